What follows belongs to an exercise in optimizing a design on an open flow for small area; a production flow would make more cautious choices.
Where RTL was checked, it was by simulation tests only, not by an equivalence proof against the original.
Order is by start time. A run may have started before the one above it ended, and the first run may already hold edits.
Some runs may be left out. An edit can pass the tests and still lose a function that they never use.
For run 15, only the layout was checked, not whether the RTL still works.

==> flow/config.mk <==
export PLATFORM = sky130hd
export DESIGN_NAME = ime_sad_8x8
export DESIGN_NICKNAME = ime_sad_8x8
export VERILOG_FILES = /design/flow/design.v
export SDC_FILE = /design/flow/constraint.sdc
export NUM_CORES = 4
export LEC_CHECK = 0
export CAP_MARGIN = 20
export CORE_MARGIN = 2
export CORE_UTILIZATION = 40
export SLEW_MARGIN = 20
==> flow/constraint.sdc <==
create_clock -name core_clock -period 14.0 [get_ports {clk}]
set_input_delay 2.8000 -clock core_clock [delete_from_list [all_inputs] [get_ports {clk}]]
set_output_delay 2.8000 -clock core_clock [all_outputs]
set_load 0.01 [all_outputs]
==> flow/run.sh <==
#!/bin/bash
# synth_recipe.tcl (not shown) runs the flow's synth.tcl, then flattens the netlist and writes it again
# the make line also repeats each setting of config.mk as NAME=value (left out here)
make -C /OpenROAD-flow-scripts/flow DESIGN_CONFIG=/design/flow/config.mk WORK_HOME=/design/flow/orfs CLKGATE_MAP_FILE= SYNTH_SCRIPT=/design/flow/synth_recipe.tcl finish
==> flow/design.v <==
`timescale 1ns/100ps
module ime_sad_8x8 (
  clk         , rstn        ,
  enable_i    ,
  ori_i       ,
  ref_i       ,
  sad_o
  );
  input                                 clk         ;
  input                                 rstn        ;
  input                                 enable_i    ;
  input      [8*64-1 : 0]    ori_i       ;
  input      [8*64-1 : 0]    ref_i       ;
  output reg [8+6-1  : 0]    sad_o       ;
  wire        [8-1 : 0]    ori_00_w    , ori_10_w    , ori_20_w    , ori_30_w    ;
  wire        [8-1 : 0]    ori_01_w    , ori_11_w    , ori_21_w    , ori_31_w    ;
  wire        [8-1 : 0]    ori_02_w    , ori_12_w    , ori_22_w    , ori_32_w    ;
  wire        [8-1 : 0]    ori_03_w    , ori_13_w    , ori_23_w    , ori_33_w    ;
  wire        [8-1 : 0]    ori_04_w    , ori_14_w    , ori_24_w    , ori_34_w    ;
  wire        [8-1 : 0]    ori_05_w    , ori_15_w    , ori_25_w    , ori_35_w    ;
  wire        [8-1 : 0]    ori_06_w    , ori_16_w    , ori_26_w    , ori_36_w    ;
  wire        [8-1 : 0]    ori_07_w    , ori_17_w    , ori_27_w    , ori_37_w    ;
  wire        [8-1 : 0]    ori_40_w    , ori_50_w    , ori_60_w    , ori_70_w    ;
  wire        [8-1 : 0]    ori_41_w    , ori_51_w    , ori_61_w    , ori_71_w    ;
  wire        [8-1 : 0]    ori_42_w    , ori_52_w    , ori_62_w    , ori_72_w    ;
  wire        [8-1 : 0]    ori_43_w    , ori_53_w    , ori_63_w    , ori_73_w    ;
  wire        [8-1 : 0]    ori_44_w    , ori_54_w    , ori_64_w    , ori_74_w    ;
  wire        [8-1 : 0]    ori_45_w    , ori_55_w    , ori_65_w    , ori_75_w    ;
  wire        [8-1 : 0]    ori_46_w    , ori_56_w    , ori_66_w    , ori_76_w    ;
  wire        [8-1 : 0]    ori_47_w    , ori_57_w    , ori_67_w    , ori_77_w    ;
  wire        [8-1 : 0]    ref_00_w    , ref_10_w    , ref_20_w    , ref_30_w    ;
  wire        [8-1 : 0]    ref_01_w    , ref_11_w    , ref_21_w    , ref_31_w    ;
  wire        [8-1 : 0]    ref_02_w    , ref_12_w    , ref_22_w    , ref_32_w    ;
  wire        [8-1 : 0]    ref_03_w    , ref_13_w    , ref_23_w    , ref_33_w    ;
  wire        [8-1 : 0]    ref_04_w    , ref_14_w    , ref_24_w    , ref_34_w    ;
  wire        [8-1 : 0]    ref_05_w    , ref_15_w    , ref_25_w    , ref_35_w    ;
  wire        [8-1 : 0]    ref_06_w    , ref_16_w    , ref_26_w    , ref_36_w    ;
  wire        [8-1 : 0]    ref_07_w    , ref_17_w    , ref_27_w    , ref_37_w    ;
  wire        [8-1 : 0]    ref_40_w    , ref_50_w    , ref_60_w    , ref_70_w    ;
  wire        [8-1 : 0]    ref_41_w    , ref_51_w    , ref_61_w    , ref_71_w    ;
  wire        [8-1 : 0]    ref_42_w    , ref_52_w    , ref_62_w    , ref_72_w    ;
  wire        [8-1 : 0]    ref_43_w    , ref_53_w    , ref_63_w    , ref_73_w    ;
  wire        [8-1 : 0]    ref_44_w    , ref_54_w    , ref_64_w    , ref_74_w    ;
  wire        [8-1 : 0]    ref_45_w    , ref_55_w    , ref_65_w    , ref_75_w    ;
  wire        [8-1 : 0]    ref_46_w    , ref_56_w    , ref_66_w    , ref_76_w    ;
  wire        [8-1 : 0]    ref_47_w    , ref_57_w    , ref_67_w    , ref_77_w    ;
  wire signed [8   : 0]    p_d_00_w    , p_d_10_w    , p_d_20_w    , p_d_30_w    ;
  wire signed [8   : 0]    p_d_01_w    , p_d_11_w    , p_d_21_w    , p_d_31_w    ;
  wire signed [8   : 0]    p_d_02_w    , p_d_12_w    , p_d_22_w    , p_d_32_w    ;
  wire signed [8   : 0]    p_d_03_w    , p_d_13_w    , p_d_23_w    , p_d_33_w    ;
  wire signed [8   : 0]    p_d_04_w    , p_d_14_w    , p_d_24_w    , p_d_34_w    ;
  wire signed [8   : 0]    p_d_05_w    , p_d_15_w    , p_d_25_w    , p_d_35_w    ;
  wire signed [8   : 0]    p_d_06_w    , p_d_16_w    , p_d_26_w    , p_d_36_w    ;
  wire signed [8   : 0]    p_d_07_w    , p_d_17_w    , p_d_27_w    , p_d_37_w    ;
  wire signed [8   : 0]    p_d_40_w    , p_d_50_w    , p_d_60_w    , p_d_70_w    ;
  wire signed [8   : 0]    p_d_41_w    , p_d_51_w    , p_d_61_w    , p_d_71_w    ;
  wire signed [8   : 0]    p_d_42_w    , p_d_52_w    , p_d_62_w    , p_d_72_w    ;
  wire signed [8   : 0]    p_d_43_w    , p_d_53_w    , p_d_63_w    , p_d_73_w    ;
  wire signed [8   : 0]    p_d_44_w    , p_d_54_w    , p_d_64_w    , p_d_74_w    ;
  wire signed [8   : 0]    p_d_45_w    , p_d_55_w    , p_d_65_w    , p_d_75_w    ;
  wire signed [8   : 0]    p_d_46_w    , p_d_56_w    , p_d_66_w    , p_d_76_w    ;
  wire signed [8   : 0]    p_d_47_w    , p_d_57_w    , p_d_67_w    , p_d_77_w    ;
  wire        [8-1 : 0]    p_ad_00_w   , p_ad_10_w   , p_ad_20_w   , p_ad_30_w   ;
  wire        [8-1 : 0]    p_ad_01_w   , p_ad_11_w   , p_ad_21_w   , p_ad_31_w   ;
  wire        [8-1 : 0]    p_ad_02_w   , p_ad_12_w   , p_ad_22_w   , p_ad_32_w   ;
  wire        [8-1 : 0]    p_ad_03_w   , p_ad_13_w   , p_ad_23_w   , p_ad_33_w   ;
  wire        [8-1 : 0]    p_ad_04_w   , p_ad_14_w   , p_ad_24_w   , p_ad_34_w   ;
  wire        [8-1 : 0]    p_ad_05_w   , p_ad_15_w   , p_ad_25_w   , p_ad_35_w   ;
  wire        [8-1 : 0]    p_ad_06_w   , p_ad_16_w   , p_ad_26_w   , p_ad_36_w   ;
  wire        [8-1 : 0]    p_ad_07_w   , p_ad_17_w   , p_ad_27_w   , p_ad_37_w   ;
  wire        [8-1 : 0]    p_ad_40_w   , p_ad_50_w   , p_ad_60_w   , p_ad_70_w   ;
  wire        [8-1 : 0]    p_ad_41_w   , p_ad_51_w   , p_ad_61_w   , p_ad_71_w   ;
  wire        [8-1 : 0]    p_ad_42_w   , p_ad_52_w   , p_ad_62_w   , p_ad_72_w   ;
  wire        [8-1 : 0]    p_ad_43_w   , p_ad_53_w   , p_ad_63_w   , p_ad_73_w   ;
  wire        [8-1 : 0]    p_ad_44_w   , p_ad_54_w   , p_ad_64_w   , p_ad_74_w   ;
  wire        [8-1 : 0]    p_ad_45_w   , p_ad_55_w   , p_ad_65_w   , p_ad_75_w   ;
  wire        [8-1 : 0]    p_ad_46_w   , p_ad_56_w   , p_ad_66_w   , p_ad_76_w   ;
  wire        [8-1 : 0]    p_ad_47_w   , p_ad_57_w   , p_ad_67_w   , p_ad_77_w   ;
  wire        [8   : 0]    l_2_00_w    , l_2_20_w    , l_2_40_w    , l_2_60_w   ;
  wire        [8   : 0]    l_2_01_w    , l_2_21_w    , l_2_41_w    , l_2_61_w   ;
  wire        [8   : 0]    l_2_02_w    , l_2_22_w    , l_2_42_w    , l_2_62_w   ;
  wire        [8   : 0]    l_2_03_w    , l_2_23_w    , l_2_43_w    , l_2_63_w   ;
  wire        [8   : 0]    l_2_04_w    , l_2_24_w    , l_2_44_w    , l_2_64_w   ;
  wire        [8   : 0]    l_2_05_w    , l_2_25_w    , l_2_45_w    , l_2_65_w   ;
  wire        [8   : 0]    l_2_06_w    , l_2_26_w    , l_2_46_w    , l_2_66_w   ;
  wire        [8   : 0]    l_2_07_w    , l_2_27_w    , l_2_47_w    , l_2_67_w   ;
  wire        [8+1 : 0]    l_3_00_w    , l_3_40_w    ;
  wire        [8+1 : 0]    l_3_01_w    , l_3_41_w    ;
  wire        [8+1 : 0]    l_3_02_w    , l_3_42_w    ;
  wire        [8+1 : 0]    l_3_03_w    , l_3_43_w    ;
  wire        [8+1 : 0]    l_3_04_w    , l_3_44_w    ;
  wire        [8+1 : 0]    l_3_05_w    , l_3_45_w    ;
  wire        [8+1 : 0]    l_3_06_w    , l_3_46_w    ;
  wire        [8+1 : 0]    l_3_07_w    , l_3_47_w    ;
  wire        [8+2 : 0]    l_4_00_w    ;
  wire        [8+2 : 0]    l_4_01_w    ;
  wire        [8+2 : 0]    l_4_02_w    ;
  wire        [8+2 : 0]    l_4_03_w    ;
  wire        [8+2 : 0]    l_4_04_w    ;
  wire        [8+2 : 0]    l_4_05_w    ;
  wire        [8+2 : 0]    l_4_06_w    ;
  wire        [8+2 : 0]    l_4_07_w    ;
  wire        [8+3 : 0]    l_5_00_w    ;
  wire        [8+3 : 0]    l_5_02_w    ;
  wire        [8+3 : 0]    l_5_04_w    ;
  wire        [8+3 : 0]    l_5_06_w    ;
  wire        [8+4 : 0]    l_6_00_w    ;
  wire        [8+4 : 0]    l_6_04_w    ;
  wire        [8+5 : 0]    l_7_00_w    ;
  assign { ori_00_w ,ori_10_w ,ori_20_w ,ori_30_w ,ori_40_w ,ori_50_w ,ori_60_w ,ori_70_w ,
           ori_01_w ,ori_11_w ,ori_21_w ,ori_31_w ,ori_41_w ,ori_51_w ,ori_61_w ,ori_71_w ,
           ori_02_w ,ori_12_w ,ori_22_w ,ori_32_w ,ori_42_w ,ori_52_w ,ori_62_w ,ori_72_w ,
           ori_03_w ,ori_13_w ,ori_23_w ,ori_33_w ,ori_43_w ,ori_53_w ,ori_63_w ,ori_73_w ,
           ori_04_w ,ori_14_w ,ori_24_w ,ori_34_w ,ori_44_w ,ori_54_w ,ori_64_w ,ori_74_w ,
           ori_05_w ,ori_15_w ,ori_25_w ,ori_35_w ,ori_45_w ,ori_55_w ,ori_65_w ,ori_75_w ,
           ori_06_w ,ori_16_w ,ori_26_w ,ori_36_w ,ori_46_w ,ori_56_w ,ori_66_w ,ori_76_w ,
           ori_07_w ,ori_17_w ,ori_27_w ,ori_37_w ,ori_47_w ,ori_57_w ,ori_67_w ,ori_77_w } = ori_i ;
  assign { ref_00_w ,ref_10_w ,ref_20_w ,ref_30_w ,ref_40_w ,ref_50_w ,ref_60_w ,ref_70_w ,
           ref_01_w ,ref_11_w ,ref_21_w ,ref_31_w ,ref_41_w ,ref_51_w ,ref_61_w ,ref_71_w ,
           ref_02_w ,ref_12_w ,ref_22_w ,ref_32_w ,ref_42_w ,ref_52_w ,ref_62_w ,ref_72_w ,
           ref_03_w ,ref_13_w ,ref_23_w ,ref_33_w ,ref_43_w ,ref_53_w ,ref_63_w ,ref_73_w ,
           ref_04_w ,ref_14_w ,ref_24_w ,ref_34_w ,ref_44_w ,ref_54_w ,ref_64_w ,ref_74_w ,
           ref_05_w ,ref_15_w ,ref_25_w ,ref_35_w ,ref_45_w ,ref_55_w ,ref_65_w ,ref_75_w ,
           ref_06_w ,ref_16_w ,ref_26_w ,ref_36_w ,ref_46_w ,ref_56_w ,ref_66_w ,ref_76_w ,
           ref_07_w ,ref_17_w ,ref_27_w ,ref_37_w ,ref_47_w ,ref_57_w ,ref_67_w ,ref_77_w } = ref_i ;
  assign p_d_00_w = ref_00_w - ori_00_w ;    assign p_d_10_w = ref_10_w - ori_10_w ;    assign p_d_20_w = ref_20_w - ori_20_w ;
  assign p_d_01_w = ref_01_w - ori_01_w ;    assign p_d_11_w = ref_11_w - ori_11_w ;    assign p_d_21_w = ref_21_w - ori_21_w ;
  assign p_d_02_w = ref_02_w - ori_02_w ;    assign p_d_12_w = ref_12_w - ori_12_w ;    assign p_d_22_w = ref_22_w - ori_22_w ;
  assign p_d_03_w = ref_03_w - ori_03_w ;    assign p_d_13_w = ref_13_w - ori_13_w ;    assign p_d_23_w = ref_23_w - ori_23_w ;
  assign p_d_04_w = ref_04_w - ori_04_w ;    assign p_d_14_w = ref_14_w - ori_14_w ;    assign p_d_24_w = ref_24_w - ori_24_w ;
  assign p_d_05_w = ref_05_w - ori_05_w ;    assign p_d_15_w = ref_15_w - ori_15_w ;    assign p_d_25_w = ref_25_w - ori_25_w ;
  assign p_d_06_w = ref_06_w - ori_06_w ;    assign p_d_16_w = ref_16_w - ori_16_w ;    assign p_d_26_w = ref_26_w - ori_26_w ;
  assign p_d_07_w = ref_07_w - ori_07_w ;    assign p_d_17_w = ref_17_w - ori_17_w ;    assign p_d_27_w = ref_27_w - ori_27_w ;
  assign p_d_30_w = ref_30_w - ori_30_w ;    assign p_d_40_w = ref_40_w - ori_40_w ;    assign p_d_50_w = ref_50_w - ori_50_w ;
  assign p_d_31_w = ref_31_w - ori_31_w ;    assign p_d_41_w = ref_41_w - ori_41_w ;    assign p_d_51_w = ref_51_w - ori_51_w ;
  assign p_d_32_w = ref_32_w - ori_32_w ;    assign p_d_42_w = ref_42_w - ori_42_w ;    assign p_d_52_w = ref_52_w - ori_52_w ;
  assign p_d_33_w = ref_33_w - ori_33_w ;    assign p_d_43_w = ref_43_w - ori_43_w ;    assign p_d_53_w = ref_53_w - ori_53_w ;
  assign p_d_34_w = ref_34_w - ori_34_w ;    assign p_d_44_w = ref_44_w - ori_44_w ;    assign p_d_54_w = ref_54_w - ori_54_w ;
  assign p_d_35_w = ref_35_w - ori_35_w ;    assign p_d_45_w = ref_45_w - ori_45_w ;    assign p_d_55_w = ref_55_w - ori_55_w ;
  assign p_d_36_w = ref_36_w - ori_36_w ;    assign p_d_46_w = ref_46_w - ori_46_w ;    assign p_d_56_w = ref_56_w - ori_56_w ;
  assign p_d_37_w = ref_37_w - ori_37_w ;    assign p_d_47_w = ref_47_w - ori_47_w ;    assign p_d_57_w = ref_57_w - ori_57_w ;
  assign p_d_60_w = ref_60_w - ori_60_w ;    assign p_d_70_w = ref_70_w - ori_70_w ;
  assign p_d_61_w = ref_61_w - ori_61_w ;    assign p_d_71_w = ref_71_w - ori_71_w ;
  assign p_d_62_w = ref_62_w - ori_62_w ;    assign p_d_72_w = ref_72_w - ori_72_w ;
  assign p_d_63_w = ref_63_w - ori_63_w ;    assign p_d_73_w = ref_73_w - ori_73_w ;
  assign p_d_64_w = ref_64_w - ori_64_w ;    assign p_d_74_w = ref_74_w - ori_74_w ;
  assign p_d_65_w = ref_65_w - ori_65_w ;    assign p_d_75_w = ref_75_w - ori_75_w ;
  assign p_d_66_w = ref_66_w - ori_66_w ;    assign p_d_76_w = ref_76_w - ori_76_w ;
  assign p_d_67_w = ref_67_w - ori_67_w ;    assign p_d_77_w = ref_77_w - ori_77_w ;
  abs #( .INPUT_BITS ( 8+1 ) ) abs00 ( .a_i ( p_d_00_w ), .b_o ( p_ad_00_w ) );
  abs #( .INPUT_BITS ( 8+1 ) ) abs01 ( .a_i ( p_d_01_w ), .b_o ( p_ad_01_w ) );
  abs #( .INPUT_BITS ( 8+1 ) ) abs02 ( .a_i ( p_d_02_w ), .b_o ( p_ad_02_w ) );
  abs #( .INPUT_BITS ( 8+1 ) ) abs03 ( .a_i ( p_d_03_w ), .b_o ( p_ad_03_w ) );
  abs #( .INPUT_BITS ( 8+1 ) ) abs04 ( .a_i ( p_d_04_w ), .b_o ( p_ad_04_w ) );
  abs #( .INPUT_BITS ( 8+1 ) ) abs05 ( .a_i ( p_d_05_w ), .b_o ( p_ad_05_w ) );
  abs #( .INPUT_BITS ( 8+1 ) ) abs06 ( .a_i ( p_d_06_w ), .b_o ( p_ad_06_w ) );
  abs #( .INPUT_BITS ( 8+1 ) ) abs07 ( .a_i ( p_d_07_w ), .b_o ( p_ad_07_w ) );
  abs #( .INPUT_BITS ( 8+1 ) ) abs10 ( .a_i ( p_d_10_w ), .b_o ( p_ad_10_w ) );
  abs #( .INPUT_BITS ( 8+1 ) ) abs11 ( .a_i ( p_d_11_w ), .b_o ( p_ad_11_w ) );
  abs #( .INPUT_BITS ( 8+1 ) ) abs12 ( .a_i ( p_d_12_w ), .b_o ( p_ad_12_w ) );
  abs #( .INPUT_BITS ( 8+1 ) ) abs13 ( .a_i ( p_d_13_w ), .b_o ( p_ad_13_w ) );
  abs #( .INPUT_BITS ( 8+1 ) ) abs14 ( .a_i ( p_d_14_w ), .b_o ( p_ad_14_w ) );
  abs #( .INPUT_BITS ( 8+1 ) ) abs15 ( .a_i ( p_d_15_w ), .b_o ( p_ad_15_w ) );
  abs #( .INPUT_BITS ( 8+1 ) ) abs16 ( .a_i ( p_d_16_w ), .b_o ( p_ad_16_w ) );
  abs #( .INPUT_BITS ( 8+1 ) ) abs17 ( .a_i ( p_d_17_w ), .b_o ( p_ad_17_w ) );
  abs #( .INPUT_BITS ( 8+1 ) ) abs20 ( .a_i ( p_d_20_w ), .b_o ( p_ad_20_w ) );
  abs #( .INPUT_BITS ( 8+1 ) ) abs21 ( .a_i ( p_d_21_w ), .b_o ( p_ad_21_w ) );
  abs #( .INPUT_BITS ( 8+1 ) ) abs22 ( .a_i ( p_d_22_w ), .b_o ( p_ad_22_w ) );
  abs #( .INPUT_BITS ( 8+1 ) ) abs23 ( .a_i ( p_d_23_w ), .b_o ( p_ad_23_w ) );
  abs #( .INPUT_BITS ( 8+1 ) ) abs24 ( .a_i ( p_d_24_w ), .b_o ( p_ad_24_w ) );
  abs #( .INPUT_BITS ( 8+1 ) ) abs25 ( .a_i ( p_d_25_w ), .b_o ( p_ad_25_w ) );
  abs #( .INPUT_BITS ( 8+1 ) ) abs26 ( .a_i ( p_d_26_w ), .b_o ( p_ad_26_w ) );
  abs #( .INPUT_BITS ( 8+1 ) ) abs27 ( .a_i ( p_d_27_w ), .b_o ( p_ad_27_w ) );
  abs #( .INPUT_BITS ( 8+1 ) ) abs30 ( .a_i ( p_d_30_w ), .b_o ( p_ad_30_w ) );
  abs #( .INPUT_BITS ( 8+1 ) ) abs31 ( .a_i ( p_d_31_w ), .b_o ( p_ad_31_w ) );
  abs #( .INPUT_BITS ( 8+1 ) ) abs32 ( .a_i ( p_d_32_w ), .b_o ( p_ad_32_w ) );
  abs #( .INPUT_BITS ( 8+1 ) ) abs33 ( .a_i ( p_d_33_w ), .b_o ( p_ad_33_w ) );
  abs #( .INPUT_BITS ( 8+1 ) ) abs34 ( .a_i ( p_d_34_w ), .b_o ( p_ad_34_w ) );
  abs #( .INPUT_BITS ( 8+1 ) ) abs35 ( .a_i ( p_d_35_w ), .b_o ( p_ad_35_w ) );
  abs #( .INPUT_BITS ( 8+1 ) ) abs36 ( .a_i ( p_d_36_w ), .b_o ( p_ad_36_w ) );
  abs #( .INPUT_BITS ( 8+1 ) ) abs37 ( .a_i ( p_d_37_w ), .b_o ( p_ad_37_w ) );
  abs #( .INPUT_BITS ( 8+1 ) ) abs40 ( .a_i ( p_d_40_w ), .b_o ( p_ad_40_w ) );
  abs #( .INPUT_BITS ( 8+1 ) ) abs41 ( .a_i ( p_d_41_w ), .b_o ( p_ad_41_w ) );
  abs #( .INPUT_BITS ( 8+1 ) ) abs42 ( .a_i ( p_d_42_w ), .b_o ( p_ad_42_w ) );
  abs #( .INPUT_BITS ( 8+1 ) ) abs43 ( .a_i ( p_d_43_w ), .b_o ( p_ad_43_w ) );
  abs #( .INPUT_BITS ( 8+1 ) ) abs44 ( .a_i ( p_d_44_w ), .b_o ( p_ad_44_w ) );
  abs #( .INPUT_BITS ( 8+1 ) ) abs45 ( .a_i ( p_d_45_w ), .b_o ( p_ad_45_w ) );
  abs #( .INPUT_BITS ( 8+1 ) ) abs46 ( .a_i ( p_d_46_w ), .b_o ( p_ad_46_w ) );
  abs #( .INPUT_BITS ( 8+1 ) ) abs47 ( .a_i ( p_d_47_w ), .b_o ( p_ad_47_w ) );
  abs #( .INPUT_BITS ( 8+1 ) ) abs50 ( .a_i ( p_d_50_w ), .b_o ( p_ad_50_w ) );
  abs #( .INPUT_BITS ( 8+1 ) ) abs51 ( .a_i ( p_d_51_w ), .b_o ( p_ad_51_w ) );
  abs #( .INPUT_BITS ( 8+1 ) ) abs52 ( .a_i ( p_d_52_w ), .b_o ( p_ad_52_w ) );
  abs #( .INPUT_BITS ( 8+1 ) ) abs53 ( .a_i ( p_d_53_w ), .b_o ( p_ad_53_w ) );
  abs #( .INPUT_BITS ( 8+1 ) ) abs54 ( .a_i ( p_d_54_w ), .b_o ( p_ad_54_w ) );
  abs #( .INPUT_BITS ( 8+1 ) ) abs55 ( .a_i ( p_d_55_w ), .b_o ( p_ad_55_w ) );
  abs #( .INPUT_BITS ( 8+1 ) ) abs56 ( .a_i ( p_d_56_w ), .b_o ( p_ad_56_w ) );
  abs #( .INPUT_BITS ( 8+1 ) ) abs57 ( .a_i ( p_d_57_w ), .b_o ( p_ad_57_w ) );
  abs #( .INPUT_BITS ( 8+1 ) ) abs60 ( .a_i ( p_d_60_w ), .b_o ( p_ad_60_w ) );
  abs #( .INPUT_BITS ( 8+1 ) ) abs61 ( .a_i ( p_d_61_w ), .b_o ( p_ad_61_w ) );
  abs #( .INPUT_BITS ( 8+1 ) ) abs62 ( .a_i ( p_d_62_w ), .b_o ( p_ad_62_w ) );
  abs #( .INPUT_BITS ( 8+1 ) ) abs63 ( .a_i ( p_d_63_w ), .b_o ( p_ad_63_w ) );
  abs #( .INPUT_BITS ( 8+1 ) ) abs64 ( .a_i ( p_d_64_w ), .b_o ( p_ad_64_w ) );
  abs #( .INPUT_BITS ( 8+1 ) ) abs65 ( .a_i ( p_d_65_w ), .b_o ( p_ad_65_w ) );
  abs #( .INPUT_BITS ( 8+1 ) ) abs66 ( .a_i ( p_d_66_w ), .b_o ( p_ad_66_w ) );
  abs #( .INPUT_BITS ( 8+1 ) ) abs67 ( .a_i ( p_d_67_w ), .b_o ( p_ad_67_w ) );
  abs #( .INPUT_BITS ( 8+1 ) ) abs70 ( .a_i ( p_d_70_w ), .b_o ( p_ad_70_w ) );
  abs #( .INPUT_BITS ( 8+1 ) ) abs71 ( .a_i ( p_d_71_w ), .b_o ( p_ad_71_w ) );
  abs #( .INPUT_BITS ( 8+1 ) ) abs72 ( .a_i ( p_d_72_w ), .b_o ( p_ad_72_w ) );
  abs #( .INPUT_BITS ( 8+1 ) ) abs73 ( .a_i ( p_d_73_w ), .b_o ( p_ad_73_w ) );
  abs #( .INPUT_BITS ( 8+1 ) ) abs74 ( .a_i ( p_d_74_w ), .b_o ( p_ad_74_w ) );
  abs #( .INPUT_BITS ( 8+1 ) ) abs75 ( .a_i ( p_d_75_w ), .b_o ( p_ad_75_w ) );
  abs #( .INPUT_BITS ( 8+1 ) ) abs76 ( .a_i ( p_d_76_w ), .b_o ( p_ad_76_w ) );
  abs #( .INPUT_BITS ( 8+1 ) ) abs77 ( .a_i ( p_d_77_w ), .b_o ( p_ad_77_w ) );
  assign l_2_00_w = p_ad_00_w + p_ad_10_w ;    assign l_2_20_w = p_ad_20_w + p_ad_30_w ;
  assign l_2_01_w = p_ad_01_w + p_ad_11_w ;    assign l_2_21_w = p_ad_21_w + p_ad_31_w ;
  assign l_2_02_w = p_ad_02_w + p_ad_12_w ;    assign l_2_22_w = p_ad_22_w + p_ad_32_w ;
  assign l_2_03_w = p_ad_03_w + p_ad_13_w ;    assign l_2_23_w = p_ad_23_w + p_ad_33_w ;
  assign l_2_04_w = p_ad_04_w + p_ad_14_w ;    assign l_2_24_w = p_ad_24_w + p_ad_34_w ;
  assign l_2_05_w = p_ad_05_w + p_ad_15_w ;    assign l_2_25_w = p_ad_25_w + p_ad_35_w ;
  assign l_2_06_w = p_ad_06_w + p_ad_16_w ;    assign l_2_26_w = p_ad_26_w + p_ad_36_w ;
  assign l_2_07_w = p_ad_07_w + p_ad_17_w ;    assign l_2_27_w = p_ad_27_w + p_ad_37_w ;
  assign l_2_40_w = p_ad_40_w + p_ad_50_w ;    assign l_2_60_w = p_ad_60_w + p_ad_70_w ;
  assign l_2_41_w = p_ad_41_w + p_ad_51_w ;    assign l_2_61_w = p_ad_61_w + p_ad_71_w ;
  assign l_2_42_w = p_ad_42_w + p_ad_52_w ;    assign l_2_62_w = p_ad_62_w + p_ad_72_w ;
  assign l_2_43_w = p_ad_43_w + p_ad_53_w ;    assign l_2_63_w = p_ad_63_w + p_ad_73_w ;
  assign l_2_44_w = p_ad_44_w + p_ad_54_w ;    assign l_2_64_w = p_ad_64_w + p_ad_74_w ;
  assign l_2_45_w = p_ad_45_w + p_ad_55_w ;    assign l_2_65_w = p_ad_65_w + p_ad_75_w ;
  assign l_2_46_w = p_ad_46_w + p_ad_56_w ;    assign l_2_66_w = p_ad_66_w + p_ad_76_w ;
  assign l_2_47_w = p_ad_47_w + p_ad_57_w ;    assign l_2_67_w = p_ad_67_w + p_ad_77_w ;
  assign l_3_00_w = l_2_00_w + l_2_20_w ;    assign l_3_40_w = l_2_40_w + l_2_60_w ;
  assign l_3_01_w = l_2_01_w + l_2_21_w ;    assign l_3_41_w = l_2_41_w + l_2_61_w ;
  assign l_3_02_w = l_2_02_w + l_2_22_w ;    assign l_3_42_w = l_2_42_w + l_2_62_w ;
  assign l_3_03_w = l_2_03_w + l_2_23_w ;    assign l_3_43_w = l_2_43_w + l_2_63_w ;
  assign l_3_04_w = l_2_04_w + l_2_24_w ;    assign l_3_44_w = l_2_44_w + l_2_64_w ;
  assign l_3_05_w = l_2_05_w + l_2_25_w ;    assign l_3_45_w = l_2_45_w + l_2_65_w ;
  assign l_3_06_w = l_2_06_w + l_2_26_w ;    assign l_3_46_w = l_2_46_w + l_2_66_w ;
  assign l_3_07_w = l_2_07_w + l_2_27_w ;    assign l_3_47_w = l_2_47_w + l_2_67_w ;
  assign l_4_00_w = l_3_00_w + l_3_40_w ;
  assign l_4_01_w = l_3_01_w + l_3_41_w ;
  assign l_4_02_w = l_3_02_w + l_3_42_w ;
  assign l_4_03_w = l_3_03_w + l_3_43_w ;
  assign l_4_04_w = l_3_04_w + l_3_44_w ;
  assign l_4_05_w = l_3_05_w + l_3_45_w ;
  assign l_4_06_w = l_3_06_w + l_3_46_w ;
  assign l_4_07_w = l_3_07_w + l_3_47_w ;
  assign l_5_00_w = l_4_00_w + l_4_01_w ;
  assign l_5_02_w = l_4_02_w + l_4_03_w ;
  assign l_5_04_w = l_4_04_w + l_4_05_w ;
  assign l_5_06_w = l_4_06_w + l_4_07_w ;
  assign l_6_00_w = l_5_00_w + l_5_02_w ;
  assign l_6_04_w = l_5_04_w + l_5_06_w ;
  assign l_7_00_w = l_6_00_w + l_6_04_w ;
  always @(posedge clk or negedge rstn ) begin
    if( !rstn )
      sad_o <= 'd0 ;
    else if( enable_i ) begin
      sad_o <= l_7_00_w ;
    end
  end
endmodule
module abs (                                       
  a_i   ,
  b_o
  );
  parameter INPUT_BITS = 8 ;
  input  [INPUT_BITS-1 : 0] a_i   ;
  output [INPUT_BITS-2 : 0] b_o   ;
  wire   [INPUT_BITS-1 : 0] b_o_w ;
  assign b_o_w = ({(INPUT_BITS-1){a_i[INPUT_BITS-1]}} ^ {a_i[INPUT_BITS-2:0]}) + {{(INPUT_BITS-1){1'b0}},a_i[INPUT_BITS-1]};
  assign b_o   = b_o_w[INPUT_BITS-2:0];
endmodule
==> impl_metrics.toml, run 1 <==
[status]
status = "no timing/DRC/antenna violations"

[floorplan]
die-area_sq_um = 125000
start_util = 0.402
io_pins = 1041
die_h_microns = 353
core_area_sq_um = 121000
die_x_microns = 353
num_rows = 128

[finish]
nNetsFinal = 9576
largest_register_ffs = 14
largestRegisters = "sad_o x14"
fillers = 12000
drive_gt1_frac = 0.0177
seq_area_sq_um = 350
multiInputGateArea_sq_um = 43500
regMostFlops = "sad_o"
areaGrowthSynthToFinish_pct = 26.0

[detailed_routing]
post_drt_wl_per_cell_microns = 19.5
drt_wl_total_mm = 176
firstDrtPassIters = 6
num_vias = 46500
drc = 0
postRouteAntennaNets = 0
first_iter_violations = 2465
viasPerCell = 5.16

[cts]
cts_sinks = 14
cts_made_buffers = 3
clk_path_buf_depth = 2
postCtsSetupBuffers = 0
clkLatencyLatePin_ps = 240
clk_pin_slew_worst_paths_ps = 50
htree_levels = 1
root_buffer = "clkbuf_16"
cts_tree = "yes"
ctsResizeCount = 0
cts_hold_buf = 0

[yosys]
async_reset_ff_frac = 1.00
synthTopCellsByArea = "fa_1 (23%), ha_1 (17%), inv_1 (9.6%), xnor2_1 (9.0%), xor2_1 (5.6%)"
yosysMostFrequentCell = "inv_1"
ys_warn_count = 1
ys.flop_type = "dfrtp_1"
netlist.area_leader.share = 0.226
yosysTopAreaCell = "fa_1"
syn-num-nets = 8542
synth.top_cells.by_count = "inv_1 (1,249), ha_1 (646), fa_1 (550)"
synth_cell_types = 89
avgSynthCellArea_sq_um = 7.72
syn-cell-area_sq_um = 48800
synth_cells = 6319
ys_seq_area_frac = 0.00719
synth-seq-cells = 14
synth_edf_count = 0

[grt]
antenna_found_initial = 43
grt_max_degree = 18
grt_use_total = 0.274
grt_pass1_wl_mm = 268
overflow = 0
grt_pass1_vias = 46600

[worst_setup_path]
r2r-end = "sad_o[0]"
r2r.worst_path.cells = 1
endpoint_kind = "flop"
critPathMostFrequentCell = "fa_1"
crit_fanout = 5
r2r_start = "sad_o[0]"
rrSetupSlack_ps = 13050
required_ps = 14130
cpPeakStageDelay_ps = 630
crit_type = "input port to flop"
cp-start-kind = "input port"
critPathCapture = "sad_o[12]"
cpMaxStageDelayCell = "a2111oi_0"
crit_start = "ori_i[368]"
worstPathArrival_ps = 13630

[timing]
fin_crit_ps = 13500
setup_viol = 0
hold_viol = 0
max_freq_mhz = 74.1
skew_ps = 0
slew_headroom = 0.269
period_share = 0.964
rsz0062_at_grt = "false"
slew_violations = 0
tightest_slew_ps = 1080
tns_ps = 0

[place]
dp_hpwl_mm = 162
numPortBuffers = 1040
place.gp.congestion = 0.999

[min_path]
hold_class = "flop to flop"

[run]
cap_violations = 0
==> worst min path at each step <==
| stage | from | end | slack, ps | depth (start not counted) |
|---|---|---|---|---|
| final | sad_o[5] | sad_o[5] | 500 | 1 |
| after detailed placement | sad_o[5] | sad_o[5] | 490 | 1 |
| after global placement | sad_o[9] | sad_o[9] | 490 | 1 |
| after floorplan | sad_o[0] | sad_o[0] | 550 | 1 |
| after global routing | sad_o[5] | sad_o[5] | 520 | 1 |
| after CTS | sad_o[5] | sad_o[5] | 500 | 1 |
==> cell families (layout without fill, tap and decap cells) <==
| family | count (synthesis) | count (layout) | synth area share |
|---|---|---|---|
| AO/OA/AOI/OAI | 1250 | 1250 | 0.165 |
| multiplexers | 84 | 84 | 0.0178 |
| adder cells (fa/ha/maj) | 1196 | 1196 | 0.392 |
| buffers and inverters | 1298 | 2331 | 0.100 |
| other | 0 | 29 | 0 |
| flip-flops | 14 | 14 | 0.00719 |
| AND/OR/NAND/NOR | 1659 | 1659 | 0.171 |
| XOR/XNOR | 818 | 818 | 0.147 |
==> stage by stage <==
step	cells	hold slack (ps)	util	area, sq um	setup slack, ps
detailed placement	8973	494	0.505	61300	323
finish	9006	503	0.506	61400	500
floorplan	6319	551	-	48800	1400
CTS	8977	504	0.506	61400	515
global route	9003	518	0.506	61400	42.6
global placement	8973	494	0.505	61300	427
==> final cells by class <==
class                           count  area share
Multi-Input combinational cell   5007       0.708
Antenna cell                       29     0.00118
Clock buffer                        4     0.00145
Tap cell                         1625      0.0331
Inverter                         1249      0.0763
Timing Repair Buffer             1078       0.174
Sequential cell                    14     0.00570
==> placed cells by master, fill, tap and decap left out, types with 130 or more instances in the layout <==
cell	n
clkdlybuf4s50_1	1040
a21oi_1	384
xor2_1	314
inv_1	1249
ha_1	646
xnor2_1	502
nand2_1	257
a21o_1	130
nor3_1	189
o21ai_0	286
fa_1	550
nor2_1	517
==> worst max-delay path, delay by kind of cell <==
kind                       cells  cell delay, ps
buffers and inverters          8             880
muxes                          1             260
and+or+nand+nor                1             190
adders and majority gates     14            6220
AOI/OAI and AO/OA             11            2860
xor gates and xnor gates       3             420
==> per-layer routing <==
layer,share of wire,vias up,global-route usage
met5,0.00061,-,0
met4,0.025,16,0.0707
met3,0.044,182,0.0347
met2,0.52,1156,0.511
met1,0.41,22100,0.329
li1,-,23000,-
Power of run 1 is not shown: default switching activity piles up to over one toggle a cycle in this logic, so the estimate is an artifact.
==> run 2: too many edits to list; what changed since run 1 <==
flow/design.v: 271 -> 1713 lines; modules unchanged: 0
  ime_sad_8x8: edited, 259 -> 1686 lines, shown in part
  sad_fa: new, 10 lines
  sad_xor: new, 7 lines
  sad_ha: new, 9 lines
  removed: abs
==> module ime_sad_8x8, changes in run 2, first 34 of 1940 lines <==
@@ -1,258 +1,1685 @@
 module ime_sad_8x8 (
-  clk         , rstn        ,
-  enable_i    ,
-  ori_i       ,
-  ref_i       ,
+  clk       ,
+  rstn      ,
+  enable_i  ,
+  ori_i     ,
+  ref_i     ,
   sad_o
   );
-  input                                 clk         ;
-  input                                 rstn        ;
-  input                                 enable_i    ;
-  input      [8*64-1 : 0]    ori_i       ;
-  input      [8*64-1 : 0]    ref_i       ;
-  output reg [8+6-1  : 0]    sad_o       ;
-  wire        [8-1 : 0]    ori_00_w    , ori_10_w    , ori_20_w    , ori_30_w    ;
-  wire        [8-1 : 0]    ori_01_w    , ori_11_w    , ori_21_w    , ori_31_w    ;
-  wire        [8-1 : 0]    ori_02_w    , ori_12_w    , ori_22_w    , ori_32_w    ;
-  wire        [8-1 : 0]    ori_03_w    , ori_13_w    , ori_23_w    , ori_33_w    ;
-  wire        [8-1 : 0]    ori_04_w    , ori_14_w    , ori_24_w    , ori_34_w    ;
-  wire        [8-1 : 0]    ori_05_w    , ori_15_w    , ori_25_w    , ori_35_w    ;
-  wire        [8-1 : 0]    ori_06_w    , ori_16_w    , ori_26_w    , ori_36_w    ;
-  wire        [8-1 : 0]    ori_07_w    , ori_17_w    , ori_27_w    , ori_37_w    ;
-  wire        [8-1 : 0]    ori_40_w    , ori_50_w    , ori_60_w    , ori_70_w    ;
-  wire        [8-1 : 0]    ori_41_w    , ori_51_w    , ori_61_w    , ori_71_w    ;
-  wire        [8-1 : 0]    ori_42_w    , ori_52_w    , ori_62_w    , ori_72_w    ;
-  wire        [8-1 : 0]    ori_43_w    , ori_53_w    , ori_63_w    , ori_73_w    ;
-  wire        [8-1 : 0]    ori_44_w    , ori_54_w    , ori_64_w    , ori_74_w    ;
-  wire        [8-1 : 0]    ori_45_w    , ori_55_w    , ori_65_w    , ori_75_w    ;
-  wire        [8-1 : 0]    ori_46_w    , ori_56_w    , ori_66_w    , ori_76_w    ;
==> module sad_fa as of run 2 <==
module sad_fa (
  input  a  ,
  input  b  ,
  input  ci ,
  output s  ,
  output co
  );
  assign s  = a ^ b ^ ci;
  assign co = (a & b) | (a & ci) | (b & ci);
endmodule
==> module sad_xor as of run 2 <==
module sad_xor (
  input  a  ,
  input  b  ,
  output s
  );
  assign s  = a ^ b;
endmodule
==> module sad_ha as of run 2 <==
module sad_ha (
  input  a  ,
  input  b  ,
  output s  ,
  output co
  );
  assign s  = a ^ b;
  assign co = a & b;
endmodule
--- a/flow/config.mk
+++ b/flow/config.mk
@@ -11 +11,3 @@
 export SLEW_MARGIN = 20
+export SYNTH_HIERARCHICAL = 1
+export SYNTH_MINIMUM_KEEP_SIZE = 0
==> run 2 against run 1 <==
  * The run now fails in I/O pin placement
  * Area after synthesis is 43% lower
  * Synthesized cell count shrank 65%
==> impl_metrics.toml, run 2 <==
[yosys]
netlist.area_leader.share = 0.721
yosysMostFrequentCell = "fa_1"
async_reset_ff_frac = 1.00
synth_cells = 2203
yosysTopAreaCell = "fa_1"
synthTopCellsByArea = "fa_1 (72%), xnor2_1 (14%), inv_1 (6.0%), xor2_1 (2.0%), nand2b_1 (1.4%)"
syn-num-nets = 4252
synth-seq-cells = 14
synth_edf_count = 0
syn-cell-area_sq_um = 28000
avgSynthCellArea_sq_um = 12.7
synth_cell_types = 11
ys_warn_count = 7
synth.top_cells.by_count = "fa_1 (1,009), inv_1 (448), xnor2_1 (448)"
ys.flop_type = "dfrtp_1"
ys_seq_area_frac = 0.0125

[floorplan]
start_util = 0.402
die_h_microns = 269
num_rows = 97
die_x_microns = 269

[status]
flow.stopped_at = "I/O pin placement"
status = "stopped before the end"
error = "[ERROR PPL-0024] Number of IO pins (1041) exceeds maximum number of available positions (968). Increase the die perimeter from 1074.46um to 1415.76um."
## run 2: changes by cell type after synthesis, moves of 110 or more
cell	before	now
a21o_1	130	0
a21oi_1	384	0
fa_1	550	1009
ha_1	646	13
inv_1	1249	448
nand2_1	257	0
nor2_1	517	64
nor2b_1	110	0
nor3_1	189	0
o21ai_0	286	0
xor2_1	314	64
## run 2: cells by family after synthesis
| family | share of synthesized area |
|---|---|
| mux | 0.00563 |
| buf+inv | 0.0719 |
| xor+xnor | 0.160 |
| flops | 0.0125 |
| simple gates | 0.0229 |
| fa+ha+maj | 0.727 |
## run 2: per-module statistics from Yosys, one instance, submodules excluded
| module | flip-flops and latches | area (sq um) | cells inside |
|---|---|---|---|
| sad_fa | 0 | 20.0 | 1 |
| sad_ha | 0 | 12.5 | 1 |
| ime_sad_8x8 | 14 | 7090 | 1117 |
| sad_xor | 0 | 8.76 | 1 |
==> run 3, diff against run 2 <==
--- a/flow/config.mk
+++ b/flow/config.mk
@@ -8,4 +8,4 @@
 export CAP_MARGIN = 20
-export CORE_MARGIN = 2
-export CORE_UTILIZATION = 40
+export CORE_AREA = 5 5 355 355
+export DIE_AREA = 0 0 360 360
 export SLEW_MARGIN = 20
==> run 3 against run 2 <==
  * The run now finishes clean
  * Area after synthesis is the same
  * Synthesized cell count is the same
==> impl_metrics.toml, run 3 <==
[finish]
largestRegisters = "sad_o x14"
drive_gt1_frac = 0.173
mostFrequentLayoutCell = "clkdlybuf4s50_1"
stdcell_count = 5132
largest_register_ffs = 14
areaGrowthSynthToFinish_pct = 56.0
regMostFlops = "sad_o"
final_cell_mix = "clkdlybuf4s50_1 (1,035), fa_1 (796), inv_1 (448)"
nNetsFinal = 5550

[yosys]
syn-num-nets = 4252
yosysTopAreaCell = "fa_1"
synth.top_cells.by_count = "fa_1 (1,009), inv_1 (448), xnor2_1 (448)"
synth_cells = 2203
synth_top_family_by_area = "adder cells"
synth_xor_area_frac = 0.160
synthTopCellsByArea = "fa_1 (72%), xnor2_1 (14%), inv_1 (6.0%), xor2_1 (2.0%), nand2b_1 (1.4%)"
synth_cell_types = 11
avgSynthCellArea_sq_um = 12.7
synthSimpleGateAreaFrac = 0.0229
synth_compound_area_frac = 0
synth_mux_area_frac = 0.00563
synth_fa_ha_area_frac = 0.727
ys.flop_type = "dfrtp_1"
synth-seq-cells = 14
syn-cell-area_sq_um = 28000
synth_edf_count = 0
ys_warn_count = 7
async_reset_ff_frac = 1.00
netlist.area_leader.share = 0.721
ys_seq_area_frac = 0.0125
yosysMostFrequentCell = "fa_1"

[floorplan]
die_h_microns = 360
core_area_sq_um = 122000
start_util = 0.230
die_x_microns = 360
num_rows = 128
io_pins = 1041
die-area_sq_um = 130000

[status]
status = "no timing/DRC/antenna violations"

[detailed_routing]
first_iter_violations = 922
viasPerCell = 3.98
postRouteAntennaNets = 0
drc = 0
post_drt_wl_per_cell_microns = 29.4
firstDrtPassIters = 4
drt_wl_total_mm = 151
num_vias = 20400

[timing]
setup_viol = 0
tightest_slew_ps = 761
period_share = 0.985
slew_headroom = 0.491
tns_ps = 0
worst_slack_ps = 212
rsz0062_at_grt = "true"
slew_violations = 0
fin_crit_ps = 13790
hold_viol = 0
skew_ps = 0
max_freq_mhz = 72.5

[cts]
clk_path_buf_depth = 2
root_buffer = "clkbuf_16"
clk_pin_slew_worst_paths_ps = 50
htree_levels = 1
cts_made_buffers = 3
clkLatencyLatePin_ps = 250
cts_sinks = 14
cts_tree = "yes"

[worst_setup_path]
required_ps = 14140
cp-start-kind = "input port"
endpoint_kind = "flop"
cpMaxStageDelayCell = "clkdlybuf4s50_1"
cpPeakStageDelay_ps = 550
crit_type = "input port to flop"
critPathMostFrequentCell = "fa_1"
worstPathArrival_ps = 13920
crit_fanout = 6

[grt]
grt_max_degree = 15
antenna_found_initial = 20
grt_pass1_wl_mm = 204
grt_use_total = 0.231
overflow = 0
grt_pass1_vias = 25200

[run]
cap_violations = 0

[place]
post-place-ws_ps = -924
numPortBuffers = 1040
dp_hpwl_mm = 147
place_inst = 5108
place.gp.congestion = 0.977

[min_path]
hold_class = "flop to flop"
==> run 3: logic make-up (layout without fill, tap and decap cells) <==
| logic type | after synthesis | count (layout) |
|---|---|---|
| muxes | 14 | 14 |
| adders and majority gates | 1022 | 1022 |
| xor gates and xnor gates | 512 | 512 |
| and+or+nand+nor | 128 | 128 |
| DFF | 14 | 14 |
| buffers and inverters | 513 | 1809 |
| other | 0 | 8 |
==> run 3: routing by layer <==
metal,up-vias,global-route usage,share of wire
met4,12,0.0155,0.0072
met3,57,0.0328,0.046
met5,-,0,0.00048
li1,8742,-,-
met2,692,0.423,0.53
met1,10900,0.304,0.42
==> run 3: worst paths after layout <==
| kind | cells after the start | start | slack (ps) | end |
|---|---|---|---|---|
| setup / recovery | 30 | ref_i[89] | 210 | sad_o[13] |
| hold / removal | 1 | sad_o[11] | 510 | sad_o[11] |
| setup reg to reg | 1 | sad_o[5] | 13230 | sad_o[5] |
| hold reg to reg | 1 | sad_o[11] | 510 | sad_o[11] |
| max in group asynchronous | 1 | rstn | 10540 | sad_o[13] |
| min in group asynchronous | 1 | rstn | 3000 | sad_o[3] |
==> run 3: cell type report <==
cell class                 count  area [sq um]
fill                       12000         78000
multi-input combinational   1676         26600
timing repair buffer        1358         12900
tap                         1625          2030
inverter                     448          1680
sequential                    14           350
clock buffer                   3          75.1
antenna                        8          20.0
==> run 3: worst max-delay path: cells and delay by family <==
kind / cells / cell delay, ps
xor+xnor: 1 / 150
fa+ha+maj: 25 / 9870
mux: 1 / 260
buf+inv: 3 / 820
==> run 3: stage by stage <==
stage	hold slack (ps)	util	area (sq um)
after floorplan	551	-	28000
after global placement	493	0.349	42500
after detailed placement	499	0.349	42500
after CTS	510	0.355	43200
after global routing	524	0.359	43700
final	506	0.359	43700
==> run 3: Yosys stat by module (local to each module, per instance) <==
module | cells | copies in the design | area, sq um
ime_sad_8x8 | 1117 | 1 | 7090
sad_fa | 1 | 1009 | 20.0
sad_ha | 1 | 13 | 12.5
sad_xor | 1 | 64 | 8.76
==> run 3: what timing repair did <==
item | in CTS | in global routing
setup endpoints to repair | 3 | 2
pin swaps | 40 | 44
resized for setup | 173 | 110
hold buffers | 0 | 0
buffers inserted | 5 | 8
Power of run 3 is left out for the same reason.
==> run 4, diff against run 3 <==
==> flow/flow/run.sh (new file) <==
#!/bin/bash
# The standard layout, except that the input and output ports are buffered
# with the smallest buffer (buf_1) instead of the one buffer_ports picks.
set -euo pipefail
export BUFFER_PORTS_ARGS="-buffer_cell sky130_fd_sc_hd__buf_1"
bash standard.sh > standard.log 2>&1
==> flow/standard.sh (new file) <==
#!/bin/bash
# synth_recipe.tcl (not shown) runs the flow's synth.tcl, then flattens the netlist and writes it again
# the make line also repeats each setting of config.mk as NAME=value (left out here)
make -C /OpenROAD-flow-scripts/flow DESIGN_CONFIG=/design/flow/config.mk WORK_HOME=/design/flow/orfs CLKGATE_MAP_FILE= SYNTH_SCRIPT=/design/flow/synth_recipe.tcl "${@:-finish}"
--- a/flow/config.mk
+++ b/flow/config.mk
@@ -10,2 +10,3 @@
 export DIE_AREA = 0 0 360 360
+export GPL_TIMING_DRIVEN = 0
 export SLEW_MARGIN = 20
removed: flow/run.sh
==> run 4 against run 3 <==
  * Still clean
  * Clock skew unchanged
  * Register-to-register slack barely moved
  * Wire length decreased by 5.9%
  * Maximum frequency grew 0.15%
  * Setup slack improved by 21 ps
  * Count of clock-buffer cells in the layout unchanged
  * Synthesized cell count did not move
  * Critical path depth down 1
  * Flip-flop and latch count unchanged
  * Via count is 4.1% lower
  * Critical endpoint unchanged
==> impl_metrics.toml, run 4 <==
[timing]
skew_ps = 0
max_freq_mhz = 72.6
slew_headroom = 0.410
setup_viol = 0
slew_violations = 0
tns_ps = 0
period_share = 0.983
fin_crit_ps = 13770
hold_viol = 0
tightest_slew_ps = 884
rsz0062_at_grt = "false"

[worst_setup_path]
critPathMostFrequentCell = "fa_1"
r2r_start = "sad_o[6]"
crit_type = "input port to flop"
required_ps = 14130
crit_fanout = 8
endpoint_kind = "flop"
cpMaxStageDelayCell = "fa_1"
worstPathArrival_ps = 13900
cp-start-kind = "input port"
r2r-end = "sad_o[6]"
cpPeakStageDelay_ps = 750
r2r.worst_path.cells = 1
rrSetupSlack_ps = 13240

[finish]
drive_gt1_frac = 0.0788
utilization = 0.286
stdcell_count = 4885
mostFrequentLayoutCell = "buf_1"
largestRegisters = "sad_o x14"
seq_area_sq_um = 350
finish.instance_area_sq_um = 34800
multiInputGateArea_sq_um = 26300
largest_register_ffs = 14
final_cell_mix = "buf_1 (1,028), fa_1 (893), inv_1 (448)"
nNetsFinal = 5300
regMostFlops = "sad_o"
areaGrowthSynthToFinish_pct = 24.3
fillers = 12900

[detailed_routing]
firstDrtPassIters = 5
viasPerCell = 4.01
postRouteAntennaNets = 0
num_vias = 19600
drt_wl_total_mm = 142
first_iter_violations = 1036
drc = 0
post_drt_wl_per_cell_microns = 29.0

[yosys]
ys_seq_area_frac = 0.0125
ys.flop_type = "dfrtp_1"
synth_edf_count = 0
synth_top_family_by_area = "adder cells"
synth.top_cells.by_count = "fa_1 (1,009), inv_1 (448), xnor2_1 (448)"
synth_fa_ha_area_frac = 0.727
syn-num-nets = 4252
netlist.area_leader.share = 0.721
ys_warn_count = 7
synth_mux_area_frac = 0.00563
synth_cells = 2203
synthSimpleGateAreaFrac = 0.0229
async_reset_ff_frac = 1.00
synthTopCellsByArea = "fa_1 (72%), xnor2_1 (14%), inv_1 (6.0%), xor2_1 (2.0%), nand2b_1 (1.4%)"
synth_xor_area_frac = 0.160
syn-cell-area_sq_um = 28000
yosysTopAreaCell = "fa_1"
yosysMostFrequentCell = "fa_1"
synth_cell_types = 11
synth-seq-cells = 14
synth_compound_area_frac = 0
avgSynthCellArea_sq_um = 12.7

[status]
status = "no timing/DRC/antenna violations"

[place]
place.gp.congestion = 0.961
dp_hpwl_mm = 139
numPortBuffers = 1040
place_area_sq_um = 33900
place_inst = 4868

[grt]
grt_max_degree = 15
grt_use_total = 0.216
grt_pass1_wl_mm = 190
grt_pass1_vias = 23800
antenna_found_initial = 43
overflow = 0

[min_path]
min_to = "sad_o[2]"
min_from = "sad_o[2]"
hold_class = "flop to flop"
worstHoldPathCells = 1

[floorplan]
start_util = 0.230
die_x_microns = 360
die_h_microns = 360
die-area_sq_um = 130000
io_pins = 1041
num_rows = 128
core_area_sq_um = 122000

[cts]
cts_sinks = 14
clk_pin_slew_worst_paths_ps = 50
clkLatencyLatePin_ps = 240
cts_tree = "yes"
cts_hold_buf = 0
clk_path_buf_depth = 2
htree_levels = 1
root_buffer = "clkbuf_16"
cts_made_buffers = 3

[run]
cap_violations = 0
## run 4: logic make-up (layout without fill, tap and decap cells)
| group | after synthesis | in the layout |
|---|---|---|
| adders and majority gates | 1022 | 1022 |
| other | 0 | 11 |
| and+or+nand+nor | 128 | 128 |
| xor gates and xnor gates | 512 | 512 |
| muxes | 14 | 14 |
| DFF | 14 | 14 |
| buffers and inverters | 513 | 1559 |
## run 4: worst max-delay path: cells and delay by family
kind	cells	cell delay, ps
muxes	1	260
adders and majority gates	24	10160
and+or+nand+nor	1	180
buffers and inverters	2	310
xor gates and xnor gates	1	180
## run 4: final cells by class
| type | instances | area share |
|---|---|---|
| diodes | 11 | 0.000790 |
| inverters | 448 | 0.0483 |
| plain buffers | 65 | 0.0118 |
| clock buffers | 3 | 0.00216 |
| well taps | 1625 | 0.0584 |
| repair buffers | 1043 | 0.114 |
| multi-input cells | 1676 | 0.755 |
| flip-flops and latches | 14 | 0.0101 |
## run 4: modules after synthesis (local to each module, per instance)
module	times used	cells
sad_fa	1009	1
ime_sad_8x8	1	1117
sad_xor	64	1
sad_ha	13	1
## run 4: per-layer routing
metal,GRT usage,vias up,wire length [microns]
met5,0,-,184
met1,0.283,10500,58400
met4,0.0173,32,1400
li1,-,8220,-
met2,0.391,725,73900
met3,0.0363,86,7990
## run 4: how the worst max path moves through the flow
stage	slack, ps	start	cells past startpoint	to
floorplan	500	ori_i[392]	29	sad_o[13]
global placement	-790	ori_i[400]	30	sad_o[13]
detailed placement	-900	ori_i[400]	30	sad_o[13]
CTS	2	ori_i[256]	30	sad_o[13]
global route	3	ori_i[208]	29	sad_o[13]
finish	230	ori_i[264]	29	sad_o[13]
## run 4: repair_timing
item                       CTS  global route
gates cloned                 0             0
gates resized for setup     39           186
pin swaps                    8            38
setup buffers                1             2
setup endpoints to repair    3             2
## run 4: through the flow
stage	setup slack (ps)	hold slack (ps)
finish	233	502
global route	2.99	518
CTS	1.80	505
detailed placement	-905	495
global placement	-791	491
floorplan	495	551
Power of run 4 is left out for the same reason.
==> run 5, diff against run 4 <==
--- a/flow/config.mk
+++ b/flow/config.mk
@@ -10,3 +10,2 @@
 export DIE_AREA = 0 0 360 360
-export GPL_TIMING_DRIVEN = 0
 export SLEW_MARGIN = 20
==> run 5 against run 4 <==
  * Flip-flop and latch count unchanged
  * Synthesized cell count unchanged
  * Core utilization up 1.1 points
  * Area after synthesis unchanged
  * Setup slack worse by 47 ps
  * Worst hold slack better by 1.0 ps
  * Maximum frequency down 0.34%
  * Largest cell class unchanged
  * Wire length up 3.9%
  * First-iteration DRC count up 24%
  * Sequential share of layout area about the same
  * Global-route usage up 0.85 points
  * Register-to-register slack about the same
==> impl_metrics.toml, run 5 <==
[status]
status = "no timing/DRC/antenna violations"

[min_path]
hold_class = "flop to flop"
worstHoldPathCells = 1

[finish]
largest_register_ffs = 14
final_cell_mix = "buf_1 (1,040), fa_1 (945), inv_1 (448)"
finish.instance_area_sq_um = 36100
nNetsFinal = 5503
largestRegisters = "sad_o x14"
drive_gt1_frac = 0.107
mostFrequentLayoutCell = "buf_1"
areaGrowthSynthToFinish_pct = 29.0
fillers = 12800
regMostFlops = "sad_o"
utilization = 0.297

[yosys]
syn-cell-area_sq_um = 28000
synth.top_cells.by_count = "fa_1 (1,009), inv_1 (448), xnor2_1 (448)"
yosysTopAreaCell = "fa_1"
yosysMostFrequentCell = "fa_1"
async_reset_ff_frac = 1.00
synth_cells = 2203
syn-num-nets = 4252
synth_edf_count = 0
ys.flop_type = "dfrtp_1"
synth_cell_types = 11
synth-seq-cells = 14
netlist.area_leader.share = 0.721
avgSynthCellArea_sq_um = 12.7
ys_seq_area_frac = 0.0125
ys_warn_count = 7
synthTopCellsByArea = "fa_1 (72%), xnor2_1 (14%), inv_1 (6.0%), xor2_1 (2.0%), nand2b_1 (1.4%)"

[detailed_routing]
firstDrtPassIters = 4
viasPerCell = 4.02
postRouteAntennaNets = 0
post_drt_wl_per_cell_microns = 29.0
first_iter_violations = 1282
num_vias = 20400
drt_wl_total_mm = 148
drc = 0

[timing]
period_share = 0.987
worst_slack_ps = 186
fin_crit_ps = 13810
slew_violations = 0
tightest_slew_ps = 888
hold_viol = 0
slew_headroom = 0.408
setup_viol = 0
max_freq_mhz = 72.4
skew_ps = 0

[cts]
root_buffer = "clkbuf_16"
clk_path_buf_depth = 2
cts_sinks = 14
clkLatencyLatePin_ps = 240
htree_levels = 1
cts_tree = "yes"
clk_pin_slew_worst_paths_ps = 50
cts_made_buffers = 3

[grt]
grt_use_total = 0.224
use_met1 = 0.293
met2_usage = 0.406
grt_pass1_wl_mm = 198
grt_pass1_vias = 24900
antenna_found_initial = 35
grt_max_degree = 15
met3_usage = 0.0394
grt-busiest-layer = "met2"
overflow = 0

[place]
place_area_sq_um = 35700
dp_hpwl_mm = 145
numPortBuffers = 1040
post-place-ws_ps = -479
place.gp.congestion = 0.966

[worst_setup_path]
r2r.worst_path.cells = 1
worstPathArrival_ps = 13950
endpoint_kind = "flop"
critPathMostFrequentCell = "fa_1"
cp-start-kind = "input port"
required_ps = 14130
crit_buf_inv = 2
crit_family = "adder cells"
cpPeakStageDelay_ps = 610
crit_fanout = 7
crit_type = "input port to flop"
cpMaxStageDelayCell = "fa_2"
critical_path_depth = 29

[floorplan]
start_util = 0.230
num_rows = 128
die_h_microns = 360
core_area_sq_um = 122000
io_pins = 1041
die-area_sq_um = 130000
die_x_microns = 360

[run]
cap_violations = 0
-- run 5: cell counts after synthesis --
Identical to the previous run, type by type.
-- run 5: path summary, 6_finish.rpt --
kind / startpoint / endpoint / slack [ps]
setup / recovery: ori_i[504] / sad_o[13] / 190
hold / removal: sad_o[5] / sad_o[5] / 500
setup reg to reg: sad_o[13] / sad_o[13] / 13240
hold reg to reg: sad_o[5] / sad_o[5] / 500
max in group asynchronous: rstn / sad_o[8] / 10800
min in group asynchronous: rstn / sad_o[3] / 2650
-- run 5: final cells by class --
| type | count | area (sq um) | area share |
|---|---|---|---|
| multi-input combinational | 1676 | 25900 | 0.718 |
| timing repair buffer | 1311 | 6040 | 0.167 |
| tap | 1625 | 2030 | 0.0563 |
| inverter | 448 | 1680 | 0.0465 |
| sequential | 14 | 350 | 0.00970 |
| clock buffer | 3 | 75.1 | 0.00208 |
| antenna | 9 | 22.5 | 0.000623 |
-- run 5: what timing repair did --
item | in CTS | in global routing
hold buffers | 0 | 0
setup endpoints to repair | 2 | 2
pin swaps | 1 | 13
resized for setup | 17 | 66
setup buffers | 0 | 0
-- run 5: through the flow --
| step | std cells | TNS (ps) | hold WS [ps] |
|---|---|---|---|
| 2_1_floorplan | 2203 | 0 | 551 |
| 6_report | 5086 | 0 | 503 |
| 4_1_cts | 5077 | 0 | 505 |
| 3_3_place_gp | 5074 | -678 | 492 |
| 3_5_place_dp | 5074 | -790 | 495 |
| 5_1_grt | 5080 | -0.0409 | 521 |
-- run 5: layer usage --
layer,wire length (microns),vias up
met5,156,-
met4,1480,24
met3,7990,88
met2,76900,789
met1,61000,10900
li1,-,8638
-- run 5: per-module statistics from Yosys (local to each module, per instance) --
module,flops+latches,cells inside,cell area (sq um)
sad_ha,0,1,12.5
sad_xor,0,1,8.76
ime_sad_8x8,14,1117,7090
sad_fa,0,1,20.0
-- run 5: cell families (layout without fill, tap and decap cells) --
kind of cell  count (synthesis)  count (layout)  synth area share
mux                          14              14           0.00563
xor+xnor                    512             512             0.160
fa+ha+maj                  1022            1022             0.727
other cells                   0               9                 0
buf+inv                     513            1762            0.0719
simple gates                128             128            0.0229
flops                        14              14            0.0125
Power of run 5 is left out for the same reason.
==> run 6, diff against run 5 <==
==> flow/flow/run.sh (replaced) <==
#!/bin/bash
# The standard layout, except that:
# - the input and output ports are buffered with the smallest buffer (buf_1)
#   instead of the one buffer_ports picks;
# - each pixel's input pins are placed together (flow/io.tcl).
set -euo pipefail
export BUFFER_PORTS_ARGS="-buffer_cell sky130_fd_sc_hd__buf_1"
export IO_CONSTRAINTS="$PWD/flow/io.tcl"
bash standard.sh > standard.log 2>&1
==> flow/flow/io.tcl (new file) <==
# Keep each pixel's 16 input pins together, bit by bit, so that its
# subtractor chain sits in one place by the die's edge.
set_io_pin_constraint -group -order -pin_names {ori_i[0] ref_i[0] ori_i[1] ref_i[1] ori_i[2] ref_i[2] ori_i[3] ref_i[3] ori_i[4] ref_i[4] ori_i[5] ref_i[5] ori_i[6] ref_i[6] ori_i[7] ref_i[7]}
set_io_pin_constraint -group -order -pin_names {ori_i[8] ref_i[8] ori_i[9] ref_i[9] ori_i[10] ref_i[10] ori_i[11] ref_i[11] ori_i[12] ref_i[12] ori_i[13] ref_i[13] ori_i[14] ref_i[14] ori_i[15] ref_i[15]}
set_io_pin_constraint -group -order -pin_names {ori_i[16] ref_i[16] ori_i[17] ref_i[17] ori_i[18] ref_i[18] ori_i[19] ref_i[19] ori_i[20] ref_i[20] ori_i[21] ref_i[21] ori_i[22] ref_i[22] ori_i[23] ref_i[23]}
set_io_pin_constraint -group -order -pin_names {ori_i[24] ref_i[24] ori_i[25] ref_i[25] ori_i[26] ref_i[26] ori_i[27] ref_i[27] ori_i[28] ref_i[28] ori_i[29] ref_i[29] ori_i[30] ref_i[30] ori_i[31] ref_i[31]}
set_io_pin_constraint -group -order -pin_names {ori_i[32] ref_i[32] ori_i[33] ref_i[33] ori_i[34] ref_i[34] ori_i[35] ref_i[35] ori_i[36] ref_i[36] ori_i[37] ref_i[37] ori_i[38] ref_i[38] ori_i[39] ref_i[39]}
set_io_pin_constraint -group -order -pin_names {ori_i[40] ref_i[40] ori_i[41] ref_i[41] ori_i[42] ref_i[42] ori_i[43] ref_i[43] ori_i[44] ref_i[44] ori_i[45] ref_i[45] ori_i[46] ref_i[46] ori_i[47] ref_i[47]}
set_io_pin_constraint -group -order -pin_names {ori_i[48] ref_i[48] ori_i[49] ref_i[49] ori_i[50] ref_i[50] ori_i[51] ref_i[51] ori_i[52] ref_i[52] ori_i[53] ref_i[53] ori_i[54] ref_i[54] ori_i[55] ref_i[55]}
set_io_pin_constraint -group -order -pin_names {ori_i[56] ref_i[56] ori_i[57] ref_i[57] ori_i[58] ref_i[58] ori_i[59] ref_i[59] ori_i[60] ref_i[60] ori_i[61] ref_i[61] ori_i[62] ref_i[62] ori_i[63] ref_i[63]}
set_io_pin_constraint -group -order -pin_names {ori_i[64] ref_i[64] ori_i[65] ref_i[65] ori_i[66] ref_i[66] ori_i[67] ref_i[67] ori_i[68] ref_i[68] ori_i[69] ref_i[69] ori_i[70] ref_i[70] ori_i[71] ref_i[71]}
set_io_pin_constraint -group -order -pin_names {ori_i[72] ref_i[72] ori_i[73] ref_i[73] ori_i[74] ref_i[74] ori_i[75] ref_i[75] ori_i[76] ref_i[76] ori_i[77] ref_i[77] ori_i[78] ref_i[78] ori_i[79] ref_i[79]}
set_io_pin_constraint -group -order -pin_names {ori_i[80] ref_i[80] ori_i[81] ref_i[81] ori_i[82] ref_i[82] ori_i[83] ref_i[83] ori_i[84] ref_i[84] ori_i[85] ref_i[85] ori_i[86] ref_i[86] ori_i[87] ref_i[87]}
set_io_pin_constraint -group -order -pin_names {ori_i[88] ref_i[88] ori_i[89] ref_i[89] ori_i[90] ref_i[90] ori_i[91] ref_i[91] ori_i[92] ref_i[92] ori_i[93] ref_i[93] ori_i[94] ref_i[94] ori_i[95] ref_i[95]}
set_io_pin_constraint -group -order -pin_names {ori_i[96] ref_i[96] ori_i[97] ref_i[97] ori_i[98] ref_i[98] ori_i[99] ref_i[99] ori_i[100] ref_i[100] ori_i[101] ref_i[101] ori_i[102] ref_i[102] ori_i[103] ref_i[103]}
set_io_pin_constraint -group -order -pin_names {ori_i[104] ref_i[104] ori_i[105] ref_i[105] ori_i[106] ref_i[106] ori_i[107] ref_i[107] ori_i[108] ref_i[108] ori_i[109] ref_i[109] ori_i[110] ref_i[110] ori_i[111] ref_i[111]}
set_io_pin_constraint -group -order -pin_names {ori_i[112] ref_i[112] ori_i[113] ref_i[113] ori_i[114] ref_i[114] ori_i[115] ref_i[115] ori_i[116] ref_i[116] ori_i[117] ref_i[117] ori_i[118] ref_i[118] ori_i[119] ref_i[119]}
set_io_pin_constraint -group -order -pin_names {ori_i[120] ref_i[120] ori_i[121] ref_i[121] ori_i[122] ref_i[122] ori_i[123] ref_i[123] ori_i[124] ref_i[124] ori_i[125] ref_i[125] ori_i[126] ref_i[126] ori_i[127] ref_i[127]}
set_io_pin_constraint -group -order -pin_names {ori_i[128] ref_i[128] ori_i[129] ref_i[129] ori_i[130] ref_i[130] ori_i[131] ref_i[131] ori_i[132] ref_i[132] ori_i[133] ref_i[133] ori_i[134] ref_i[134] ori_i[135] ref_i[135]}
set_io_pin_constraint -group -order -pin_names {ori_i[136] ref_i[136] ori_i[137] ref_i[137] ori_i[138] ref_i[138] ori_i[139] ref_i[139] ori_i[140] ref_i[140] ori_i[141] ref_i[141] ori_i[142] ref_i[142] ori_i[143] ref_i[143]}
set_io_pin_constraint -group -order -pin_names {ori_i[144] ref_i[144] ori_i[145] ref_i[145] ori_i[146] ref_i[146] ori_i[147] ref_i[147] ori_i[148] ref_i[148] ori_i[149] ref_i[149] ori_i[150] ref_i[150] ori_i[151] ref_i[151]}
set_io_pin_constraint -group -order -pin_names {ori_i[152] ref_i[152] ori_i[153] ref_i[153] ori_i[154] ref_i[154] ori_i[155] ref_i[155] ori_i[156] ref_i[156] ori_i[157] ref_i[157] ori_i[158] ref_i[158] ori_i[159] ref_i[159]}
set_io_pin_constraint -group -order -pin_names {ori_i[160] ref_i[160] ori_i[161] ref_i[161] ori_i[162] ref_i[162] ori_i[163] ref_i[163] ori_i[164] ref_i[164] ori_i[165] ref_i[165] ori_i[166] ref_i[166] ori_i[167] ref_i[167]}
set_io_pin_constraint -group -order -pin_names {ori_i[168] ref_i[168] ori_i[169] ref_i[169] ori_i[170] ref_i[170] ori_i[171] ref_i[171] ori_i[172] ref_i[172] ori_i[173] ref_i[173] ori_i[174] ref_i[174] ori_i[175] ref_i[175]}
set_io_pin_constraint -group -order -pin_names {ori_i[176] ref_i[176] ori_i[177] ref_i[177] ori_i[178] ref_i[178] ori_i[179] ref_i[179] ori_i[180] ref_i[180] ori_i[181] ref_i[181] ori_i[182] ref_i[182] ori_i[183] ref_i[183]}
set_io_pin_constraint -group -order -pin_names {ori_i[184] ref_i[184] ori_i[185] ref_i[185] ori_i[186] ref_i[186] ori_i[187] ref_i[187] ori_i[188] ref_i[188] ori_i[189] ref_i[189] ori_i[190] ref_i[190] ori_i[191] ref_i[191]}
set_io_pin_constraint -group -order -pin_names {ori_i[192] ref_i[192] ori_i[193] ref_i[193] ori_i[194] ref_i[194] ori_i[195] ref_i[195] ori_i[196] ref_i[196] ori_i[197] ref_i[197] ori_i[198] ref_i[198] ori_i[199] ref_i[199]}
set_io_pin_constraint -group -order -pin_names {ori_i[200] ref_i[200] ori_i[201] ref_i[201] ori_i[202] ref_i[202] ori_i[203] ref_i[203] ori_i[204] ref_i[204] ori_i[205] ref_i[205] ori_i[206] ref_i[206] ori_i[207] ref_i[207]}
set_io_pin_constraint -group -order -pin_names {ori_i[208] ref_i[208] ori_i[209] ref_i[209] ori_i[210] ref_i[210] ori_i[211] ref_i[211] ori_i[212] ref_i[212] ori_i[213] ref_i[213] ori_i[214] ref_i[214] ori_i[215] ref_i[215]}
set_io_pin_constraint -group -order -pin_names {ori_i[216] ref_i[216] ori_i[217] ref_i[217] ori_i[218] ref_i[218] ori_i[219] ref_i[219] ori_i[220] ref_i[220] ori_i[221] ref_i[221] ori_i[222] ref_i[222] ori_i[223] ref_i[223]}
set_io_pin_constraint -group -order -pin_names {ori_i[224] ref_i[224] ori_i[225] ref_i[225] ori_i[226] ref_i[226] ori_i[227] ref_i[227] ori_i[228] ref_i[228] ori_i[229] ref_i[229] ori_i[230] ref_i[230] ori_i[231] ref_i[231]}
set_io_pin_constraint -group -order -pin_names {ori_i[232] ref_i[232] ori_i[233] ref_i[233] ori_i[234] ref_i[234] ori_i[235] ref_i[235] ori_i[236] ref_i[236] ori_i[237] ref_i[237] ori_i[238] ref_i[238] ori_i[239] ref_i[239]}
set_io_pin_constraint -group -order -pin_names {ori_i[240] ref_i[240] ori_i[241] ref_i[241] ori_i[242] ref_i[242] ori_i[243] ref_i[243] ori_i[244] ref_i[244] ori_i[245] ref_i[245] ori_i[246] ref_i[246] ori_i[247] ref_i[247]}
set_io_pin_constraint -group -order -pin_names {ori_i[248] ref_i[248] ori_i[249] ref_i[249] ori_i[250] ref_i[250] ori_i[251] ref_i[251] ori_i[252] ref_i[252] ori_i[253] ref_i[253] ori_i[254] ref_i[254] ori_i[255] ref_i[255]}
set_io_pin_constraint -group -order -pin_names {ori_i[256] ref_i[256] ori_i[257] ref_i[257] ori_i[258] ref_i[258] ori_i[259] ref_i[259] ori_i[260] ref_i[260] ori_i[261] ref_i[261] ori_i[262] ref_i[262] ori_i[263] ref_i[263]}
set_io_pin_constraint -group -order -pin_names {ori_i[264] ref_i[264] ori_i[265] ref_i[265] ori_i[266] ref_i[266] ori_i[267] ref_i[267] ori_i[268] ref_i[268] ori_i[269] ref_i[269] ori_i[270] ref_i[270] ori_i[271] ref_i[271]}
set_io_pin_constraint -group -order -pin_names {ori_i[272] ref_i[272] ori_i[273] ref_i[273] ori_i[274] ref_i[274] ori_i[275] ref_i[275] ori_i[276] ref_i[276] ori_i[277] ref_i[277] ori_i[278] ref_i[278] ori_i[279] ref_i[279]}
set_io_pin_constraint -group -order -pin_names {ori_i[280] ref_i[280] ori_i[281] ref_i[281] ori_i[282] ref_i[282] ori_i[283] ref_i[283] ori_i[284] ref_i[284] ori_i[285] ref_i[285] ori_i[286] ref_i[286] ori_i[287] ref_i[287]}
set_io_pin_constraint -group -order -pin_names {ori_i[288] ref_i[288] ori_i[289] ref_i[289] ori_i[290] ref_i[290] ori_i[291] ref_i[291] ori_i[292] ref_i[292] ori_i[293] ref_i[293] ori_i[294] ref_i[294] ori_i[295] ref_i[295]}
set_io_pin_constraint -group -order -pin_names {ori_i[296] ref_i[296] ori_i[297] ref_i[297] ori_i[298] ref_i[298] ori_i[299] ref_i[299] ori_i[300] ref_i[300] ori_i[301] ref_i[301] ori_i[302] ref_i[302] ori_i[303] ref_i[303]}
set_io_pin_constraint -group -order -pin_names {ori_i[304] ref_i[304] ori_i[305] ref_i[305] ori_i[306] ref_i[306] ori_i[307] ref_i[307] ori_i[308] ref_i[308] ori_i[309] ref_i[309] ori_i[310] ref_i[310] ori_i[311] ref_i[311]}
set_io_pin_constraint -group -order -pin_names {ori_i[312] ref_i[312] ori_i[313] ref_i[313] ori_i[314] ref_i[314] ori_i[315] ref_i[315] ori_i[316] ref_i[316] ori_i[317] ref_i[317] ori_i[318] ref_i[318] ori_i[319] ref_i[319]}
set_io_pin_constraint -group -order -pin_names {ori_i[320] ref_i[320] ori_i[321] ref_i[321] ori_i[322] ref_i[322] ori_i[323] ref_i[323] ori_i[324] ref_i[324] ori_i[325] ref_i[325] ori_i[326] ref_i[326] ori_i[327] ref_i[327]}
set_io_pin_constraint -group -order -pin_names {ori_i[328] ref_i[328] ori_i[329] ref_i[329] ori_i[330] ref_i[330] ori_i[331] ref_i[331] ori_i[332] ref_i[332] ori_i[333] ref_i[333] ori_i[334] ref_i[334] ori_i[335] ref_i[335]}
set_io_pin_constraint -group -order -pin_names {ori_i[336] ref_i[336] ori_i[337] ref_i[337] ori_i[338] ref_i[338] ori_i[339] ref_i[339] ori_i[340] ref_i[340] ori_i[341] ref_i[341] ori_i[342] ref_i[342] ori_i[343] ref_i[343]}
set_io_pin_constraint -group -order -pin_names {ori_i[344] ref_i[344] ori_i[345] ref_i[345] ori_i[346] ref_i[346] ori_i[347] ref_i[347] ori_i[348] ref_i[348] ori_i[349] ref_i[349] ori_i[350] ref_i[350] ori_i[351] ref_i[351]}
set_io_pin_constraint -group -order -pin_names {ori_i[352] ref_i[352] ori_i[353] ref_i[353] ori_i[354] ref_i[354] ori_i[355] ref_i[355] ori_i[356] ref_i[356] ori_i[357] ref_i[357] ori_i[358] ref_i[358] ori_i[359] ref_i[359]}
set_io_pin_constraint -group -order -pin_names {ori_i[360] ref_i[360] ori_i[361] ref_i[361] ori_i[362] ref_i[362] ori_i[363] ref_i[363] ori_i[364] ref_i[364] ori_i[365] ref_i[365] ori_i[366] ref_i[366] ori_i[367] ref_i[367]}
set_io_pin_constraint -group -order -pin_names {ori_i[368] ref_i[368] ori_i[369] ref_i[369] ori_i[370] ref_i[370] ori_i[371] ref_i[371] ori_i[372] ref_i[372] ori_i[373] ref_i[373] ori_i[374] ref_i[374] ori_i[375] ref_i[375]}
set_io_pin_constraint -group -order -pin_names {ori_i[376] ref_i[376] ori_i[377] ref_i[377] ori_i[378] ref_i[378] ori_i[379] ref_i[379] ori_i[380] ref_i[380] ori_i[381] ref_i[381] ori_i[382] ref_i[382] ori_i[383] ref_i[383]}
set_io_pin_constraint -group -order -pin_names {ori_i[384] ref_i[384] ori_i[385] ref_i[385] ori_i[386] ref_i[386] ori_i[387] ref_i[387] ori_i[388] ref_i[388] ori_i[389] ref_i[389] ori_i[390] ref_i[390] ori_i[391] ref_i[391]}
set_io_pin_constraint -group -order -pin_names {ori_i[392] ref_i[392] ori_i[393] ref_i[393] ori_i[394] ref_i[394] ori_i[395] ref_i[395] ori_i[396] ref_i[396] ori_i[397] ref_i[397] ori_i[398] ref_i[398] ori_i[399] ref_i[399]}
set_io_pin_constraint -group -order -pin_names {ori_i[400] ref_i[400] ori_i[401] ref_i[401] ori_i[402] ref_i[402] ori_i[403] ref_i[403] ori_i[404] ref_i[404] ori_i[405] ref_i[405] ori_i[406] ref_i[406] ori_i[407] ref_i[407]}
set_io_pin_constraint -group -order -pin_names {ori_i[408] ref_i[408] ori_i[409] ref_i[409] ori_i[410] ref_i[410] ori_i[411] ref_i[411] ori_i[412] ref_i[412] ori_i[413] ref_i[413] ori_i[414] ref_i[414] ori_i[415] ref_i[415]}
set_io_pin_constraint -group -order -pin_names {ori_i[416] ref_i[416] ori_i[417] ref_i[417] ori_i[418] ref_i[418] ori_i[419] ref_i[419] ori_i[420] ref_i[420] ori_i[421] ref_i[421] ori_i[422] ref_i[422] ori_i[423] ref_i[423]}
set_io_pin_constraint -group -order -pin_names {ori_i[424] ref_i[424] ori_i[425] ref_i[425] ori_i[426] ref_i[426] ori_i[427] ref_i[427] ori_i[428] ref_i[428] ori_i[429] ref_i[429] ori_i[430] ref_i[430] ori_i[431] ref_i[431]}
set_io_pin_constraint -group -order -pin_names {ori_i[432] ref_i[432] ori_i[433] ref_i[433] ori_i[434] ref_i[434] ori_i[435] ref_i[435] ori_i[436] ref_i[436] ori_i[437] ref_i[437] ori_i[438] ref_i[438] ori_i[439] ref_i[439]}
set_io_pin_constraint -group -order -pin_names {ori_i[440] ref_i[440] ori_i[441] ref_i[441] ori_i[442] ref_i[442] ori_i[443] ref_i[443] ori_i[444] ref_i[444] ori_i[445] ref_i[445] ori_i[446] ref_i[446] ori_i[447] ref_i[447]}
set_io_pin_constraint -group -order -pin_names {ori_i[448] ref_i[448] ori_i[449] ref_i[449] ori_i[450] ref_i[450] ori_i[451] ref_i[451] ori_i[452] ref_i[452] ori_i[453] ref_i[453] ori_i[454] ref_i[454] ori_i[455] ref_i[455]}
set_io_pin_constraint -group -order -pin_names {ori_i[456] ref_i[456] ori_i[457] ref_i[457] ori_i[458] ref_i[458] ori_i[459] ref_i[459] ori_i[460] ref_i[460] ori_i[461] ref_i[461] ori_i[462] ref_i[462] ori_i[463] ref_i[463]}
set_io_pin_constraint -group -order -pin_names {ori_i[464] ref_i[464] ori_i[465] ref_i[465] ori_i[466] ref_i[466] ori_i[467] ref_i[467] ori_i[468] ref_i[468] ori_i[469] ref_i[469] ori_i[470] ref_i[470] ori_i[471] ref_i[471]}
set_io_pin_constraint -group -order -pin_names {ori_i[472] ref_i[472] ori_i[473] ref_i[473] ori_i[474] ref_i[474] ori_i[475] ref_i[475] ori_i[476] ref_i[476] ori_i[477] ref_i[477] ori_i[478] ref_i[478] ori_i[479] ref_i[479]}
set_io_pin_constraint -group -order -pin_names {ori_i[480] ref_i[480] ori_i[481] ref_i[481] ori_i[482] ref_i[482] ori_i[483] ref_i[483] ori_i[484] ref_i[484] ori_i[485] ref_i[485] ori_i[486] ref_i[486] ori_i[487] ref_i[487]}
set_io_pin_constraint -group -order -pin_names {ori_i[488] ref_i[488] ori_i[489] ref_i[489] ori_i[490] ref_i[490] ori_i[491] ref_i[491] ori_i[492] ref_i[492] ori_i[493] ref_i[493] ori_i[494] ref_i[494] ori_i[495] ref_i[495]}
set_io_pin_constraint -group -order -pin_names {ori_i[496] ref_i[496] ori_i[497] ref_i[497] ori_i[498] ref_i[498] ori_i[499] ref_i[499] ori_i[500] ref_i[500] ori_i[501] ref_i[501] ori_i[502] ref_i[502] ori_i[503] ref_i[503]}
set_io_pin_constraint -group -order -pin_names {ori_i[504] ref_i[504] ori_i[505] ref_i[505] ori_i[506] ref_i[506] ori_i[507] ref_i[507] ori_i[508] ref_i[508] ori_i[509] ref_i[509] ori_i[510] ref_i[510] ori_i[511] ref_i[511]}
--- a/flow/config.mk
+++ b/flow/config.mk
@@ -10,2 +10,3 @@
 export DIE_AREA = 0 0 360 360
+export GPL_TIMING_DRIVEN = 0
 export SLEW_MARGIN = 20
==> run 6 against run 5 <==
  * Count of clock-buffer cells in the layout stayed put
  * Core utilization is 0.84 points lower
  * Register-to-register slack worse by 30 ps
  * First-iteration DRC count is 35% lower
  * Highest routed layer unchanged
==> impl_metrics.toml, run 6 <==
[timing]
skew_ps = 0
setup_viol = 0
tightest_slew_ps = 581
max_freq_mhz = 72.3
holdWs_ps = 510
period_share = 0.987
worst_slack_ps = 177
tns_ps = 0
slew_violations = 0
fin_crit_ps = 13820
slew_headroom = 0.610
hold_viol = 0

[yosys]
syn-num-nets = 4252
avgSynthCellArea_sq_um = 12.7
synthTopCellsByArea = "fa_1 (72%), xnor2_1 (14%), inv_1 (6.0%), xor2_1 (2.0%), nand2b_1 (1.4%)"
ys_warn_count = 7
synth_cell_types = 11
netlist.area_leader.share = 0.721
synth.top_cells.by_count = "fa_1 (1,009), inv_1 (448), xnor2_1 (448)"
synthSimpleGateAreaFrac = 0.0229
ys.flop_type = "dfrtp_1"
synth_compound_area_frac = 0
synth-seq-cells = 14
synth_cells = 2203
syn-cell-area_sq_um = 28000
synth_xor_area_frac = 0.160
ys_seq_area_frac = 0.0125
synth_mux_area_frac = 0.00563
async_reset_ff_frac = 1.00
yosysTopAreaCell = "fa_1"
synth_edf_count = 0
synth_fa_ha_area_frac = 0.727
synth_top_family_by_area = "adder cells"
yosysMostFrequentCell = "fa_1"

[detailed_routing]
post_drt_wl_per_cell_microns = 25.3
drt_wl_total_mm = 123
drc = 0
viasPerCell = 3.86
postRouteAntennaNets = 0
num_vias = 18800
first_iter_violations = 828
firstDrtPassIters = 7

[worst_setup_path]
crit_type = "input port to flop"
cp-start-kind = "input port"
required_ps = 14140
endpoint_kind = "flop"
crit_start = "ori_i[88]"
cpMaxStageDelayCell = "fa_1"
critPathMostFrequentCell = "fa_1"
worstPathArrival_ps = 13970
rrSetupSlack_ps = 13210
r2r_start = "sad_o[9]"
crit_fanout = 8
cpPeakStageDelay_ps = 580

[finish]
diodes = 0
largestRegisters = "sad_o x14"
areaGrowthSynthToFinish_pct = 25.4
seq_area_sq_um = 350
nNetsFinal = 5302
regMostFlops = "sad_o"
fillers = 12800
finish.instance_area_sq_um = 35100
drive_gt1_frac = 0.0840
largest_register_ffs = 14
multiInputGateArea_sq_um = 26600
final_cell_mix = "buf_1 (1,035), fa_1 (912), inv_1 (448)"
mostFrequentLayoutCell = "buf_1"

[place]
numPortBuffers = 1040
place.gp.congestion = 0.936
place_area_sq_um = 33900
post-place-ws_ps = -711
dp_hpwl_mm = 120

[floorplan]
core_area_sq_um = 122000
die-area_sq_um = 130000
num_rows = 128
die_x_microns = 360
die_h_microns = 360
io_pins = 1041
start_util = 0.230

[min_path]
hold_class = "flop to flop"
min_from = "sad_o[3]"

[cts]
htree_levels = 1
clk_path_buf_depth = 2
cts_sinks = 14
cts_made_buffers = 3
clkLatencyLatePin_ps = 260
root_buffer = "clkbuf_16"
cts_hold_buf = 0
clk_pin_slew_worst_paths_ps = 60
cts_tree = "yes"

[run]
cap_violations = 0

[grt]
antenna_found_initial = 2
overflow = 0
grt_pass1_wl_mm = 166
grt_max_degree = 15
grt_use_total = 0.187
grt_pass1_vias = 22600

[status]
status = "no timing/DRC/antenna violations"
-- run 6: what timing repair did --
action	CTS	global route
resized for setup	50	174
pin swaps	6	33
setup buffers	1	4
endpoints found under the setup margin	2	2
-- run 6: logic make-up after synthesis --
group | after synthesis
adder cells (fa/ha/maj) | 1022
AND/OR/NAND/NOR | 128
buffers and inverters | 513
flip-flops | 14
multiplexers | 14
XOR/XNOR | 512
-- run 6: layout make-up --
class                   instances  area share
well taps                    1625      0.0579
inverters                     448      0.0479
plain buffers                  65      0.0109
repair buffers               1045       0.113
flip-flops and latches         14     0.00998
multi-input cells            1676       0.758
clock buffers                   3     0.00214
-- run 6: worst paths after layout --
check,cells past startpoint,to
worst max-delay path,29,sad_o[13]
worst min-delay path,1,sad_o[3]
worst max register to register,1,sad_o[9]
worst min register to register,1,sad_o[3]
max in group asynchronous,1,sad_o[3]
min in group asynchronous,1,sad_o[12]
-- run 6: per-stage QoR --
| stage | cells | utilization |
|---|---|---|
| 2_1_floorplan | 2203 | - |
| 3_3_place_gp | 4868 | 0.279 |
| 3_5_place_dp | 4868 | 0.279 |
| 4_1_cts | 4872 | 0.282 |
| 5_1_grt | 4876 | 0.288 |
| 6_report | 4876 | 0.288 |
-- run 6: worst max-delay path, delay by kind of cell --
kind,cells,cell delay [ps]
xor+xnor,1,470
fa+ha+maj,24,9970
buf+inv,2,290
mux,1,260
simple gates,1,160
-- run 6: metal layers --
layer  vias to the layer above  GRT usage  wire [microns]
met4                         2     0.0230            1930
met5                         -          0              20
met1                      9867      0.234           48100
met2                       668      0.353           67400
li1                       8214          -               -
met3                        54     0.0223            5850
-- run 6: modules after synthesis (local to each module, per instance) --
module | flip-flops and latches | times used
sad_ha | 0 | 13
sad_fa | 0 | 1009
ime_sad_8x8 | 14 | 1
sad_xor | 0 | 64
Power of run 6 is left out for the same reason.
==> run 7, diff against run 6 <==
==> flow/flow/run.sh (replaced) <==
#!/bin/bash
# The standard layout, except that:
# - the input and output ports are buffered with the smallest buffer (buf_1)
#   instead of the one buffer_ports picks;
# - pins may sit one routing track apart, so that a smaller die holds them;
# - each pixel's input pins are placed together (flow/io.tcl);
# - synthesis's buffers are removed before global placement (flow/pre_gpl.tcl).
set -euo pipefail
export BUFFER_PORTS_ARGS="-buffer_cell sky130_fd_sc_hd__buf_1"
export PLACE_PINS_ARGS="-min_distance 1 -min_distance_in_tracks"
export IO_CONSTRAINTS="$PWD/flow/io.tcl"
export PRE_GLOBAL_PLACE_TCL="$PWD/flow/pre_gpl.tcl"
bash standard.sh > standard.log 2>&1
==> flow/flow/pre_gpl.tcl (new file) <==
# Take out the buffers that synthesis (abc) put in, before the ports are
# buffered and the design is placed; repair_design puts back those it needs.
remove_buffers
--- a/flow/config.mk
+++ b/flow/config.mk
@@ -8,4 +8,5 @@
 export CAP_MARGIN = 20
-export CORE_AREA = 5 5 355 355
-export DIE_AREA = 0 0 360 360
+export CORE_AREA = 5 5 255 255
+export CTS_BUF_LIST = sky130_fd_sc_hd__clkbuf_4
+export DIE_AREA = 0 0 260 260
 export GPL_TIMING_DRIVEN = 0
==> run 7 against run 6 <==
  * Maximum frequency about the same
  * Highest routed layer unchanged
  * Synthesized cell count stayed put
  * Critical endpoint unchanged
  * Cell area fell by 4.2%
  * Area after synthesis is the same
  * Sequential share of layout area about the same
  * Flip-flop and latch count unchanged
  * First-iteration DRC count is 48% higher
==> impl_metrics.toml, run 7 <==
[status]
status = "no timing/DRC/antenna violations"

[cts]
clkLatencyLatePin_ps = 280
clk_pin_slew_worst_paths_ps = 80
cts_sinks = 14
clk_path_buf_depth = 2
cts_made_buffers = 3
cts_tree = "yes"
root_buffer = "clkbuf_4"
htree_levels = 1
cts_hold_buf = 0

[timing]
fin_crit_ps = 13820
setup_viol = 0
skew_ps = 0
hold_viol = 0
slew_violations = 0
period_share = 0.987
slew_headroom = 0.471
max_freq_mhz = 72.4
tightest_slew_ps = 793

[yosys]
synth-seq-cells = 14
syn-cell-area_sq_um = 28000
ys_seq_area_frac = 0.0125
netlist.area_leader.share = 0.721
syn-num-nets = 4252
synth_edf_count = 0
synthTopCellsByArea = "fa_1 (72%), xnor2_1 (14%), inv_1 (6.0%), xor2_1 (2.0%), nand2b_1 (1.4%)"
synth.top_cells.by_count = "fa_1 (1,009), inv_1 (448), xnor2_1 (448)"
yosysMostFrequentCell = "fa_1"
avgSynthCellArea_sq_um = 12.7
synth_cells = 2203
async_reset_ff_frac = 1.00
ys.flop_type = "dfrtp_1"
synth_cell_types = 11
yosysTopAreaCell = "fa_1"
ys_warn_count = 7

[detailed_routing]
highest_layer = "met5"
viasPerCell = 4.84
num_vias = 19800
postRouteAntennaNets = 0
firstDrtPassIters = 16
drt_wl_total_mm = 103
post_drt_wl_per_cell_microns = 25.1
met3WireLength_mm = 9.59
first_iter_violations = 1222
wl_met2_mm = 47.3
met1_length_mm = 42.9
drc = 0

[worst_setup_path]
crit_family = "adder cells"
critical_path_depth = 29
cp-start-kind = "input port"
crit_type = "input port to flop"
critPathMostFrequentCell = "fa_1"
crit_buf_inv = 1
crit_fanout = 6
required_ps = 14160
cpPeakStageDelay_ps = 630
cpMaxStageDelayCell = "fa_2"
worstPathArrival_ps = 13980
r2r.worst_path.cells = 1
endpoint_kind = "flop"

[floorplan]
io_pins = 1041
die_h_microns = 260
num_rows = 91
start_util = 0.453
die_x_microns = 260
core_area_sq_um = 61800
die-area_sq_um = 67600

[grt]
overflow = 0
grt_use_total = 0.301
grt_pass1_wl_mm = 148
grt_pass1_vias = 23700
grt_max_degree = 15
antenna_found_initial = 7

[run]
cap_violations = 0

[min_path]
worstHoldPathCells = 1
hold_class = "flop to flop"

[finish]
drive_gt1_frac = 0.0639
seq_area_sq_um = 350
mostFrequentLayoutCell = "buf_1"
fillers = 5565
finish.instance_area_sq_um = 33600
multiInputGateArea_sq_um = 26000
areaGrowthSynthToFinish_pct = 20.0
largestRegisters = "sad_o x14"
utilization = 0.544
nNetsFinal = 5306
largest_register_ffs = 14
final_cell_mix = "buf_1 (1,037), fa_1 (915), inv_1 (448)"
regMostFlops = "sad_o"

[place]
numPortBuffers = 1040
place_area_sq_um = 32600
dp_hpwl_mm = 98.9
place.gp.congestion = 1.00
run 7: layer usage:
metal | global-route usage | vias to the layer above
li1 | - | 8232
met1 | 0.427 | 10200
met2 | 0.482 | 1200
met3 | 0.0693 | 204
met4 | 0.0640 | 8
met5 | 0 | -
run 7: worst paths after layout:
check	to	startpoint	slack (ps)
min in group asynchronous	sad_o[6]	rstn	2570
worst min-delay path	sad_o[1]	sad_o[1]	520
max in group asynchronous	sad_o[12]	rstn	10930
worst max register to register	sad_o[6]	sad_o[6]	13230
worst max-delay path	sad_o[13]	ori_i[384]	180
worst min register to register	sad_o[1]	sad_o[1]	520
run 7: what timing repair did:
| item | CTS | global route |
|---|---|---|
| buffers inserted | 1 | 73 |
| resized for setup | 19 | 100 |
| endpoints found under the setup margin | 1 | 2 |
| pin swaps | 1 | 34 |
| cloned | 0 | 0 |
run 7: layout make-up:
| class | count | area share |
|---|---|---|
| antenna | 4 | 0.000298 |
| clock buffer | 3 | 0.000670 |
| inverter | 448 | 0.0500 |
| multi-input combinational | 1676 | 0.775 |
| sequential | 14 | 0.0104 |
| tap | 837 | 0.0311 |
| timing repair buffer | 1114 | 0.133 |
run 7: kinds of logic after synthesis:
family | synth area share
multiplexers | 0.00563
buffers and inverters | 0.0719
adder cells (fa/ha/maj) | 0.727
AND/OR/NAND/NOR | 0.0229
flip-flops | 0.0125
XOR/XNOR | 0.160
run 7: metrics by stage:
stage	TNS [ps]	cells	hold slack [ps]	setup slack, ps
global route	-39.2	4095	535	-39.2
global placement	-445	4015	496	-312
CTS	0	4019	517	0.966
floorplan	0	2203	551	495
detailed placement	-699	4015	498	-445
finish	0	4096	518	182
run 7: modules after synthesis, one instance, submodules excluded:
module       copies in the design  cells  cell area, sq um  flops+latches
sad_xor                        64      1              8.76              0
ime_sad_8x8                     1   1117              7090             14
sad_ha                         13      1              12.5              0
sad_fa                       1009      1              20.0              0
Power of run 7 is left out for the same reason.
==> run 8, diff against run 7 <==
--- a/flow/flow/run.sh
+++ b/flow/flow/run.sh
@@ -5,4 +5,3 @@
 # - pins may sit one routing track apart, so that a smaller die holds them;
-# - each pixel's input pins are placed together (flow/io.tcl);
-# - synthesis's buffers are removed before global placement (flow/pre_gpl.tcl).
+# - each pixel's input pins are placed together (flow/io.tcl).
 set -euo pipefail
@@ -11,3 +10,2 @@
 export IO_CONSTRAINTS="$PWD/flow/io.tcl"
-export PRE_GLOBAL_PLACE_TCL="$PWD/flow/pre_gpl.tcl"
 bash standard.sh > standard.log 2>&1
--- a/flow/config.mk
+++ b/flow/config.mk
@@ -9,3 +9,2 @@
 export CORE_AREA = 5 5 255 255
-export CTS_BUF_LIST = sky130_fd_sc_hd__clkbuf_4
 export DIE_AREA = 0 0 260 260
removed: flow/flow/pre_gpl.tcl
==> run 8 against run 7 <==
  * Setup slack improved by 60 ps
  * Maximum frequency rose by 0.43%
  * Cell area fell by 0.83%
  * Critical endpoint unchanged
  * Largest cell class unchanged
==> impl_metrics.toml, run 8 <==
[status]
status = "no timing/DRC/antenna violations"

[grt]
overflow = 0
grt_max_degree = 15
grt_pass1_vias = 23800
grt_pass1_wl_mm = 149
grt_use_total = 0.302
antenna_found_initial = 2

[place]
place.gp.congestion = 0.987
post-place-ws_ps = -352
place_area_sq_um = 33000
numPortBuffers = 1040
dp_hpwl_mm = 98.7

[finish]
diodes = 0
finish.instance_area_sq_um = 33300
largest_register_ffs = 14
fillers = 5600
regMostFlops = "sad_o"
seq_area_sq_um = 350
multiInputGateArea_sq_um = 25900
largestRegisters = "sad_o x14"
areaGrowthSynthToFinish_pct = 19.0
final_cell_mix = "buf_1 (1,037), fa_1 (972), inv_1 (448)"
drive_gt1_frac = 0.0450
mostFrequentLayoutCell = "buf_1"
nNetsFinal = 5299

[worst_setup_path]
crit_type = "input port to flop"
crit_fanout = 8
required_ps = 14130
critPathMostFrequentCell = "fa_1"
worstPathArrival_ps = 13890
cpPeakStageDelay_ps = 550
cp-start-kind = "input port"
endpoint_kind = "flop"
cpMaxStageDelayCell = "fa_1"

[yosys]
yosysMostFrequentCell = "fa_1"
synth_edf_count = 0
avgSynthCellArea_sq_um = 12.7
async_reset_ff_frac = 1.00
ys_seq_area_frac = 0.0125
syn-cell-area_sq_um = 28000
netlist.area_leader.share = 0.721
ys_warn_count = 7
synthTopCellsByArea = "fa_1 (72%), xnor2_1 (14%), inv_1 (6.0%), xor2_1 (2.0%), nand2b_1 (1.4%)"
synth-seq-cells = 14
synth_cell_types = 11
synth_cells = 2203
syn-num-nets = 4252
ys.flop_type = "dfrtp_1"
yosysTopAreaCell = "fa_1"
synth.top_cells.by_count = "fa_1 (1,009), inv_1 (448), xnor2_1 (448)"

[detailed_routing]
firstDrtPassIters = 25
drc = 0
post_drt_wl_per_cell_microns = 24.9
first_iter_violations = 1284
num_vias = 19700
viasPerCell = 4.82
postRouteAntennaNets = 0
drt_wl_total_mm = 102

[cts]
clk_path_buf_depth = 2
clk_pin_slew_worst_paths_ps = 50
clkLatencyLatePin_ps = 240
cts_tree = "yes"
cts_hold_buf = 0
root_buffer = "clkbuf_16"
cts_sinks = 14
cts_made_buffers = 3
htree_levels = 1

[min_path]
hold_class = "flop to flop"

[timing]
tns_ps = 0
worst_slack_ps = 242
period_share = 0.983
setup_viol = 0
slew_violations = 0
slew_headroom = 0.463
skew_ps = 0
hold_viol = 0
tightest_slew_ps = 806
fin_crit_ps = 13760
max_freq_mhz = 72.7
rsz0062_at_grt = "false"
holdWs_ps = 504

[floorplan]
die_h_microns = 260
core_area_sq_um = 61800
io_pins = 1041
num_rows = 91
die_x_microns = 260
die-area_sq_um = 67600
start_util = 0.453

[run]
cap_violations = 0
-- run 8: changes by cell type in the layout (fill, tap and decap cells not counted), sizes merged --
cell / before / now
buf: 1111 / 1099
clkbuf: 6 / 11
diode: 4 / 0
-- run 8: routing by layer --
| layer | share of wire | vias up | track usage |
|---|---|---|---|
| met5 | 0.00027 | - | 0 |
| met4 | 0.031 | 4 | 0.0653 |
| met3 | 0.10 | 200 | 0.0709 |
| met2 | 0.45 | 1268 | 0.481 |
| met1 | 0.41 | 10000 | 0.429 |
| li1 | - | 8211 | - |
-- run 8: layout make-up --
class / instances / area share
Multi-Input combinational cell: 1676 / 0.777
Timing Repair Buffer: 1042 / 0.118
Inverter: 448 / 0.0504
Tap cell: 837 / 0.0314
Buffer: 65 / 0.0105
Sequential cell: 14 / 0.0105
Clock buffer: 3 / 0.00225
-- run 8: logic make-up (layout without fill, tap and decap cells) --
family / after synthesis / count (layout) / synth area share
and+or+nand+nor: 128 / 128 / 0.0229
xor gates and xnor gates: 512 / 512 / 0.160
buffers and inverters: 513 / 1558 / 0.0719
DFF: 14 / 14 / 0.0125
muxes: 14 / 14 / 0.00563
adders and majority gates: 1022 / 1022 / 0.727
-- run 8: timing repair --
action | in CTS | in global routing
buffers inserted | 0 | 2
endpoints found under the setup margin | 1 | 2
resized for setup | 9 | 65
pin swaps | 4 | 13
-- run 8: through the flow --
stage | utilization | std cells
2_1_floorplan | - | 2203
3_3_place_gp | 0.533 | 4080
3_5_place_dp | 0.533 | 4080
4_1_cts | 0.535 | 4083
5_1_grt | 0.539 | 4085
6_report | 0.539 | 4085
-- run 8: worst max-delay path: cells and delay by family --
| family | cells | cell delay, ps |
|---|---|---|
| fa+ha+maj | 24 | 9980 |
| xor+xnor | 1 | 340 |
| buf+inv | 2 | 330 |
| mux | 1 | 260 |
| simple gates | 1 | 170 |
-- run 8: path summary, 6_finish.rpt --
| kind | from | depth (start not counted) | slack, ps | end |
|---|---|---|---|---|
| min in group asynchronous | rstn | 1 | 2630 | sad_o[0] |
| max in group asynchronous | rstn | 1 | 10880 | sad_o[3] |
| max | ori_i[408] | 29 | 240 | sad_o[13] |
| min reg2reg | sad_o[13] | 1 | 500 | sad_o[13] |
| min | sad_o[13] | 1 | 500 | sad_o[13] |
| max reg2reg | sad_o[1] | 1 | 13230 | sad_o[1] |
-- run 8: Yosys stat by module (local to each module, per instance) --
module	flops+latches	times used
sad_xor	0	64
sad_fa	0	1009
sad_ha	0	13
ime_sad_8x8	14	1
Power of run 8 is left out for the same reason.
==> run 9, diff against run 8 <==
--- a/flow/config.mk
+++ b/flow/config.mk
@@ -9,2 +9,3 @@
 export CORE_AREA = 5 5 255 255
+export CTS_BUF_LIST = sky130_fd_sc_hd__clkbuf_4
 export DIE_AREA = 0 0 260 260
==> run 9 against run 8 <==
  * Still clean on timing, DRC and antenna
  * Die area unchanged
  * Worst hold slack better by 7.0 ps
  * First-iteration DRC count fell by 0.16%
  * Non-clock buffer count did not move
  * Clock skew unchanged
  * Critical path depth grew 1
  * Global-route usage hardly changed
  * Count of clock-buffer cells in the layout unchanged
  * Via count up 0.13%
  * Register-to-register slack about the same
  * Wire length barely moved
  * Maximum frequency rose by 0.14%
  * Largest cell class unchanged
==> impl_metrics.toml, run 9 <==
[status]
status = "no timing/DRC/antenna violations"

[worst_setup_path]
worstPathArrival_ps = 13910
cp-start-kind = "input port"
cpMaxStageDelayCell = "fa_1"
endpoint_kind = "flop"
critPathMostFrequentCell = "fa_1"
required_ps = 14170
crit_type = "input port to flop"
crit_fanout = 8
cpPeakStageDelay_ps = 550

[yosys]
netlist.area_leader.share = 0.721
synth-seq-cells = 14
ys_seq_area_frac = 0.0125
syn-num-nets = 4252
synth_edf_count = 0
async_reset_ff_frac = 1.00
synth.top_cells.by_count = "fa_1 (1,009), inv_1 (448), xnor2_1 (448)"
synthTopCellsByArea = "fa_1 (72%), xnor2_1 (14%), inv_1 (6.0%), xor2_1 (2.0%), nand2b_1 (1.4%)"
avgSynthCellArea_sq_um = 12.7
ys_warn_count = 7
yosysMostFrequentCell = "fa_1"
syn-cell-area_sq_um = 28000
synth_cells = 2203
ys.flop_type = "dfrtp_1"
synth_cell_types = 11
yosysTopAreaCell = "fa_1"

[place]
dp_hpwl_mm = 98.7
numPortBuffers = 1040
place.gp.congestion = 0.987
place_area_sq_um = 33000

[grt]
grt_pass1_wl_mm = 149
grt_use_total = 0.301
grt_pass1_vias = 23800
grt_max_degree = 15
antenna_found_initial = 3
overflow = 0

[floorplan]
die-area_sq_um = 67600
num_rows = 91
io_pins = 1041
start_util = 0.453
die_h_microns = 260
core_area_sq_um = 61800
die_x_microns = 260

[cts]
cts_hold_buf = 0
cts_made_buffers = 3
clk_path_buf_depth = 2
cts_sinks = 14
cts_tree = "yes"
htree_levels = 1
root_buffer = "clkbuf_4"
clk_pin_slew_worst_paths_ps = 80
clkLatencyLatePin_ps = 280

[run]
cap_violations = 0

[detailed_routing]
first_iter_violations = 1282
post_drt_wl_per_cell_microns = 24.9
drc = 0
firstDrtPassIters = 27
postRouteAntennaNets = 0
drt_wl_total_mm = 102
num_vias = 19700
viasPerCell = 4.82

[finish]
largestRegisters = "sad_o x14"
largest_register_ffs = 14
utilization = 0.539
areaGrowthSynthToFinish_pct = 19.0
multiInputGateArea_sq_um = 25900
seq_area_sq_um = 350
nNetsFinal = 5299
finish.instance_area_sq_um = 33300
regMostFlops = "sad_o"
fillers = 5599
drive_gt1_frac = 0.0483
mostFrequentLayoutCell = "buf_1"
final_cell_mix = "buf_1 (1,036), fa_1 (964), inv_1 (448)"

[timing]
tightest_slew_ps = 791
max_freq_mhz = 72.8
slew_violations = 0
slew_headroom = 0.473
hold_viol = 0
setup_viol = 0
skew_ps = 0
period_share = 0.981
tns_ps = 0
fin_crit_ps = 13740

[min_path]
hold_class = "flop to flop"
==> run 9: cell counts after synthesis <==
No cell type changed its count.
==> run 9: routing by layer <==
metal  wire length (microns)  track usage  vias to the layer above
li1                        -            -                     8208
met4                    2900       0.0633                        4
met3                   10300       0.0689                      192
met1                   42000        0.430                    10100
met2                   46600        0.481                     1244
met5                      27            0                        -
==> run 9: metrics by stage <==
stage | hold WS (ps) | cells | setup slack (ps)
after global placement | 497 | 4080 | -278
after detailed placement | 495 | 4080 | -352
final | 511 | 4086 | 261
after global routing | 530 | 4086 | -8.41
after CTS | 514 | 4083 | 1.52
after floorplan | 551 | 2203 | 495
==> run 9: cell type report <==
cell class              instances  share of cell area
diodes                          1           0.0000751
flip-flops and latches         14              0.0105
repair buffers               1042               0.118
plain buffers                  65              0.0106
well taps                     837              0.0314
inverters                     448              0.0505
clock buffers                   3            0.000676
multi-input cells            1676               0.779
==> run 9: per-module statistics from Yosys (local to each module, per instance) <==
module       cells inside  area [sq um]
sad_xor                 1          8.76
sad_fa                  1          20.0
sad_ha                  1          12.5
ime_sad_8x8          1117          7090
==> run 9: worst max-delay path, delay by kind of cell <==
family	cells	cell delay [ps]
AND/OR/NAND/NOR	1	150
buffers and inverters	2	290
XOR/XNOR	1	170
adder cells (fa/ha/maj)	25	10230
multiplexers	1	260
==> run 9: final timing paths <==
kind	from	end	slack [ps]	depth (start not counted)
worst max register to register	sad_o[1]	sad_o[1]	13230	1
min in group asynchronous	rstn	sad_o[5]	2580	1
max in group asynchronous	rstn	sad_o[2]	10940	1
worst min register to register	sad_o[13]	sad_o[13]	510	1
worst max-delay path	ori_i[128]	sad_o[13]	260	30
worst min-delay path	sad_o[13]	sad_o[13]	510	1
==> run 9: repair_timing <==
| item | in CTS | in global routing |
|---|---|---|
| pin swaps | 1 | 22 |
| endpoints found under the hold margin | 0 | 0 |
| resized for setup | 4 | 85 |
| buffers inserted | 0 | 2 |
| setup endpoints to repair | 1 | 2 |
==> run 9: cells by family (layout without fill, tap and decap cells) <==
family                   after synthesis  in the layout  share of synthesized area
buffers and inverters                513           1558                     0.0719
flip-flops                            14             14                     0.0125
adder cells (fa/ha/maj)             1022           1022                      0.727
multiplexers                          14             14                    0.00563
AND/OR/NAND/NOR                      128            128                     0.0229
other                                  0              1                          0
XOR/XNOR                             512            512                      0.160
Power of run 9 is left out for the same reason.
==> run 10, diff against run 9 <==
--- a/flow/flow/run.sh
+++ b/flow/flow/run.sh
@@ -5,2 +5,4 @@
 # - pins may sit one routing track apart, so that a smaller die holds them;
+# - gates off the critical paths are downsized after global routing
+#   (RECOVER_POWER);
 # - each pixel's input pins are placed together (flow/io.tcl).
@@ -9,2 +11,3 @@
 export PLACE_PINS_ARGS="-min_distance 1 -min_distance_in_tracks"
+export RECOVER_POWER=100
 export IO_CONSTRAINTS="$PWD/flow/io.tcl"
--- a/flow/config.mk
+++ b/flow/config.mk
@@ -8,5 +8,5 @@
 export CAP_MARGIN = 20
-export CORE_AREA = 5 5 255 255
+export CORE_AREA = 5 5 225 225
 export CTS_BUF_LIST = sky130_fd_sc_hd__clkbuf_4
-export DIE_AREA = 0 0 260 260
+export DIE_AREA = 0 0 230 230
 export GPL_TIMING_DRIVEN = 0
==> run 10 against run 9 <==
  * Cell area fell by 1.1%
  * Still clean
  * Maximum frequency decreased by 0.30%
  * Critical path depth fell by 3
  * Non-clock buffer count fell by 1
  * Area after synthesis unchanged
  * Final cell count is 5.4% lower
  * Critical endpoint unchanged
  * Register-to-register slack about the same
  * Die area shrank 22%
  * Count of clock-buffer cells in the layout is the same
  * Flip-flop and latch count stayed put
==> impl_metrics.toml, run 10 <==
[worst_setup_path]
r2r-end = "sad_o[7]"
rrSetupSlack_ps = 13220
r2r_start = "sad_o[7]"
crit_buf_inv = 1
cpPeakStageDelay_ps = 640
r2r.worst_path.cells = 1
crit_fanout = 2
cp-start-kind = "input port"
required_ps = 14170
critPathMostFrequentCell = "fa_1"
cpMaxStageDelayCell = "fa_2"
endpoint_kind = "flop"
worstPathArrival_ps = 13950
crit_family = "adder cells"
crit_type = "input port to flop"

[place]
numPortBuffers = 1040
place.gp.congestion = 0.964
place_area_sq_um = 32700
place_inst = 3858
dp_hpwl_mm = 90.5

[timing]
tightest_slew_ps = 772
max_freq_mhz = 72.6
hold_viol = 0
skew_ps = 0
fin_crit_ps = 13780
setup_viol = 0
slew_violations = 0
period_share = 0.984
slew_headroom = 0.485

[min_path]
min_to = "sad_o[12]"
min_from = "sad_o[12]"
worstHoldPathCells = 1
hold_class = "flop to flop"

[floorplan]
die_x_microns = 230
start_util = 0.585
die-area_sq_um = 52900
die_h_microns = 230
io_pins = 1041
num_rows = 80
core_area_sq_um = 47800

[yosys]
synthTopCellsByArea = "fa_1 (72%), xnor2_1 (14%), inv_1 (6.0%), xor2_1 (2.0%), nand2b_1 (1.4%)"
ys_warn_count = 7
syn-cell-area_sq_um = 28000
avgSynthCellArea_sq_um = 12.7
synth_cells = 2203
yosysTopAreaCell = "fa_1"
ys.flop_type = "dfrtp_1"
netlist.area_leader.share = 0.721
ys_seq_area_frac = 0.0125
async_reset_ff_frac = 1.00
synth.top_cells.by_count = "fa_1 (1,009), inv_1 (448), xnor2_1 (448)"
synth_edf_count = 0
synth-seq-cells = 14
synth_cell_types = 11
yosysMostFrequentCell = "fa_1"
syn-num-nets = 4252

[grt]
overflow = 0
antenna_found_initial = 4
grt_pass1_vias = 24500
grt_use_total = 0.358
grt_pass1_wl_mm = 141
grt_max_degree = 15

[finish]
mostFrequentLayoutCell = "buf_1"
largestRegisters = "sad_o x14"
finish.instance_area_sq_um = 33000
final_cell_mix = "buf_1 (1,032), fa_1 (961), inv_1 (448)"
fillers = 3711
utilization = 0.689
drive_gt1_frac = 0.0447
largest_register_ffs = 14
areaGrowthSynthToFinish_pct = 17.7
nNetsFinal = 5298
regMostFlops = "sad_o"
stdcell_count = 3865

[cts]
cts_sinks = 14
clk_path_buf_depth = 2
root_buffer = "clkbuf_4"
cts_tree = "yes"
cts_made_buffers = 3
cts_hold_buf = 0
clk_pin_slew_worst_paths_ps = 80
htree_levels = 1
clkLatencyLatePin_ps = 270

[detailed_routing]
drc = 0
wl_met2_mm = 45.7
viasPerCell = 5.20
firstDrtPassIters = 21
postRouteAntennaNets = 0
first_iter_violations = 1048
met3WireLength_mm = 8.92
num_vias = 20100
post_drt_wl_per_cell_microns = 24.2
highest_layer = "met5"
drt_wl_total_mm = 93.5
met1_length_mm = 34.6

[status]
status = "no timing/DRC/antenna violations"

[run]
cap_violations = 0
## run 10: cell counts after synthesis
No cell type changed its count.
## run 10: how the worst max path moves through the flow
stage               cells after the start   endpoint  startpoint  slack, ps
CTS                                    27  sad_o[13]  ref_i[400]          8
floorplan                              29  sad_o[13]  ori_i[392]        500
global route                           30  sad_o[13]   ori_i[80]         -2
finish                                 27  sad_o[13]  ref_i[384]        220
detailed placement                     27  sad_o[13]  ori_i[392]       -410
global placement                       27  sad_o[13]  ref_i[392]       -230
## run 10: routing by layer
metal / global-route usage / up-vias
met5: 0 / -
met4: 0.123 / 2
met3: 0.0898 / 278
met2: 0.599 / 1260
met1: 0.465 / 10300
li1: - / 8210
## run 10: stage by stage
stage | worst slack (ps) | hold slack, ps | TNS [ps]
after floorplan | 495 | 551 | 0
after global placement | -225 | 494 | -278
after detailed placement | -405 | 497 | -628
after CTS | 8.40 | 515 | 0
after global routing | -2.17 | 528 | -2.17
final | 220 | 516 | 0
## run 10: final cells by class
cell class	count	area (sq um)	area share
repair buffers	1041	3910	0.119
plain buffers	65	372	0.0113
diodes	3	7.51	0.000228
clock buffers	3	22.5	0.000683
multi-input cells	1676	25900	0.784
flip-flops and latches	14	350	0.0106
inverters	448	1680	0.0510
well taps	615	769	0.0233
## run 10: modules after synthesis (local to each module, per instance)
module / cells / cell area, sq um / copies in the design / flops+latches
ime_sad_8x8: 1117 / 7090 / 1 / 14
sad_fa: 1 / 20.0 / 1009 / 0
sad_ha: 1 / 12.5 / 13 / 0
sad_xor: 1 / 8.76 / 64 / 0
## run 10: timing repair
action | 4_1_cts | 5_1_grt
endpoints found under the setup margin | 1 | 2
buffers inserted | 0 | 1
pin swaps | 0 | 15
gates resized for setup | 4 | 81
## run 10: cells by family (layout without fill, tap and decap cells)
family | count (synthesis) | in the layout | share of synthesized area
muxes | 14 | 14 | 0.00563
adders and majority gates | 1022 | 1022 | 0.727
and+or+nand+nor | 128 | 128 | 0.0229
DFF | 14 | 14 | 0.0125
xor gates and xnor gates | 512 | 512 | 0.160
buffers and inverters | 513 | 1557 | 0.0719
other | 0 | 3 | 0
Power of run 10 is left out for the same reason.
==> run 11, diff against run 10 <==
--- a/flow/config.mk
+++ b/flow/config.mk
@@ -8,5 +8,5 @@
 export CAP_MARGIN = 20
-export CORE_AREA = 5 5 225 225
+export CORE_AREA = 5 5 255 255
 export CTS_BUF_LIST = sky130_fd_sc_hd__clkbuf_4
-export DIE_AREA = 0 0 230 230
+export DIE_AREA = 0 0 260 260
 export GPL_TIMING_DRIVEN = 0
==> run 11 against run 10 <==
  * Still clean on timing, DRC and antenna
  * Setup slack gained 46 ps
  * Maximum frequency grew 0.33%
  * Core utilization shrank 15 points
  * Flip-flop and latch count is the same
  * First-iteration DRC count grew 25%
  * Worst hold slack lost 4.3 ps
  * Die area grew 28%
  * Register-to-register slack is essentially flat
  * Global-route usage shrank 5.7 points
  * Largest cell class unchanged
  * Highest routed layer unchanged
==> impl_metrics.toml, run 11 <==
[place]
numPortBuffers = 1040
place.gp.congestion = 0.987
dp_hpwl_mm = 98.7

[cts]
cts_hold_buf = 0
clk_path_buf_depth = 2
htree_levels = 1
cts_tree = "yes"
clkLatencyLatePin_ps = 270
root_buffer = "clkbuf_4"
clk_pin_slew_worst_paths_ps = 80
cts_made_buffers = 3
cts_sinks = 14

[floorplan]
die-area_sq_um = 67600
io_pins = 1041
core_area_sq_um = 61800
num_rows = 91
start_util = 0.453
die_x_microns = 260
die_h_microns = 260

[min_path]
hold_class = "flop to flop"

[finish]
mostFrequentLayoutCell = "buf_1"
largest_register_ffs = 14
drive_gt1_frac = 0.0483
seq_area_sq_um = 350
multiInputGateArea_sq_um = 25900
regMostFlops = "sad_o"
areaGrowthSynthToFinish_pct = 19.0
fillers = 5599
final_cell_mix = "buf_1 (1,031), fa_1 (964), inv_1 (448)"
nNetsFinal = 5299
largestRegisters = "sad_o x14"

[yosys]
async_reset_ff_frac = 1.00
synth_fa_ha_area_frac = 0.727
ys_warn_count = 7
yosysTopAreaCell = "fa_1"
ys.flop_type = "dfrtp_1"
synth-seq-cells = 14
synth_edf_count = 0
synth_cells = 2203
syn-num-nets = 4252
synthSimpleGateAreaFrac = 0.0229
synth_mux_area_frac = 0.00563
synth_top_family_by_area = "adder cells"
synthTopCellsByArea = "fa_1 (72%), xnor2_1 (14%), inv_1 (6.0%), xor2_1 (2.0%), nand2b_1 (1.4%)"
avgSynthCellArea_sq_um = 12.7
synth_compound_area_frac = 0
yosysMostFrequentCell = "fa_1"
synth_cell_types = 11
ys_seq_area_frac = 0.0125
syn-cell-area_sq_um = 28000
synth.top_cells.by_count = "fa_1 (1,009), inv_1 (448), xnor2_1 (448)"
netlist.area_leader.share = 0.721
synth_xor_area_frac = 0.160

[detailed_routing]
first_iter_violations = 1309
viasPerCell = 4.83
postRouteAntennaNets = 0
num_vias = 19700
post_drt_wl_per_cell_microns = 24.9
drc = 0
drt_wl_total_mm = 102
firstDrtPassIters = 26

[grt]
grt_max_degree = 15
grt_use_total = 0.301
grt-busiest-layer = "met2"
overflow = 0
antenna_found_initial = 3
met3_usage = 0.0689
grt_pass1_wl_mm = 149
met2_usage = 0.481
use_met1 = 0.430
grt_pass1_vias = 23800

[worst_setup_path]
rrSetupSlack_ps = 13230
crit_fanout = 8
critPathMostFrequentCell = "fa_1"
cp-start-kind = "input port"
crit_type = "input port to flop"
cpMaxStageDelayCell = "fa_1"
cpPeakStageDelay_ps = 550
required_ps = 14170
worstPathArrival_ps = 13900
endpoint_kind = "flop"

[run]
cap_violations = 0

[timing]
slew_headroom = 0.476
setup_viol = 0
skew_ps = 0
period_share = 0.981
holdWs_ps = 511
slew_violations = 0
tightest_slew_ps = 786
hold_viol = 0
fin_crit_ps = 13730
max_freq_mhz = 72.8

[status]
status = "no timing/DRC/antenna violations"
==> run 11: cell count changes in the layout (fill, tap and decap cells not counted), moves of 2 or more <==
cell      delta
fa_1         +3
fa_2         -3
clkbuf_4     -6
buf_2        +7
xnor2_1      -7
clkbuf_2     +3
clkbuf_1     -2
xor2_1       -4
xnor2_2      +7
diode_2      -2
xor2_2       +3
==> run 11: final cells by class <==
| type | count | area share |
|---|---|---|
| multi-input cells | 1676 | 0.779 |
| repair buffers | 1042 | 0.118 |
| inverters | 448 | 0.0505 |
| well taps | 837 | 0.0314 |
| plain buffers | 65 | 0.0106 |
| flip-flops and latches | 14 | 0.0105 |
| clock buffers | 3 | 0.000676 |
| diodes | 1 | 0.0000751 |
==> run 11: metrics by stage <==
| stage | setup slack [ps] | area [sq um] | instances | TNS, ps | util |
|---|---|---|---|---|---|
| 5_1_grt | -8.41 | 33300 | 4086 | -8.41 | 0.539 |
| 3_5_place_dp | -352 | 33000 | 4080 | -517 | 0.533 |
| 3_3_place_gp | -278 | 33000 | 4080 | -380 | 0.533 |
| 4_1_cts | 1.52 | 33000 | 4083 | 0 | 0.534 |
| 2_1_floorplan | 495 | 28000 | 2203 | 0 | - |
| 6_report | 265 | 33300 | 4086 | 0 | 0.539 |
==> run 11: critical path, delay by kind of cell <==
kind,cells,cell delay [ps]
xor+xnor,1,170
fa+ha+maj,25,10230
buf+inv,2,290
mux,1,260
simple gates,1,150
==> run 11: path summary, 6_finish.rpt <==
| path | from | to | cells past startpoint |
|---|---|---|---|
| worst max-delay path | ori_i[128] | sad_o[13] | 30 |
| max in group asynchronous | rstn | sad_o[2] | 1 |
| min in group asynchronous | rstn | sad_o[9] | 1 |
| worst min register to register | sad_o[13] | sad_o[13] | 1 |
| worst min-delay path | sad_o[13] | sad_o[13] | 1 |
| worst max register to register | sad_o[1] | sad_o[1] | 1 |
==> run 11: logic make-up after synthesis <==
family | count (synthesis)
adder cells (fa/ha/maj) | 1022
buffers and inverters | 513
XOR/XNOR | 512
AND/OR/NAND/NOR | 128
multiplexers | 14
flip-flops | 14
==> run 11: timing repair <==
item,4_1_cts,5_1_grt
pin swaps,1,22
setup endpoints to repair,1,2
setup buffers,0,2
resized for setup,4,85
==> run 11: routing by layer <==
layer	share of wire	vias to the layer above	wire length, microns
li1	-	8210	-
met1	0.41	10100	42000
met2	0.46	1251	46500
met3	0.10	200	10300
met4	0.029	4	2960
met5	0.00027	-	27
==> run 11: Yosys stat by module (local to each module, per instance) <==
| module | cells | copies in the design |
|---|---|---|
| ime_sad_8x8 | 1117 | 1 |
| sad_fa | 1 | 1009 |
| sad_ha | 1 | 13 |
| sad_xor | 1 | 64 |
Power of run 11 is left out for the same reason.
==> run 12, diff against run 11 <==
--- a/flow/flow/run.sh
+++ b/flow/flow/run.sh
@@ -5,4 +5,2 @@
 # - pins may sit one routing track apart, so that a smaller die holds them;
-# - gates off the critical paths are downsized after global routing
-#   (RECOVER_POWER);
 # - each pixel's input pins are placed together (flow/io.tcl).
@@ -11,3 +9,2 @@
 export PLACE_PINS_ARGS="-min_distance 1 -min_distance_in_tracks"
-export RECOVER_POWER=100
 export IO_CONSTRAINTS="$PWD/flow/io.tcl"
--- a/flow/config.mk
+++ b/flow/config.mk
@@ -8,5 +8,5 @@
 export CAP_MARGIN = 20
-export CORE_AREA = 5 5 255 255
+export CORE_AREA = 5 5 225 225
 export CTS_BUF_LIST = sky130_fd_sc_hd__clkbuf_4
-export DIE_AREA = 0 0 260 260
+export DIE_AREA = 0 0 230 230
 export GPL_TIMING_DRIVEN = 0
==> run 12 against run 11 <==
  * Die area is 22% lower
  * Cell area fell by 1.1%
  * Largest cell class unchanged
  * Still clean on timing, DRC and antenna
  * Register-to-register slack about the same
  * Final cell count fell by 5.4%
  * Critical endpoint unchanged
==> impl_metrics.toml, run 12 <==
[status]
status = "no timing/DRC/antenna violations"

[detailed_routing]
drc = 0
post_drt_wl_per_cell_microns = 24.2
wl_met2_mm = 45.6
highest_layer = "met5"
first_iter_violations = 1169
drt_wl_total_mm = 93.6
met3WireLength_mm = 9.06
firstDrtPassIters = 20
viasPerCell = 5.20
postRouteAntennaNets = 0
met1_length_mm = 34.6
num_vias = 20100

[worst_setup_path]
crit_start = "ref_i[384]"
crit_type = "input port to flop"
r2r_start = "sad_o[7]"
cp-start-kind = "input port"
cpPeakStageDelay_ps = 650
critPathCapture = "sad_o[13]"
endpoint_kind = "flop"
cpMaxStageDelayCell = "fa_2"
critical_path_depth = 27
required_ps = 14170
crit_family = "adder cells"
critPathMostFrequentCell = "fa_1"
r2r.worst_path.cells = 1
rrSetupSlack_ps = 13230
crit_fanout = 2
r2r-end = "sad_o[7]"
crit_buf_inv = 1
worstPathArrival_ps = 13950

[cts]
cts_tree = "yes"
clkLatencyLatePin_ps = 270
htree_levels = 1
clk_path_buf_depth = 2
root_buffer = "clkbuf_4"
cts_sinks = 14
cts_made_buffers = 3
clk_pin_slew_worst_paths_ps = 80

[run]
cap_violations = 0

[min_path]
hold_class = "flop to flop"
min_from = "sad_o[9]"

[yosys]
syn-num-nets = 4252
synth_cell_types = 11
syn-cell-area_sq_um = 28000
netlist.area_leader.share = 0.721
synthTopCellsByArea = "fa_1 (72%), xnor2_1 (14%), inv_1 (6.0%), xor2_1 (2.0%), nand2b_1 (1.4%)"
ys_warn_count = 7
yosysTopAreaCell = "fa_1"
yosysMostFrequentCell = "fa_1"
synth_cells = 2203
ys_seq_area_frac = 0.0125
synth-seq-cells = 14
avgSynthCellArea_sq_um = 12.7
synth_edf_count = 0
async_reset_ff_frac = 1.00
synth.top_cells.by_count = "fa_1 (1,009), inv_1 (448), xnor2_1 (448)"
ys.flop_type = "dfrtp_1"

[timing]
fin_crit_ps = 13780
slew_violations = 0
tightest_slew_ps = 770
setup_viol = 0
worst_slack_ps = 217
skew_ps = 0
hold_viol = 0
holdWs_ps = 516
period_share = 0.985
slew_headroom = 0.486
max_freq_mhz = 72.6

[place]
post-place-ws_ps = -405
numPortBuffers = 1040
place.gp.congestion = 0.964
place_area_sq_um = 32700
place_inst = 3858
dp_hpwl_mm = 90.5

[finish]
finish.instance_area_sq_um = 33000
mostFrequentLayoutCell = "buf_1"
areaGrowthSynthToFinish_pct = 17.7
regMostFlops = "sad_o"
stdcell_count = 3865
drive_gt1_frac = 0.0447
largestRegisters = "sad_o x14"
largest_register_ffs = 14
final_cell_mix = "buf_1 (1,039), fa_1 (961), inv_1 (448)"
nNetsFinal = 5298

[floorplan]
die-area_sq_um = 52900
die_h_microns = 230
die_x_microns = 230
core_area_sq_um = 47800
start_util = 0.585
num_rows = 80
io_pins = 1041

[grt]
grt_pass1_wl_mm = 141
overflow = 0
grt_pass1_vias = 24500
grt_use_total = 0.358
antenna_found_initial = 4
grt_max_degree = 15
## run 12: cell count changes in the layout (fill, tap and decap cells not counted), sizes merged
cell,previous run,this run
clkbuf,15,13
diode,1,3
buf,1095,1096
## run 12: repair_timing
action,CTS,global route
gates resized for setup,4,81
setup buffers,0,1
hold buffers,0,0
pin swaps,0,15
setup endpoints to repair,1,2
## run 12: layout make-up
| cell class | instances | area (sq um) |
|---|---|---|
| Multi-Input combinational cell | 1676 | 25900 |
| Fill cell | 3711 | 14900 |
| Timing Repair Buffer | 1041 | 3910 |
| Inverter | 448 | 1680 |
| Tap cell | 615 | 769 |
| Buffer | 65 | 372 |
| Sequential cell | 14 | 350 |
| Clock buffer | 3 | 22.5 |
| Antenna cell | 3 | 7.51 |
## run 12: per-module statistics from Yosys, one instance, submodules excluded
module       flip-flops and latches  cell area (sq um)
sad_xor                           0               8.76
sad_ha                            0               12.5
sad_fa                            0               20.0
ime_sad_8x8                      14               7090
## run 12: worst min-delay path by stage
stage / depth (start not counted) / to
after floorplan: 1 / sad_o[0]
after global placement: 1 / sad_o[7]
after detailed placement: 1 / sad_o[9]
after CTS: 1 / sad_o[9]
after global routing: 1 / sad_o[12]
final: 1 / sad_o[9]
## run 12: metal layers
layer  track usage  vias to the layer above
li1              -                     8211
met1         0.465                    10300
met2         0.599                     1258
met3        0.0898                      286
met4         0.123                        2
met5             0                        -
## run 12: stage by stage
| step | setup TNS (ps) | util |
|---|---|---|
| floorplan | 0 | - |
| global placement | -278 | 0.683 |
| detailed placement | -628 | 0.683 |
| CTS | 0 | 0.684 |
| global route | -2.17 | 0.689 |
| finish | 0 | 0.689 |
## run 12: kinds of logic (layout without fill, tap and decap cells)
family / count (synthesis) / in the layout / share of synthesized area
muxes: 14 / 14 / 0.00563
adders and majority gates: 1022 / 1022 / 0.727
xor gates and xnor gates: 512 / 512 / 0.160
and+or+nand+nor: 128 / 128 / 0.0229
other: 0 / 3 / 0
DFF: 14 / 14 / 0.0125
buffers and inverters: 513 / 1557 / 0.0719
Power of run 12 is left out for the same reason.
==> run 13, diff against run 12 <==
--- a/flow/flow/run.sh
+++ b/flow/flow/run.sh
@@ -5,2 +5,4 @@
 # - pins may sit one routing track apart, so that a smaller die holds them;
+# - timing repair only removes buffers, sizes up and swaps pins
+#   (SETUP_MOVE_SEQUENCE);
 # - each pixel's input pins are placed together (flow/io.tcl).
@@ -9,2 +11,3 @@
 export PLACE_PINS_ARGS="-min_distance 1 -min_distance_in_tracks"
+export SETUP_MOVE_SEQUENCE="unbuffer,sizeup,swap"
 export IO_CONSTRAINTS="$PWD/flow/io.tcl"
==> run 13 against run 12 <==
  * Still clean
  * Sequential share of layout area about the same
  * Core utilization hardly changed
  * Synthesized cell count unchanged
  * First-iteration DRC count shrank 3.4%
  * Global-route usage is the same
  * Maximum frequency hardly changed
  * Clock skew did not move
==> impl_metrics.toml, run 13 <==
[detailed_routing]
first_iter_violations = 1129
post_drt_wl_per_cell_microns = 24.3
drc = 0
num_vias = 20100
drt_wl_total_mm = 93.7
postRouteAntennaNets = 0
firstDrtPassIters = 21
viasPerCell = 5.19

[worst_setup_path]
worstPathArrival_ps = 13950
r2r.worst_path.cells = 1
required_ps = 14170
cp-start-kind = "input port"
crit_type = "input port to flop"
endpoint_kind = "flop"
crit_fanout = 2

[yosys]
syn-cell-area_sq_um = 28000
synth-seq-cells = 14
yosysTopAreaCell = "fa_1"
ys_seq_area_frac = 0.0125
synthTopCellsByArea = "fa_1 (72%), xnor2_1 (14%), inv_1 (6.0%), xor2_1 (2.0%), nand2b_1 (1.4%)"
async_reset_ff_frac = 1.00
synth_cells = 2203
netlist.area_leader.share = 0.721
synth.top_cells.by_count = "fa_1 (1,009), inv_1 (448), xnor2_1 (448)"
yosysMostFrequentCell = "fa_1"
ys.flop_type = "dfrtp_1"
synth_cell_types = 11
ys_warn_count = 7
synth_edf_count = 0
syn-num-nets = 4252
avgSynthCellArea_sq_um = 12.7

[cts]
clkLatencyLatePin_ps = 270
clk_path_buf_depth = 2
cts_made_buffers = 3
htree_levels = 1
cts_sinks = 14
root_buffer = "clkbuf_4"
postCtsSetupBuffers = 0
cts_tree = "yes"
clk_pin_slew_worst_paths_ps = 80
cts_hold_buf = 0

[timing]
holdWs_ps = 515
period_share = 0.985
tns_ps = 0
hold_viol = 0
skew_ps = 0
slew_violations = 0
tightest_slew_ps = 767
max_freq_mhz = 72.5
fin_crit_ps = 13790
slew_headroom = 0.488
setup_viol = 0

[min_path]
worstHoldPathCells = 1
hold_class = "flop to flop"

[grt]
grt_pass1_wl_mm = 141
grt_pass1_vias = 24500
grt_use_total = 0.358
grt_max_degree = 15
antenna_found_initial = 4
overflow = 0

[floorplan]
core_area_sq_um = 47800
die_x_microns = 230
die-area_sq_um = 52900
io_pins = 1041
start_util = 0.585
die_h_microns = 230
num_rows = 80

[status]
status = "no timing/DRC/antenna violations"

[place]
dp_hpwl_mm = 90.5
place_area_sq_um = 32700
numPortBuffers = 1040
place.gp.congestion = 0.964
place_inst = 3858

[run]
cap_violations = 0

[finish]
stdcell_count = 3864
largest_register_ffs = 14
regMostFlops = "sad_o"
largestRegisters = "sad_o x14"
areaGrowthSynthToFinish_pct = 17.7
multiInputGateArea_sq_um = 25900
drive_gt1_frac = 0.0444
seq_area_sq_um = 350
final_cell_mix = "buf_1 (1,039), fa_1 (961), inv_1 (448)"
mostFrequentLayoutCell = "buf_1"
fillers = 3711
finish.instance_area_sq_um = 33000
nNetsFinal = 5297
-- run 13: cell counts after synthesis --
No cell type changed its count.
-- run 13: logic make-up after synthesis --
family / Yosys count / synth area share
flops: 14 / 0.0125
xor+xnor: 512 / 0.160
fa+ha+maj: 1022 / 0.727
simple gates: 128 / 0.0229
mux: 14 / 0.00563
buf+inv: 513 / 0.0719
-- run 13: area by class of cell --
class,count,area share
timing repair buffer,1040,0.118
buffer,65,0.0113
inverter,448,0.0510
tap,615,0.0233
antenna,3,0.000228
multi-input combinational,1676,0.784
sequential,14,0.0106
clock buffer,3,0.000683
-- run 13: Yosys stat by module, one instance, submodules excluded --
module       flops+latches  area [sq um]  cells
sad_fa                   0          20.0      1
sad_xor                  0          8.76      1
sad_ha                   0          12.5      1
ime_sad_8x8             14          7090   1117
-- run 13: repair_timing --
| action | CTS | global route |
|---|---|---|
| pin swaps | 0 | 16 |
| setup endpoints to repair | 1 | 2 |
| resized for setup | 4 | 81 |
-- run 13: final timing paths --
| check | slack (ps) | to | from |
|---|---|---|---|
| worst max-delay path | 210 | sad_o[13] | ref_i[384] |
| worst min-delay path | 510 | sad_o[12] | sad_o[12] |
| worst max register to register | 13230 | sad_o[7] | sad_o[7] |
| worst min register to register | 510 | sad_o[12] | sad_o[12] |
| max in group asynchronous | 10950 | sad_o[0] | rstn |
| min in group asynchronous | 2570 | sad_o[7] | rstn |
-- run 13: per-layer routing --
layer	global-route usage	part of all wire
met3	0.0898	0.096
met1	0.465	0.37
met4	0.123	0.045
met5	0	0.00014
met2	0.599	0.49
-- run 13: metrics by stage --
| step | worst slack, ps | util |
|---|---|---|
| global route | -2.17 | 0.689 |
| finish | 214 | 0.689 |
| detailed placement | -405 | 0.683 |
| CTS | 8.40 | 0.684 |
| floorplan | 495 | - |
| global placement | -225 | 0.683 |
-- run 13: critical path, cell delays in order --
cell and delay [ps]:
buf_1 170, xor2_2 260, fa_1 510, fa_2 640
fa_1 440, fa_1 400, fa_1 410, fa_1 490
fa_1 410, fa_1 480, fa_1 430, fa_1 520
fa_1 420, fa_1 610, fa_2 490, fa_1 450
fa_1 460, fa_1 390, fa_1 400, fa_1 390
fa_1 390, fa_1 400, fa_1 390, fa_1 460
ha_1 200, ha_1 280, mux2_2 260
Power of run 13 is left out for the same reason.
==> run 14, diff against run 13 <==
--- a/flow/flow/run.sh
+++ b/flow/flow/run.sh
@@ -5,4 +5,4 @@
 # - pins may sit one routing track apart, so that a smaller die holds them;
-# - timing repair only removes buffers, sizes up and swaps pins
-#   (SETUP_MOVE_SEQUENCE);
+# - synthesis buffers are removed before global placement (flow/pre_gpl.tcl)
+#   and timing repair only sizes up and swaps pins (SETUP_MOVE_SEQUENCE);
 # - each pixel's input pins are placed together (flow/io.tcl).
@@ -11,3 +11,4 @@
 export PLACE_PINS_ARGS="-min_distance 1 -min_distance_in_tracks"
-export SETUP_MOVE_SEQUENCE="unbuffer,sizeup,swap"
+export SETUP_MOVE_SEQUENCE="sizeup,swap"
+export PRE_GLOBAL_PLACE_TCL="$PWD/flow/pre_gpl.tcl"
 export IO_CONSTRAINTS="$PWD/flow/io.tcl"
==> flow/flow/pre_gpl.tcl (new file) <==
# Take out the buffers that synthesis (abc) put in, before the ports are
# buffered and the design is placed; repair_design puts back those it needs.
remove_buffers
==> run 14 against run 13 <==
  * Via count down 0.67%
  * Synthesized cell count stayed put
  * Still clean on timing, DRC and antenna
  * Core utilization shrank 0.60 points
  * Setup slack gained 36 ps
  * Global-route usage is 0.28 points lower
  * Critical path depth stayed put
  * Sequential share of layout area about the same
  * Maximum frequency is 0.26% higher
  * Cell area decreased by 0.87%
  * Flip-flop and latch count did not move
  * Worst hold slack worse by 4.9 ps
==> impl_metrics.toml, run 14 <==
[yosys]
synth-seq-cells = 14
ys_seq_area_frac = 0.0125
synth_edf_count = 0
ys_warn_count = 7
async_reset_ff_frac = 1.00
avgSynthCellArea_sq_um = 12.7
syn-cell-area_sq_um = 28000
synth.top_cells.by_count = "fa_1 (1,009), inv_1 (448), xnor2_1 (448)"
synth_cells = 2203
synth_cell_types = 11
synthTopCellsByArea = "fa_1 (72%), xnor2_1 (14%), inv_1 (6.0%), xor2_1 (2.0%), nand2b_1 (1.4%)"
netlist.area_leader.share = 0.721
syn-num-nets = 4252
yosysMostFrequentCell = "fa_1"
ys.flop_type = "dfrtp_1"
yosysTopAreaCell = "fa_1"

[worst_setup_path]
crit_type = "input port to flop"
r2r.worst_path.cells = 1
rrSetupSlack_ps = 13230
required_ps = 14170
cp-start-kind = "input port"
worstPathArrival_ps = 13920
endpoint_kind = "flop"
r2r_start = "sad_o[13]"
crit_fanout = 2
r2r-end = "sad_o[13]"

[finish]
largest_register_ffs = 14
regMostFlops = "sad_o"
final_cell_mix = "buf_1 (1,040), fa_1 (931), inv_1 (448)"
finish.instance_area_sq_um = 32700
drive_gt1_frac = 0.0346
largestRegisters = "sad_o x14"
mostFrequentLayoutCell = "buf_1"
nNetsFinal = 5232
areaGrowthSynthToFinish_pct = 16.7

[timing]
rsz0062_at_grt = "false"
holdWs_ps = 510
fin_crit_ps = 13750
worst_slack_ps = 251
period_share = 0.982
tns_ps = 0
tightest_slew_ps = 801
setup_viol = 0
slew_headroom = 0.466
max_freq_mhz = 72.7
slew_violations = 0
hold_viol = 0
skew_ps = 0

[detailed_routing]
post_drt_wl_per_cell_microns = 24.6
num_vias = 19900
postRouteAntennaNets = 0
firstDrtPassIters = 23
first_iter_violations = 1117
viasPerCell = 5.25
drt_wl_total_mm = 93.3
drc = 0

[cts]
postCtsSetupBuffers = 0
cts_tree = "yes"
cts_made_buffers = 3
clk_path_buf_depth = 2
htree_levels = 1
clkLatencyLatePin_ps = 280
root_buffer = "clkbuf_4"
clk_pin_slew_worst_paths_ps = 80
cts_sinks = 14
cts_hold_buf = 0

[grt]
grt_max_degree = 15
antenna_found_initial = 1
grt_pass1_vias = 24000
grt_use_total = 0.356
overflow = 0
grt_pass1_wl_mm = 139

[place]
post-place-ws_ps = -348
place.gp.congestion = 0.983
dp_hpwl_mm = 89.9
numPortBuffers = 1040
place_area_sq_um = 32300

[floorplan]
io_pins = 1041
die_h_microns = 230
die_x_microns = 230
core_area_sq_um = 47800
num_rows = 80
die-area_sq_um = 52900
start_util = 0.585

[min_path]
min_to = "sad_o[7]"
worstHoldPathCells = 1
min_from = "sad_o[7]"
hold_class = "flop to flop"

[run]
cap_violations = 0

[status]
status = "no timing/DRC/antenna violations"
==> run 14: cell counts after synthesis <==
No cell type changed its count.
==> run 14: metal layers <==
| metal | up-vias | global-route usage | share of wire |
|---|---|---|---|
| met5 | - | 0 | 0 |
| met3 | 247 | 0.0780 | 0.092 |
| met1 | 10400 | 0.470 | 0.37 |
| li1 | 8075 | - | - |
| met2 | 1207 | 0.598 | 0.49 |
| met4 | 0 | 0.112 | 0.040 |
==> run 14: cells by family after synthesis <==
family / synth area share
fa+ha+maj: 0.727
buf+inv: 0.0719
xor+xnor: 0.160
simple gates: 0.0229
mux: 0.00563
flops: 0.0125
==> run 14: how the worst max path moves through the flow <==
stage / to / depth (start not counted) / slack, ps / from
floorplan: sad_o[13] / 29 / 500 / ori_i[392]
global placement: sad_o[13] / 29 / -210 / ori_i[392]
detailed placement: sad_o[13] / 29 / -350 / ori_i[392]
CTS: sad_o[13] / 27 / 2 / ref_i[392]
global route: sad_o[13] / 29 / 2 / ori_i[192]
finish: sad_o[13] / 27 / 250 / ref_i[376]
==> run 14: repair_timing <==
action	CTS	global route
endpoints found under the hold margin	0	0
pin swaps	0	17
resized for setup	1	92
endpoints found under the setup margin	1	2
==> run 14: critical path: stages <==
cell	delay, ps
buf_1	150
xor2_2	290
fa_1	510
fa_2	640
fa_1	450
fa_1	400
fa_1	390
fa_1	460
fa_1	390
fa_1	400
fa_1	600
fa_2	470
fa_1	430
fa_1	450
fa_2	590
fa_2	460
fa_1	490
fa_1	400
fa_1	390
fa_1	390
fa_1	390
fa_1	390
fa_1	400
fa_1	450
ha_1	200
ha_1	280
mux2_2	270
==> run 14: through the flow <==
step | utilization | std cells
floorplan | - | 2203
global placement | 0.676 | 3793
detailed placement | 0.676 | 3793
CTS | 0.677 | 3796
global route | 0.683 | 3797
finish | 0.683 | 3797
==> run 14: cell type report <==
| type | count | area [sq um] |
|---|---|---|
| sequential | 14 | 350 |
| antenna | 1 | 2.50 |
| clock buffer | 3 | 22.5 |
| inverter | 448 | 1680 |
| tap | 615 | 769 |
| fill | 3731 | 15200 |
| multi-input combinational | 1676 | 26000 |
| timing repair buffer | 1040 | 3900 |
==> run 14: Yosys stat by module, one instance, submodules excluded <==
module       cells inside  flip-flops and latches
ime_sad_8x8          1117                      14
sad_fa                  1                       0
sad_ha                  1                       0
sad_xor                 1                       0
Power of run 14 is left out for the same reason.
==> run 15, diff against run 14 <==
--- a/flow/design.v
+++ b/flow/design.v
@@ -1148,6 +1148,6 @@
   sad_fa u_n1621 (.a(n1605), .b(n1607), .ci(n1609), .s(n1621), .co(n1622));
-  sad_fa u_n1623 (.a(n1611), .b(n1613), .ci(n1615), .s(n1623), .co(n1624));
-  sad_fa u_n1625 (.a(n1617), .b(n1619), .ci(n1621), .s(n1625), .co(n1626));
-  sad_fa u_n1627 (.a(n1594), .b(n1596), .ci(n1598), .s(n1627), .co(n1628));
-  sad_fa u_n1629 (.a(n1623), .b(n1625), .ci(n1600), .s(n1629), .co(n1630));
+  sad_fa u_n1623 (.a(n1611), .b(n1613), .ci(n1594), .s(n1623), .co(n1624));
+  sad_fa u_n1625 (.a(n1596), .b(n1615), .ci(n1617), .s(n1625), .co(n1626));
+  sad_fa u_n1627 (.a(n1619), .b(n1621), .ci(n1623), .s(n1627), .co(n1628));
+  sad_fa u_n1629 (.a(n1598), .b(n1625), .ci(n1600), .s(n1629), .co(n1630));
   sad_fa u_n1631 (.a(n1627), .b(n1629), .ci(n1001), .s(n1631), .co(n1632));
@@ -1221,4 +1221,4 @@
   sad_fa u_n1767 (.a(n1620), .b(n1622), .ci(n1761), .s(n1767), .co(n1768));
-  sad_fa u_n1769 (.a(n1763), .b(n1765), .ci(n1624), .s(n1769), .co(n1770));
-  sad_fa u_n1771 (.a(n1626), .b(n1767), .ci(n1628), .s(n1771), .co(n1772));
+  sad_fa u_n1769 (.a(n1763), .b(n1624), .ci(n1626), .s(n1769), .co(n1770));
+  sad_fa u_n1771 (.a(n1765), .b(n1767), .ci(n1628), .s(n1771), .co(n1772));
   sad_fa u_n1773 (.a(n1769), .b(n1630), .ci(n1771), .s(n1773), .co(n1774));
@@ -1267,21 +1267,21 @@
   sad_fa u_n1859 (.a(n1811), .b(n1813), .ci(n1815), .s(n1859), .co(n1860));
-  sad_fa u_n1861 (.a(n1817), .b(n1819), .ci(n1821), .s(n1861), .co(n1862));
-  sad_fa u_n1863 (.a(n1823), .b(n1825), .ci(n1827), .s(n1863), .co(n1864));
-  sad_fa u_n1865 (.a(n1829), .b(n1831), .ci(n1833), .s(n1865), .co(n1866));
-  sad_fa u_n1867 (.a(n1835), .b(n1837), .ci(n1839), .s(n1867), .co(n1868));
-  sad_fa u_n1869 (.a(n1841), .b(n1843), .ci(n1845), .s(n1869), .co(n1870));
-  sad_fa u_n1871 (.a(n1718), .b(n1720), .ci(n1722), .s(n1871), .co(n1872));
-  sad_fa u_n1873 (.a(n1724), .b(n1726), .ci(n1728), .s(n1873), .co(n1874));
-  sad_fa u_n1875 (.a(n1730), .b(n1732), .ci(n1734), .s(n1875), .co(n1876));
-  sad_fa u_n1877 (.a(n1736), .b(n1738), .ci(n1740), .s(n1877), .co(n1878));
-  sad_fa u_n1879 (.a(n1742), .b(n1744), .ci(n1847), .s(n1879), .co(n1880));
+  sad_fa u_n1861 (.a(n1817), .b(n1718), .ci(n1720), .s(n1861), .co(n1862));
+  sad_fa u_n1863 (.a(n1722), .b(n1724), .ci(n1726), .s(n1863), .co(n1864));
+  sad_fa u_n1865 (.a(n1728), .b(n1730), .ci(n1732), .s(n1865), .co(n1866));
+  sad_fa u_n1867 (.a(n1734), .b(n1736), .ci(n1738), .s(n1867), .co(n1868));
+  sad_fa u_n1869 (.a(n1740), .b(n1742), .ci(n1744), .s(n1869), .co(n1870));
+  sad_fa u_n1871 (.a(n1819), .b(n1821), .ci(n1823), .s(n1871), .co(n1872));
+  sad_fa u_n1873 (.a(n1825), .b(n1827), .ci(n1829), .s(n1873), .co(n1874));
+  sad_fa u_n1875 (.a(n1831), .b(n1833), .ci(n1835), .s(n1875), .co(n1876));
+  sad_fa u_n1877 (.a(n1837), .b(n1839), .ci(n1841), .s(n1877), .co(n1878));
+  sad_fa u_n1879 (.a(n1843), .b(n1845), .ci(n1847), .s(n1879), .co(n1880));
   sad_fa u_n1881 (.a(n1849), .b(n1851), .ci(n1853), .s(n1881), .co(n1882));
   sad_fa u_n1883 (.a(n1855), .b(n1857), .ci(n1859), .s(n1883), .co(n1884));
-  sad_fa u_n1885 (.a(n1861), .b(n1863), .ci(n1865), .s(n1885), .co(n1886));
-  sad_fa u_n1887 (.a(n1867), .b(n1869), .ci(n1746), .s(n1887), .co(n1888));
-  sad_fa u_n1889 (.a(n1748), .b(n1750), .ci(n1752), .s(n1889), .co(n1890));
-  sad_fa u_n1891 (.a(n1754), .b(n1871), .ci(n1873), .s(n1891), .co(n1892));
+  sad_fa u_n1885 (.a(n1746), .b(n1861), .ci(n1748), .s(n1885), .co(n1886));
+  sad_fa u_n1887 (.a(n1750), .b(n1752), .ci(n1754), .s(n1887), .co(n1888));
+  sad_fa u_n1889 (.a(n1863), .b(n1865), .ci(n1867), .s(n1889), .co(n1890));
+  sad_fa u_n1891 (.a(n1869), .b(n1871), .ci(n1873), .s(n1891), .co(n1892));
   sad_fa u_n1893 (.a(n1875), .b(n1877), .ci(n1879), .s(n1893), .co(n1894));
-  sad_fa u_n1895 (.a(n1881), .b(n1883), .ci(n1885), .s(n1895), .co(n1896));
-  sad_fa u_n1897 (.a(n1756), .b(n1758), .ci(n1887), .s(n1897), .co(n1898));
+  sad_fa u_n1895 (.a(n1881), .b(n1883), .ci(n1756), .s(n1895), .co(n1896));
+  sad_fa u_n1897 (.a(n1885), .b(n1758), .ci(n1887), .s(n1897), .co(n1898));
   sad_fa u_n1899 (.a(n1889), .b(n1891), .ci(n1893), .s(n1899), .co(n1900));
@@ -1290,26 +1290,26 @@
   sad_fa u_n1905 (.a(n1762), .b(n1764), .ci(n1766), .s(n1905), .co(n1906));
-  sad_fa u_n1907 (.a(n1768), .b(n1770), .ci(n1905), .s(n1907), .co(n1908));
-  sad_fa u_n1909 (.a(n1772), .b(n1907), .ci(n1774), .s(n1909), .co(n1910));
-  sad_fa u_n1911 (.a(n1004), .b(n1028), .ci(n1052), .s(n1911), .co(n1912));
-  sad_fa u_n1913 (.a(n1076), .b(n1100), .ci(n1124), .s(n1913), .co(n1914));
-  sad_fa u_n1915 (.a(n1148), .b(n116), .ci(n1172), .s(n1915), .co(n1916));
-  sad_fa u_n1917 (.a(n1196), .b(n1220), .ci(n1244), .s(n1917), .co(n1918));
-  sad_fa u_n1919 (.a(n1268), .b(n1292), .ci(n1316), .s(n1919), .co(n1920));
-  sad_fa u_n1921 (.a(n1340), .b(n1364), .ci(n1388), .s(n1921), .co(n1922));
-  sad_fa u_n1923 (.a(n140), .b(n1412), .ci(n1436), .s(n1923), .co(n1924));
-  sad_fa u_n1925 (.a(n1460), .b(n1484), .ci(n1508), .s(n1925), .co(n1926));
-  sad_fa u_n1927 (.a(n1532), .b(n164), .ci(n188), .s(n1927), .co(n1928));
-  sad_fa u_n1929 (.a(n20), .b(n212), .ci(n236), .s(n1929), .co(n1930));
-  sad_fa u_n1931 (.a(n260), .b(n284), .ci(n308), .s(n1931), .co(n1932));
-  sad_fa u_n1933 (.a(n332), .b(n356), .ci(n380), .s(n1933), .co(n1934));
-  sad_fa u_n1935 (.a(n404), .b(n428), .ci(n44), .s(n1935), .co(n1936));
-  sad_fa u_n1937 (.a(n452), .b(n476), .ci(n500), .s(n1937), .co(n1938));
-  sad_fa u_n1939 (.a(n524), .b(n548), .ci(n572), .s(n1939), .co(n1940));
-  sad_fa u_n1941 (.a(n596), .b(n620), .ci(n644), .s(n1941), .co(n1942));
-  sad_fa u_n1943 (.a(n668), .b(n68), .ci(n692), .s(n1943), .co(n1944));
-  sad_fa u_n1945 (.a(n716), .b(n740), .ci(n764), .s(n1945), .co(n1946));
-  sad_fa u_n1947 (.a(n788), .b(n812), .ci(n836), .s(n1947), .co(n1948));
-  sad_fa u_n1949 (.a(n860), .b(n884), .ci(n908), .s(n1949), .co(n1950));
-  sad_fa u_n1951 (.a(n92), .b(n932), .ci(n956), .s(n1951), .co(n1952));
-  sad_fa u_n1953 (.a(n980), .b(n1776), .ci(n1778), .s(n1953), .co(n1954));
+  sad_fa u_n1907 (.a(n1768), .b(n1905), .ci(n1770), .s(n1907), .co(n1908));
+  sad_fa u_n1909 (.a(n1772), .b(n1907), .ci(n1004), .s(n1909), .co(n1910));
+  sad_fa u_n1911 (.a(n1028), .b(n1052), .ci(n1076), .s(n1911), .co(n1912));
+  sad_fa u_n1913 (.a(n1100), .b(n1124), .ci(n1148), .s(n1913), .co(n1914));
+  sad_fa u_n1915 (.a(n116), .b(n1172), .ci(n1196), .s(n1915), .co(n1916));
+  sad_fa u_n1917 (.a(n1220), .b(n1244), .ci(n1268), .s(n1917), .co(n1918));
+  sad_fa u_n1919 (.a(n1292), .b(n1316), .ci(n1340), .s(n1919), .co(n1920));
+  sad_fa u_n1921 (.a(n1364), .b(n1388), .ci(n140), .s(n1921), .co(n1922));
+  sad_fa u_n1923 (.a(n1412), .b(n1436), .ci(n1460), .s(n1923), .co(n1924));
+  sad_fa u_n1925 (.a(n1484), .b(n1508), .ci(n1532), .s(n1925), .co(n1926));
+  sad_fa u_n1927 (.a(n164), .b(n188), .ci(n20), .s(n1927), .co(n1928));
+  sad_fa u_n1929 (.a(n212), .b(n236), .ci(n260), .s(n1929), .co(n1930));
+  sad_fa u_n1931 (.a(n284), .b(n308), .ci(n332), .s(n1931), .co(n1932));
+  sad_fa u_n1933 (.a(n356), .b(n380), .ci(n404), .s(n1933), .co(n1934));
+  sad_fa u_n1935 (.a(n428), .b(n44), .ci(n452), .s(n1935), .co(n1936));
+  sad_fa u_n1937 (.a(n476), .b(n500), .ci(n524), .s(n1937), .co(n1938));
+  sad_fa u_n1939 (.a(n548), .b(n572), .ci(n596), .s(n1939), .co(n1940));
+  sad_fa u_n1941 (.a(n620), .b(n644), .ci(n668), .s(n1941), .co(n1942));
+  sad_fa u_n1943 (.a(n68), .b(n692), .ci(n716), .s(n1943), .co(n1944));
+  sad_fa u_n1945 (.a(n740), .b(n764), .ci(n788), .s(n1945), .co(n1946));
+  sad_fa u_n1947 (.a(n812), .b(n836), .ci(n860), .s(n1947), .co(n1948));
+  sad_fa u_n1949 (.a(n884), .b(n908), .ci(n92), .s(n1949), .co(n1950));
+  sad_fa u_n1951 (.a(n932), .b(n956), .ci(n980), .s(n1951), .co(n1952));
+  sad_fa u_n1953 (.a(n1774), .b(n1776), .ci(n1778), .s(n1953), .co(n1954));
   sad_fa u_n1955 (.a(n1780), .b(n1782), .ci(n1784), .s(n1955), .co(n1956));
@@ -1332,25 +1332,25 @@
   sad_fa u_n1989 (.a(n1838), .b(n1840), .ci(n1842), .s(n1989), .co(n1990));
-  sad_fa u_n1991 (.a(n1844), .b(n1846), .ci(n1953), .s(n1991), .co(n1992));
-  sad_fa u_n1993 (.a(n1955), .b(n1957), .ci(n1959), .s(n1993), .co(n1994));
-  sad_fa u_n1995 (.a(n1961), .b(n1963), .ci(n1965), .s(n1995), .co(n1996));
-  sad_fa u_n1997 (.a(n1848), .b(n1850), .ci(n1852), .s(n1997), .co(n1998));
-  sad_fa u_n1999 (.a(n1854), .b(n1856), .ci(n1858), .s(n1999), .co(n2000));
-  sad_fa u_n2001 (.a(n1860), .b(n1967), .ci(n1969), .s(n2001), .co(n2002));
+  sad_fa u_n1991 (.a(n1844), .b(n1846), .ci(n1848), .s(n1991), .co(n1992));
+  sad_fa u_n1993 (.a(n1850), .b(n1852), .ci(n1854), .s(n1993), .co(n1994));
+  sad_fa u_n1995 (.a(n1856), .b(n1858), .ci(n1860), .s(n1995), .co(n1996));
+  sad_fa u_n1997 (.a(n1953), .b(n1955), .ci(n1957), .s(n1997), .co(n1998));
+  sad_fa u_n1999 (.a(n1959), .b(n1961), .ci(n1963), .s(n1999), .co(n2000));
+  sad_fa u_n2001 (.a(n1965), .b(n1967), .ci(n1969), .s(n2001), .co(n2002));
   sad_fa u_n2003 (.a(n1971), .b(n1973), .ci(n1975), .s(n2003), .co(n2004));
-  sad_fa u_n2005 (.a(n1977), .b(n1979), .ci(n1862), .s(n2005), .co(n2006));
-  sad_fa u_n2007 (.a(n1864), .b(n1866), .ci(n1868), .s(n2007), .co(n2008));
-  sad_fa u_n2009 (.a(n1870), .b(n1981), .ci(n1983), .s(n2009), .co(n2010));
-  sad_fa u_n2011 (.a(n1985), .b(n1987), .ci(n1989), .s(n2011), .co(n2012));
-  sad_fa u_n2013 (.a(n1872), .b(n1874), .ci(n1876), .s(n2013), .co(n2014));
-  sad_fa u_n2015 (.a(n1878), .b(n1991), .ci(n1993), .s(n2015), .co(n2016));
-  sad_fa u_n2017 (.a(n1995), .b(n1880), .ci(n1882), .s(n2017), .co(n2018));
-  sad_fa u_n2019 (.a(n1884), .b(n1997), .ci(n1999), .s(n2019), .co(n2020));
-  sad_fa u_n2021 (.a(n2001), .b(n2003), .ci(n1886), .s(n2021), .co(n2022));
-  sad_fa u_n2023 (.a(n2005), .b(n2007), .ci(n2009), .s(n2023), .co(n2024));
-  sad_fa u_n2025 (.a(n2011), .b(n1888), .ci(n1890), .s(n2025), .co(n2026));
-  sad_fa u_n2027 (.a(n1892), .b(n2013), .ci(n2015), .s(n2027), .co(n2028));
-  sad_fa u_n2029 (.a(n1894), .b(n2017), .ci(n2019), .s(n2029), .co(n2030));
-  sad_fa u_n2031 (.a(n1896), .b(n2021), .ci(n2023), .s(n2031), .co(n2032));
-  sad_fa u_n2033 (.a(n1898), .b(n2025), .ci(n2027), .s(n2033), .co(n2034));
-  sad_fa u_n2035 (.a(n1900), .b(n2029), .ci(n2031), .s(n2035), .co(n2036));
+  sad_fa u_n2005 (.a(n1977), .b(n1979), .ci(n1981), .s(n2005), .co(n2006));
+  sad_fa u_n2007 (.a(n1862), .b(n1864), .ci(n1866), .s(n2007), .co(n2008));
+  sad_fa u_n2009 (.a(n1868), .b(n1870), .ci(n1872), .s(n2009), .co(n2010));
+  sad_fa u_n2011 (.a(n1874), .b(n1876), .ci(n1878), .s(n2011), .co(n2012));
+  sad_fa u_n2013 (.a(n1983), .b(n1985), .ci(n1987), .s(n2013), .co(n2014));
+  sad_fa u_n2015 (.a(n1989), .b(n1991), .ci(n1880), .s(n2015), .co(n2016));
+  sad_fa u_n2017 (.a(n1882), .b(n1884), .ci(n1993), .s(n2017), .co(n2018));
+  sad_fa u_n2019 (.a(n1995), .b(n1997), .ci(n1999), .s(n2019), .co(n2020));
+  sad_fa u_n2021 (.a(n2001), .b(n2003), .ci(n2005), .s(n2021), .co(n2022));
+  sad_fa u_n2023 (.a(n1886), .b(n1888), .ci(n1890), .s(n2023), .co(n2024));
+  sad_fa u_n2025 (.a(n1892), .b(n1894), .ci(n2007), .s(n2025), .co(n2026));
+  sad_fa u_n2027 (.a(n2009), .b(n2011), .ci(n2013), .s(n2027), .co(n2028));
+  sad_fa u_n2029 (.a(n2015), .b(n2017), .ci(n2019), .s(n2029), .co(n2030));
+  sad_fa u_n2031 (.a(n2021), .b(n1896), .ci(n1898), .s(n2031), .co(n2032));
+  sad_fa u_n2033 (.a(n1900), .b(n2023), .ci(n2025), .s(n2033), .co(n2034));
+  sad_fa u_n2035 (.a(n2027), .b(n2029), .ci(n2031), .s(n2035), .co(n2036));
   sad_fa u_n2037 (.a(n1902), .b(n2033), .ci(n1904), .s(n2037), .co(n2038));
@@ -1396,7 +1396,7 @@
   sad_fa u_n2117 (.a(n1962), .b(n1964), .ci(n1966), .s(n2117), .co(n2118));
-  sad_fa u_n2119 (.a(n2085), .b(n2087), .ci(n2089), .s(n2119), .co(n2120));
-  sad_fa u_n2121 (.a(n2091), .b(n2093), .ci(n2095), .s(n2121), .co(n2122));
-  sad_fa u_n2123 (.a(n2097), .b(n1968), .ci(n1970), .s(n2123), .co(n2124));
-  sad_fa u_n2125 (.a(n1972), .b(n1974), .ci(n1976), .s(n2125), .co(n2126));
-  sad_fa u_n2127 (.a(n1978), .b(n1980), .ci(n2099), .s(n2127), .co(n2128));
+  sad_fa u_n2119 (.a(n1968), .b(n1970), .ci(n1972), .s(n2119), .co(n2120));
+  sad_fa u_n2121 (.a(n1974), .b(n1976), .ci(n1978), .s(n2121), .co(n2122));
+  sad_fa u_n2123 (.a(n1980), .b(n2085), .ci(n2087), .s(n2123), .co(n2124));
+  sad_fa u_n2125 (.a(n2089), .b(n2091), .ci(n2093), .s(n2125), .co(n2126));
+  sad_fa u_n2127 (.a(n2095), .b(n2097), .ci(n2099), .s(n2127), .co(n2128));
   sad_fa u_n2129 (.a(n2101), .b(n2103), .ci(n2105), .s(n2129), .co(n2130));
@@ -1404,19 +1404,19 @@
   sad_fa u_n2133 (.a(n1982), .b(n1984), .ci(n1986), .s(n2133), .co(n2134));
-  sad_fa u_n2135 (.a(n1988), .b(n1990), .ci(n1992), .s(n2135), .co(n2136));
-  sad_fa u_n2137 (.a(n1994), .b(n1996), .ci(n2113), .s(n2137), .co(n2138));
-  sad_fa u_n2139 (.a(n2115), .b(n2117), .ci(n1998), .s(n2139), .co(n2140));
-  sad_fa u_n2141 (.a(n2000), .b(n2119), .ci(n2121), .s(n2141), .co(n2142));
-  sad_fa u_n2143 (.a(n2002), .b(n2004), .ci(n2123), .s(n2143), .co(n2144));
-  sad_fa u_n2145 (.a(n2125), .b(n2127), .ci(n2129), .s(n2145), .co(n2146));
-  sad_fa u_n2147 (.a(n2131), .b(n2006), .ci(n2008), .s(n2147), .co(n2148));
-  sad_fa u_n2149 (.a(n2010), .b(n2012), .ci(n2133), .s(n2149), .co(n2150));
-  sad_fa u_n2151 (.a(n2014), .b(n2016), .ci(n2135), .s(n2151), .co(n2152));
-  sad_fa u_n2153 (.a(n2137), .b(n2018), .ci(n2020), .s(n2153), .co(n2154));
-  sad_fa u_n2155 (.a(n2139), .b(n2141), .ci(n2143), .s(n2155), .co(n2156));
-  sad_fa u_n2157 (.a(n2145), .b(n2022), .ci(n2024), .s(n2157), .co(n2158));
-  sad_fa u_n2159 (.a(n2147), .b(n2149), .ci(n2026), .s(n2159), .co(n2160));
-  sad_fa u_n2161 (.a(n2028), .b(n2151), .ci(n2030), .s(n2161), .co(n2162));
-  sad_fa u_n2163 (.a(n2153), .b(n2155), .ci(n2032), .s(n2163), .co(n2164));
-  sad_fa u_n2165 (.a(n2157), .b(n2159), .ci(n2034), .s(n2165), .co(n2166));
-  sad_fa u_n2167 (.a(n2161), .b(n2036), .ci(n2163), .s(n2167), .co(n2168));
+  sad_fa u_n2135 (.a(n1988), .b(n1990), .ci(n2113), .s(n2135), .co(n2136));
+  sad_fa u_n2137 (.a(n1992), .b(n1994), .ci(n1996), .s(n2137), .co(n2138));
+  sad_fa u_n2139 (.a(n1998), .b(n2000), .ci(n2115), .s(n2139), .co(n2140));
+  sad_fa u_n2141 (.a(n2117), .b(n2002), .ci(n2004), .s(n2141), .co(n2142));
+  sad_fa u_n2143 (.a(n2119), .b(n2121), .ci(n2123), .s(n2143), .co(n2144));
+  sad_fa u_n2145 (.a(n2125), .b(n2127), .ci(n2006), .s(n2145), .co(n2146));
+  sad_fa u_n2147 (.a(n2129), .b(n2131), .ci(n2008), .s(n2147), .co(n2148));
+  sad_fa u_n2149 (.a(n2010), .b(n2012), .ci(n2014), .s(n2149), .co(n2150));
+  sad_fa u_n2151 (.a(n2016), .b(n2133), .ci(n2135), .s(n2151), .co(n2152));
+  sad_fa u_n2153 (.a(n2018), .b(n2020), .ci(n2137), .s(n2153), .co(n2154));
+  sad_fa u_n2155 (.a(n2139), .b(n2141), .ci(n2022), .s(n2155), .co(n2156));
+  sad_fa u_n2157 (.a(n2143), .b(n2145), .ci(n2147), .s(n2157), .co(n2158));
+  sad_fa u_n2159 (.a(n2024), .b(n2026), .ci(n2028), .s(n2159), .co(n2160));
+  sad_fa u_n2161 (.a(n2149), .b(n2151), .ci(n2030), .s(n2161), .co(n2162));
+  sad_fa u_n2163 (.a(n2153), .b(n2155), .ci(n2157), .s(n2163), .co(n2164));
+  sad_fa u_n2165 (.a(n2032), .b(n2034), .ci(n2159), .s(n2165), .co(n2166));
+  sad_fa u_n2167 (.a(n2161), .b(n2163), .ci(n2036), .s(n2167), .co(n2168));
   sad_fa u_n2169 (.a(n2165), .b(n2038), .ci(n2167), .s(n2169), .co(n2170));
@@ -1461,7 +1461,7 @@
   sad_fa u_n2247 (.a(n2094), .b(n2096), .ci(n2098), .s(n2247), .co(n2248));
-  sad_fa u_n2249 (.a(n2215), .b(n2217), .ci(n2219), .s(n2249), .co(n2250));
-  sad_fa u_n2251 (.a(n2221), .b(n2223), .ci(n2225), .s(n2251), .co(n2252));
-  sad_fa u_n2253 (.a(n2227), .b(n2100), .ci(n2102), .s(n2253), .co(n2254));
-  sad_fa u_n2255 (.a(n2104), .b(n2106), .ci(n2108), .s(n2255), .co(n2256));
-  sad_fa u_n2257 (.a(n2110), .b(n2112), .ci(n2229), .s(n2257), .co(n2258));
+  sad_fa u_n2249 (.a(n2100), .b(n2215), .ci(n2102), .s(n2249), .co(n2250));
+  sad_fa u_n2251 (.a(n2104), .b(n2106), .ci(n2108), .s(n2251), .co(n2252));
+  sad_fa u_n2253 (.a(n2110), .b(n2112), .ci(n2217), .s(n2253), .co(n2254));
+  sad_fa u_n2255 (.a(n2219), .b(n2221), .ci(n2223), .s(n2255), .co(n2256));
+  sad_fa u_n2257 (.a(n2225), .b(n2227), .ci(n2229), .s(n2257), .co(n2258));
   sad_fa u_n2259 (.a(n2231), .b(n2233), .ci(n2235), .s(n2259), .co(n2260));
@@ -1469,15 +1469,15 @@
   sad_fa u_n2263 (.a(n2114), .b(n2116), .ci(n2118), .s(n2263), .co(n2264));
-  sad_fa u_n2265 (.a(n2120), .b(n2122), .ci(n2243), .s(n2265), .co(n2266));
-  sad_fa u_n2267 (.a(n2245), .b(n2247), .ci(n2124), .s(n2267), .co(n2268));
-  sad_fa u_n2269 (.a(n2126), .b(n2249), .ci(n2251), .s(n2269), .co(n2270));
-  sad_fa u_n2271 (.a(n2128), .b(n2130), .ci(n2132), .s(n2271), .co(n2272));
+  sad_fa u_n2265 (.a(n2243), .b(n2120), .ci(n2122), .s(n2265), .co(n2266));
+  sad_fa u_n2267 (.a(n2124), .b(n2126), .ci(n2128), .s(n2267), .co(n2268));
+  sad_fa u_n2269 (.a(n2245), .b(n2247), .ci(n2249), .s(n2269), .co(n2270));
+  sad_fa u_n2271 (.a(n2130), .b(n2132), .ci(n2251), .s(n2271), .co(n2272));
   sad_fa u_n2273 (.a(n2253), .b(n2255), .ci(n2257), .s(n2273), .co(n2274));
   sad_fa u_n2275 (.a(n2259), .b(n2261), .ci(n2134), .s(n2275), .co(n2276));
-  sad_fa u_n2277 (.a(n2136), .b(n2138), .ci(n2263), .s(n2277), .co(n2278));
-  sad_fa u_n2279 (.a(n2140), .b(n2142), .ci(n2265), .s(n2279), .co(n2280));
-  sad_fa u_n2281 (.a(n2144), .b(n2267), .ci(n2269), .s(n2281), .co(n2282));
+  sad_fa u_n2277 (.a(n2136), .b(n2138), .ci(n2140), .s(n2277), .co(n2278));
+  sad_fa u_n2279 (.a(n2263), .b(n2142), .ci(n2144), .s(n2279), .co(n2280));
+  sad_fa u_n2281 (.a(n2265), .b(n2267), .ci(n2269), .s(n2281), .co(n2282));
   sad_fa u_n2283 (.a(n2146), .b(n2271), .ci(n2273), .s(n2283), .co(n2284));
-  sad_fa u_n2285 (.a(n2148), .b(n2150), .ci(n2275), .s(n2285), .co(n2286));
-  sad_fa u_n2287 (.a(n2152), .b(n2277), .ci(n2154), .s(n2287), .co(n2288));
-  sad_fa u_n2289 (.a(n2279), .b(n2156), .ci(n2281), .s(n2289), .co(n2290));
+  sad_fa u_n2285 (.a(n2275), .b(n2148), .ci(n2150), .s(n2285), .co(n2286));
+  sad_fa u_n2287 (.a(n2152), .b(n2154), .ci(n2277), .s(n2287), .co(n2288));
+  sad_fa u_n2289 (.a(n2156), .b(n2279), .ci(n2281), .s(n2289), .co(n2290));
   sad_fa u_n2291 (.a(n2283), .b(n2158), .ci(n2285), .s(n2291), .co(n2292));
@@ -1485,4 +1485,4 @@
   sad_fa u_n2295 (.a(n2289), .b(n2164), .ci(n2291), .s(n2295), .co(n2296));
-  sad_fa u_n2297 (.a(n2166), .b(n2293), .ci(n2168), .s(n2297), .co(n2298));
-  sad_fa u_n2299 (.a(n2295), .b(n2170), .ci(n2297), .s(n2299), .co(n2300));
+  sad_fa u_n2297 (.a(n2166), .b(n2293), .ci(n2295), .s(n2297), .co(n2298));
+  sad_fa u_n2299 (.a(n2168), .b(n2297), .ci(n2170), .s(n2299), .co(n2300));
   sad_ha u_n2301 (.a(n2172), .b(n2299), .s(n2301), .co(n2302));
@@ -1525,23 +1525,23 @@
   sad_fa u_n2375 (.a(n2220), .b(n2222), .ci(n2224), .s(n2375), .co(n2376));
-  sad_fa u_n2377 (.a(n2226), .b(n2228), .ci(n2345), .s(n2377), .co(n2378));
-  sad_fa u_n2379 (.a(n2347), .b(n2349), .ci(n2351), .s(n2379), .co(n2380));
-  sad_fa u_n2381 (.a(n2353), .b(n2355), .ci(n2357), .s(n2381), .co(n2382));
-  sad_fa u_n2383 (.a(n2230), .b(n2232), .ci(n2234), .s(n2383), .co(n2384));
-  sad_fa u_n2385 (.a(n2236), .b(n2238), .ci(n2240), .s(n2385), .co(n2386));
-  sad_fa u_n2387 (.a(n2242), .b(n2359), .ci(n2361), .s(n2387), .co(n2388));
+  sad_fa u_n2377 (.a(n2226), .b(n2228), .ci(n2230), .s(n2377), .co(n2378));
+  sad_fa u_n2379 (.a(n2232), .b(n2234), .ci(n2236), .s(n2379), .co(n2380));
+  sad_fa u_n2381 (.a(n2238), .b(n2240), .ci(n2242), .s(n2381), .co(n2382));
+  sad_fa u_n2383 (.a(n2345), .b(n2347), .ci(n2349), .s(n2383), .co(n2384));
+  sad_fa u_n2385 (.a(n2351), .b(n2353), .ci(n2355), .s(n2385), .co(n2386));
+  sad_fa u_n2387 (.a(n2357), .b(n2359), .ci(n2361), .s(n2387), .co(n2388));
   sad_fa u_n2389 (.a(n2363), .b(n2365), .ci(n2367), .s(n2389), .co(n2390));
   sad_fa u_n2391 (.a(n2369), .b(n2371), .ci(n2244), .s(n2391), .co(n2392));
-  sad_fa u_n2393 (.a(n2246), .b(n2248), .ci(n2250), .s(n2393), .co(n2394));
-  sad_fa u_n2395 (.a(n2252), .b(n2373), .ci(n2375), .s(n2395), .co(n2396));
-  sad_fa u_n2397 (.a(n2254), .b(n2256), .ci(n2377), .s(n2397), .co(n2398));
-  sad_fa u_n2399 (.a(n2379), .b(n2381), .ci(n2258), .s(n2399), .co(n2400));
-  sad_fa u_n2401 (.a(n2260), .b(n2262), .ci(n2383), .s(n2401), .co(n2402));
+  sad_fa u_n2393 (.a(n2246), .b(n2248), .ci(n2373), .s(n2393), .co(n2394));
+  sad_fa u_n2395 (.a(n2250), .b(n2252), .ci(n2254), .s(n2395), .co(n2396));
+  sad_fa u_n2397 (.a(n2256), .b(n2258), .ci(n2375), .s(n2397), .co(n2398));
+  sad_fa u_n2399 (.a(n2377), .b(n2260), .ci(n2262), .s(n2399), .co(n2400));
+  sad_fa u_n2401 (.a(n2379), .b(n2381), .ci(n2383), .s(n2401), .co(n2402));
   sad_fa u_n2403 (.a(n2385), .b(n2387), .ci(n2389), .s(n2403), .co(n2404));
-  sad_fa u_n2405 (.a(n2264), .b(n2266), .ci(n2391), .s(n2405), .co(n2406));
+  sad_fa u_n2405 (.a(n2391), .b(n2264), .ci(n2266), .s(n2405), .co(n2406));
   sad_fa u_n2407 (.a(n2268), .b(n2270), .ci(n2393), .s(n2407), .co(n2408));
-  sad_fa u_n2409 (.a(n2395), .b(n2272), .ci(n2397), .s(n2409), .co(n2410));
-  sad_fa u_n2411 (.a(n2274), .b(n2399), .ci(n2401), .s(n2411), .co(n2412));
-  sad_fa u_n2413 (.a(n2403), .b(n2276), .ci(n2278), .s(n2413), .co(n2414));
-  sad_fa u_n2415 (.a(n2280), .b(n2405), .ci(n2282), .s(n2415), .co(n2416));
-  sad_fa u_n2417 (.a(n2407), .b(n2409), .ci(n2284), .s(n2417), .co(n2418));
+  sad_fa u_n2409 (.a(n2272), .b(n2274), .ci(n2395), .s(n2409), .co(n2410));
+  sad_fa u_n2411 (.a(n2397), .b(n2399), .ci(n2401), .s(n2411), .co(n2412));
+  sad_fa u_n2413 (.a(n2276), .b(n2403), .ci(n2278), .s(n2413), .co(n2414));
+  sad_fa u_n2415 (.a(n2405), .b(n2280), .ci(n2282), .s(n2415), .co(n2416));
+  sad_fa u_n2417 (.a(n2407), .b(n2284), .ci(n2409), .s(n2417), .co(n2418));
   sad_fa u_n2419 (.a(n2411), .b(n2286), .ci(n2413), .s(n2419), .co(n2420));
@@ -1589,8 +1589,8 @@
   sad_fa u_n2503 (.a(n2350), .b(n2352), .ci(n2354), .s(n2503), .co(n2504));
-  sad_fa u_n2505 (.a(n2356), .b(n2358), .ci(n2473), .s(n2505), .co(n2506));
-  sad_fa u_n2507 (.a(n2475), .b(n2477), .ci(n2479), .s(n2507), .co(n2508));
-  sad_fa u_n2509 (.a(n2481), .b(n2483), .ci(n2485), .s(n2509), .co(n2510));
-  sad_fa u_n2511 (.a(n2360), .b(n2362), .ci(n2364), .s(n2511), .co(n2512));
-  sad_fa u_n2513 (.a(n2366), .b(n2368), .ci(n2370), .s(n2513), .co(n2514));
-  sad_fa u_n2515 (.a(n2372), .b(n2487), .ci(n2489), .s(n2515), .co(n2516));
+  sad_fa u_n2505 (.a(n2356), .b(n2358), .ci(n2360), .s(n2505), .co(n2506));
+  sad_fa u_n2507 (.a(n2362), .b(n2364), .ci(n2366), .s(n2507), .co(n2508));
+  sad_fa u_n2509 (.a(n2368), .b(n2370), .ci(n2372), .s(n2509), .co(n2510));
+  sad_fa u_n2511 (.a(n2473), .b(n2475), .ci(n2477), .s(n2511), .co(n2512));
+  sad_fa u_n2513 (.a(n2479), .b(n2481), .ci(n2483), .s(n2513), .co(n2514));
+  sad_fa u_n2515 (.a(n2485), .b(n2487), .ci(n2489), .s(n2515), .co(n2516));
   sad_fa u_n2517 (.a(n2491), .b(n2493), .ci(n2495), .s(n2517), .co(n2518));
@@ -1598,17 +1598,17 @@
   sad_fa u_n2521 (.a(n2376), .b(n2378), .ci(n2380), .s(n2521), .co(n2522));
-  sad_fa u_n2523 (.a(n2382), .b(n2501), .ci(n2503), .s(n2523), .co(n2524));
-  sad_fa u_n2525 (.a(n2384), .b(n2386), .ci(n2505), .s(n2525), .co(n2526));
-  sad_fa u_n2527 (.a(n2507), .b(n2509), .ci(n2388), .s(n2527), .co(n2528));
-  sad_fa u_n2529 (.a(n2390), .b(n2511), .ci(n2513), .s(n2529), .co(n2530));
-  sad_fa u_n2531 (.a(n2515), .b(n2517), .ci(n2392), .s(n2531), .co(n2532));
-  sad_fa u_n2533 (.a(n2394), .b(n2396), .ci(n2519), .s(n2533), .co(n2534));
-  sad_fa u_n2535 (.a(n2398), .b(n2521), .ci(n2523), .s(n2535), .co(n2536));
-  sad_fa u_n2537 (.a(n2400), .b(n2402), .ci(n2525), .s(n2537), .co(n2538));
+  sad_fa u_n2523 (.a(n2382), .b(n2384), .ci(n2386), .s(n2523), .co(n2524));
+  sad_fa u_n2525 (.a(n2501), .b(n2503), .ci(n2505), .s(n2525), .co(n2526));
+  sad_fa u_n2527 (.a(n2388), .b(n2390), .ci(n2507), .s(n2527), .co(n2528));
+  sad_fa u_n2529 (.a(n2509), .b(n2511), .ci(n2513), .s(n2529), .co(n2530));
+  sad_fa u_n2531 (.a(n2392), .b(n2515), .ci(n2517), .s(n2531), .co(n2532));
+  sad_fa u_n2533 (.a(n2519), .b(n2394), .ci(n2396), .s(n2533), .co(n2534));
+  sad_fa u_n2535 (.a(n2398), .b(n2521), .ci(n2400), .s(n2535), .co(n2536));
+  sad_fa u_n2537 (.a(n2402), .b(n2523), .ci(n2525), .s(n2537), .co(n2538));
   sad_fa u_n2539 (.a(n2404), .b(n2527), .ci(n2529), .s(n2539), .co(n2540));
-  sad_fa u_n2541 (.a(n2406), .b(n2531), .ci(n2408), .s(n2541), .co(n2542));
+  sad_fa u_n2541 (.a(n2531), .b(n2406), .ci(n2408), .s(n2541), .co(n2542));
   sad_fa u_n2543 (.a(n2533), .b(n2410), .ci(n2535), .s(n2543), .co(n2544));
   sad_fa u_n2545 (.a(n2412), .b(n2537), .ci(n2539), .s(n2545), .co(n2546));
-  sad_fa u_n2547 (.a(n2414), .b(n2416), .ci(n2541), .s(n2547), .co(n2548));
-  sad_fa u_n2549 (.a(n2543), .b(n2418), .ci(n2545), .s(n2549), .co(n2550));
-  sad_fa u_n2551 (.a(n2420), .b(n2422), .ci(n2547), .s(n2551), .co(n2552));
+  sad_fa u_n2547 (.a(n2414), .b(n2541), .ci(n2416), .s(n2547), .co(n2548));
+  sad_fa u_n2549 (.a(n2418), .b(n2543), .ci(n2545), .s(n2549), .co(n2550));
+  sad_fa u_n2551 (.a(n2420), .b(n2547), .ci(n2422), .s(n2551), .co(n2552));
   sad_fa u_n2553 (.a(n2549), .b(n2424), .ci(n2551), .s(n2553), .co(n2554));
@@ -1631,4 +1631,4 @@
   sad_fa u_n2587 (.a(n2502), .b(n2504), .ci(n2506), .s(n2587), .co(n2588));
-  sad_fa u_n2589 (.a(n2508), .b(n2510), .ci(n2573), .s(n2589), .co(n2590));
-  sad_fa u_n2591 (.a(n2575), .b(n2512), .ci(n2514), .s(n2591), .co(n2592));
+  sad_fa u_n2589 (.a(n2508), .b(n2510), .ci(n2512), .s(n2589), .co(n2590));
+  sad_fa u_n2591 (.a(n2514), .b(n2573), .ci(n2575), .s(n2591), .co(n2592));
   sad_fa u_n2593 (.a(n2516), .b(n2518), .ci(n2577), .s(n2593), .co(n2594));
@@ -1637,8 +1637,8 @@
   sad_fa u_n2599 (.a(n2524), .b(n2526), .ci(n2587), .s(n2599), .co(n2600));
-  sad_fa u_n2601 (.a(n2589), .b(n2528), .ci(n2530), .s(n2601), .co(n2602));
-  sad_fa u_n2603 (.a(n2591), .b(n2593), .ci(n2595), .s(n2603), .co(n2604));
-  sad_fa u_n2605 (.a(n2532), .b(n2534), .ci(n2536), .s(n2605), .co(n2606));
-  sad_fa u_n2607 (.a(n2597), .b(n2538), .ci(n2599), .s(n2607), .co(n2608));
+  sad_fa u_n2601 (.a(n2528), .b(n2530), .ci(n2589), .s(n2601), .co(n2602));
+  sad_fa u_n2603 (.a(n2591), .b(n2532), .ci(n2593), .s(n2603), .co(n2604));
+  sad_fa u_n2605 (.a(n2595), .b(n2534), .ci(n2597), .s(n2605), .co(n2606));
+  sad_fa u_n2607 (.a(n2536), .b(n2538), .ci(n2599), .s(n2607), .co(n2608));
   sad_fa u_n2609 (.a(n2540), .b(n2601), .ci(n2603), .s(n2609), .co(n2610));
-  sad_fa u_n2611 (.a(n2542), .b(n2544), .ci(n2605), .s(n2611), .co(n2612));
+  sad_fa u_n2611 (.a(n2542), .b(n2605), .ci(n2544), .s(n2611), .co(n2612));
   sad_fa u_n2613 (.a(n2607), .b(n2546), .ci(n2609), .s(n2613), .co(n2614));
@@ -1651,11 +1651,11 @@
   sad_fa u_n2627 (.a(n2572), .b(n2574), .ci(n2576), .s(n2627), .co(n2628));
-  sad_fa u_n2629 (.a(n2578), .b(n2580), .ci(n2582), .s(n2629), .co(n2630));
-  sad_fa u_n2631 (.a(n2584), .b(n2586), .ci(n2623), .s(n2631), .co(n2632));
-  sad_fa u_n2633 (.a(n2625), .b(n2588), .ci(n2590), .s(n2633), .co(n2634));
-  sad_fa u_n2635 (.a(n2627), .b(n2592), .ci(n2594), .s(n2635), .co(n2636));
-  sad_fa u_n2637 (.a(n2596), .b(n2629), .ci(n2631), .s(n2637), .co(n2638));
+  sad_fa u_n2629 (.a(n2623), .b(n2625), .ci(n2578), .s(n2629), .co(n2630));
+  sad_fa u_n2631 (.a(n2580), .b(n2582), .ci(n2584), .s(n2631), .co(n2632));
+  sad_fa u_n2633 (.a(n2586), .b(n2588), .ci(n2590), .s(n2633), .co(n2634));
+  sad_fa u_n2635 (.a(n2592), .b(n2627), .ci(n2629), .s(n2635), .co(n2636));
+  sad_fa u_n2637 (.a(n2594), .b(n2596), .ci(n2631), .s(n2637), .co(n2638));
   sad_fa u_n2639 (.a(n2598), .b(n2600), .ci(n2633), .s(n2639), .co(n2640));
-  sad_fa u_n2641 (.a(n2602), .b(n2604), .ci(n2635), .s(n2641), .co(n2642));
+  sad_fa u_n2641 (.a(n2602), .b(n2635), .ci(n2604), .s(n2641), .co(n2642));
   sad_fa u_n2643 (.a(n2637), .b(n2606), .ci(n2608), .s(n2643), .co(n2644));
-  sad_fa u_n2645 (.a(n2639), .b(n2610), .ci(n2641), .s(n2645), .co(n2646));
+  sad_fa u_n2645 (.a(n2639), .b(n2641), .ci(n2610), .s(n2645), .co(n2646));
   sad_fa u_n2647 (.a(n2612), .b(n2643), .ci(n2614), .s(n2647), .co(n2648));
@@ -1663,14 +1663,14 @@
   sad_fa u_n2651 (.a(n2618), .b(n2649), .ci(n2620), .s(n2651), .co(n2652));
-  sad_ha u_n2653 (.a(n2651), .b(n2622), .s(n2653), .co(n2654));
+  sad_ha u_n2653 (.a(n2622), .b(n2651), .s(n2653), .co(n2654));
   sad_fa u_n2655 (.a(n2624), .b(n2626), .ci(n2628), .s(n2655), .co(n2656));
-  sad_fa u_n2657 (.a(n2630), .b(n2632), .ci(n2634), .s(n2657), .co(n2658));
-  sad_fa u_n2659 (.a(n2655), .b(n2636), .ci(n2638), .s(n2659), .co(n2660));
-  sad_fa u_n2661 (.a(n2640), .b(n2657), .ci(n2642), .s(n2661), .co(n2662));
-  sad_fa u_n2663 (.a(n2659), .b(n2644), .ci(n2646), .s(n2663), .co(n2664));
-  sad_fa u_n2665 (.a(n2661), .b(n2648), .ci(n2663), .s(n2665), .co(n2666));
+  sad_fa u_n2657 (.a(n2630), .b(n2632), .ci(n2655), .s(n2657), .co(n2658));
+  sad_fa u_n2659 (.a(n2634), .b(n2636), .ci(n2638), .s(n2659), .co(n2660));
+  sad_fa u_n2661 (.a(n2657), .b(n2640), .ci(n2659), .s(n2661), .co(n2662));
+  sad_fa u_n2663 (.a(n2642), .b(n2644), .ci(n2661), .s(n2663), .co(n2664));
+  sad_fa u_n2665 (.a(n2646), .b(n2663), .ci(n2648), .s(n2665), .co(n2666));
   sad_fa u_n2667 (.a(n2650), .b(n2665), .ci(n2652), .s(n2667), .co(n2668));
-  sad_ha u_n2669 (.a(n2667), .b(n2654), .s(n2669), .co(n2670));
+  sad_ha u_n2669 (.a(n2654), .b(n2667), .s(n2669), .co(n2670));
   sad_fa u_n2671 (.a(n2656), .b(n2658), .ci(n2660), .s(n2671), .co(n2672));
-  sad_fa u_n2673 (.a(n2662), .b(n2671), .ci(n2664), .s(n2673), .co(n2674));
-  sad_fa u_n2675 (.a(n2666), .b(n2673), .ci(n2668), .s(n2675), .co(n2676));
+  sad_fa u_n2673 (.a(n2671), .b(n2662), .ci(n2664), .s(n2673), .co(n2674));
+  sad_fa u_n2675 (.a(n2673), .b(n2666), .ci(n2668), .s(n2675), .co(n2676));
   sad_ha u_n2677 (.a(n2670), .b(n2675), .s(n2677), .co(n2678));
==> run 15 against run 14 <==
  * Non-clock buffer count unchanged
  * Worst hold slack improved by 0.75 ps
  * Synthesized cell count did not move
==> impl_metrics.toml, run 15 <==
[detailed_routing]
firstDrtPassIters = 5
viasPerCell = 5.35
postRouteAntennaNets = 0
drt_wl_total_mm = 96.5
post_drt_wl_per_cell_microns = 25.4
drc = 0
num_vias = 20300
first_iter_violations = 1118

[grt]
grt_max_degree = 15
overflow = 0
antenna_found_initial = 3
grt_use_total = 0.369
grt_pass1_wl_mm = 144
grt_pass1_vias = 24500

[finish]
fillers = 3678
largest_register_ffs = 14
final_cell_mix = "buf_1 (1,038), fa_1 (934), inv_1 (448)"
regMostFlops = "sad_o"
drive_gt1_frac = 0.0402
areaGrowthSynthToFinish_pct = 17.2
largestRegisters = "sad_o x14"
nNetsFinal = 5232
mostFrequentLayoutCell = "buf_1"
finish.instance_area_sq_um = 32800

[yosys]
ys_seq_area_frac = 0.0125
synth_cell_types = 11
synth-seq-cells = 14
syn-cell-area_sq_um = 28000
async_reset_ff_frac = 1.00
ys.flop_type = "dfrtp_1"
yosysTopAreaCell = "fa_1"
yosysMostFrequentCell = "fa_1"
synth.top_cells.by_count = "fa_1 (1,009), inv_1 (448), xnor2_1 (448)"
synthTopCellsByArea = "fa_1 (72%), xnor2_1 (14%), inv_1 (6.0%), xor2_1 (2.0%), nand2b_1 (1.4%)"
avgSynthCellArea_sq_um = 12.7
synth_edf_count = 0
netlist.area_leader.share = 0.721
synth_cells = 2203
ys_warn_count = 7
syn-num-nets = 4252

[floorplan]
die_h_microns = 230
io_pins = 1041
num_rows = 80
die-area_sq_um = 52900
core_area_sq_um = 47800
die_x_microns = 230
start_util = 0.585

[worst_setup_path]
cp-start-kind = "input port"
required_ps = 14180
worstPathArrival_ps = 13990
crit_type = "input port to flop"
critPathMostFrequentCell = "fa_1"
cpMaxStageDelayCell = "fa_1"
rrSetupSlack_ps = 13230
endpoint_kind = "flop"
crit_family = "adder cells"
crit_buf_inv = 1
cpPeakStageDelay_ps = 610
crit_fanout = 2

[cts]
postCtsSetupBuffers = 0
cts_hold_buf = 0
root_buffer = "clkbuf_4"
cts_made_buffers = 3
clk_pin_slew_worst_paths_ps = 80
clkLatencyLatePin_ps = 280
htree_levels = 1
cts_sinks = 14
cts_tree = "yes"
clk_path_buf_depth = 2

[place]
place_area_sq_um = 32300
place.gp.congestion = 1.04
dp_hpwl_mm = 92.9
numPortBuffers = 1040

[min_path]
hold_class = "flop to flop"

[timing]
slew_headroom = 0.433
slew_violations = 0
period_share = 0.987
fin_crit_ps = 13810
setup_viol = 0
tightest_slew_ps = 851
hold_viol = 0
max_freq_mhz = 72.4
skew_ps = 0

[status]
status = "no timing/DRC/antenna violations"

[run]
cap_violations = 0
## run 15: cell counts after synthesis
No cell type changed its count.
## run 15: layer usage
| layer | part of all wire | track usage | wire (microns) | vias to the layer above |
|---|---|---|---|---|
| met3 | 0.092 | 0.0830 | 8860 | 302 |
| met1 | 0.37 | 0.481 | 35900 | 10600 |
| met4 | 0.050 | 0.135 | 4830 | 0 |
| li1 | - | - | - | 8076 |
| met2 | 0.49 | 0.616 | 46900 | 1348 |
| met5 | 0 | 0 | 0 | - |
## run 15: through the flow
step / utilization / TNS, ps / setup slack, ps / hold slack, ps / cells
global placement: 0.676 / -323 / -249 / 495 / 3793
floorplan: - / 0 / 483 / 551 / 2203
CTS: 0.677 / 0 / 0.278 / 512 / 3796
detailed placement: 0.676 / -515 / -357 / 494 / 3793
global route: 0.686 / -4.71 / -4.71 / 536 / 3799
finish: 0.686 / 0 / 188 / 510 / 3799
## run 15: cells by family (layout without fill, tap and decap cells)
group | after synthesis | after routing | synth area share
and+or+nand+nor | 128 | 128 | 0.0229
buffers and inverters | 513 | 1491 | 0.0719
DFF | 14 | 14 | 0.0125
adders and majority gates | 1022 | 1022 | 0.727
xor gates and xnor gates | 512 | 512 | 0.160
muxes | 14 | 14 | 0.00563
other | 0 | 3 | 0
## run 15: final cells by class
cell class	instances	area [sq um]	share of cell area
timing repair buffer	1040	3910	0.119
tap	615	769	0.0234
antenna	3	7.51	0.000229
inverter	448	1680	0.0512
multi-input combinational	1676	26100	0.795
clock buffer	3	22.5	0.000686
sequential	14	350	0.0107
## run 15: worst paths after layout
| kind | to | from | cells after the start |
|---|---|---|---|
| worst max-delay path | sad_o[13] | ref_i[40] | 26 |
| worst min-delay path | sad_o[10] | sad_o[10] | 1 |
| worst max register to register | sad_o[2] | sad_o[2] | 1 |
| worst min register to register | sad_o[10] | sad_o[10] | 1 |
| max in group asynchronous | sad_o[1] | rstn | 1 |
| min in group asynchronous | sad_o[8] | rstn | 1 |
## run 15: what timing repair did
action                                  4_1_cts  5_1_grt
endpoints found under the setup margin        1        2
pin swaps                                     0       16
gates resized for setup                       1      111
## run 15: modules after synthesis, one instance, submodules excluded
module       cells  flops+latches  times used  area (sq um)
sad_xor          1              0          64          8.76
sad_fa           1              0        1009          20.0
sad_ha           1              0          13          12.5
ime_sad_8x8   1117             14           1          7090
Power of run 15 is left out for the same reason.

re-timing with driven ports:
How much do the figures lean on ideal ports? The routed layouts below were timed once more, with nothing changed but the port constraints. Step 1 (the two cells are an assumption about what drives the block):
set clk [get_ports {clk}]
set_driving_cell -lib_cell sky130_fd_sc_hd__clkbuf_16 $clk
set_driving_cell -lib_cell sky130_fd_sc_hd__buf_2 [delete_from_list [all_inputs] $clk]
Step 2 moves the port delays by t, midway between the first and last clock arrival at a register: inputs arrive t later, outputs are due t later. That takes back most of the time a late clock gives input paths. a / b / c = ideal / step 1 / step 2; a / b = the first two.
| run | t, ns | setup WS [ns] | worst setup path at the end |
|---|---|---|---|
| run 1 | 0.310 | 0.500 / 0.541 / 0.231 | input to register |
| run 3 | 0.322 | 0.212 / 0.057 / -0.265 | input to register |
| run 4 | 0.312 | 0.233 / 0.166 / -0.147 | input to register |
| run 5 | 0.311 | 0.186 / 0.151 / -0.160 | input to register |
| run 6 | 0.320 | 0.177 / 0.217 / -0.102 | input to register |
| run 7 | 0.304 | 0.182 / 0.186 / -0.118 | input to register |
| run 8 | 0.278 | 0.242 / 0.253 / -0.025 | input to register |
| run 9 | 0.304 | 0.261 / 0.262 / -0.043 | input to register |
| run 10 | 0.305 | 0.220 / 0.218 / -0.087 | input to register |
| run 11 | 0.301 | 0.265 / 0.268 / -0.034 | input to register |
| run 12 | 0.305 | 0.217 / 0.215 / -0.091 | input to register |
| run 13 | 0.305 | 0.214 / 0.213 / -0.092 | input to register |
| run 14 | 0.308 | 0.251 / 0.258 / -0.050 | input to register |
| run 15 | 0.320 | 0.188 / 0.190 / -0.130 | input to register |
Met with ideal ports but missed after step 2: setup timing in 13 of these runs. For run 3, which loses most, drivers alone change the setup slack by -0.155 ns; drivers and shift together by -0.477 ns.
